From an optimization exercise on the open Yosys and OpenROAD flow, aimed at small area and a short achievable clock period; shortcuts taken in it are not production practice.
At most, simulation tests tie the RTL to the original design; equivalence was not proved.
The runs stand in the order in which they began. Some may have run side by side, so a run need not build on the results above it, and the first need not be the original design.
Not every run is shown, and edits may drop behaviour that the tests do not exercise.
Only the layout flow was run in runs 2 to 6, 12 and 23; the RTL was not checked for function there.
Power and IR drop assume default switching activity.

`flow/config.mk`:
```
export PLATFORM = sky130hd
export DESIGN_NAME = alu
export DESIGN_NICKNAME = alu
export VERILOG_FILES = /design/flow/design.v
export SDC_FILE = /design/flow/constraint.sdc
export NUM_CORES = 4
export LEC_CHECK = 0
export CAP_MARGIN = 20
export CORE_MARGIN = 2
export CORE_UTILIZATION = 40
export SLEW_MARGIN = 20
```
`flow/design.v`:
```
module alu #(parameter DATA_WIDTH = 8, CMD_WIDTH = 4)(
        input clk, rst, MODE, CE,
        input [1:0]INP_VALID,
        input [CMD_WIDTH-1:0]CMD,
        input [DATA_WIDTH-1:0]OPA,OPB,
        input CIN,
        output reg [2*DATA_WIDTH:0]res,
        output reg cout, oflow, g, l, e, err
);
        localparam ADD = 4'b0000,  
                        SUB = 4'b0001,
                        ADD_CIN = 4'b0010,
                        SUB_CIN = 4'b0011,
                        INC_A = 4'b0100,
                        DEC_A = 4'b0101,
                        INC_B = 4'b0110,
                        DEC_B = 4'b0111,
                        CMP = 4'b1000,
                        MUL_1 = 4'b1001,
                        MUL_2 = 4'b1010,
                        ADD_S = 4'b1011,
                        SUB_S = 4'b1100,
                        AND = 4'b0000,  
                        NAND = 4'b0001,
                        OR = 4'b0010,
                        NOR = 4'b0011,
                        XOR = 4'b0100,
                        XNOR = 4'b0101,
                        NOT_A = 4'b0110,
                        NOT_B = 4'b0111,
                        SHR1_A = 4'b1000,
                        SHL1_A = 4'b1001,
                        SHR1_B = 4'b1010,
                        SHL1_B = 4'b1011,
                        ROL_A_B = 4'b1100,
                        ROR_A_B = 4'b1101;
        localparam N = $clog2(DATA_WIDTH);
        localparam signed [DATA_WIDTH:0] MAX_POS = (1 << (DATA_WIDTH - 1)) - 1;
        localparam signed [DATA_WIDTH:0] MIN_NEG = -(1 << (DATA_WIDTH - 1));
        reg [DATA_WIDTH-1:0]opa_reg, opb_reg;
        reg [CMD_WIDTH-1:0] cmd_reg;
        reg mode_reg, ce_reg;
        reg [1:0] inp_valid_reg;
        reg cin_reg;
        reg [DATA_WIDTH-1:0] mul_opa, mul_opb;
        reg mul_reg1;
        reg [2*DATA_WIDTH:0] mul_res;
        reg mul_reg2;
        reg [N-1:0]shift_amount;
        reg [2*DATA_WIDTH:0] RES;
        reg COUT, OFLOW, G, L, E, ERR;
        wire signed [DATA_WIDTH-1:0] opa_s = opa_reg;
        wire signed [DATA_WIDTH-1:0] opb_s = opb_reg;
        reg signed [2*DATA_WIDTH:0] res_s;
    	always@(posedge clk or posedge rst) begin
		if(rst) begin
			opa_reg <= 0;
			opb_reg <= 0;
			ce_reg <= 0;
			mode_reg <= 0;
			cmd_reg <= 0;
			inp_valid_reg <= 0;
			cin_reg <= 0;
		end
		else begin
			opa_reg <= OPA;
			opb_reg <= OPB;
			cmd_reg <= CMD;
			mode_reg <= MODE;
			ce_reg <= CE;
			inp_valid_reg <= INP_VALID;
			cin_reg <= CIN;
		end
	end
	always @(*) begin
        RES = 0;
        COUT = 0;
        OFLOW = 0;
        G = 0;
        L = 0;
        E = 0;
        ERR = 0;
        res_s = 0;
        shift_amount = 0;
        if(ce_reg) begin
            if(mode_reg) begin
                if(inp_valid_reg == 2'b11)begin
                    case(cmd_reg)
                        ADD : begin
                            RES = opa_reg + opb_reg;
                            COUT = RES[DATA_WIDTH]?1:0;
                        end
                        SUB : begin
                            OFLOW = (opa_reg < opb_reg)?1:0;
                            RES = opa_reg - opb_reg;
                        end
                        ADD_CIN : begin
                            RES = opa_reg + opb_reg + cin_reg;
                            COUT = RES[DATA_WIDTH]?1:0;
                        end
                        SUB_CIN : begin
                            OFLOW = (opa_reg < opb_reg)?1:0;
                            RES = opa_reg - opb_reg - cin_reg;
                        end
                        CMP : begin
                            if(opa_reg == opb_reg)
                            begin
                                E = 1'b1;
                            end
                            else if(opa_reg > opb_reg)
                            begin
                                G = 1'b1;
                            end
                            else if(opa_reg < opb_reg)
                            begin
                                L = 1'b1;
                            end
                            else
                            begin
                                E = 0;
                                G = 0;
                                L = 0;
                            end
                        end
                        MUL_1 : begin
                                if(mul_reg2) begin
                                    RES = mul_res;
                                end else begin
                                    RES = 0;
                                end
                        end
                        MUL_2 : begin
                                if(mul_reg2) begin
                                   RES = mul_res;
                                end else begin
                                    RES = 0;
                                end
                        end
                        ADD_S : begin
                                res_s = opa_s + opb_s;
                                RES = res_s;
                                COUT = res_s[DATA_WIDTH];
                                OFLOW = (res_s > MAX_POS) || (res_s < MIN_NEG);
                                E = (opa_s == opb_s)?1:0;
                                G = (opa_s > opb_s)?1:0;
                                L = (opa_s < opb_s)?1:0;
                        end
					    SUB_S : begin
                                res_s = opa_s - opb_s;
                                RES = res_s;
                                COUT = res_s[DATA_WIDTH];
                                OFLOW = (res_s > MAX_POS) || (res_s < MIN_NEG);
                                E = (opa_s == opb_s)?1:0;
                                G = (opa_s > opb_s)?1:0;
                                L = (opa_s < opb_s)?1:0;
                        end
                        default : begin
                                    RES = 0;
                                    COUT = 0;
                                    OFLOW = 0;
                                    G = 0;
                                    L = 0;
                                    E = 0;
                                    ERR = 1;
                               end
                    endcase
                end
                else if(inp_valid_reg == 2'b10) begin
                    case(cmd_reg)
                        INC_A : begin
                            RES = opa_reg + 1;
                            OFLOW = RES[DATA_WIDTH]?1:0;
                        end
                        DEC_A : begin
                            RES = opa_reg - 1;
                            OFLOW = (opa_reg < 1)?1:0;
                        end
                        default : begin
                            RES = 0;
                            COUT = 0;
                            OFLOW = 0;
                            G = 0;
                            L = 0;
                            E = 0;
                            ERR = 1;
                        end
                    endcase
                end
                else if(inp_valid_reg == 2'b01) begin
                    case(cmd_reg)
                        INC_B : begin
                            RES = opb_reg + 1;
                            OFLOW = RES[DATA_WIDTH]?1:0;
                        end
                        DEC_B : begin
                            RES = opb_reg - 1;
                            OFLOW = (opb_reg < 1)?1:0;
                        end
                        default : begin
                            RES = 0;
                            COUT = 0;
                            OFLOW = 0;
                            E = 0;
                            G = 0;
                            L = 0;
                            ERR = 1;
                        end
                    endcase
                end
				else begin
                        RES = 0;
                        COUT = 0;
                        OFLOW = 0;
                        G = 0;
                        L = 0;
                        E = 0;
                        ERR = 1;
                end
            end
            else begin
                if(inp_valid_reg == 2'b11) begin
                    case(cmd_reg)
                        AND : RES = {1'b0, opa_reg & opb_reg};
                        NAND : RES = {1'b0, ~(opa_reg & opb_reg)};
                        OR : RES = {1'b0, opa_reg | opb_reg};
                        NOR : RES = {1'b0, ~(opa_reg | opb_reg)};
                        XOR : RES = {1'b0, opa_reg ^ opb_reg};
                        XNOR : RES = {1'b0, ~(opa_reg ^ opb_reg)};
                        SHR1_A : RES = {1'b0, opa_reg >> 1};
                        SHL1_A : RES = {1'b0, opa_reg << 1};
                        SHR1_B : RES = {1'b0, opb_reg >> 1};
                        SHL1_B : RES = {1'b0, opb_reg << 1};
                        ROL_A_B : begin
                            ERR = (opb_reg[7] | opb_reg[6] | opb_reg[5] | opb_reg[4]);
                            shift_amount = opb_reg[N-1:0];
                            if(shift_amount == 0) begin
                                RES = opa_reg;
                            end
                            else begin
                                RES = (opa_reg << shift_amount) | (opa_reg >> (DATA_WIDTH - shift_amount));
                            end
                        end
			            ROR_A_B : begin
                            ERR = (opb_reg[7] | opb_reg[6] | opb_reg[5] | opb_reg[4]);
                            shift_amount = opb_reg[N-1:0];
                            if(shift_amount == 0)begin
                                RES = opa_reg;
                            end
                            else begin
                                RES = (opa_reg >> shift_amount) | (opa_reg << (DATA_WIDTH - shift_amount));
                            end
                        end
                        default : begin
                            RES = 0;
                            COUT = 0;
                            OFLOW = 0;
                            E = 0;
                            G = 0;
                            L = 0;
                            ERR = 1;
                        end
                    endcase
                end
                else if(inp_valid_reg == 2'b10) begin
                    case(cmd_reg)
                        NOT_A : RES = {1'b0, ~opa_reg};
                        default : ERR = 1;
                    endcase
                end
                else if(inp_valid_reg == 2'b01) begin
                    case(cmd_reg)
                        NOT_B : RES = {1'b0, ~opb_reg};
                        default : ERR = 1;
                    endcase
                end
                else begin
                    RES = 0;
                    COUT = 0;
                    OFLOW = 0;
                    E = 0;
                    G = 0;
                    L = 0;
                    ERR = 1;
                end
            end
        end
    end
    always@(posedge clk  or posedge rst) begin
        if(rst) begin
            mul_opa <= 0;
            mul_opb <= 0;
            mul_reg1 <= 0;
        end
        else begin
            if(ce_reg && mode_reg && inp_valid_reg == 2'b11) begin
                case(cmd_reg)
                    MUL_1 : begin
                        mul_opa <= opa_reg + 1;
                        mul_opb <= opb_reg + 1;
                    end
                    MUL_2 : begin
                        mul_opa <= opa_reg >> 1;
                        mul_opb <= opb_reg;
                    end
                    default : begin
                        mul_opa <= opa_reg;
                        mul_opb <= opb_reg;
                    end
                endcase
                mul_reg1 <= 1;
            end else begin
                mul_reg1 <= 0;
            end
        end
    end  
    always @(posedge clk or posedge rst) begin
        if(rst) begin
            mul_res <= 0;
            mul_reg2 <= 0;
        end else begin
            if(mul_reg1) begin
                mul_res <= mul_opa * mul_opb;
                mul_reg2 <= 1;
            end else begin
                mul_reg2 <= 0;
            end
        end
    end
    always@(posedge clk or posedge rst) begin
        if(rst) begin
            res <= 0;
            cout <= 0;
            oflow <= 0;
            g <= 0;
            l <= 0;
            e <= 0;
            err <= 0;
        end 
        else begin
            res <= RES;
            cout <= COUT;
            oflow <= OFLOW;
            g <= G;
            l <= L;
            e <= E;
            err <= ERR;
        end
    end
endmodule
```
`flow/constraint.sdc`:
```
create_clock -name core_clock -period 5.0 [get_ports {clk}]
set_input_delay 1.0000 -clock core_clock [delete_from_list [all_inputs] [get_ports {clk}]]
set_output_delay 1.0000 -clock core_clock [all_outputs]
set_load 0.01 [all_outputs]
```
`flow/run.sh`:
```
#!/bin/bash
# synth_recipe.tcl (not shown) runs the flow's synth.tcl, then flattens the netlist and writes it again
# the make line also repeats each setting of config.mk as NAME=value (left out here)
make -C /OpenROAD-flow-scripts/flow DESIGN_CONFIG=/design/flow/config.mk WORK_HOME=/design/flow/orfs CLKGATE_MAP_FILE= SYNTH_SCRIPT=/design/flow/synth_recipe.tcl finish
```
==> impl_results.md, run 1 <==
- Pwr/cell area: 331 nW/µm²
- Overflow left after global routing: 0
- Topmost layer with routed signal wires: met4
- Most used flip-flop cell after synthesis: sky130_fd_sc_hd__dfrtp_1
- Gp weighted congestion: ~1
- Sum Neg Setup Slack: 0 ns
- Setup repair after global routing missed its margin: no
- Post-CTS clock slew at the launch and capture registers of the worst setup and hold paths: 0.08 ns
- Total of flip-flops plus latches after synthesis: about 80
- Synthesized netlist net count: between 1000 and 1500
- Placement Cell Area: ~11000 µm²
- Placeable Area: around 25000 µm²
- Source of the worst hold timing path: mul_res[10]
- Antenna Cells: 0
- Min-delay worst type: register to register
- Number of rows in the core area: 58
- Routed wl met2: around 16 mm
- Chip height: 162 µm
- Synthesized netlist cell count: roughly 1200
- Post-DP HPWL: around 27 mm
- Die boundary width: roughly 160 µm
- Routed length on met1: around 15 mm
- Launching element type of the critical path: register
- Gates resized, CTS repair: 0
- Number of nets in the finished design: approximately 1400
- Leakage power figure: 4.61 nW
- Routed length per placed instance: ~23 µm
- Type of the worst setup path: register to register
- H-tree lvl count: 3
- Timing startpoint of the critical path: mul_opa[2]
- Share of synthesized flip-flops with an asynchronous set or reset: 1.00
- Final worst path period share: 0.915
- Maximum number of pins on one net before global-route repair: 48
- Number of top-level pins: 50
- Final routed wirelength across all metal layers: around 35 mm
- Max rail drop VDD: between 0.0004 and 0.0005 V
- Count of different cell masters after synthesis: 91
- Final setup violation count: 0
- Flip-flop count of the largest register, all copies and words added: 17
- Max_cap viols: 0
- Headroom to the max-slew limit: 0.295
- Max FO, Critical Path: 9
- Min Hold Slack: about 0.52 ns
- Critical path capture point type: register
- Initial DRC count: about 1400
- Fraction of final layout cells sized beyond drive strength 1: 0.0958
- Transition time of the tightest slew-check pin: between 1 and 1.5 ns
- Sequential cell area fraction in the yosys report: 0.204
- Highest attainable clock frequency: ~220 MHz
- Global-route wire length before repair: ~55 mm
- Max Transition Viols Final: 0
- Count of endpoints failing hold in the final timing report: 0
- Vias: between 9000 and 10000
- Worst-skew pair later-pin latency: approximately 0.37 ns
- Detailed-routed wire length on met3: 3.16 mm
- Largest reg by FF count: res
- Mean number of vias per cell: roughly 6.2
- Buffer levels on the longest clock path: 2
- Synth-to-layout area growth: 11.1%
- Post-synth EDFFs: 0
- Average cell area after synthesis: between 8 and 9 µm²
- Fillers: ~2500
- Fin area: about 11000 µm²
- Total CTS buffers: 9
- Largest regs: res (17), mul_res (16)
- Antenna-violating nets left: 0
- Clock sink count: 82
- Worst reg2reg startpoint: mul_opa[2]
- Clock tree skew after final layout: 0.0151 ns
- DRC errors left: 0
- CTS Hold Buffers Added: 0
- TritonCTS clock tree: built
- Global-route usage over all layers: 0.272
- Number of global-route vias before repair: 9273
- Warning count from the yosys run: 1
- Number of search-and-repair iterations in the first detailed-routing pass: 6
- Antenna violations before repair: 0
- Status: complete, no violations
- Die outline area: roughly 26000 µm²
- Time the worst path needs with I/O delays and setup: 4.58 ns
- Required time of the worst setup path: about 5.3 ns
- Cell area after synthesis: ~10000 µm²
- WP data arrival: between 4 and 5 ns
- Post-CTS Repair Setup Buffers: 0
- Clock root buffer: sky130_fd_sc_hd__clkbuf_16
- Starting density of the core: 0.404
- Port bufs: 49
-- placed cells by master, fill, tap and decap left out, types with 32 or more instances in the layout --
cell / n
sky130_fd_sc_hd__buf_4: 39
sky130_fd_sc_hd__nand2_1: 130
sky130_fd_sc_hd__dfrtp_1: 81
sky130_fd_sc_hd__nand3_1: 32
sky130_fd_sc_hd__ha_1: 74
sky130_fd_sc_hd__nor3_1: 32
sky130_fd_sc_hd__fa_1: 38
sky130_fd_sc_hd__clkdlybuf4s50_1: 49
sky130_fd_sc_hd__inv_1: 90
sky130_fd_sc_hd__xnor2_1: 35
sky130_fd_sc_hd__and2_1: 38
sky130_fd_sc_hd__a21oi_1: 54
sky130_fd_sc_hd__o21ai_0: 58
sky130_fd_sc_hd__nor2_1: 97
-- cells by family (layout without fill, tap and decap cells) --
kind of cell | Yosys count | after routing | share of synthesized area
compound gates | 319 | 319 | 0.228
buf+inv | 188 | 197 | 0.0740
flops | 82 | 82 | 0.204
fa+ha+maj | 112 | 112 | 0.168
simple gates | 428 | 428 | 0.212
xor+xnor | 49 | 49 | 0.0441
mux | 55 | 55 | 0.0701
-- routing by layer --
| layer | track usage | vias to the layer above |
|---|---|---|
| met4 | 0.116 | 0 |
| met2 | 0.428 | 540 |
| met3 | 0.0369 | 90 |
| met5 | 0 | - |
| met1 | 0.377 | 4675 |
| li1 | - | 4472 |
-- synth_stat cells, drive strengths merged (23+ instances only) --
cell type / instances / area, µm²
o21ai: 58 / 290
dfrtp: 82 / 2050
a21oi: 54 / 270
fa: 38 / 761
nand2: 130 / 488
nor3: 35 / 190
nor2: 98 / 370
ha: 74 / 926
and2: 40 / 250
nand3: 32 / 160
xnor2: 35 / 307
clkbuf: 73 / 274
mux2: 23 / 259
inv: 92 / 345
-- report_power, final --
part / switching [mW] / internal [mW]
Sequential: 0.152 / 0.765
Clock: 0.325 / 0.344
Combinational: 1.22 / 0.898
-- worst max-delay path, stage by stage, from the launching register on --
cell	delay, ns
sky130_fd_sc_hd__dfrtp_1	0.51
sky130_fd_sc_hd__nand2_1	0.11
sky130_fd_sc_hd__fa_1	0.48
sky130_fd_sc_hd__fa_1	0.54
sky130_fd_sc_hd__inv_1	0.05
sky130_fd_sc_hd__fa_1	0.52
sky130_fd_sc_hd__inv_1	0.05
sky130_fd_sc_hd__fa_1	0.52
sky130_fd_sc_hd__inv_1	0.04
sky130_fd_sc_hd__ha_1	0.32
sky130_fd_sc_hd__o21a_1	0.14
sky130_fd_sc_hd__o31a_1	0.19
sky130_fd_sc_hd__o211ai_1	0.14
sky130_fd_sc_hd__a21oi_1	0.23
sky130_fd_sc_hd__nor3_1	0.10
sky130_fd_sc_hd__or3_1	0.36
sky130_fd_sc_hd__a31oi_1	0.16
-- through the flow --
step | setup slack (ns) | util | power [mW] | instances
5_1_grt | 0.0943 | 0.449 | 4.07 | 1572
3_3_place_gp | 0.347 | 0.437 | 2.99 | 1556
4_1_cts | 0.188 | 0.448 | 3.72 | 1572
2_1_floorplan | 0.594 | - | 2.45 | 1233
3_5_place_dp | 0.233 | 0.437 | 3.03 | 1556
6_report | 0.423 | 0.449 | 3.70 | 1572
-- path summary, 6_finish.rpt --
kind	cells past startpoint	slack, ns	end
setup / recovery	16	0.42	mul_res[15]
hold / removal	1	0.52	mul_res[10]
setup reg to reg	16	0.42	mul_res[15]
hold reg to reg	1	0.52	mul_res[10]
max in group asynchronous	3	2.95	res[9]
min in group asynchronous	2	1.09	cout
-- cell type report --
cell class / count / area (µm²) / area share
multi-input combinational: 963 / 7290 / 0.653
sequential: 82 / 2050 / 0.184
timing repair buffer: 88 / 783 / 0.0702
tap: 330 / 413 / 0.0370
inverter: 93 / 350 / 0.0314
clock buffer: 10 / 229 / 0.0205
clock inverter: 6 / 48.8 / 0.00437
==> run 2, diff against run 1 <==
==> flow/design.v (replaced) <==
module alu #(parameter DATA_WIDTH = 8, CMD_WIDTH = 4)(
        input clk, rst, MODE, CE,
        input [1:0]INP_VALID,
        input [CMD_WIDTH-1:0]CMD,
        input [DATA_WIDTH-1:0]OPA,OPB,
        input CIN,
        output reg [2*DATA_WIDTH:0]res,
        output reg cout, oflow, g, l, e, err
);
        reg ce_r;
        reg mode_r, cin_r;
        reg [1:0] iv_r;
        reg [3:0] cmd_r;
        reg [7:0] a_r, b_r;
        reg [15:0] p1, p2;
        reg s1, s2;
        wire mul1_in = MODE & (CMD == 4'd9);
        wire mul2_in = MODE & (CMD == 4'd10);
        always @(posedge clk or posedge rst)
                if (rst) ce_r <= 1'b0;
                else ce_r <= CE;
        always @(posedge clk) begin
                mode_r <= MODE;
                cin_r  <= CIN;
                iv_r   <= INP_VALID;
                cmd_r  <= CMD;
                a_r    <= mul1_in ? OPA + 8'd1 : mul2_in ? {1'b0, OPA[7:1]} : OPA;
                b_r    <= mul1_in ? OPB + 8'd1 : OPB;
                p1     <= a_r * b_r;
                p2     <= p1;
        end
        wire start = ce_r & mode_r & (iv_r == 2'b11);
        always @(posedge clk or posedge rst)
                if (rst) begin
                        s1 <= 1'b0;
                        s2 <= 1'b0;
                end else begin
                        s1 <= start;
                        s2 <= s1;
                end
        wire v11 = iv_r == 2'b11, v10 = iv_r == 2'b10, v01 = iv_r == 2'b01;
        wire am = ce_r & mode_r, lm = ce_r & ~mode_r;
        wire [15:0] c = 16'd1 << cmd_r;
        wire op_add  = am & v11 & c[0];
        wire op_sub  = am & v11 & c[1];
        wire op_addc = am & v11 & c[2];
        wire op_subc = am & v11 & c[3];
        wire op_cmp  = am & v11 & c[8];
        wire op_mul  = am & v11 & (c[9] | c[10]);
        wire op_adds = am & v11 & c[11];
        wire op_subs = am & v11 & c[12];
        wire op_inca = am & v10 & c[4];
        wire op_deca = am & v10 & c[5];
        wire op_incb = am & v01 & c[6];
        wire op_decb = am & v01 & c[7];
        wire op_rol  = lm & v11 & c[12];
        wire op_ror  = lm & v11 & c[13];
        wire err_a = am & (v11 ? (c[4] | c[5] | c[6] | c[7] | c[13] | c[14] | c[15]) :
                           v10 ? ~(c[4] | c[5]) : v01 ? ~(c[6] | c[7]) : 1'b1);
        wire err_l = lm & (v11 ? (c[6] | c[7] | c[14] | c[15]) :
                           v10 ? ~c[6] : v01 ? ~c[7] : 1'b1);
        wire err_r = (op_rol | op_ror) & (|b_r[7:4]);
        wire sgn   = op_adds | op_subs;
        wire use_a = op_add | op_sub | op_addc | op_subc | op_adds | op_subs | op_inca | op_deca;
        wire use_b = op_add | op_sub | op_addc | op_subc | op_adds | op_subs | op_incb | op_decb;
        wire inv_b = op_sub | op_subc | op_subs;
        wire [8:0] x9 = ({9{use_a}} & {sgn & a_r[7], a_r}) | {9{op_decb}};
        wire [8:0] y9 = (({9{use_b}} & {sgn & b_r[7], b_r}) ^ {9{inv_b}}) | {9{op_deca}};
        wire ci = op_sub | op_subs | op_inca | op_incb | (op_addc & cin_r) | (op_subc & ~cin_r);
        wire [8:0] s9 = x9 + y9 + ci;
        wire sext = op_sub | op_subc | op_deca | op_decb | op_adds | op_subs;
        wire [7:0] ca = {a_r[7] ^ sgn, a_r[6:0]};
        wire [7:0] cb = {b_r[7] ^ sgn, b_r[6:0]};
        wire eq = a_r == b_r;
        wire lt = ca < cb;
        wire cmpop = op_cmp | op_adds | op_subs;
        wire [2:0] sh = op_ror ? (3'd0 - b_r[2:0]) : b_r[2:0];
        wire [15:0] rx = {8'd0, a_r} << sh;
        wire rot = op_rol | op_ror;
        wire l11 = lm & v11;
        wire [7:0] lres =
                ({8{l11 & c[0]}} & (a_r & b_r)) |
                ({8{l11 & c[1]}} & ~(a_r & b_r)) |
                ({8{l11 & c[2]}} & (a_r | b_r)) |
                ({8{l11 & c[3]}} & ~(a_r | b_r)) |
                ({8{l11 & c[4]}} & (a_r ^ b_r)) |
                ({8{l11 & c[5]}} & ~(a_r ^ b_r)) |
                ({8{lm & v10 & c[6]}} & ~a_r) |
                ({8{lm & v01 & c[7]}} & ~b_r) |
                ({8{l11 & c[8]}} & {1'b0, a_r[7:1]}) |
                ({8{l11 & c[9]}} & {a_r[6:0], 1'b0}) |
                ({8{l11 & c[10]}} & {1'b0, b_r[7:1]}) |
                ({8{l11 & c[11]}} & {b_r[6:0], 1'b0}) |
                ({8{rot}} & (rx[7:0] | rx[15:8]));
        wire [15:0] mres = {16{op_mul & s2}} & p2;
        wire [16:0] RES = {{8{sext & s9[8]}}, {9{use_a | use_b}} & s9} |
                          {1'b0, {8{rot}} & rx[15:8], lres} |
                          {1'b0, mres};
        wire COUT  = (op_add | op_addc | op_adds | op_subs) & s9[8];
        wire OFLOW = ((op_sub | op_subc) & lt) |
                     ((op_inca | op_incb | op_deca | op_decb) & s9[8]) |
                     ((op_adds | op_subs) & (s9[8] ^ s9[7]));
        wire E = cmpop & eq;
        wire L = cmpop & lt;
        wire G = cmpop & ~eq & ~lt;
        wire ERR = err_a | err_l | err_r;
        always @(posedge clk or posedge rst)
                if (rst) begin
                        res <= 0;
                        cout <= 0;
                        oflow <= 0;
                        g <= 0;
                        l <= 0;
                        e <= 0;
                        err <= 0;
                end else begin
                        res <= RES;
                        cout <= COUT;
                        oflow <= OFLOW;
                        g <= G;
                        l <= L;
                        e <= E;
                        err <= ERR;
                end
endmodule
==> impl_results.md, run 2 <==
- Status: complete, no violations
- Peak per-stage delay on the critical path: roughly 0.57 ns
- Slowest cell on the critical path: sky130_fd_sc_hd__dfxtp_1
- Synthesized netlist cell count: 800
- Warning count from the yosys run: 1
- Post-DP HPWL: ~15 mm
- Chip height: roughly 140 µm
- Max FO, Critical Path: 10
- Worst reg2reg startpoint: b_r[6]
- Global-route wire length before repair: 31.0 mm
- Initial DRC count: roughly 600
- Total CTS buffers: 9
- Number of cells on the worst reg-to-reg path: 15
- Max Transition Viols Final: 0
- Die outline area: 18500 µm²
- Routed length per placed instance: between 15 and 20 µm
- Setup repair after global routing missed its margin: no
- Number of search-and-repair iterations in the first detailed-routing pass: 5
- CP Cell Sequence: inv_1, nor2_1, fa_1, inv_1, fa_1, fa_1, fa_1, inv_1, ha_1, or3_1, o221a_2, o21a_1, o21a_1, o41a_1, xor2_1
- Count leader, synth: sky130_fd_sc_hd__nor2_1
- Number of top-level pins: 50
- Largest regs: res (17), p1 (16), p2 (16)
- Synthesized netlist net count: 937
- Gates resized, CTS repair: 0
- Fillers: approximately 1700
- Worst-skew pair later-pin latency: 0.36 ns
- Type of the worst setup path: register to register
- Final routed wirelength across all metal layers: 19.0 mm
- Flip-flop count of the largest register, all copies and words added: 17
- Max rail drop VDD: around 0.00016 V
- Total of flip-flops plus latches after synthesis: 82
- Sum Neg Setup Slack: 0 ns
- CTS Hold Buffers Added: 0
- Die boundary width: 136 µm
- Most common library cell in the layout ignoring fill and taps: sky130_fd_sc_hd__nor2_1
- Headroom to the max-slew limit: 0.378
- Starting density of the core: 0.406
- Clock root buffer: sky130_fd_sc_hd__clkbuf_16
- Post-CTS clock slew at the launch and capture registers of the worst setup and hold paths: ~0.06 ns
- Pwr/cell area: between 300 and 400 nW/µm²
- Largest reg by FF count: res
- Synth top area cells: sky130_fd_sc_hd__dfxtp_1 16%, sky130_fd_sc_hd__ha_1 13%, sky130_fd_sc_hd__fa_1 11%
- Placeable Area: ~17000 µm²
- Required time of the worst setup path: around 5.2 ns
- Final worst path period share: 0.943
- Number of rows in the core area: 48
- Global-route usage over all layers: 0.220
- Average cell area after synthesis: roughly 8.7 µm²
- Placement Cell Area: between 7000 and 8000 µm²
- Launching element type of the critical path: register
- Vias: just under 6000
- Combined flip-flop and latch cell area: about 1800 µm²
- Count of endpoints failing hold in the final timing report: 0
- Cell area after synthesis: roughly 7000 µm²
- Post-CTS Repair Setup Buffers: 0
- Maximum number of pins on one net before global-route repair: 30
- Antenna-violating nets left: 0
- Overflow left after global routing: 0
- Terminating pin of the worst hold path: p2[0]
- Commonest cells in the synthesized netlist: 96 x sky130_fd_sc_hd__nor2_1, 77 x sky130_fd_sc_hd__inv_1, 72 x sky130_fd_sc_hd__ha_1
- Most used flip-flop cell after synthesis: sky130_fd_sc_hd__dfxtp_1
- Area of combinational cells with multiple inputs: between 4000 and 5000 µm²
- H-tree lvl count: 3
- Count of different cell masters after synthesis: 78
- Max_cap viols: 0
- Leakage power figure: 3.79 nW
- Fin area: 8140 µm²
- Highest attainable clock frequency: between 200 and 250 MHz
- Clock sink count: between 80 and 90
- Number of cells on the worst hold path: 0
- Min-delay worst type: register to register
- Source of the worst hold timing path: p1[0]
- Clock tree skew after final layout: a little over 0.008 ns
- Critical path capture point type: register
- Number of nets in the finished design: about 990
- Mean number of vias per cell: 5.49
- TritonCTS clock tree: built
- Post-synth EDFFs: 0
- DRC errors left: 0
- Buffer levels on the longest clock path: 2
- Register-to-Register Setup Slack: 0.29 ns
- Share of synthesized flip-flops with an asynchronous set or reset: 0.317
- Top cell type by total area after synthesis: sky130_fd_sc_hd__dfxtp_1
- Final setup violation count: 0
- WP data arrival: approximately 5.0 ns
- Most frequent cell on the critical path: sky130_fd_sc_hd__fa_1
- Antenna Cells: 0
- Most frequent cells in the layout: 96 x sky130_fd_sc_hd__nor2_1, 77 x sky130_fd_sc_hd__inv_1, 72 x sky130_fd_sc_hd__ha_1
- Share of Yosys cell area claimed by the top area cell type: 0.161
- Worst reg2reg path endpoint: p1[14]
- Transition time of the tightest slew-check pin: ~0.93 ns
- Sequential cell area fraction in the yosys report: 0.254
- Time the worst path needs with I/O delays and setup: roughly 4.7 ns
- Antenna violations before repair: 0
- Number of global-route vias before repair: approximately 5800
- Fraction of final layout cells sized beyond drive strength 1: 0.0863
- Gp weighted congestion: 0.954
- Synth-to-layout area growth: 16.8%
- Port bufs: between 40 and 50
[run 2: stage by stage]
stage | utilization | cells | hold WS, ns | power (mW) | worst slack (ns)
6_report | 0.474 | 1082 | 0.320 | 2.53 | 0.286
3_3_place_gp | 0.454 | 1065 | 0.310 | 1.83 | 0.388
4_1_cts | 0.473 | 1081 | 0.321 | 2.56 | 0.300
5_1_grt | 0.474 | 1082 | 0.331 | 2.74 | 0.0428
3_5_place_dp | 0.454 | 1065 | 0.312 | 1.84 | 0.321
2_1_floorplan | - | 800 | 0.310 | 1.56 | 0.354
[run 2: worst max-delay path, delay by kind of cell (launching register included)]
family | cells | cell delay (ns)
adder cells (fa/ha/maj) | 5 | 2.05
AO/OA/AOI/OAI | 4 | 0.97
flip-flops | 1 | 0.57
AND/OR/NAND/NOR | 2 | 0.55
buffers and inverters | 3 | 0.34
XOR/XNOR | 1 | 0.15
[run 2: area by class of cell]
cell class / instances / share of cell area
multi-input combinational: 597 / 0.580
inverter: 83 / 0.0383
timing repair buffer: 79 / 0.0903
sequential: 82 / 0.218
clock buffer: 10 / 0.0281
clock inverter: 6 / 0.0111
tap: 225 / 0.0346
[run 2: worst max-delay path by stage]
stage / start / endpoint / slack (ns) / depth (start not counted)
after floorplan: a_r[5] / p1[14] / 0.35 / 16
after global placement: b_r[4] / p1[14] / 0.39 / 14
after detailed placement: b_r[4] / p1[14] / 0.32 / 14
after CTS: b_r[4] / p1[14] / 0.30 / 14
after global routing: b_r[4] / p1[15] / 0.04 / 17
final: b_r[6] / p1[14] / 0.29 / 15
[run 2: logic make-up (layout without fill, tap and decap cells)]
family / after synthesis / after routing / synth area share
compound gates: 162 / 162 / 0.160
xor+xnor: 38 / 38 / 0.0488
fa+ha+maj: 110 / 110 / 0.238
buf+inv: 121 / 178 / 0.0687
flops: 82 / 82 / 0.254
mux: 22 / 22 / 0.0500
simple gates: 265 / 265 / 0.180
[run 2: routing by layer]
metal  GRT usage  wire [µm]  vias up
met3      0.0444       1090       45
met2       0.345       8780      212
li1            -          -     2868
met4      0.0995        709        0
met5           0          0        -
met1       0.291       8430     2811
[run 2: power breakdown]
part | total, mW | internal (mW) | switching (mW) | leakage, nW
logic | 0.939 | 0.432 | 0.507 | 2.81
clock network | 0.713 | 0.439 | 0.274 | 0.155
registers | 0.882 | 0.793 | 0.0883 | 0.830
total | 2.53 | 1.66 | 0.869 | 3.79
==> run 3, diff against run 2 <==
--- a/flow/config.mk
+++ b/flow/config.mk
@@ -5,7 +5,9 @@
 export SDC_FILE = /design/flow/constraint.sdc
 export NUM_CORES = 4
 export LEC_CHECK = 0
+export ABC_CLOCK_PERIOD_IN_PS = 2500
 export CAP_MARGIN = 20
 export CORE_MARGIN = 2
-export CORE_UTILIZATION = 40
+export CORE_UTILIZATION = 60
+export SETUP_SLACK_MARGIN = 2.5
 export SLEW_MARGIN = 20
==> impl_results.md, run 3 <==
- Worst reg2reg path endpoint: p1[14]
- Leakage power figure: about 4.4 nW
- Clock root buffer: sky130_fd_sc_hd__clkbuf_16
- Maximum number of pins on one net before global-route repair: 28
- TritonCTS clock tree: built
- Flip-flop count of the largest register, all copies and words added: 17
- Post-CTS clock slew at the launch and capture registers of the worst setup and hold paths: 0.06 ns
- Transition time of the tightest slew-check pin: around 1.0 ns
- Die outline area: roughly 13000 µm²
- Post-DP HPWL: about 16 mm
- Port bufs: 49
- Antenna violations before repair: 1
- Fraction of power consumed by sequential logic: 0.290
- Sw Share: 0.375
- Sequential cell area fraction in the yosys report: 0.254
- Clock power share: 0.225
- Max FO, Critical Path: 5
- Fraction of final layout cells sized beyond drive strength 1: 0.343
- Warning count from the yosys run: 1
- Max_cap viols: 0
- Psw: between 1 and 1.5 mW
- Max rail drop VDD: roughly 0.00044 V
- Final worst path period share: 0.901
- Total of flip-flops plus latches after synthesis: 82
- Initial DRC count: 969
- Post-synth EDFFs: 0
- Count of endpoints failing hold in the final timing report: 0
- Overflow left after global routing: 0
- Synthesized netlist net count: 937
- Type of the worst setup path: register to register
- Status: complete, no violations
- Worst reg2reg startpoint: a_r[1]
- Timing startpoint of the critical path: a_r[1]
- Most frequent cells in the layout: 87 x sky130_fd_sc_hd__buf_4, 76 x sky130_fd_sc_hd__nor2_1, 58 x sky130_fd_sc_hd__inv_1, 58 x sky130_fd_sc_hd__nand2_1, 56 x sky130_fd_sc_hd__ha_1
- Share of power burned in combinational logic: 0.484
- Headroom to the max-slew limit: 0.297
- Min-delay worst type: register to register
- Count of different cell masters after synthesis: between 70 and 80
- Time the worst path needs with I/O delays and setup: between 4 and 5 ns
- Antenna-violating nets left: 0
- Clock tree skew after final layout: between 0.008 and 0.009 ns
- Endpoint of the worst setup timing path: p1[14]
- Pwr/cell area: between 300 and 400 nW/µm²
- Sum Neg Setup Slack: 0 ns
- Count leader, synth: sky130_fd_sc_hd__nor2_1
- Setup repair after global routing missed its margin: yes
- Total CTS buffers: 9
- Share of Yosys cell area claimed by the top area cell type: 0.161
- Share of synthesized flip-flops with an asynchronous set or reset: 0.317
- Clock sink count: a little over 80
- Largest regs: res (17), p1 (16), p2 (16)
- Final setup violation count: 0
- Launching element type of the critical path: register
- Starting density of the core: 0.614
- H-tree lvl count: 3
- Buffer levels on the longest clock path: 2
- Routed length per placed instance: 23.7 µm
- Number of cells on the worst reg-to-reg path: 18
- Cell-internal power: approximately 1.9 mW
- Global-route usage over all layers: 0.389
- Number of global-route vias before repair: approximately 7000
- Number of rows in the core area: 39
- Global-route wire length before repair: 37.4 mm
- Final routed wirelength across all metal layers: between 20 and 30 mm
- Top cell type by total area after synthesis: sky130_fd_sc_hd__dfxtp_1
- Number of search-and-repair iterations in the first detailed-routing pass: 6
- Most used flip-flop cell after synthesis: sky130_fd_sc_hd__dfxtp_1
- Max Transition Viols Final: 0
- Commonest cells in the synthesized netlist: 96 x sky130_fd_sc_hd__nor2_1, 77 x sky130_fd_sc_hd__inv_1, 72 x sky130_fd_sc_hd__ha_1
- Average cell area after synthesis: approximately 8.7 µm²
- Required time of the worst setup path: about 5.2 ns
- Number of top-level pins: 50
- Synthesized netlist cell count: 800
- Register-to-Register Setup Slack: around 0.50 ns
- Vias: 7161
- Number of nets in the finished design: 1082
- Critical path capture point type: register
- Antenna Cells: 0
- CTS Hold Buffers Added: 0
- Chip height: approximately 110 µm
- Synth-to-layout area growth: 38.6%
- Cell area after synthesis: 6980 µm²
- Placeable Area: 11400 µm²
- WP data arrival: around 4.8 ns
- Fin area: about 9700 µm²
- Highest attainable clock frequency: between 200 and 250 MHz
- Synth top area cells: sky130_fd_sc_hd__dfxtp_1 16%, sky130_fd_sc_hd__ha_1 13%, sky130_fd_sc_hd__fa_1 11%
- Mean number of vias per cell: between 6 and 7
- Largest reg by FF count: res
- Most common library cell in the layout ignoring fill and taps: sky130_fd_sc_hd__buf_4
- Gp weighted congestion: about 1.0
- Worst-skew pair later-pin latency: 0.36 ns
- Die boundary width: roughly 110 µm
- Placement Cell Area: about 7800 µm²
- DRC errors left: 0
- Min Hold Slack: roughly 0.32 ns
run 3: critical path: stages (launching register included):
cell and delay, ns:
sky130_fd_sc_hd__dfxtp_4 0.39, sky130_fd_sc_hd__inv_6 0.04, sky130_fd_sc_hd__buf_6 0.13, sky130_fd_sc_hd__nor2_1 0.17, sky130_fd_sc_hd__ha_1 0.21, sky130_fd_sc_hd__inv_1 0.07
sky130_fd_sc_hd__fa_1 0.55, sky130_fd_sc_hd__inv_1 0.07, sky130_fd_sc_hd__fa_1 0.50, sky130_fd_sc_hd__inv_1 0.07, sky130_fd_sc_hd__fa_1 0.48, sky130_fd_sc_hd__inv_1 0.06
sky130_fd_sc_hd__ha_4 0.16, sky130_fd_sc_hd__or3_4 0.38, sky130_fd_sc_hd__o221a_4 0.27, sky130_fd_sc_hd__o21a_1 0.18, sky130_fd_sc_hd__o21a_1 0.18, sky130_fd_sc_hd__o41a_1 0.33
sky130_fd_sc_hd__xor2_1 0.15
run 3: stage by stage:
step / std cells / worst slack (ns) / util / power, mW
floorplan: 800 / 0.666 / - / 1.64
global placement: 971 / 0.412 / 0.685 / 1.87
detailed placement: 971 / 0.285 / 0.685 / 1.92
CTS: 1065 / 0.580 / 0.805 / 2.73
global route: 1093 / 0.442 / 0.850 / 3.13
finish: 1093 / 0.495 / 0.850 / 2.99
run 3: power groups by stage:
stage	logic (mW)	registers (mW)	clock network, mW
after detailed placement	1.02	0.893	0
after global routing	1.56	0.871	0.697
after CTS	1.20	0.860	0.674
after global placement	0.984	0.889	0
final	1.45	0.870	0.674
after floorplan	0.801	0.837	0
run 3: area by class of cell:
class | count | area, µm²
multi-input combinational | 598 | 5440
sequential | 82 | 1840
fill | 603 | 1700
timing repair buffer | 171 | 1560
inverter | 83 | 360
clock buffer | 9 | 225
tap | 143 | 179
clock inverter | 7 | 68.8
run 3: how the worst min path moves through the flow:
stage	slack (ns)	cells after the start	from	endpoint
final	0.32	0	p1[9]	p2[9]
after global routing	0.33	0	p1[6]	p2[6]
after CTS	0.32	0	p1[9]	p2[9]
after detailed placement	0.31	0	p1[9]	p2[9]
after global placement	0.31	0	p1[7]	p2[7]
after floorplan	0.31	0	p1[0]	p2[0]
run 3: logic make-up after synthesis:
family / share of synthesized area
flops: 0.254
xor+xnor: 0.0488
buf+inv: 0.0687
simple gates: 0.180
fa+ha+maj: 0.238
compound gates: 0.160
mux: 0.0500
run 3: layer usage:
metal	vias to the layer above	GRT usage	wire [µm]
met4	2	0.206	1720
met5	-	0	11
met3	161	0.0974	2660
met2	517	0.638	12100
met1	3410	0.472	9470
li1	3071	-	-
run 3: what timing repair did:
item	CTS	global route
gates cloned	1	0
pin swaps	36	52
endpoints found under the setup margin	34	36
resized for setup	124	80
setup buffers	77	28
hold endpoints to repair	0	0
==> run 4, diff against run 3 <==
==> flow/design.v (replaced) <==
module alu #(parameter DATA_WIDTH = 8, CMD_WIDTH = 4)(
        input clk, rst, MODE, CE,
        input [1:0]INP_VALID,
        input [CMD_WIDTH-1:0]CMD,
        input [DATA_WIDTH-1:0]OPA,OPB,
        input CIN,
        output reg [2*DATA_WIDTH:0]res,
        output reg cout, oflow, g, l, e, err
);
        wire iv11 = INP_VALID == 2'b11, iv10 = INP_VALID == 2'b10, iv01 = INP_VALID == 2'b01;
        wire i_sub  = MODE & iv11 & (CMD == 4'd1 || CMD == 4'd3 || CMD == 4'd8 || CMD == 4'd12);
        wire i_adds = MODE & iv11 & (CMD == 4'd11 || CMD == 4'd12);
        wire i_inca = MODE & iv10 & (CMD == 4'd4);
        wire i_deca = MODE & iv10 & (CMD == 4'd5);
        wire i_incb = MODE & iv01 & (CMD == 4'd6);
        wire i_decb = MODE & iv01 & (CMD == 4'd7);
        wire i_ror  = ~MODE & (CMD == 4'd13);
        wire m1 = MODE & (CMD == 4'd9);
        wire m2 = MODE & (CMD == 4'd10);
        wire [7:0] a_in = m1 ? OPA + 8'd1 : m2 ? {1'b0, OPA[7:1]} :
                          ({8{~(i_incb | i_decb)}} & OPA) | {8{i_decb}};
        wire [7:0] b_in = m1 ? OPB + 8'd1 :
                          i_ror ? {OPB[7:3], 3'd0 - OPB[2:0]} :
                          ({8{~(i_inca | i_deca)}} & OPB) | {8{i_deca}};
        reg ce_r;
        reg mode_r, cin_r;
        reg [1:0] iv_r;
        reg [3:0] cmd_r;
        reg [7:0] a_r, b_r;
        reg xe_r, ye_r, inv_r, ci_r;
        reg st1, st2;
        always @(posedge clk or posedge rst)
                if (rst) ce_r <= 1'b0;
                else ce_r <= CE;
        always @(posedge clk) begin
                mode_r <= MODE;
                cin_r  <= CIN;
                iv_r   <= INP_VALID;
                cmd_r  <= CMD;
                a_r    <= a_in;
                b_r    <= b_in;
                xe_r   <= i_adds & OPA[7] | i_decb;
                ye_r   <= i_adds & OPB[7] | i_deca;
                inv_r  <= i_sub;
                ci_r   <= (i_sub & ~(CMD == 4'd3)) | i_inca | i_incb | (MODE & (CMD == 4'd2) & CIN) | (MODE & (CMD == 4'd3) & ~CIN);
        end
        wire [15:0] c = 16'd1 << cmd_r;
        wire v11 = iv_r == 2'b11, v10 = iv_r == 2'b10, v01 = iv_r == 2'b01;
        wire am = ce_r & mode_r, lm = ce_r & ~mode_r;
        wire a11 = am & v11, l11 = lm & v11;
        wire op_add  = a11 & c[0];
        wire op_sub  = a11 & c[1];
        wire op_addc = a11 & c[2];
        wire op_subc = a11 & c[3];
        wire op_cmp  = a11 & c[8];
        wire op_mul  = a11 & (c[9] | c[10]);
        wire op_adds = a11 & c[11];
        wire op_subs = a11 & c[12];
        wire op_inca = am & v10 & c[4];
        wire op_deca = am & v10 & c[5];
        wire op_incb = am & v01 & c[6];
        wire op_decb = am & v01 & c[7];
        wire op_rot  = l11 & (c[12] | c[13]);
        wire sel_add  = op_add | op_sub | op_addc | op_subc | op_adds | op_subs |
                        op_inca | op_deca | op_incb | op_decb;
        wire sel_sext = op_sub | op_subc | op_deca | op_decb | op_adds | op_subs;
        wire sel_cout = op_add | op_addc | op_adds | op_subs;
        wire sel_ovc  = op_sub | (op_subc & ~cin_r) | op_inca | op_deca | op_incb | op_decb;
        wire sel_ovl  = op_subc & cin_r;
        wire sel_ovs  = op_adds | op_subs;
        wire sel_cmpu = op_cmp | op_subs;
        wire sel_mul  = op_mul & st2;
        wire ERR = (am & (v11 ? (c[4] | c[5] | c[6] | c[7] | c[13] | c[14] | c[15]) :
                          v10 ? ~(c[4] | c[5]) : v01 ? ~(c[6] | c[7]) : 1'b1)) |
                   (lm & (v11 ? (c[6] | c[7] | c[14] | c[15]) :
                          v10 ? ~c[6] : v01 ? ~c[7] : 1'b1)) |
                   (op_rot & (|b_r[7:4]));
        always @(posedge clk or posedge rst)
                if (rst) begin
                        st1 <= 1'b0;
                        st2 <= 1'b0;
                end else begin
                        st1 <= a11;
                        st2 <= st1;
                end
        reg [9:0] u0, u1, u2, u3;
        reg [11:0] w0, w1;
        always @(posedge clk) begin
                u0 <= a_r * b_r[1:0];
                u1 <= a_r * b_r[3:2];
                u2 <= a_r * b_r[5:4];
                u3 <= a_r * b_r[7:6];
                w0 <= u0 + {u1, 2'b0};
                w1 <= u2 + {u3, 2'b0};
        end
        wire [15:0] prod = {4'd0, w0} + {w1, 4'd0};
        wire [8:0] y9 = {ye_r, b_r} ^ {9{inv_r}};
        wire [8:0] s9 = {xe_r, a_r} + y9 + ci_r;
        wire eq = a_r == b_r;
        wire lt_s = {~a_r[7], a_r[6:0]} < {~b_r[7], b_r[6:0]};
        wire [15:0] rx = {8'd0, a_r} << b_r[2:0];
        wire [7:0] lres =
                ({8{l11 & c[0]}} & (a_r & b_r)) |
                ({8{l11 & c[1]}} & ~(a_r & b_r)) |
                ({8{l11 & c[2]}} & (a_r | b_r)) |
                ({8{l11 & c[3]}} & ~(a_r | b_r)) |
                ({8{l11 & c[4]}} & (a_r ^ b_r)) |
                ({8{l11 & c[5]}} & ~(a_r ^ b_r)) |
                ({8{lm & v10 & c[6]}} & ~a_r) |
                ({8{lm & v01 & c[7]}} & ~b_r) |
                ({8{l11 & c[8]}} & {1'b0, a_r[7:1]}) |
                ({8{l11 & c[9]}} & {a_r[6:0], 1'b0}) |
                ({8{l11 & c[10]}} & {1'b0, b_r[7:1]}) |
                ({8{l11 & c[11]}} & {b_r[6:0], 1'b0}) |
                ({8{op_rot}} & (rx[7:0] | rx[15:8]));
        wire [16:0] RES = {{8{sel_sext & s9[8]}}, {9{sel_add}} & s9} |
                          {1'b0, {8{op_rot}} & rx[15:8], lres} |
                          {1'b0, {16{sel_mul}} & prod};
        wire COUT  = sel_cout & s9[8];
        wire OFLOW = (sel_ovc & s9[8]) | (sel_ovl & s9[8] & ~eq) | (sel_ovs & (s9[8] ^ s9[7]));
        wire E = (sel_cmpu | op_adds) & eq;
        wire L = (sel_cmpu & s9[8]) | (op_adds & lt_s);
        wire G = (sel_cmpu & ~eq & ~s9[8]) | (op_adds & ~eq & ~lt_s);
        always @(posedge clk or posedge rst)
                if (rst) begin
                        res <= 0;
                        cout <= 0;
                        oflow <= 0;
                        g <= 0;
                        l <= 0;
                        e <= 0;
                        err <= 0;
                end else begin
                        res <= RES;
                        cout <= COUT;
                        oflow <= OFLOW;
                        g <= G;
                        l <= L;
                        e <= E;
                        err <= ERR;
                end
endmodule
--- a/flow/config.mk
+++ b/flow/config.mk
@@ -5,7 +5,6 @@
 export SDC_FILE = /design/flow/constraint.sdc
 export NUM_CORES = 4
 export LEC_CHECK = 0
-export ABC_CLOCK_PERIOD_IN_PS = 2500
 export CAP_MARGIN = 20
 export CORE_MARGIN = 2
 export CORE_UTILIZATION = 60
==> impl_results.md, run 4 <==
- Sum Neg Setup Slack: 0 ns
- Die boundary width: 121 µm
- Post-synth EDFFs: 0
- Global-route usage over all layers: 0.344
- Most common library cell in the layout ignoring fill and taps: sky130_fd_sc_hd__nor2_1
- Transition time of the tightest slew-check pin: around 0.85 ns
- DRC errors left: 0
- Critical path capture point type: register
- Required time of the worst setup path: between 5 and 6 ns
- Initial DRC count: about 800
- Time the worst path needs with I/O delays and setup: ~2.6 ns
- Launching element type of the critical path: register
- Overall power after layout: approximately 3.6 mW
- Port bufs: 49
- Number of nets in the finished design: between 1000 and 1500
- Antenna-violating nets left: 0
- Buffer levels on the longest clock path: 2
- Adder-cell area share of the yosys netlist: 0.154
- Final setup violation count: 0
- Leakage power figure: ~4.5 nW
- WP data arrival: 2.92 ns
- Combined flip-flop and latch cell area: roughly 2500 µm²
- Area of combinational cells with multiple inputs: approximately 5400 µm²
- Main combinational cell family by area after synthesis: compound AO/OA/AOI/OAI gates
- Max_cap viols: 0
- Fraction of the mapped netlist area in simple logic gates: 0.188
- Min-delay worst type: register to register
- Share of synthesized flip-flops with an asynchronous set or reset: 0.220
- Highest attainable clock frequency: about 380 MHz
- Fillers: between 1000 and 1500
- Gp weighted congestion: roughly 1
- Vias: between 7000 and 8000
- Number of rows in the core area: 42
- Final routed wirelength across all metal layers: roughly 25 mm
- Final worst path period share: 0.521
- Number of search-and-repair iterations in the first detailed-routing pass: 6
- Number of top-level pins: 50
- Synth top area cells: sky130_fd_sc_hd__dfxtp_1 22%, sky130_fd_sc_hd__ha_1 13%, sky130_fd_sc_hd__dfrtp_1 7.9%
- Headroom to the max-slew limit: 0.434
- Commonest cells in the synthesized netlist: 109 x sky130_fd_sc_hd__nor2_1, 92 x sky130_fd_sc_hd__dfxtp_1, 87 x sky130_fd_sc_hd__ha_1
- Starting density of the core: 0.617
- Warning count from the yosys run: 1
- Sequential cell area fraction in the yosys report: 0.302
- Fraction of final layout cells sized beyond drive strength 1: 0.141
- TritonCTS clock tree: built
- Most used flip-flop cell after synthesis: sky130_fd_sc_hd__dfxtp_1
- Most frequent cells in the layout: 106 x sky130_fd_sc_hd__nor2_1, 87 x sky130_fd_sc_hd__ha_1, 73 x sky130_fd_sc_hd__nand2_1, 73 x sky130_fd_sc_hd__dfxtp_1, 52 x sky130_fd_sc_hd__a21oi_1
- Status: complete, no violations
- Synth Area in XOR/XNOR: 0.0852
- Total CTS buffers: 17
- Placeable Area: 13300 µm²
- Clock sink count: ~120
- Overflow left after global routing: 0
- Multiplexer fraction of the synthesized cell area: 0.0285
- Mean number of vias per cell: approximately 6.3
- Number of global-route vias before repair: 7548
- Chip height: 121 µm
- Clock root buffer: sky130_fd_sc_hd__clkbuf_16
- Post-synthesis compound-gate area fraction: 0.190
- Number of cells on the worst hold path: 0
- Number of cells on the worst reg-to-reg path: 12
- Total of flip-flops plus latches after synthesis: about 120
- Post-CTS clock slew at the launch and capture registers of the worst setup and hold paths: 0.05 ns
- Maximum number of pins on one net before global-route repair: 31
- Synthesized netlist net count: ~1100
- Synth-to-layout area growth: 18.8%
- Cell area after synthesis: a little over 8000 µm²
- Synthesized netlist cell count: 963
- Die outline area: ~15000 µm²
- Share of Yosys cell area claimed by the top area cell type: 0.224
- Largest regs: res (17), w0 (12), w1 (12)
- H-tree lvl count: 4
- Antenna Cells: 0
- Largest reg by FF count: res
- Global-route wire length before repair: 38.9 mm
- Clock tree skew after final layout: between 0.01 and 0.015 ns
- Average cell area after synthesis: 8.56 µm²
- Type of the worst setup path: register to register
- Max rail drop VDD: ~0.00023 V
- Top cell type by total area after synthesis: sky130_fd_sc_hd__dfxtp_1
- Worst-skew pair later-pin latency: 0.43 ns
- Max Transition Viols Final: 0
- Max FO, Critical Path: 8
- Count leader, synth: sky130_fd_sc_hd__nor2_1
- Setup repair after global routing missed its margin: yes
- Routed length per placed instance: roughly 20 µm
- Count of endpoints failing hold in the final timing report: 0
- Post-DP HPWL: around 17 mm
- Count of different cell masters after synthesis: between 80 and 90
- Antenna violations before repair: 0
- Flip-flop count of the largest register, all copies and words added: 17
- Pwr/cell area: ~360 nW/µm²
==> run 4: cell count changes after synthesis, moves of 15 or more <==
cell	before	now
sky130_fd_sc_hd__dfxtp_1	56	92
sky130_fd_sc_hd__o21ai_0	33	51
sky130_fd_sc_hd__xnor2_1	27	42
sky130_fd_sc_hd__clkbuf_1	27	6
sky130_fd_sc_hd__xor2_1	10	35
sky130_fd_sc_hd__a21oi_1	27	52
sky130_fd_sc_hd__ha_1	72	87
sky130_fd_sc_hd__fa_1	38	9
sky130_fd_sc_hd__inv_1	77	58
==> run 4: report_power, final <==
group          switching, mW  total (mW)  internal (mW)
combinational          0.646        1.13          0.484
clock                  0.461        1.24          0.780
sequential             0.113        1.20           1.09
total                   1.22        3.57           2.35
==> run 4: repair_timing <==
item / in CTS / in global routing
pin swaps: 10 / 5
setup endpoints to repair: 48 / 30
hold buffers: 0 / 0
setup buffers: 12 / 15
gates resized for setup: 49 / 28
==> run 4: worst max-delay path: stages (launching register included) <==
cell and delay, ns:
sky130_fd_sc_hd__dfxtp_4 0.36, sky130_fd_sc_hd__xnor2_2 0.17, sky130_fd_sc_hd__fa_2 0.26, sky130_fd_sc_hd__inv_2 0.05, sky130_fd_sc_hd__fa_2 0.37, sky130_fd_sc_hd__a211oi_4 0.25
sky130_fd_sc_hd__nor2_2 0.08, sky130_fd_sc_hd__o211a_4 0.26, sky130_fd_sc_hd__nor2_8 0.14, sky130_fd_sc_hd__xor2_4 0.21, sky130_fd_sc_hd__a21o_4 0.21, sky130_fd_sc_hd__buf_4 0.13
sky130_fd_sc_hd__inv_2 0.02
==> run 4: worst paths after layout <==
path / start / slack, ns / endpoint
max in group asynchronous: rst / 3.61 / res[13]
min in group asynchronous: rst / 0.97 / ce_r
worst max register to register: inv_r / 2.40 / res[16]
worst min-delay path: u0[0] / 0.33 / w0[0]
worst min register to register: u0[0] / 0.33 / w0[0]
worst max-delay path: inv_r / 2.40 / res[16]
==> run 4: cell type report <==
| type | instances | share of cell area |
|---|---|---|
| Inverter | 65 | 0.0275 |
| Multi-Input combinational cell | 748 | 0.555 |
| Timing Repair Buffer | 79 | 0.0736 |
| Clock inverter | 13 | 0.0148 |
| Tap cell | 176 | 0.0225 |
| Clock buffer | 19 | 0.0474 |
| Sequential cell | 118 | 0.259 |
==> run 4: stage by stage <==
step	setup slack [ns]	utilization	hold WS [ns]	instance area, µm²	cells
6_report	2.40	0.734	0.330	9790	1218
5_1_grt	2.32	0.734	0.342	9790	1218
4_1_cts	2.34	0.720	0.334	9610	1203
3_5_place_dp	1.31	0.659	0.317	8800	1159
3_3_place_gp	1.44	0.659	0.312	8800	1159
2_1_floorplan	2.53	-	0.310	8250	963
==> run 4: per-layer routing <==
metal | GRT usage | part of all wire
met1 | 0.398 | 0.39
met2 | 0.601 | 0.48
met4 | 0.185 | 0.056
met3 | 0.0653 | 0.069
met5 | 0 | 0
==> run 4: kinds of logic after synthesis <==
group / count (synthesis)
adders and majority gates: 96
DFF: 118
buffers and inverters: 97
and+or+nand+nor: 320
AOI/OAI and AO/OA: 235
muxes: 19
xor gates and xnor gates: 78
==> run 5, diff against run 4 <==
--- a/flow/config.mk
+++ b/flow/config.mk
@@ -7,6 +7,9 @@
 export LEC_CHECK = 0
 export CAP_MARGIN = 20
 export CORE_MARGIN = 2
-export CORE_UTILIZATION = 60
+export CORE_UTILIZATION = 50
+export CTS_BUF_LIST = sky130_fd_sc_hd__clkbuf_4 sky130_fd_sc_hd__clkbuf_8
+export CTS_CLUSTER_DIAMETER = 80
+export CTS_CLUSTER_SIZE = 40
 export SETUP_SLACK_MARGIN = 2.5
 export SLEW_MARGIN = 20
==> impl_results.md, run 5 <==
- Share of synthesized flip-flops with an asynchronous set or reset: 0.220
- Number of rows in the core area: between 40 and 50
- Sw Share: 0.342
- Placeable Area: 16000 µm²
- Max rail drop VDD: about 0.00018 V
- Number of nets in the finished design: roughly 1100
- Warning count from the yosys run: 1
- Antenna violations before repair: 0
- Number of global-route vias before repair: 6952
- Largest regs: res (17), w0 (12), w1 (12)
- Initial DRC count: ~620
- Post-synth EDFFs: 0
- Finished Core Util: 0.602
- Clock tree skew after final layout: ~0.012 ns
- Source of the worst hold timing path: u0[0]
- Final worst path period share: 0.501
- Mean number of vias per cell: just under 6
- Gp weighted congestion: ~0.97
- Synthesized netlist net count: between 1000 and 1500
- Count leader, synth: sky130_fd_sc_hd__nor2_1
- Antenna-violating nets left: 0
- Transition time of the tightest slew-check pin: between 0.9 and 1 ns
- Synthesized netlist cell count: 963
- Maximum number of pins on one net before global-route repair: 31
- Max_cap viols: 0
- Port bufs: approximately 50
- Final Non-Filler Cells: 1252
- Top cell type by total area after synthesis: sky130_fd_sc_hd__dfxtp_1
- Worst reg2reg startpoint: b_r[0]
- Type of the worst setup path: register to register
- Most frequent cells in the layout: 105 x sky130_fd_sc_hd__nor2_1, 86 x sky130_fd_sc_hd__ha_1, 75 x sky130_fd_sc_hd__dfxtp_1
- Commonest cells in the synthesized netlist: 109 x sky130_fd_sc_hd__nor2_1, 92 x sky130_fd_sc_hd__dfxtp_1, 87 x sky130_fd_sc_hd__ha_1
- Post-CTS clock slew at the launch and capture registers of the worst setup and hold paths: 0.06 ns
- Critical path capture point type: register
- Required time of the worst setup path: between 5 and 6 ns
- Number of top-level pins: 50
- Global-route wire length before repair: 37.4 mm
- Timing startpoint of the critical path: b_r[0]
- Max FO, Critical Path: 8
- Buffer levels on the longest clock path: 2
- Most frequent cell on the critical path: sky130_fd_sc_hd__fa_2
- Post-DP HPWL: approximately 18 mm
- H-tree lvl count: 4
- Worst-skew pair later-pin latency: 0.45 ns
- Share of power burned in combinational logic: 0.334
- Number of search-and-repair iterations in the first detailed-routing pass: 5
- Synth top area cells: sky130_fd_sc_hd__dfxtp_1 22%, sky130_fd_sc_hd__ha_1 13%, sky130_fd_sc_hd__dfrtp_1 7.9%
- Count of different cell masters after synthesis: between 80 and 90
- Cell-internal power: roughly 2.2 mW
- Placement Cell Area: between 8000 and 9000 µm²
- Setup repair after global routing missed its margin: yes
- Cell area after synthesis: ~8000 µm²
- WP data arrival: around 2.8 ns
- Topmost layer with routed signal wires: met4
- Time the worst path needs with I/O delays and setup: between 2 and 3 ns
- Global-route usage over all layers: 0.274
- Cell count after placement: approximately 1200
- Status: complete, no violations
- Die outline area: roughly 18000 µm²
- Overflow left after global routing: 0
- Slowest cell on the critical path: sky130_fd_sc_hd__fa_2
- Clock sink count: about 120
- Largest reg by FF count: res
- Clock power share: 0.296
- Leakage power figure: 4.37 nW
- Fin area: between 9000 and 10000 µm²
- Starting density of the core: 0.515
- Flip-flop count of the largest register, all copies and words added: 17
- CP Cell Sequence: xnor2_2, fa_2, inv_2, fa_2, a211oi_2, nor2_2, o211a_4, nor2_8, xor2_4, a21o_4, o221ai_2
- Routed length per placed instance: approximately 19 µm
- Final routed wirelength across all metal layers: 23.6 mm
- Sequential cell area fraction in the yosys report: 0.302
- Highest attainable clock frequency: approximately 400 MHz
- Psw: 1.12 mW
- Routed length on met1: 10.8 mm
- Total CTS buffers: 17
- Fraction of power consumed by sequential logic: 0.370
- CTS Hold Buffers Added: 0
- Fraction of final layout cells sized beyond drive strength 1: 0.128
- Min-delay worst type: register to register
- Detailed-routed wire length on met3: around 1.5 mm
- Total of flip-flops plus latches after synthesis: around 120
- Routed wl met2: between 10 and 15 mm
- Count of endpoints failing hold in the final timing report: 0
- Launching element type of the critical path: register
- Antenna Cells: 0
- Sum Neg Setup Slack: 0 ns
- Chip height: roughly 130 µm
- Most common library cell in the layout ignoring fill and taps: sky130_fd_sc_hd__nor2_1
- Final setup violation count: 0
- Vias: between 7000 and 8000
- Clock root buffer: sky130_fd_sc_hd__clkbuf_8
- TritonCTS clock tree: built
- Peak per-stage delay on the critical path: around 0.37 ns
- Die boundary width: 132 µm
- Most used flip-flop cell after synthesis: sky130_fd_sc_hd__dfxtp_1
- Max Transition Viols Final: 0
- Share of Yosys cell area claimed by the top area cell type: 0.224
- DRC errors left: 0
- Pwr/cell area: ~340 nW/µm²
- Average cell area after synthesis: between 8 and 9 µm²
- Synth-to-layout area growth: 16.9%
- Headroom to the max-slew limit: 0.374
- Overall power after layout: between 3 and 4 mW
-- run 5: worst max-delay path: cells and delay by family (launching register included) --
kind | cells | cell delay (ns)
simple gates | 2 | 0.19
buf+inv | 1 | 0.04
fa+ha+maj | 2 | 0.61
flops | 1 | 0.36
compound gates | 4 | 0.77
xor+xnor | 2 | 0.40
-- run 5: final timing paths --
| kind | end | slack, ns | cells past startpoint |
|---|---|---|---|
| worst min register to register | w0[0] | 0.33 | 0 |
| worst max-delay path | res[11] | 2.49 | 11 |
| worst min-delay path | w0[0] | 0.33 | 0 |
| max in group asynchronous | res[0] | 3.34 | 2 |
| worst max register to register | res[11] | 2.49 | 11 |
| min in group asynchronous | g | 1.08 | 2 |
-- run 5: kinds of logic after synthesis --
family | share of synthesized area
AND/OR/NAND/NOR | 0.188
AO/OA/AOI/OAI | 0.190
flip-flops | 0.302
buffers and inverters | 0.0518
adder cells (fa/ha/maj) | 0.154
XOR/XNOR | 0.0852
multiplexers | 0.0285
-- run 5: layer usage --
metal,vias to the layer above,GRT usage
met1,3471,0.372
met4,0,0.0741
met5,-,0
met3,30,0.0623
li1,3516,-
met2,196,0.440
-- run 5: power groups by stage --
stage,Clock (mW),Sequential [mW],Combinational [mW]
final,0.970,1.21,1.10
after global routing,1.03,1.22,1.21
after CTS,0.989,1.21,1.07
after detailed placement,0,1.23,1.05
after global placement,0,1.23,1.02
after floorplan,0,1.16,0.785
-- run 5: repair_timing --
item | CTS | global route
pin swaps | 2 | 5
setup buffers | 8 | 12
endpoints found under the hold margin | 0 | 0
gates resized for setup | 41 | 26
endpoints found under the setup margin | 41 | 34
-- run 5: area by class of cell --
cell class	instances	area, µm²
fill	1443	6370
timing repair buffer	75	709
clock inverter	8	146
tap	216	270
inverter	65	274
multi-input combinational	748	5400
clock buffer	22	297
sequential	118	2530
-- run 5: per-stage QoR --
stage	hold WS, ns	worst slack [ns]
after floorplan	0.310	2.53
final	0.329	2.49
after global placement	0.312	1.47
after CTS	0.329	2.49
after global routing	0.332	2.40
after detailed placement	0.313	1.40
==> run 6, diff against run 5 <==
--- a/flow/design.v
+++ b/flow/design.v
@@ -7,6 +7,31 @@
         output reg [2*DATA_WIDTH:0]res,
         output reg cout, oflow, g, l, e, err
 );
+        function [16:0] ks_add(input [15:0] x, input [15:0] y, input c);
+                reg [16:0] kg, kp, kg2, kp2;
+                integer i, d;
+                begin
+                        kg[0] = c;
+                        kp[0] = 1'b0;
+                        for (i = 0; i < 16; i = i + 1) begin
+                                kg[i+1] = x[i] & y[i];
+                                kp[i+1] = x[i] ^ y[i];
+                        end
+                        for (d = 1; d < 17; d = d * 2) begin
+                                kg2 = kg;
+                                kp2 = kp;
+                                for (i = d; i < 17; i = i + 1) begin
+                                        kg2[i] = kg[i] | (kp[i] & kg[i-d]);
+                                        kp2[i] = kp[i] & kp[i-d];
+                                end
+                                kg = kg2;
+                                kp = kp2;
+                        end
+                        for (i = 0; i < 16; i = i + 1)
+                                ks_add[i] = x[i] ^ y[i] ^ kg[i];
+                        ks_add[16] = kg[16];
+                end
+        endfunction
         wire iv11 = INP_VALID == 2'b11, iv10 = INP_VALID == 2'b10, iv01 = INP_VALID == 2'b01;
         wire i_sub  = MODE & iv11 & (CMD == 4'd1 || CMD == 4'd3 || CMD == 4'd8 || CMD == 4'd12);
         wire i_adds = MODE & iv11 & (CMD == 4'd11 || CMD == 4'd12);
@@ -20,14 +45,18 @@
         wire [7:0] a_in = m1 ? OPA + 8'd1 : m2 ? {1'b0, OPA[7:1]} :
                           ({8{~(i_incb | i_decb)}} & OPA) | {8{i_decb}};
         wire [7:0] b_in = m1 ? OPB + 8'd1 :
-                          i_ror ? {OPB[7:3], 3'd0 - OPB[2:0]} :
-                          ({8{~(i_inca | i_deca)}} & OPB) | {8{i_deca}};
+                          i_ror ? {OPB[7:3], 3'd0 - OPB[2:0]} : OPB;
+        wire use_b = MODE & ((iv11 & (CMD == 4'd0 || CMD == 4'd1 || CMD == 4'd2 || CMD == 4'd3 ||
+                                      CMD == 4'd8 || CMD == 4'd11 || CMD == 4'd12)) |
+                             (iv01 & (CMD == 4'd6 || CMD == 4'd7)));
+        wire [8:0] yb_in = ({9{use_b}} & ({i_adds & OPB[7], OPB} ^ {9{i_sub}})) | {9{i_deca}};
         reg ce_r;
         reg mode_r, cin_r;
         reg [1:0] iv_r;
         reg [3:0] cmd_r;
         reg [7:0] a_r, b_r;
-        reg xe_r, ye_r, inv_r, ci_r;
+        reg xe_r, ci_r;
+        reg [8:0] yb_r;
         reg st1, st2;
         always @(posedge clk or posedge rst)
                 if (rst) ce_r <= 1'b0;
@@ -40,8 +69,7 @@
                 a_r    <= a_in;
                 b_r    <= b_in;
                 xe_r   <= i_adds & OPA[7] | i_decb;
-                ye_r   <= i_adds & OPB[7] | i_deca;
-                inv_r  <= i_sub;
+                yb_r   <= yb_in;
                 ci_r   <= (i_sub & ~(CMD == 4'd3)) | i_inca | i_incb | (MODE & (CMD == 4'd2) & CIN) | (MODE & (CMD == 4'd3) & ~CIN);
         end
         wire [15:0] c = 16'd1 << cmd_r;
@@ -85,17 +113,24 @@
                 end
         reg [9:0] u0, u1, u2, u3;
         reg [11:0] w0, w1;
+        wire [16:0] u0w = ks_add({8'd0, a_r & {8{b_r[0]}}}, {7'd0, a_r & {8{b_r[1]}}, 1'b0}, 1'b0);
+        wire [16:0] u1w = ks_add({8'd0, a_r & {8{b_r[2]}}}, {7'd0, a_r & {8{b_r[3]}}, 1'b0}, 1'b0);
+        wire [16:0] u2w = ks_add({8'd0, a_r & {8{b_r[4]}}}, {7'd0, a_r & {8{b_r[5]}}, 1'b0}, 1'b0);
+        wire [16:0] u3w = ks_add({8'd0, a_r & {8{b_r[6]}}}, {7'd0, a_r & {8{b_r[7]}}, 1'b0}, 1'b0);
+        wire [16:0] w0w = ks_add({6'd0, u0}, {4'd0, u1, 2'd0}, 1'b0);
+        wire [16:0] w1w = ks_add({6'd0, u2}, {4'd0, u3, 2'd0}, 1'b0);
         always @(posedge clk) begin
-                u0 <= a_r * b_r[1:0];
-                u1 <= a_r * b_r[3:2];
-                u2 <= a_r * b_r[5:4];
-                u3 <= a_r * b_r[7:6];
-                w0 <= u0 + {u1, 2'b0};
-                w1 <= u2 + {u3, 2'b0};
+                u0 <= u0w[9:0];
+                u1 <= u1w[9:0];
+                u2 <= u2w[9:0];
+                u3 <= u3w[9:0];
+                w0 <= w0w[11:0];
+                w1 <= w1w[11:0];
         end
-        wire [15:0] prod = {4'd0, w0} + {w1, 4'd0};
-        wire [8:0] y9 = {ye_r, b_r} ^ {9{inv_r}};
-        wire [8:0] s9 = {xe_r, a_r} + y9 + ci_r;
+        wire [16:0] prodw = ks_add({4'd0, w0}, {w1, 4'd0}, 1'b0);
+        wire [15:0] prod = prodw[15:0];
+        wire [16:0] s9w = ks_add({7'd0, xe_r, a_r}, {7'd0, yb_r}, ci_r);
+        wire [8:0] s9 = s9w[8:0];
         wire eq = a_r == b_r;
         wire lt_s = {~a_r[7], a_r[6:0]} < {~b_r[7], b_r[6:0]};
         wire [15:0] rx = {8'd0, a_r} << b_r[2:0];
--- a/flow/config.mk
+++ b/flow/config.mk
@@ -11,5 +11,5 @@
 export CTS_BUF_LIST = sky130_fd_sc_hd__clkbuf_4 sky130_fd_sc_hd__clkbuf_8
 export CTS_CLUSTER_DIAMETER = 80
 export CTS_CLUSTER_SIZE = 40
-export SETUP_SLACK_MARGIN = 2.5
+export SETUP_SLACK_MARGIN = 2.7
 export SLEW_MARGIN = 20
==> impl_results.md, run 6 <==
- Die outline area: 18000 µm²
- Peak per-stage delay on the critical path: 0.47 ns
- WP data arrival: approximately 2.5 ns
- Starting density of the core: 0.511
- Slowest cell on the critical path: sky130_fd_sc_hd__dfxtp_4
- Warning count from the yosys run: 1
- Number of rows in the core area: 47
- Count of endpoints failing hold in the final timing report: 0
- Pre-CTS setup slack: about 1.7 ns
- Initial DRC count: 650
- Flip-flop count of the largest register, all copies and words added: 17
- Worst-skew pair later-pin latency: around 0.45 ns
- Max rail drop VDD: 0.000214 V
- Headroom to the max-slew limit: 0.542
- Pwr/cell area: 323 nW/µm²
- Final routed wirelength across all metal layers: approximately 25 mm
- Largest reg by FF count: res
- Critical path capture point type: register
- TritonCTS clock tree: built
- Die boundary width: ~130 µm
- Max Transition Viols Final: 0
- Setup repair after global routing missed its margin: yes
- Overflow left after global routing: 0
- Max_cap viols: 0
- Top cell type by total area after synthesis: sky130_fd_sc_hd__dfxtp_1
- Share of synthesized flip-flops with an asynchronous set or reset: 0.208
- Most common library cell in the layout ignoring fill and taps: sky130_fd_sc_hd__nor2_1
- Synthesized netlist cell count: around 1000
- Sequential cell area fraction in the yosys report: 0.312
- Global-route wire length before repair: 38.1 mm
- Antenna Cells: 0
- Commonest cells in the synthesized netlist: 127 x sky130_fd_sc_hd__nor2_1, 99 x sky130_fd_sc_hd__dfxtp_1, 88 x sky130_fd_sc_hd__ha_1
- Number of global-route vias before repair: roughly 7000
- Cell area after synthesis: about 8500 µm²
- Post-CTS clock slew at the launch and capture registers of the worst setup and hold paths: 0.07 ns
- DRC errors left: 0
- Most frequent cells in the layout: 122 x sky130_fd_sc_hd__nor2_1, 84 x sky130_fd_sc_hd__ha_1, 80 x sky130_fd_sc_hd__dfxtp_1
- Routed length per placed instance: about 19 µm
- H-tree lvl count: 4
- Placeable Area: roughly 17000 µm²
- Final setup violation count: 0
- Antenna-violating nets left: 0
- Max FO, Critical Path: 10
- Clock sink count: 125
- Type of the worst setup path: register to register
- Post-synth EDFFs: 0
- Launching element type of the critical path: register
- Share of Yosys cell area claimed by the top area cell type: 0.235
- Post-DP HPWL: approximately 18 mm
- Most used flip-flop cell after synthesis: sky130_fd_sc_hd__dfxtp_1
- Total CTS buffers: 17
- Vias: between 7000 and 8000
- Number of top-level pins: 50
- Status: complete, no violations
- Fillers: between 1500 and 2000
- Gp weighted congestion: around 0.93
- Global-route usage over all layers: 0.275
- Largest regs: res (17), w0 (12), w1 (12)
- Count of different cell masters after synthesis: between 80 and 90
- CTS Hold Buffers Added: 0
- Min-delay worst type: register to register
- Total of flip-flops plus latches after synthesis: 125
- Highest attainable clock frequency: approximately 440 MHz
- Clock root buffer: sky130_fd_sc_hd__clkbuf_8
- Count leader, synth: sky130_fd_sc_hd__nor2_1
- Transition time of the tightest slew-check pin: approximately 0.7 ns
- Time the worst path needs with I/O delays and setup: between 2 and 2.5 ns
- Antenna violations before repair: 0
- Final worst path period share: 0.451
- Required time of the worst setup path: between 5 and 6 ns
- Buffer levels on the longest clock path: 2
- Chip height: ~130 µm
- Sum Neg Setup Slack: 0 ns
- Mean number of vias per cell: 5.77
- Fraction of final layout cells sized beyond drive strength 1: 0.163
- Maximum number of pins on one net before global-route repair: 29
- CP Cell Sequence: clkinvlp_4, buf_4, ha_1, xor2_1, a222oi_1, nor3b_2, o311ai_0
- Number of search-and-repair iterations in the first detailed-routing pass: 6
- Port bufs: 49
- Synth top area cells: sky130_fd_sc_hd__dfxtp_1 23%, sky130_fd_sc_hd__ha_1 13%, sky130_fd_sc_hd__dfrtp_1 7.7%
- Clock tree skew after final layout: between 0.009 and 0.01 ns
- Average cell area after synthesis: ~8.5 µm²
- Number of nets in the finished design: 1197
- Least setup slack across all paths after layout: ~2.7 ns
- Synthesized netlist net count: 1115
- Leakage power figure: roughly 4.5 nW
- Synth-to-layout area growth: 19.7%
run 6: cell count changes in the layout (fill, tap and decap cells not counted), moves of 8 or more:
cell / delta
sky130_fd_sc_hd__dfxtp_4: +9
sky130_fd_sc_hd__o21ai_0: +8
sky130_fd_sc_hd__dlygate4sd2_1: +22
sky130_fd_sc_hd__buf_4: +23
sky130_fd_sc_hd__nor2_1: +17
sky130_fd_sc_hd__clkdlybuf4s50_1: -23
sky130_fd_sc_hd__xnor2_1: +13
sky130_fd_sc_hd__a22oi_1: -12
sky130_fd_sc_hd__nand2b_1: -12
run 6: power by group:
group	leakage (nW)	total, mW	switching (mW)	internal (mW)
clock	0.199	0.876	0.421	0.455
combinational	3.08	1.12	0.617	0.505
sequential	1.19	1.27	0.121	1.15
total	4.46	3.27	1.16	2.11
run 6: cells by family after synthesis:
family	synth area share
and+or+nand+nor	0.189
AOI/OAI and AO/OA	0.188
DFF	0.312
buffers and inverters	0.0514
adders and majority gates	0.149
xor gates and xnor gates	0.0850
muxes	0.0262
run 6: worst paths after layout:
check / cells after the start / end / slack, ns / from
max in group asynchronous: 3 / res[4] / 3.74 / rst
min in group asynchronous: 3 / ce_r / 0.94 / rst
min: 0 / w1[1] / 0.33 / u2[1]
max reg2reg: 7 / res[2] / 2.74 / a_r[2]
min reg2reg: 0 / w1[1] / 0.33 / u2[1]
max: 7 / res[2] / 2.74 / a_r[2]
run 6: area by class of cell:
| class | instances | area [µm²] | share of cell area |
|---|---|---|---|
| Timing Repair Buffer | 98 | 867 | 0.0857 |
| Clock inverter | 14 | 144 | 0.0142 |
| Clock buffer | 18 | 248 | 0.0245 |
| Tap cell | 220 | 275 | 0.0272 |
| Inverter | 70 | 307 | 0.0303 |
| Sequential cell | 125 | 2690 | 0.266 |
| Multi-Input combinational cell | 762 | 5580 | 0.552 |
run 6: per-layer routing:
metal | share of wire | vias to the layer above | wire (µm) | track usage
li1 | - | 3682 | - | -
met1 | 0.42 | 3478 | 10400 | 0.341
met2 | 0.47 | 302 | 11600 | 0.460
met3 | 0.062 | 83 | 1530 | 0.0616
met4 | 0.044 | 0 | 1080 | 0.120
met5 | 0 | - | 0 | 0
run 6: critical path, delay by kind of cell, from the launching register on:
kind,cells,cell delay [ns]
adder cells (fa/ha/maj),1,0.31
AND/OR/NAND/NOR,1,0.31
flip-flops,1,0.47
buffers and inverters,2,0.43
XOR/XNOR,1,0.16
AO/OA/AOI/OAI,2,0.41
run 6: through the flow:
| stage | cell area [µm²] | total power, mW | hold slack, ns | instances | util |
|---|---|---|---|---|---|
| 2_1_floorplan | 8460 | 2.02 | 0.310 | 992 | - |
| 3_3_place_gp | 9090 | 2.32 | 0.310 | 1231 | 0.550 |
| 3_5_place_dp | 9090 | 2.32 | 0.316 | 1231 | 0.550 |
| 4_1_cts | 9730 | 3.23 | 0.333 | 1281 | 0.589 |
| 5_1_grt | 10100 | 3.48 | 0.337 | 1307 | 0.612 |
| 6_report | 10100 | 3.27 | 0.328 | 1307 | 0.612 |
run 6: timing repair:
item	CTS	global route
endpoints found under the hold margin	0	0
resized for setup	88	65
setup buffers	18	26
pin swaps	3	16
endpoints found under the setup margin	88	46
==> run 7, diff against run 6 <==
--- a/flow/design.v
+++ b/flow/design.v
@@ -111,19 +111,28 @@
                         st1 <= a11;
                         st2 <= st1;
                 end
-        reg [9:0] u0, u1, u2, u3;
+        reg [7:0] mx;
+        reg [3:0] d1, d2, d3;
+        reg [9:0] m3;
         reg [11:0] w0, w1;
-        wire [16:0] u0w = ks_add({8'd0, a_r & {8{b_r[0]}}}, {7'd0, a_r & {8{b_r[1]}}, 1'b0}, 1'b0);
-        wire [16:0] u1w = ks_add({8'd0, a_r & {8{b_r[2]}}}, {7'd0, a_r & {8{b_r[3]}}, 1'b0}, 1'b0);
-        wire [16:0] u2w = ks_add({8'd0, a_r & {8{b_r[4]}}}, {7'd0, a_r & {8{b_r[5]}}, 1'b0}, 1'b0);
-        wire [16:0] u3w = ks_add({8'd0, a_r & {8{b_r[6]}}}, {7'd0, a_r & {8{b_r[7]}}, 1'b0}, 1'b0);
+        wire [16:0] m3w = ks_add({8'd0, a_r}, {7'd0, a_r, 1'b0}, 1'b0);
+        always @(posedge clk) begin
+                mx <= a_r;
+                d1 <= {b_r[7:6] == 2'd1, b_r[5:4] == 2'd1, b_r[3:2] == 2'd1, b_r[1:0] == 2'd1};
+                d2 <= {b_r[7:6] == 2'd2, b_r[5:4] == 2'd2, b_r[3:2] == 2'd2, b_r[1:0] == 2'd2};
+                d3 <= {b_r[7:6] == 2'd3, b_r[5:4] == 2'd3, b_r[3:2] == 2'd3, b_r[1:0] == 2'd3};
+                m3 <= m3w[9:0];
+        end
+        function [9:0] digit(input e1, input e2, input e3, input [7:0] x, input [9:0] x3);
+                digit = ({10{e1}} & {2'd0, x}) | ({10{e2}} & {1'b0, x, 1'b0}) | ({10{e3}} & x3);
+        endfunction
+        wire [9:0] u0 = digit(d1[0], d2[0], d3[0], mx, m3);
+        wire [9:0] u1 = digit(d1[1], d2[1], d3[1], mx, m3);
+        wire [9:0] u2 = digit(d1[2], d2[2], d3[2], mx, m3);
+        wire [9:0] u3 = digit(d1[3], d2[3], d3[3], mx, m3);
         wire [16:0] w0w = ks_add({6'd0, u0}, {4'd0, u1, 2'd0}, 1'b0);
         wire [16:0] w1w = ks_add({6'd0, u2}, {4'd0, u3, 2'd0}, 1'b0);
         always @(posedge clk) begin
-                u0 <= u0w[9:0];
-                u1 <= u1w[9:0];
-                u2 <= u2w[9:0];
-                u3 <= u3w[9:0];
                 w0 <= w0w[11:0];
                 w1 <= w1w[11:0];
         end
--- a/flow/config.mk
+++ b/flow/config.mk
@@ -9,7 +9,7 @@
 export CORE_MARGIN = 2
 export CORE_UTILIZATION = 50
 export CTS_BUF_LIST = sky130_fd_sc_hd__clkbuf_4 sky130_fd_sc_hd__clkbuf_8
-export CTS_CLUSTER_DIAMETER = 80
-export CTS_CLUSTER_SIZE = 40
-export SETUP_SLACK_MARGIN = 2.7
+export CTS_CLUSTER_DIAMETER = 150
+export CTS_CLUSTER_SIZE = 60
+export SETUP_SLACK_MARGIN = 2.8
 export SLEW_MARGIN = 20
==> impl_results.md, run 7 <==
- Status: complete, no violations
- Max Transition Viols Final: 0
- Most frequent cells in the layout: 70 x sky130_fd_sc_hd__inv_1, 68 x sky130_fd_sc_hd__nand2_1, 60 x sky130_fd_sc_hd__dfxtp_1
- Worst-skew pair later-pin latency: between 0.4 and 0.5 ns
- Most common library cell in the layout ignoring fill and taps: sky130_fd_sc_hd__inv_1
- TritonCTS clock tree: built
- Port bufs: about 50
- Required time of the worst setup path: around 5.3 ns
- Final worst path period share: 0.494
- Clock root buffer: sky130_fd_sc_hd__clkbuf_8
- Fraction of final layout cells sized beyond drive strength 1: 0.221
- Layer with the highest usage: met2
- Die boundary width: between 100 and 150 µm
- Global-route wire length before repair: about 36 mm
- Average cell area after synthesis: between 8 and 9 µm²
- Finished Core Util: 0.631
- Total CTS buffers: 17
- Type of the worst setup path: register to register
- Register-to-Register Setup Slack: roughly 2.5 ns
- Post-DP HPWL: approximately 17 mm
- Cell area after synthesis: approximately 7600 µm²
- Global-route usage over all layers: 0.290
- Top cell type by total area after synthesis: sky130_fd_sc_hd__dfxtp_1
- Commonest cells in the synthesized netlist: 88 x sky130_fd_sc_hd__dfxtp_1, 76 x sky130_fd_sc_hd__inv_1, 71 x sky130_fd_sc_hd__nand2_1
- Launching element type of the critical path: register
- Synthesized netlist cell count: roughly 900
- Sequential cell area fraction in the yosys report: 0.318
- Antenna Cells: 0
- Clock sink count: ~110
- Number of global-route vias before repair: roughly 6800
- Endpoint of the worst setup timing path: w0[10]
- Total of flip-flops plus latches after synthesis: ~110
- Worst reg2reg startpoint: d2[0]
- Synth-to-layout area growth: 25.0%
- Placeable Area: ~15000 µm²
- Final routed wirelength across all metal layers: around 24 mm
- Overflow left after global routing: 0
- Synth top area cells: sky130_fd_sc_hd__dfxtp_1 23%, sky130_fd_sc_hd__ha_1 11%, sky130_fd_sc_hd__dfrtp_1 8.6%
- Initial DRC count: just over 800
- Die outline area: ~16000 µm²
- Global routing met3 resource utilization: 0.0666
- H-tree lvl count: 4
- Clock tree skew after final layout: between 0.015 and 0.02 ns
- Warning count from the yosys run: 1
- Number of nets in the finished design: about 1100
- DRC errors left: 0
- Worst reg2reg path endpoint: w0[10]
- Most used flip-flop cell after synthesis: sky130_fd_sc_hd__dfxtp_1
- Number of cells on the worst reg-to-reg path: 12
- Vias: 7030
- Sum Neg Setup Slack: 0 ns
- Share of synthesized flip-flops with an asynchronous set or reset: 0.228
- Chip height: 127 µm
- Count leader, synth: sky130_fd_sc_hd__dfxtp_1
- Time the worst path needs with I/O delays and setup: roughly 2.5 ns
- Synthesized netlist net count: around 980
- Met2 track demand over resource in global routing: 0.453
- Number of rows in the core area: 45
- Largest reg by FF count: res
- Highest attainable clock frequency: a little over 400 MHz
- Buffer levels on the longest clock path: 2
- Maximum number of pins on one net before global-route repair: 36
- Post-synth EDFFs: 0
- Antenna violations before repair: 0
- Mean number of vias per cell: about 6
- Fillers: 1302
- WP data arrival: ~2.8 ns
- Count of endpoints failing hold in the final timing report: 0
- Gp weighted congestion: 0.924
- Count of different cell masters after synthesis: 76
- Flip-flop count of the largest register, all copies and words added: 17
- Routed length per placed instance: 20.3 µm
- Headroom to the max-slew limit: 0.561
- Max FO, Critical Path: 4
- Transition time of the tightest slew-check pin: between 0.6 and 0.7 ns
- Post-CTS clock slew at the launch and capture registers of the worst setup and hold paths: 0.07 ns
- Largest regs: res (17), w0 (12), w1 (12)
- Antenna-violating nets left: 0
- Final setup violation count: 0
- Least setup slack across all paths after layout: between 2 and 3 ns
- Number of top-level pins: 50
- Critical path capture point type: register
- Max_cap viols: 0
- Pre-CTS setup slack: ~1.9 ns
- Leakage power figure: roughly 4.4 nW
- Max rail drop VDD: ~0.00037 V
- Timing startpoint of the critical path: d2[0]
- Number of search-and-repair iterations in the first detailed-routing pass: 9
- Pwr/cell area: 331 nW/µm²
- Share of Yosys cell area claimed by the top area cell type: 0.232
- Min-delay worst type: register to register
- Starting density of the core: 0.505
- Met1 layer usage reported by global route: 0.392
- Setup repair after global routing missed its margin: yes
run 7: changes by cell type in the layout (fill, tap and decap cells not counted), sizes merged, moves of 7 or more:
cell	before	now
a21boi	9	1
a222oi	3	29
buf	49	61
clkinv	12	5
dfxtp	99	88
ha	88	69
inv	63	82
nor2	129	55
nor3	23	11
o21ai	67	50
o21bai	2	12
run 7: cell type report:
class / count / area (µm²) / share of cell area
Multi-Input combinational cell: 640 / 5080 / 0.536
Timing Repair Buffer: 110 / 971 / 0.102
Inverter: 77 / 294 / 0.0310
Clock buffer: 17 / 234 / 0.0247
Sequential cell: 114 / 2490 / 0.263
Clock inverter: 15 / 173 / 0.0182
Tap cell: 188 / 235 / 0.0248
run 7: logic make-up after synthesis:
kind of cell,count (synthesis),share of synthesized area
AOI/OAI and AO/OA,258,0.238
xor gates and xnor gates,72,0.0831
adders and majority gates,74,0.127
buffers and inverters,128,0.0675
DFF,114,0.318
muxes,17,0.0262
and+or+nand+nor,217,0.140
run 7: worst min path at each step:
| stage | from | end | slack (ns) | cells after the start |
|---|---|---|---|---|
| floorplan | st1 | st2 | 0.33 | 0 |
| global placement | st1 | st2 | 0.34 | 0 |
| detailed placement | st1 | st2 | 0.34 | 0 |
| CTS | st1 | st2 | 0.36 | 0 |
| global route | st1 | st2 | 0.38 | 0 |
| finish | st1 | st2 | 0.36 | 0 |
run 7: critical path, cell delays in order, from the launching register on:
cell	delay (ns)
sky130_fd_sc_hd__dfxtp_4	0.37
sky130_fd_sc_hd__a222oi_1	0.36
sky130_fd_sc_hd__inv_1	0.09
sky130_fd_sc_hd__ha_2	0.19
sky130_fd_sc_hd__inv_2	0.06
sky130_fd_sc_hd__fa_2	0.21
sky130_fd_sc_hd__inv_2	0.03
sky130_fd_sc_hd__a21o_1	0.16
sky130_fd_sc_hd__a21oi_2	0.16
sky130_fd_sc_hd__o21bai_1	0.09
sky130_fd_sc_hd__a21o_1	0.18
sky130_fd_sc_hd__a31oi_1	0.18
sky130_fd_sc_hd__xor2_1	0.28
run 7: report_power, final:
| part | total, mW | switching (mW) | internal [mW] |
|---|---|---|---|
| Clock | 0.883 | 0.427 | 0.455 |
| Sequential | 1.17 | 0.144 | 1.03 |
| Combinational | 1.08 | 0.580 | 0.498 |
| Total | 3.13 | 1.15 | 1.98 |
run 7: stage by stage:
step / hold slack [ns] / area [µm²] / power, mW / instances
floorplan: 0.331 / 7670 / 1.81 / 880
global placement: 0.342 / 8170 / 2.08 / 1071
detailed placement: 0.343 / 8170 / 2.10 / 1071
CTS: 0.365 / 9030 / 3.07 / 1132
global route: 0.377 / 9480 / 3.30 / 1161
finish: 0.359 / 9480 / 3.13 / 1161
run 7: routing by layer:
| metal | routed length (µm) | part of all wire |
|---|---|---|
| met1 | 10500 | 0.44 |
| met2 | 10900 | 0.46 |
| met3 | 1590 | 0.068 |
| met4 | 571 | 0.024 |
| met5 | 0 | 0 |
run 7: timing repair:
action | CTS | global route
hold buffers | 0 | 0
gates cloned | 1 | 1
buffers inserted | 28 | 27
pin swaps | 40 | 36
gates resized for setup | 110 | 64
endpoints found under the setup margin | 83 | 53
==> run 8, diff against run 7 <==
==> flow/flow/run.sh (new file) <==
#!/bin/bash
# The standard layout, with plain buffers (buf_2) as the port buffers
# instead of the delay buffers buffer_ports picks by default.
set -euo pipefail
export BUFFER_PORTS_ARGS="-buffer_cell sky130_fd_sc_hd__buf_2"
bash standard.sh > standard.log 2>&1
==> flow/standard.sh (new file) <==
#!/bin/bash
# synth_recipe.tcl (not shown) runs the flow's synth.tcl, then flattens the netlist and writes it again
# the make line also repeats each setting of config.mk as NAME=value (left out here)
make -C /OpenROAD-flow-scripts/flow DESIGN_CONFIG=/design/flow/config.mk WORK_HOME=/design/flow/orfs CLKGATE_MAP_FILE= SYNTH_SCRIPT=/design/flow/synth_recipe.tcl "${@:-finish}"
removed: flow/run.sh
==> impl_results.md, run 8 <==
- Count of endpoints failing hold in the final timing report: 0
- Synth top area cells: sky130_fd_sc_hd__dfxtp_1 23%, sky130_fd_sc_hd__ha_1 11%, sky130_fd_sc_hd__dfrtp_1 8.6%
- Warning count from the yosys run: 1
- Antenna violations before repair: 0
- Flip-flop count of the largest register, all copies and words added: 17
- Placeable Area: 15000 µm²
- Total of flip-flops plus latches after synthesis: about 110
- Clock sink count: 114
- Count of different cell masters after synthesis: between 70 and 80
- Max rail drop VDD: ~0.00021 V
- Fraction of final layout cells sized beyond drive strength 1: 0.254
- Number of cells on the worst hold path: 0
- Min Hold Slack: roughly 0.35 ns
- Global-route usage over all layers: 0.290
- Routed length per placed instance: 20.1 µm
- Final worst path period share: 0.484
- Max FO, Critical Path: 8
- Number of global-route vias before repair: about 6600
- Time the worst path needs with I/O delays and setup: 2.42 ns
- Clock root buffer: sky130_fd_sc_hd__clkbuf_8
- Highest attainable clock frequency: a little over 400 MHz
- Cell area after synthesis: between 7000 and 8000 µm²
- Final setup violation count: 0
- Gp weighted congestion: approximately 0.94
- Type of the worst setup path: register to register
- Pwr/cell area: about 350 nW/µm²
- Clock power share: 0.301
- CP Cell Sequence: a222oi_1, inv_1, ha_2, inv_2, fa_2, inv_2, a21o_1, a21oi_2, o21bai_1, a21o_1, a31oi_1, xor2_1
- Global-route wire length before repair: ~36 mm
- Share of Yosys cell area claimed by the top area cell type: 0.232
- Vias: about 7000
- Synthesized netlist cell count: 880
- Synthesized netlist net count: roughly 980
- Clock tree skew after final layout: around 0.010 ns
- Number of nets in the finished design: 1047
- Synth-to-layout area growth: 20.3%
- Final routed wirelength across all metal layers: about 23 mm
- Sequential cell area fraction in the yosys report: 0.318
- Share of synthesized flip-flops with an asynchronous set or reset: 0.228
- TritonCTS clock tree: built
- Headroom to the max-slew limit: 0.394
- Count leader, synth: sky130_fd_sc_hd__dfxtp_1
- Maximum number of pins on one net before global-route repair: 27
- Initial DRC count: a little under 900
- Die outline area: about 16000 µm²
- Antenna-violating nets left: 0
- Peak per-stage delay on the critical path: slightly above 0.4 ns
- Setup repair after global routing missed its margin: yes
- Number of search-and-repair iterations in the first detailed-routing pass: 7
- Critical path capture point type: register
- Number of top-level pins: 50
- Overflow left after global routing: 0
- CTS Hold Buffers Added: 0
- Placement Cell Area: 7920 µm²
- Die boundary width: roughly 130 µm
- Cell-internal power: 2.08 mW
- Sw Share: 0.347
- Most common library cell in the layout ignoring fill and taps: sky130_fd_sc_hd__nand2_1
- Number of rows in the core area: 45
- Top cell type by total area after synthesis: sky130_fd_sc_hd__dfxtp_1
- Slowest cell on the critical path: sky130_fd_sc_hd__dfxtp_1
- Total CTS buffers: 17
- DRC errors left: 0
- Commonest cells in the synthesized netlist: 88 x sky130_fd_sc_hd__dfxtp_1, 76 x sky130_fd_sc_hd__inv_1, 71 x sky130_fd_sc_hd__nand2_1
- Required time of the worst setup path: 5.34 ns
- Port bufs: a little under 50
- Chip height: 127 µm
- Most frequent cells in the layout: 69 x sky130_fd_sc_hd__nand2_1, 68 x sky130_fd_sc_hd__inv_1, 59 x sky130_fd_sc_hd__ha_1
- Sum Neg Setup Slack: 0 ns
- Buffer levels on the longest clock path: 2
- Largest regs: res (17), w0 (12), w1 (12)
- Min-delay worst type: register to register
- Worst-skew pair later-pin latency: roughly 0.45 ns
- Mean number of vias per cell: just over 6
- Post-CTS clock slew at the launch and capture registers of the worst setup and hold paths: approximately 0.080 ns
- Status: complete, no violations
- Largest reg by FF count: res
- Leakage power figure: 4.17 nW
- H-tree lvl count: 4
- Max Transition Viols Final: 0
- Launching element type of the critical path: register
- Number of cells on the worst reg-to-reg path: 12
- Most used flip-flop cell after synthesis: sky130_fd_sc_hd__dfxtp_1
- Psw: approximately 1.1 mW
- Fin area: between 9000 and 10000 µm²
- Post-synth EDFFs: 0
- Max_cap viols: 0
- Average cell area after synthesis: 8.62 µm²
- Share of power burned in combinational logic: 0.328
- Post-DP HPWL: between 15 and 20 mm
- WP data arrival: ~2.8 ns
- Starting density of the core: 0.505
- Antenna Cells: 0
- Transition time of the tightest slew-check pin: 0.909 ns
- Fraction of power consumed by sequential logic: 0.371
## run 8: stage by stage
| step | instances | worst slack, ns | util | power [mW] |
|---|---|---|---|---|
| CTS | 1127 | 2.63 | 0.580 | 3.11 |
| finish | 1147 | 2.58 | 0.607 | 3.19 |
| detailed placement | 1071 | 1.98 | 0.527 | 2.07 |
| global placement | 1071 | 2.00 | 0.527 | 2.05 |
| floorplan | 880 | 2.77 | - | 1.81 |
| global route | 1147 | 2.43 | 0.607 | 3.36 |
## run 8: what timing repair did
item	4_1_cts	5_1_grt
setup endpoints to repair	34	50
cloned	0	0
buffers inserted	24	20
pin swaps	40	25
resized for setup	58	63
## run 8: final timing paths
check / from / endpoint / slack [ns]
max in group asynchronous: rst / res[14] / 3.70
worst max-delay path: d1[0] / w0[10] / 2.58
worst max register to register: d1[0] / w0[10] / 2.58
worst min-delay path: st1 / st2 / 0.35
min in group asynchronous: rst / st1 / 0.74
worst min register to register: st1 / st2 / 0.35
## run 8: per-layer routing
layer  routed length [µm]  part of all wire  global-route usage
met5                    0                 0                   0
met2                10500              0.45               0.457
met1                10100              0.44               0.393
met3                 1720             0.074              0.0653
met4                  696             0.030               0.105
## run 8: cells by family (layout without fill, tap and decap cells)
group / Yosys count / after routing / synth area share
AOI/OAI and AO/OA: 258 / 258 / 0.238
and+or+nand+nor: 217 / 217 / 0.140
buffers and inverters: 128 / 207 / 0.0675
DFF: 114 / 114 / 0.318
adders and majority gates: 74 / 74 / 0.127
xor gates and xnor gates: 72 / 72 / 0.0831
muxes: 17 / 17 / 0.0262
## run 8: layout make-up
type / instances / area (µm²)
clock buffers: 19 / 262
clock inverters: 13 / 183
fillers: 1310 / 5910
inverters: 77 / 295
multi-input cells: 638 / 5000
flip-flops and latches: 114 / 2490
well taps: 188 / 235
repair buffers: 98 / 652
## run 8: power by group through the flow
stage | clock network (mW) | registers, mW | logic (mW)
final | 0.958 | 1.18 | 1.05
after global routing | 1.02 | 1.20 | 1.14
after global placement | 0 | 1.19 | 0.862
after detailed placement | 0 | 1.19 | 0.874
after floorplan | 0 | 1.11 | 0.703
after CTS | 0.979 | 1.18 | 0.957
## run 8: worst max-delay path, delay by kind of cell (launching register included)
| kind | cells | cell delay (ns) |
|---|---|---|
| flip-flops | 1 | 0.41 |
| buffers and inverters | 3 | 0.17 |
| adder cells (fa/ha/maj) | 2 | 0.41 |
| AO/OA/AOI/OAI | 6 | 1.04 |
| XOR/XNOR | 1 | 0.29 |
==> run 9, diff against run 8 <==
--- a/flow/design.v
+++ b/flow/design.v
@@ -40,12 +40,15 @@
         wire i_incb = MODE & iv01 & (CMD == 4'd6);
         wire i_decb = MODE & iv01 & (CMD == 4'd7);
         wire i_ror  = ~MODE & (CMD == 4'd13);
+        wire i_shra = ~MODE & (CMD == 4'd8);
+        wire i_shla = ~MODE & (CMD == 4'd9);
         wire m1 = MODE & (CMD == 4'd9);
         wire m2 = MODE & (CMD == 4'd10);
         wire [7:0] a_in = m1 ? OPA + 8'd1 : m2 ? {1'b0, OPA[7:1]} :
                           ({8{~(i_incb | i_decb)}} & OPA) | {8{i_decb}};
         wire [7:0] b_in = m1 ? OPB + 8'd1 :
-                          i_ror ? {OPB[7:3], 3'd0 - OPB[2:0]} : OPB;
+                          i_ror ? {OPB[7:3], 3'd0 - OPB[2:0]} :
+                          i_shla ? {OPB[7:3], 3'd1} : i_shra ? {OPB[7:3], 3'd7} : OPB;
         wire use_b = MODE & ((iv11 & (CMD == 4'd0 || CMD == 4'd1 || CMD == 4'd2 || CMD == 4'd3 ||
                                       CMD == 4'd8 || CMD == 4'd11 || CMD == 4'd12)) |
                              (iv01 & (CMD == 4'd6 || CMD == 4'd7)));
@@ -114,7 +117,7 @@
         reg [7:0] mx;
         reg [3:0] d1, d2, d3;
         reg [9:0] m3;
-        reg [11:0] w0, w1;
+        reg [15:0] w0, w1;
         wire [16:0] m3w = ks_add({8'd0, a_r}, {7'd0, a_r, 1'b0}, 1'b0);
         always @(posedge clk) begin
                 mx <= a_r;
@@ -130,33 +133,39 @@
         wire [9:0] u1 = digit(d1[1], d2[1], d3[1], mx, m3);
         wire [9:0] u2 = digit(d1[2], d2[2], d3[2], mx, m3);
         wire [9:0] u3 = digit(d1[3], d2[3], d3[3], mx, m3);
-        wire [16:0] w0w = ks_add({6'd0, u0}, {4'd0, u1, 2'd0}, 1'b0);
-        wire [16:0] w1w = ks_add({6'd0, u2}, {4'd0, u3, 2'd0}, 1'b0);
+        wire [15:0] r0 = {6'd0, u0};
+        wire [15:0] r1 = {4'd0, u1, 2'd0};
+        wire [15:0] r2 = {2'd0, u2, 4'd0};
+        wire [15:0] r3 = {u3, 6'd0};
+        wire [15:0] cs1 = r0 ^ r1 ^ r2;
+        wire [15:0] cc1 = {(r0[14:0] & r1[14:0]) | (r0[14:0] & r2[14:0]) | (r1[14:0] & r2[14:0]), 1'b0};
+        wire [15:0] cs2 = cs1 ^ cc1 ^ r3;
+        wire [15:0] cc2 = {(cs1[14:0] & cc1[14:0]) | (cs1[14:0] & r3[14:0]) | (cc1[14:0] & r3[14:0]), 1'b0};
         always @(posedge clk) begin
-                w0 <= w0w[11:0];
-                w1 <= w1w[11:0];
+                w0 <= cs2;
+                w1 <= cc2;
         end
-        wire [16:0] prodw = ks_add({4'd0, w0}, {w1, 4'd0}, 1'b0);
+        wire [16:0] prodw = ks_add(w0, w1, 1'b0);
         wire [15:0] prod = prodw[15:0];
         wire [16:0] s9w = ks_add({7'd0, xe_r, a_r}, {7'd0, yb_r}, ci_r);
         wire [8:0] s9 = s9w[8:0];
         wire eq = a_r == b_r;
         wire lt_s = {~a_r[7], a_r[6:0]} < {~b_r[7], b_r[6:0]};
         wire [15:0] rx = {8'd0, a_r} << b_r[2:0];
-        wire [7:0] lres =
-                ({8{l11 & c[0]}} & (a_r & b_r)) |
-                ({8{l11 & c[1]}} & ~(a_r & b_r)) |
-                ({8{l11 & c[2]}} & (a_r | b_r)) |
-                ({8{l11 & c[3]}} & ~(a_r | b_r)) |
-                ({8{l11 & c[4]}} & (a_r ^ b_r)) |
-                ({8{l11 & c[5]}} & ~(a_r ^ b_r)) |
-                ({8{lm & v10 & c[6]}} & ~a_r) |
-                ({8{lm & v01 & c[7]}} & ~b_r) |
-                ({8{l11 & c[8]}} & {1'b0, a_r[7:1]}) |
-                ({8{l11 & c[9]}} & {a_r[6:0], 1'b0}) |
-                ({8{l11 & c[10]}} & {1'b0, b_r[7:1]}) |
-                ({8{l11 & c[11]}} & {b_r[6:0], 1'b0}) |
-                ({8{op_rot}} & (rx[7:0] | rx[15:8]));
+        wire [3:0] tt = ({4{l11 & c[0]}} & 4'b1000) |
+                        ({4{l11 & c[1]}} & 4'b0111) |
+                        ({4{l11 & c[2]}} & 4'b1110) |
+                        ({4{l11 & c[3]}} & 4'b0001) |
+                        ({4{l11 & c[4]}} & 4'b0110) |
+                        ({4{l11 & c[5]}} & 4'b1001) |
+                        ({4{lm & v10 & c[6]}} & 4'b0011) |
+                        ({4{lm & v01 & c[7]}} & 4'b0101);
+        wire sel_lo = op_rot | (l11 & c[9]);
+        wire sel_hi = op_rot | (l11 & c[8]);
+        wire [7:0] lres = (a_r & b_r & {8{tt[3]}}) | (a_r & ~b_r & {8{tt[2]}}) |
+                          (~a_r & b_r & {8{tt[1]}}) | (~a_r & ~b_r & {8{tt[0]}}) |
+                          ({8{l11 & c[10]}} & {1'b0, b_r[7:1]}) | ({8{l11 & c[11]}} & {b_r[6:0], 1'b0}) |
+                          ({8{sel_lo}} & rx[7:0]) | ({8{sel_hi}} & rx[15:8]);
         wire [16:0] RES = {{8{sel_sext & s9[8]}}, {9{sel_add}} & s9} |
                           {1'b0, {8{op_rot}} & rx[15:8], lres} |
                           {1'b0, {16{sel_mul}} & prod};
--- a/flow/config.mk
+++ b/flow/config.mk
@@ -11,5 +11,5 @@
 export CTS_BUF_LIST = sky130_fd_sc_hd__clkbuf_4 sky130_fd_sc_hd__clkbuf_8
 export CTS_CLUSTER_DIAMETER = 150
 export CTS_CLUSTER_SIZE = 60
-export SETUP_SLACK_MARGIN = 2.8
+export SETUP_SLACK_MARGIN = 3.0
 export SLEW_MARGIN = 20
==> impl_results.md, run 9 <==
- Status: complete, no violations
- Share of power burned in combinational logic: 0.322
- Peak per-stage delay on the critical path: about 0.37 ns
- Largest reg by FF count: res
- Post-synth EDFFs: 0
- Dominant delay contributor by cell family on the critical path: compound AO/OA/AOI/OAI gates
- Commonest cells in the synthesized netlist: 91 x sky130_fd_sc_hd__dfxtp_1, 72 x sky130_fd_sc_hd__ha_1, 64 x sky130_fd_sc_hd__inv_1
- Maximum number of pins on one net before global-route repair: 27
- Clock power share: 0.269
- Pwr/cell area: slightly above 300 nW/µm²
- Placeable Area: ~15000 µm²
- Sequential cell area fraction in the yosys report: 0.330
- Max FO, Critical Path: 4
- Total of flip-flops plus latches after synthesis: between 100 and 150
- Vias: 6822
- Die boundary width: between 100 and 150 µm
- Sw Share: 0.365
- CP Cell Sequence: buf_6, ha_4, a211o_4, a211oi_2, o21ai_0, a21oi_1, xnor2_1, a211o_1
- Count leader, synth: sky130_fd_sc_hd__dfxtp_1
- Mean number of vias per cell: roughly 6.2
- Slowest cell on the critical path: sky130_fd_sc_hd__dfxtp_4
- Antenna Cells: 0
- Flip-flop count of the largest register, all copies and words added: 17
- Share of synthesized flip-flops with an asynchronous set or reset: 0.222
- Final worst path period share: 0.423
- Global-route usage over all layers: 0.284
- Warning count from the yosys run: 1
- Psw: 1.05 mW
- Overall power after layout: around 2.9 mW
- Synthesized netlist cell count: between 800 and 900
- Chip height: 126 µm
- Share of Yosys cell area claimed by the top area cell type: 0.244
- Gp weighted congestion: 0.922
- Worst-skew pair later-pin latency: between 0.4 and 0.5 ns
- Buffer levels on the longest clock path: 2
- Top cell type by total area after synthesis: sky130_fd_sc_hd__dfxtp_1
- Highest attainable clock frequency: ~470 MHz
- Sum Neg Setup Slack: 0 ns
- Transition time of the tightest slew-check pin: between 0.6 and 0.7 ns
- Cell area after synthesis: between 7000 and 8000 µm²
- CP Buf/Inv Count: 1
- Final Non-Filler Cells: between 1000 and 1500
- Launching element type of the critical path: register
- Fillers: 1224
- Routed length per placed instance: approximately 21 µm
- Number of global-route vias before repair: ~6400
- Final routed wirelength across all metal layers: about 23 mm
- Number of nets in the finished design: ~1000
- Initial DRC count: between 900 and 1000
- Synth top area cells: sky130_fd_sc_hd__dfxtp_1 24%, sky130_fd_sc_hd__ha_1 12%, sky130_fd_sc_hd__dfrtp_1 8.7%
- DRC errors left: 0
- Required time of the worst setup path: around 5.3 ns
- WP data arrival: approximately 2.4 ns
- Antenna violations before repair: 0
- TritonCTS clock tree: built
- Max rail drop VDD: ~0.00021 V
- Largest regs: res (17), w0 (16), w1 (11)
- Fraction of final layout cells sized beyond drive strength 1: 0.310
- Number of search-and-repair iterations in the first detailed-routing pass: 11
- Placement Cell Area: roughly 7800 µm²
- Synthesized netlist net count: 926
- Post-DP HPWL: about 16 mm
- Min Hold Slack: around 0.36 ns
- Time the worst path needs with I/O delays and setup: between 2 and 2.5 ns
- Synth-to-layout area growth: 24.4%
- Post-CTS clock slew at the launch and capture registers of the worst setup and hold paths: around 0.07 ns
- Max Transition Viols Final: 0
- Count of endpoints failing hold in the final timing report: 0
- Type of the worst setup path: register to register
- Number of top-level pins: 50
- Setup repair after global routing missed its margin: yes
- Headroom to the max-slew limit: 0.592
- Fin area: between 9000 and 10000 µm²
- Starting density of the core: 0.513
- Most used flip-flop cell after synthesis: sky130_fd_sc_hd__dfxtp_1
- Clock tree skew after final layout: 0.00984 ns
- Most frequent cells in the layout: 60 x sky130_fd_sc_hd__inv_1, 60 x sky130_fd_sc_hd__ha_1, 56 x sky130_fd_sc_hd__buf_4
- Critical path capture point type: register
- Max_cap viols: 0
- Register-to-Register Setup Slack: 2.89 ns
- Fraction of power consumed by sequential logic: 0.410
- Leakage power figure: between 4 and 5 nW
- Port bufs: 49
- Global-route wire length before repair: ~35 mm
- Min-delay worst type: register to register
- Die outline area: 16000 µm²
- Total CTS buffers: 17
- Clock sink count: 117
- H-tree lvl count: 4
- Number of rows in the core area: 44
- Final setup violation count: 0
- Overflow left after global routing: 0
- Count of different cell masters after synthesis: 75
- Cell-internal power: 1.83 mW
- Cell count after placement: 1000
- Average cell area after synthesis: 9.22 µm²
- CTS Hold Buffers Added: 0
- Antenna-violating nets left: 0
- Clock root buffer: sky130_fd_sc_hd__clkbuf_8
-- run 9: cell types whose count changed after synthesis, sizes merged, moves of 7 or more --
cell and change:
o211ai -7, fa +11, xnor2 -30, o21bai -8
a211oi +7, nand2 -15, a31oi -8, inv -11
o21ai -9, o22ai -11, buf -11
-- run 9: final timing paths --
| path | from | to | cells past startpoint |
|---|---|---|---|
| setup / recovery | a_r[0] | res[6] | 8 |
| hold / removal | st1 | st2 | 0 |
| setup reg to reg | a_r[0] | res[6] | 8 |
| hold reg to reg | st1 | st2 | 0 |
| max in group asynchronous | rst | g | 3 |
| min in group asynchronous | rst | res[8] | 2 |
-- run 9: timing repair --
action                     in CTS  in global routing
setup endpoints to repair      37                 44
setup buffers                  33                 31
pin swaps                      14                 45
gates resized for setup        73                 80
-- run 9: through the flow --
| step | worst slack [ns] | utilization |
|---|---|---|
| 6_report | 2.89 | 0.638 |
| 5_1_grt | 2.80 | 0.638 |
| 4_1_cts | 2.90 | 0.599 |
| 3_5_place_dp | 2.15 | 0.537 |
| 3_3_place_gp | 2.13 | 0.537 |
| 2_1_floorplan | 2.72 | - |
-- run 9: metal layers --
metal	global-route usage	share of wire	routed length (µm)
met5	0	0	0
met2	0.429	0.44	10300
met1	0.397	0.45	10400
met4	0.118	0.027	618
met3	0.0590	0.082	1900
-- run 9: cell type report --
class / instances / area [µm²] / share of cell area
sequential: 117 / 2580 / 0.277
clock buffer: 19 / 255 / 0.0274
tap: 184 / 230 / 0.0247
timing repair buffer: 116 / 843 / 0.0906
clock inverter: 13 / 100 / 0.0108
inverter: 66 / 262 / 0.0281
multi-input combinational: 582 / 5040 / 0.541
-- run 9: cells by family (layout without fill, tap and decap cells) --
logic type	after synthesis	after routing	synth area share
AOI/OAI and AO/OA	224	224	0.223
buffers and inverters	112	214	0.0599
adders and majority gates	88	88	0.163
and+or+nand+nor	210	210	0.141
DFF	117	117	0.330
xor gates and xnor gates	42	42	0.0492
muxes	18	18	0.0328
-- run 9: worst reg2reg max path: stages (launching register included) --
cell	delay, ns
sky130_fd_sc_hd__dfxtp_4	0.37
sky130_fd_sc_hd__buf_6	0.12
sky130_fd_sc_hd__ha_4	0.23
sky130_fd_sc_hd__a211o_4	0.36
sky130_fd_sc_hd__a211oi_2	0.22
sky130_fd_sc_hd__o21ai_0	0.12
sky130_fd_sc_hd__a21oi_1	0.16
sky130_fd_sc_hd__xnor2_1	0.09
sky130_fd_sc_hd__a211o_1	0.31
-- run 9: power groups by stage --
| stage | logic (mW) | clock network, mW | registers, mW |
|---|---|---|---|
| 3_5_place_dp | 0.756 | 0 | 1.21 |
| 2_1_floorplan | 0.598 | 0 | 1.13 |
| 5_1_grt | 1.02 | 0.832 | 1.19 |
| 6_report | 0.926 | 0.773 | 1.18 |
| 4_1_cts | 0.842 | 0.786 | 1.18 |
| 3_3_place_gp | 0.754 | 0 | 1.21 |
==> run 10, diff against run 9 <==
--- a/flow/config.mk
+++ b/flow/config.mk
@@ -11,5 +11,5 @@
 export CTS_BUF_LIST = sky130_fd_sc_hd__clkbuf_4 sky130_fd_sc_hd__clkbuf_8
 export CTS_CLUSTER_DIAMETER = 150
 export CTS_CLUSTER_SIZE = 60
-export SETUP_SLACK_MARGIN = 3.0
+export SETUP_SLACK_MARGIN = 2.8
 export SLEW_MARGIN = 20
==> impl_results.md, run 10 <==
- Port bufs: 49
- Largest regs: res (17), w0 (16), w1 (11)
- Cell area after synthesis: approximately 7500 µm²
- Max rail drop VDD: 0.000197 V
- H-tree lvl count: 4
- Transition time of the tightest slew-check pin: about 0.68 ns
- TritonCTS clock tree: built
- Sequential cell area fraction in the yosys report: 0.330
- Fillers: between 1000 and 1500
- Number of cells on the worst hold path: 0
- Synth top area cells: sky130_fd_sc_hd__dfxtp_1 24%, sky130_fd_sc_hd__ha_1 12%, sky130_fd_sc_hd__dfrtp_1 8.7%
- Status: complete, no violations
- Count of different cell masters after synthesis: between 70 and 80
- Maximum number of pins on one net before global-route repair: 27
- Worst-skew pair later-pin latency: around 0.46 ns
- Buffer levels on the longest clock path: 2
- Number of rows in the core area: 44
- Count leader, synth: sky130_fd_sc_hd__dfxtp_1
- DRC errors left: 0
- Antenna violations before repair: 0
- Share of Yosys cell area claimed by the top area cell type: 0.244
- Global-route wire length before repair: 34.4 mm
- Setup repair after global routing missed its margin: yes
- WP data arrival: 2.48 ns
- Clock power share: 0.321
- Most used flip-flop cell after synthesis: sky130_fd_sc_hd__dfxtp_1
- Top cell type by total area after synthesis: sky130_fd_sc_hd__dfxtp_1
- Starting density of the core: 0.513
- Warning count from the yosys run: 1
- Flip-flop count of the largest register, all copies and words added: 17
- Headroom to the max-slew limit: 0.547
- Fraction of final layout cells sized beyond drive strength 1: 0.196
- Highest attainable clock frequency: around 470 MHz
- Synthesized netlist cell count: 811
- Clock root buffer: sky130_fd_sc_hd__clkbuf_8
- Most frequent cells in the layout: 71 x sky130_fd_sc_hd__ha_1, 71 x sky130_fd_sc_hd__dfxtp_1, 63 x sky130_fd_sc_hd__inv_1
- Cell-internal power: between 1.5 and 2 mW
- Worst reg2reg path endpoint: res[6]
- Leakage power figure: 3.92 nW
- Routed length per placed instance: between 20 and 25 µm
- Final worst path period share: 0.429
- Overall power after layout: ~3 mW
- Mean number of vias per cell: approximately 6.2
- Max Transition Viols Final: 0
- Required time of the worst setup path: between 5 and 6 ns
- Placeable Area: 14600 µm²
- Pwr/cell area: ~350 nW/µm²
- Psw: between 1 and 1.5 mW
- Gp weighted congestion: just under 1
- Time the worst path needs with I/O delays and setup: between 2 and 2.5 ns
- Share of synthesized flip-flops with an asynchronous set or reset: 0.222
- Average cell area after synthesis: approximately 9.2 µm²
- Sw Share: 0.352
- Max FO, Critical Path: 4
- Vias: approximately 6500
- Commonest cells in the synthesized netlist: 91 x sky130_fd_sc_hd__dfxtp_1, 72 x sky130_fd_sc_hd__ha_1, 64 x sky130_fd_sc_hd__inv_1
- Terminating pin of the worst hold path: st2
- Share of power burned in combinational logic: 0.282
- Synthesized netlist net count: 926
- Clock sink count: ~120
- Register-to-Register Setup Slack: approximately 2.9 ns
- Sum Neg Setup Slack: 0 ns
- Antenna-violating nets left: 0
- Final routed wirelength across all metal layers: between 20 and 25 mm
- Overflow left after global routing: 0
- Source of the worst hold timing path: st1
- Number of nets in the finished design: between 900 and 1000
- Critical path capture point type: register
- Initial DRC count: 843
- Launching element type of the critical path: register
- Number of global-route vias before repair: between 6000 and 7000
- Number of search-and-repair iterations in the first detailed-routing pass: 11
- Antenna Cells: 0
- Synth-to-layout area growth: 13.9%
- Post-DP HPWL: roughly 16 mm
- Global-route usage over all layers: 0.278
- Total CTS buffers: 17
- Die outline area: around 16000 µm²
- Chip height: around 130 µm
- Post-synth EDFFs: 0
- Largest reg by FF count: res
- Die boundary width: roughly 130 µm
- Post-CTS clock slew at the launch and capture registers of the worst setup and hold paths: 0.08 ns
- Min-delay worst type: register to register
- Clock tree skew after final layout: around 0.014 ns
- Max_cap viols: 0
- Type of the worst setup path: register to register
- Final setup violation count: 0
- Number of cells on the worst reg-to-reg path: 7
- Worst reg2reg startpoint: a_r[0]
- CTS Hold Buffers Added: 0
- Number of top-level pins: 50
- Count of endpoints failing hold in the final timing report: 0
- Fraction of power consumed by sequential logic: 0.397
- Total of flip-flops plus latches after synthesis: about 120
run 10: worst max path at each step:
stage          startpoint     end  slack, ns  cells past startpoint
6_report           a_r[0]  res[6]       2.85                      7
2_1_floorplan      CMD[2]  b_r[7]       2.72                      8
4_1_cts            a_r[4]   oflow       2.80                      8
5_1_grt            a_r[0]  res[6]       2.78                      7
3_5_place_dp       b_r[2]       g       2.09                      8
3_3_place_gp       b_r[2]   oflow       2.12                      8
run 10: worst max-delay path: stages, from the launching register on:
cell                       delay, ns
sky130_fd_sc_hd__dfxtp_4        0.37
sky130_fd_sc_hd__ha_1           0.31
sky130_fd_sc_hd__a211o_1        0.37
sky130_fd_sc_hd__a211oi_2       0.28
sky130_fd_sc_hd__o21ai_1        0.10
sky130_fd_sc_hd__a21oi_1        0.17
sky130_fd_sc_hd__xnor2_1        0.11
sky130_fd_sc_hd__a211o_1        0.30
run 10: metal layers:
metal / GRT usage / vias to the layer above / routed length, µm
met2: 0.419 / 312 / 9530
met1: 0.390 / 3097 / 10100
met3: 0.0755 / 34 / 1780
met4: 0.0853 / 0 / 397
li1: - / 3039 / -
met5: 0 / - / 0
run 10: logic make-up after synthesis:
family,after synthesis,synth area share
xor gates and xnor gates,42,0.0492
muxes,18,0.0328
adders and majority gates,88,0.163
buffers and inverters,112,0.0599
and+or+nand+nor,210,0.141
DFF,117,0.330
AOI/OAI and AO/OA,224,0.223
run 10: repair_timing:
action	4_1_cts	5_1_grt
setup endpoints to repair	25	27
pin swaps	4	12
resized for setup	35	26
buffers inserted	3	13
run 10: stage by stage:
stage	setup WS (ns)	area [µm²]	utilization	instances	hold WS [ns]
5_1_grt	2.78	8520	0.584	1047	0.372
4_1_cts	2.80	8330	0.571	1034	0.368
3_5_place_dp	2.09	7770	0.533	999	0.354
2_1_floorplan	2.72	7510	-	811	0.331
6_report	2.85	8520	0.584	1047	0.370
3_3_place_gp	2.12	7770	0.533	999	0.347
run 10: cell type report:
class / instances / area, µm² / share of cell area
clock buffers: 18 / 248 / 0.0291
multi-input cells: 582 / 4700 / 0.551
well taps: 184 / 230 / 0.0270
inverters: 66 / 251 / 0.0295
repair buffers: 66 / 375 / 0.0441
clock inverters: 14 / 189 / 0.0222
flip-flops and latches: 117 / 2530 / 0.297
run 10: power by group through the flow:
stage               combinational, mW  sequential, mW  clock, mW
floorplan                       0.585            1.13          0
global placement                0.759            1.21          0
detailed placement              0.764            1.21          0
CTS                             0.786            1.19      0.976
global route                    0.930            1.20       1.03
finish                          0.842            1.19      0.959
==> run 11, diff against run 10 <==
==> flow/flow/run.sh (replaced) <==
#!/bin/bash
# The standard layout with two changes: plain buffers (buf_2) as the port
# buffers instead of the delay buffers buffer_ports picks by default, and a
# clock tree without the dummy loads CTS adds for balancing.
set -euo pipefail
export BUFFER_PORTS_ARGS="-buffer_cell sky130_fd_sc_hd__buf_2"
export CTS_ARGS="-sink_clustering_enable -repair_clock_nets -dont_use_dummy_load -sink_clustering_size 60 -sink_clustering_max_diameter 150 -buf_list sky130_fd_sc_hd__clkbuf_8"
bash standard.sh > standard.log 2>&1
==> flow/config.mk (replaced) <==
export PLATFORM = sky130hd
export DESIGN_NAME = alu
export DESIGN_NICKNAME = alu
export VERILOG_FILES = /design/flow/design.v
export SDC_FILE = /design/flow/constraint.sdc
export NUM_CORES = 4
export LEC_CHECK = 0
export ABC_AREA = 1
export CAP_MARGIN = 20
export CORE_MARGIN = 2
export CORE_UTILIZATION = 50
export SETUP_SLACK_MARGIN = 3.0
export SLEW_MARGIN = 20
==> impl_results.md, run 11 <==
- Status: complete, no violations
- Post-CTS clock slew at the launch and capture registers of the worst setup and hold paths: around 0.07 ns
- Largest reg by FF count: res
- Commonest cells in the synthesized netlist: 327 x sky130_fd_sc_hd__nand2_1, 123 x sky130_fd_sc_hd__inv_1, 107 x sky130_fd_sc_hd__nand3_1
- Maximum number of pins on one net before global-route repair: 27
- Max_cap viols: 0
- Flip-flop count of the largest register, all copies and words added: 17
- Clock tree skew after final layout: 0.0217 ns
- Type of the worst setup path: register to register
- Placeable Area: between 15000 and 20000 µm²
- Number of search-and-repair iterations in the first detailed-routing pass: 5
- DRC errors left: 0
- Initial DRC count: about 610
- Area of combinational cells with multiple inputs: around 4800 µm²
- Required time of the worst setup path: about 5.3 ns
- Time the worst path needs with I/O delays and setup: approximately 1.9 ns
- Number of top-level pins: 50
- Pre-CTS setup slack: 2.55 ns
- Number of cells on the worst reg-to-reg path: 8
- Count of endpoints failing hold in the final timing report: 0
- Number of global-route vias before repair: approximately 6400
- Fraction of final layout cells sized beyond drive strength 1: 0.144
- Clock sink count: about 120
- Register-to-Register Setup Slack: 3.05 ns
- Setup repair after global routing missed its margin: yes
- Clock root buffer: sky130_fd_sc_hd__clkbuf_8
- Routed length on met1: 10.4 mm
- Synth top area cells: sky130_fd_sc_hd__dfxtp_1 23%, sky130_fd_sc_hd__nand2_1 16%, sky130_fd_sc_hd__ha_1 12%
- Gp weighted congestion: a little over 0.9
- Launching element type of the critical path: register
- Synthesized netlist net count: 1213
- Share of power burned in combinational logic: 0.296
- Final routed wirelength across all metal layers: between 20 and 25 mm
- Worst-skew pair later-pin latency: between 0.4 and 0.5 ns
- Max Transition Viols Final: 0
- Port bufs: 49
- Cell-internal power: ~1.6 mW
- TritonCTS clock tree: built
- Transition time of the tightest slew-check pin: between 0.8 and 0.9 ns
- Routed length per placed instance: 15.8 µm
- Share of Yosys cell area claimed by the top area cell type: 0.233
- Total of flip-flops plus latches after synthesis: roughly 120
- Final worst path period share: 0.390
- Fillers: between 1500 and 2000
- Critical path capture point type: register
- Most common library cell in the layout ignoring fill and taps: sky130_fd_sc_hd__nand2_1
- Overall power after layout: approximately 2.5 mW
- Max FO, Critical Path: 7
- Average cell area after synthesis: 7.13 µm²
- Post-synth EDFFs: 0
- Antenna violations before repair: 0
- Antenna-violating nets left: 0
- Die boundary width: about 130 µm
- Least setup slack across all paths after layout: 3.05 ns
- Antenna Cells: 0
- Overflow left after global routing: 0
- Most used flip-flop cell after synthesis: sky130_fd_sc_hd__dfxtp_1
- Clock power share: 0.240
- CTS Hold Buffers Added: 0
- Finished Core Util: 0.567
- Combined flip-flop and latch cell area: 2530 µm²
- Min-delay worst type: register to register
- Sw Share: 0.356
- Global-route usage over all layers: 0.266
- Global-route wire length before repair: 33.9 mm
- Most frequent cells in the layout: 325 x sky130_fd_sc_hd__nand2_1, 121 x sky130_fd_sc_hd__inv_1, 107 x sky130_fd_sc_hd__nand3_1
- Max rail drop VDD: 0.000160 V
- Count leader, synth: sky130_fd_sc_hd__nand2_1
- Detailed-routed wire length on met3: 1.45 mm
- Psw: 0.905 mW
- Chip height: around 130 µm
- Vias: slightly above 7000
- Starting density of the core: 0.513
- Sequential cell area fraction in the yosys report: 0.316
- Fraction of power consumed by sequential logic: 0.465
- Final setup violation count: 0
- Synth-to-layout area growth: 10.4%
- Number of nets in the finished design: roughly 1300
- Headroom to the max-slew limit: 0.402
- Topmost layer with routed signal wires: met4
- Total CTS buffers: 17
- Synthesized netlist cell count: around 1100
- Warning count from the yosys run: 1
- H-tree lvl count: 4
- Number of cells on the worst hold path: 0
- Largest regs: res (17), w0 (16), w1 (11)
- Leakage power figure: about 4.5 nW
- Die outline area: about 17000 µm²
- Mean number of vias per cell: approximately 5.3
- Post-DP HPWL: about 17 mm
- Number of rows in the core area: 45
- Count of different cell masters after synthesis: 47
- Cell area after synthesis: 7830 µm²
- Routed wl met2: ~9.1 mm
- WP data arrival: 2.26 ns
- Pwr/cell area: roughly 300 nW/µm²
- Highest attainable clock frequency: 513 MHz
- Top cell type by total area after synthesis: sky130_fd_sc_hd__dfxtp_1
- Buffer levels on the longest clock path: 2
- Share of synthesized flip-flops with an asynchronous set or reset: 0.222
- Sum Neg Setup Slack: 0 ns
run 11: cell types whose count changed in the layout (fill, tap and decap cells not counted), sizes merged, moves of 9 or more:
cell	before	now
a211oi	13	1
nand2	56	340
a222oi	31	0
xnor2	18	6
nor2	51	102
nand4	8	22
nand3	22	112
mux2i	11	1
a21o	10	1
inv	73	132
nor2b	12	0
run 11: critical path, cell delays in order, from the launching register on:
cell and delay (ns):
sky130_fd_sc_hd__dfxtp_2 0.49, sky130_fd_sc_hd__inv_1 0.19, sky130_fd_sc_hd__ha_1 0.33, sky130_fd_sc_hd__nor2_1 0.15, sky130_fd_sc_hd__nand2_1 0.08, sky130_fd_sc_hd__nor2_2 0.20
sky130_fd_sc_hd__a21oi_1 0.09, sky130_fd_sc_hd__o31ai_1 0.19, sky130_fd_sc_hd__nand2_1 0.07
run 11: repair_timing:
| action | 4_1_cts | 5_1_grt |
|---|---|---|
| cloned | 0 | 1 |
| endpoints found under the setup margin | 24 | 44 |
| setup buffers | 1 | 7 |
| resized for setup | 26 | 25 |
| pin swaps | 0 | 4 |
run 11: kinds of logic after synthesis:
family | Yosys count | synth area share
fa+ha+maj | 88 | 0.156
simple gates | 590 | 0.331
flops | 117 | 0.316
mux | 1 | 0.00128
xor+xnor | 22 | 0.0246
compound gates | 122 | 0.0945
buf+inv | 158 | 0.0770
run 11: worst paths after layout:
kind	from	endpoint
setup / recovery	b_r[5]	oflow
hold / removal	st1	st2
setup reg to reg	b_r[5]	oflow
hold reg to reg	st1	st2
max in group asynchronous	rst	l
min in group asynchronous	rst	ce_r
run 11: power groups by stage:
stage	Sequential, mW	Clock [mW]	Combinational (mW)
after global placement	1.20	0	0.728
after floorplan	1.13	0	0.567
final	1.18	0.609	0.752
after global routing	1.19	0.665	0.856
after detailed placement	1.19	0	0.732
after CTS	1.18	0.627	0.739
run 11: cell type report:
class	instances	area share
timing repair buffer	57	0.0353
tap	211	0.0305
clock buffer	17	0.0271
timing repair inverter	1	0.000868
multi-input combinational	823	0.554
sequential	117	0.292
inverter	135	0.0595
run 11: through the flow:
step           std cells  hold slack, ns  cell area [µm²]
2_1_floorplan       1098           0.331             7830
3_3_place_gp        1335           0.341             8240
3_5_place_dp        1335           0.336             8240
4_1_cts             1353           0.374             8530
5_1_grt             1361           0.377             8640
6_report            1361           0.367             8640
run 11: metal layers:
metal  vias to the layer above  track usage
li1                       3631            -
met1                      3226        0.383
met3                        37       0.0495
met2                       274        0.393
met5                         -            0
met4                         0        0.107
==> run 12, diff against run 11 <==
--- a/flow/design.v
+++ b/flow/design.v
@@ -32,34 +32,48 @@
                         ks_add[16] = kg[16];
                 end
         endfunction
-        wire iv11 = INP_VALID == 2'b11, iv10 = INP_VALID == 2'b10, iv01 = INP_VALID == 2'b01;
-        wire i_sub  = MODE & iv11 & (CMD == 4'd1 || CMD == 4'd3 || CMD == 4'd8 || CMD == 4'd12);
-        wire i_adds = MODE & iv11 & (CMD == 4'd11 || CMD == 4'd12);
-        wire i_inca = MODE & iv10 & (CMD == 4'd4);
-        wire i_deca = MODE & iv10 & (CMD == 4'd5);
-        wire i_incb = MODE & iv01 & (CMD == 4'd6);
-        wire i_decb = MODE & iv01 & (CMD == 4'd7);
+        function [8:0] ks_pg(input [8:0] p, input [8:0] g, input c);
+                reg [9:0] kg, kp, kg2, kp2;
+                integer i, d;
+                begin
+                        kg = {g, c};
+                        kp = {p, 1'b0};
+                        for (d = 1; d < 10; d = d * 2) begin
+                                kg2 = kg;
+                                kp2 = kp;
+                                for (i = d; i < 10; i = i + 1) begin
+                                        kg2[i] = kg[i] | (kp[i] & kg[i-d]);
+                                        kp2[i] = kp[i] & kp[i-d];
+                                end
+                                kg = kg2;
+                                kp = kp2;
+                        end
+                        ks_pg = p ^ kg[8:0];
+                end
+        endfunction
+        wire sub_f = (~CMD[3] & ~CMD[2] & CMD[0]) | (CMD[3] & ~CMD[1] & ~CMD[0]);  
+        wire sgn_f = CMD[3] & (CMD[2] | CMD[0]);                                    
+        wire c_inca = CMD == 4'd4, c_deca = CMD == 4'd5;
+        wire c_incb = CMD == 4'd6, c_decb = CMD == 4'd7;
+        wire ci_in = (~CMD[3] & ~CMD[2]) ? (CMD[1] ? (CIN ^ CMD[0]) : CMD[0]) : ~CMD[0];
         wire i_ror  = ~MODE & (CMD == 4'd13);
         wire i_shra = ~MODE & (CMD == 4'd8);
         wire i_shla = ~MODE & (CMD == 4'd9);
         wire m1 = MODE & (CMD == 4'd9);
         wire m2 = MODE & (CMD == 4'd10);
-        wire [7:0] a_in = m1 ? OPA + 8'd1 : m2 ? {1'b0, OPA[7:1]} :
-                          ({8{~(i_incb | i_decb)}} & OPA) | {8{i_decb}};
+        wire [7:0] a_in = m1 ? OPA + 8'd1 : m2 ? {1'b0, OPA[7:1]} : OPA;
         wire [7:0] b_in = m1 ? OPB + 8'd1 :
                           i_ror ? {OPB[7:3], 3'd0 - OPB[2:0]} :
                           i_shla ? {OPB[7:3], 3'd1} : i_shra ? {OPB[7:3], 3'd7} : OPB;
-        wire use_b = MODE & ((iv11 & (CMD == 4'd0 || CMD == 4'd1 || CMD == 4'd2 || CMD == 4'd3 ||
-                                      CMD == 4'd8 || CMD == 4'd11 || CMD == 4'd12)) |
-                             (iv01 & (CMD == 4'd6 || CMD == 4'd7)));
-        wire [8:0] yb_in = ({9{use_b}} & ({i_adds & OPB[7], OPB} ^ {9{i_sub}})) | {9{i_deca}};
+        wire [8:0] xa_in = c_incb ? 9'd0 : c_decb ? 9'h1ff : {sgn_f & OPA[7], OPA};
+        wire [8:0] yb_in = c_inca ? 9'd0 : c_deca ? 9'h1ff : {sgn_f & OPB[7], OPB} ^ {9{sub_f}};
         reg ce_r;
         reg mode_r, cin_r;
         reg [1:0] iv_r;
         reg [3:0] cmd_r;
         reg [7:0] a_r, b_r;
-        reg xe_r, ci_r;
-        reg [8:0] yb_r;
+        reg ci_r;
+        reg [8:0] p_r, g_r;
         reg st1, st2;
         always @(posedge clk or posedge rst)
                 if (rst) ce_r <= 1'b0;
@@ -71,9 +85,9 @@
                 cmd_r  <= CMD;
                 a_r    <= a_in;
                 b_r    <= b_in;
-                xe_r   <= i_adds & OPA[7] | i_decb;
-                yb_r   <= yb_in;
-                ci_r   <= (i_sub & ~(CMD == 4'd3)) | i_inca | i_incb | (MODE & (CMD == 4'd2) & CIN) | (MODE & (CMD == 4'd3) & ~CIN);
+                p_r    <= xa_in ^ yb_in;
+                g_r    <= xa_in & yb_in;
+                ci_r   <= ci_in;
         end
         wire [15:0] c = 16'd1 << cmd_r;
         wire v11 = iv_r == 2'b11, v10 = iv_r == 2'b10, v01 = iv_r == 2'b01;
@@ -147,8 +161,7 @@
         end
         wire [16:0] prodw = ks_add(w0, w1, 1'b0);
         wire [15:0] prod = prodw[15:0];
-        wire [16:0] s9w = ks_add({7'd0, xe_r, a_r}, {7'd0, yb_r}, ci_r);
-        wire [8:0] s9 = s9w[8:0];
+        wire [8:0] s9 = ks_pg(p_r, g_r, ci_r);
         wire eq = a_r == b_r;
         wire lt_s = {~a_r[7], a_r[6:0]} < {~b_r[7], b_r[6:0]};
         wire [15:0] rx = {8'd0, a_r} << b_r[2:0];
--- a/flow/config.mk
+++ b/flow/config.mk
@@ -9,5 +9,5 @@
 export CAP_MARGIN = 20
 export CORE_MARGIN = 2
 export CORE_UTILIZATION = 50
-export SETUP_SLACK_MARGIN = 3.0
+export SETUP_SLACK_MARGIN = 3.05
 export SLEW_MARGIN = 20
==> impl_results.md, run 12 <==
- Final Non-Filler Cells: 1337
- Sequential cell area fraction in the yosys report: 0.336
- Cell area after synthesis: roughly 7800 µm²
- Register-to-Register Setup Slack: between 3 and 4 ns
- Placeable Area: roughly 15000 µm²
- Post-DP HPWL: ~17 mm
- Commonest cells in the synthesized netlist: 280 x sky130_fd_sc_hd__nand2_1, 144 x sky130_fd_sc_hd__inv_1, 110 x sky130_fd_sc_hd__nor2_1
- Routed length per placed instance: approximately 16 µm
- CTS Hold Buffers Added: 0
- Global-route usage over all layers: 0.270
- Max FO, Critical Path: 1
- Antenna Cells: 0
- Transition time of the tightest slew-check pin: 0.937 ns
- Post-CTS clock slew at the launch and capture registers of the worst setup and hold paths: about 0.070 ns
- Initial DRC count: 498
- Min-delay worst type: register to register
- Final setup violation count: 0
- Count of endpoints failing hold in the final timing report: 0
- Flip-flop count of the largest register, all copies and words added: 17
- Worst reg2reg startpoint: d3[2]
- Cell count after placement: approximately 1300
- CP Cell Sequence: buf_6
- Slowest cell on the critical path: sky130_fd_sc_hd__dfrtp_1
- Required time of the worst setup path: 4.00 ns
- Number of search-and-repair iterations in the first detailed-routing pass: 6
- Most common library cell in the layout ignoring fill and taps: sky130_fd_sc_hd__nand2_1
- Worst-skew pair later-pin latency: ~0.43 ns
- Area of combinational cells with multiple inputs: roughly 4600 µm²
- Clock tree skew after final layout: between 0.02 and 0.03 ns
- Die outline area: approximately 17000 µm²
- Sum Neg Setup Slack: 0 ns
- Share of Yosys cell area claimed by the top area cell type: 0.252
- Clock root buffer: sky130_fd_sc_hd__clkbuf_8
- Chip height: about 130 µm
- Antenna violations before repair: 0
- Most frequent cells in the layout: 279 x sky130_fd_sc_hd__nand2_1, 136 x sky130_fd_sc_hd__inv_1, 101 x sky130_fd_sc_hd__nor2_1
- Warning count from the yosys run: 1
- Max rail drop VDD: 0.000165 V
- Combined flip-flop and latch cell area: about 2700 µm²
- Worst reg2reg path endpoint: w0[9]
- Peak per-stage delay on the critical path: ~0.38 ns
- Most used flip-flop cell after synthesis: sky130_fd_sc_hd__dfxtp_1
- Timing startpoint of the critical path: res[8]
- Gp weighted congestion: ~0.99
- Starting density of the core: 0.511
- Pwr/cell area: between 300 and 400 nW/µm²
- Number of cells on the worst reg-to-reg path: 5
- Synth top area cells: sky130_fd_sc_hd__dfxtp_1 25%, sky130_fd_sc_hd__nand2_1 14%, sky130_fd_sc_hd__ha_1 12%
- Number of cells on the worst hold path: 0
- Final routed wirelength across all metal layers: roughly 22 mm
- Largest regs: res (17), w0 (16), w1 (11)
- CP Buf/Inv Count: 1
- Total of flip-flops plus latches after synthesis: 124
- Leakage power figure: approximately 4.6 nW
- Fraction of final layout cells sized beyond drive strength 1: 0.142
- Largest reg by FF count: res
- Number of top-level pins: 50
- Maximum number of pins on one net before global-route repair: 27
- Average cell area after synthesis: 7.13 µm²
- Count leader, synth: sky130_fd_sc_hd__nand2_1
- Vias: 7098
- Buffer levels on the longest clock path: 2
- Final worst path period share: 0.388
- Dominant delay contributor by cell family on the critical path: flip-flops
- Die boundary width: 129 µm
- Global-route wire length before repair: 34.4 mm
- Headroom to the max-slew limit: 0.375
- Synthesized netlist net count: between 1000 and 1500
- Time the worst path needs with I/O delays and setup: 1.94 ns
- Total CTS buffers: 17
- Setup repair after global routing missed its margin: yes
- Number of nets in the finished design: roughly 1300
- Critical path capture point type: output port
- WP data arrival: between 0.9 and 1 ns
- Antenna-violating nets left: 0
- DRC errors left: 0
- Max Transition Viols Final: 0
- Overflow left after global routing: 0
- Synthesized netlist cell count: approximately 1100
- Count of different cell masters after synthesis: 38
- Type of the worst setup path: register to output port
- Number of global-route vias before repair: around 6400
- Status: complete, no violations
- H-tree lvl count: 4
- Clock sink count: roughly 120
- Fillers: 1490
- Max_cap viols: 0
- Mean number of vias per cell: between 5 and 6
- Share of synthesized flip-flops with an asynchronous set or reset: 0.210
- TritonCTS clock tree: built
- Synth-to-layout area growth: 12.7%
- Launching element type of the critical path: register
- Top cell type by total area after synthesis: sky130_fd_sc_hd__dfxtp_1
- Number of logic stages on the critical path including buffering: 1
- Post-synth EDFFs: 0
- Highest attainable clock frequency: between 500 and 600 MHz
- Endpoint of the worst setup timing path: res[8]
- Port bufs: 49
- Number of rows in the core area: 45
## run 12: changes by cell type in the layout (fill, tap and decap cells not counted), sizes merged, moves of 3 or more
cell	delta
nand4	-12
nand2	-55
nor2	+11
a31oi	-3
a21oi	+21
buf	+8
o21ai	+21
inv	+13
nand3	-10
nor3	+3
dfxtp	+7
## run 12: how the worst min path moves through the flow
stage,to,start
after floorplan,st2,st1
after global placement,st2,st1
after detailed placement,st2,st1
after CTS,st2,st1
after global routing,st2,st1
final,st2,st1
## run 12: repair_timing
action,CTS,global route
setup buffers,3,15
hold endpoints to repair,0,0
resized for setup,25,54
pin swaps,1,5
endpoints found under the setup margin,36,60
## run 12: where the power goes
part / switching [mW] / internal (mW) / total, mW
combinational: 0.491 / 0.304 / 0.794
sequential: 0.143 / 1.13 / 1.27
clock: 0.323 / 0.298 / 0.621
total: 0.957 / 1.73 / 2.69
## run 12: area by class of cell
| type | instances | area share |
|---|---|---|
| clock buffers | 17 | 0.0267 |
| inverters | 147 | 0.0638 |
| multi-input cells | 794 | 0.529 |
| flip-flops and latches | 124 | 0.305 |
| well taps | 188 | 0.0268 |
| repair buffers | 67 | 0.0483 |
## run 12: per-stage QoR
stage | util | instance area [µm²] | setup WS (ns) | hold WS, ns | total power [mW]
5_1_grt | 0.576 | 8760 | 3.01 | 0.368 | 2.88
3_5_place_dp | 0.538 | 8180 | 2.33 | 0.340 | 2.04
4_1_cts | 0.559 | 8500 | 3.01 | 0.354 | 2.68
2_1_floorplan | - | 7830 | 2.94 | 0.331 | 1.80
6_report | 0.576 | 8760 | 3.06 | 0.351 | 2.69
3_3_place_gp | 0.538 | 8180 | 2.38 | 0.337 | 2.04
## run 12: kinds of logic after synthesis
logic type	Yosys count	share of synthesized area
AND/OR/NAND/NOR	529	0.285
AO/OA/AOI/OAI	156	0.113
multiplexers	2	0.00258
XOR/XNOR	19	0.0214
flip-flops	124	0.336
adder cells (fa/ha/maj)	88	0.156
buffers and inverters	173	0.0855
## run 12: metal layers
layer,vias to the layer above,GRT usage,wire (µm),share of wire
met5,-,0,0,0
met4,0,0.0729,312,0.014
met3,25,0.0511,1580,0.073
met2,236,0.400,9260,0.43
met1,3224,0.402,10400,0.48
li1,3613,-,-,-
==> run 13, diff against run 12 <==
--- a/flow/design.v
+++ b/flow/design.v
@@ -32,48 +32,30 @@
                         ks_add[16] = kg[16];
                 end
         endfunction
-        function [8:0] ks_pg(input [8:0] p, input [8:0] g, input c);
-                reg [9:0] kg, kp, kg2, kp2;
-                integer i, d;
-                begin
-                        kg = {g, c};
-                        kp = {p, 1'b0};
-                        for (d = 1; d < 10; d = d * 2) begin
-                                kg2 = kg;
-                                kp2 = kp;
-                                for (i = d; i < 10; i = i + 1) begin
-                                        kg2[i] = kg[i] | (kp[i] & kg[i-d]);
-                                        kp2[i] = kp[i] & kp[i-d];
-                                end
-                                kg = kg2;
-                                kp = kp2;
-                        end
-                        ks_pg = p ^ kg[8:0];
-                end
-        endfunction
         wire sub_f = (~CMD[3] & ~CMD[2] & CMD[0]) | (CMD[3] & ~CMD[1] & ~CMD[0]);  
         wire sgn_f = CMD[3] & (CMD[2] | CMD[0]);                                    
         wire c_inca = CMD == 4'd4, c_deca = CMD == 4'd5;
-        wire c_incb = CMD == 4'd6, c_decb = CMD == 4'd7;
         wire ci_in = (~CMD[3] & ~CMD[2]) ? (CMD[1] ? (CIN ^ CMD[0]) : CMD[0]) : ~CMD[0];
+        wire i_incb = (INP_VALID == 2'b01) & (CMD == 4'd6);
+        wire i_decb = (INP_VALID == 2'b01) & (CMD == 4'd7);
         wire i_ror  = ~MODE & (CMD == 4'd13);
         wire i_shra = ~MODE & (CMD == 4'd8);
         wire i_shla = ~MODE & (CMD == 4'd9);
         wire m1 = MODE & (CMD == 4'd9);
         wire m2 = MODE & (CMD == 4'd10);
-        wire [7:0] a_in = m1 ? OPA + 8'd1 : m2 ? {1'b0, OPA[7:1]} : OPA;
+        wire [7:0] a_in = m1 ? OPA + 8'd1 : m2 ? {1'b0, OPA[7:1]} :
+                          ({8{~(i_incb | i_decb)}} & OPA) | {8{i_decb}};
         wire [7:0] b_in = m1 ? OPB + 8'd1 :
                           i_ror ? {OPB[7:3], 3'd0 - OPB[2:0]} :
                           i_shla ? {OPB[7:3], 3'd1} : i_shra ? {OPB[7:3], 3'd7} : OPB;
-        wire [8:0] xa_in = c_incb ? 9'd0 : c_decb ? 9'h1ff : {sgn_f & OPA[7], OPA};
         wire [8:0] yb_in = c_inca ? 9'd0 : c_deca ? 9'h1ff : {sgn_f & OPB[7], OPB} ^ {9{sub_f}};
         reg ce_r;
         reg mode_r, cin_r;
         reg [1:0] iv_r;
         reg [3:0] cmd_r;
         reg [7:0] a_r, b_r;
-        reg ci_r;
-        reg [8:0] p_r, g_r;
+        reg xe_r, ci_r;
+        reg [8:0] yb_r;
         reg st1, st2;
         always @(posedge clk or posedge rst)
                 if (rst) ce_r <= 1'b0;
@@ -85,8 +67,8 @@
                 cmd_r  <= CMD;
                 a_r    <= a_in;
                 b_r    <= b_in;
-                p_r    <= xa_in ^ yb_in;
-                g_r    <= xa_in & yb_in;
+                xe_r   <= sgn_f & OPA[7] | i_decb;
+                yb_r   <= yb_in;
                 ci_r   <= ci_in;
         end
         wire [15:0] c = 16'd1 << cmd_r;
@@ -161,7 +143,8 @@
         end
         wire [16:0] prodw = ks_add(w0, w1, 1'b0);
         wire [15:0] prod = prodw[15:0];
-        wire [8:0] s9 = ks_pg(p_r, g_r, ci_r);
+        wire [16:0] s9w = ks_add({7'd0, xe_r, a_r}, {7'd0, yb_r}, ci_r);
+        wire [8:0] s9 = s9w[8:0];
         wire eq = a_r == b_r;
         wire lt_s = {~a_r[7], a_r[6:0]} < {~b_r[7], b_r[6:0]};
         wire [15:0] rx = {8'd0, a_r} << b_r[2:0];
--- a/flow/config.mk
+++ b/flow/config.mk
@@ -9,5 +9,5 @@
 export CAP_MARGIN = 20
 export CORE_MARGIN = 2
 export CORE_UTILIZATION = 50
-export SETUP_SLACK_MARGIN = 3.05
+export SETUP_SLACK_MARGIN = 3.1
 export SLEW_MARGIN = 20
==> impl_results.md, run 13 <==
- Status: complete, no violations
- Cell area after synthesis: about 7700 µm²
- Synthesized netlist net count: between 1000 and 1500
- Chip height: 128 µm
- Clock sink count: 117
- Post-synth EDFFs: 0
- Port bufs: a little under 50
- Final setup violation count: 0
- Headroom to the max-slew limit: 0.407
- Number of rows in the core area: 45
- Least setup slack across all paths after layout: 3.07 ns
- Average cell area after synthesis: 7.11 µm²
- Synth-to-layout area growth: 15.0%
- Count leader, synth: sky130_fd_sc_hd__nand2_1
- Share of synthesized flip-flops with an asynchronous set or reset: 0.222
- Min Hold Slack: approximately 0.36 ns
- Clock tree skew after final layout: about 0.017 ns
- Flip-flop count of the largest register, all copies and words added: 17
- Overflow left after global routing: 0
- Post-DP HPWL: roughly 17 mm
- Peak per-stage delay on the critical path: between 0.3 and 0.4 ns
- Antenna violations before repair: 0
- Starting density of the core: 0.510
- Maximum number of pins on one net before global-route repair: 27
- Routed length per placed instance: 16.9 µm
- Die outline area: roughly 16000 µm²
- Fillers: 1475
- Global-route wire length before repair: roughly 35 mm
- Count of endpoints failing hold in the final timing report: 0
- Most used flip-flop cell after synthesis: sky130_fd_sc_hd__dfxtp_1
- Overall power after layout: between 2 and 3 mW
- Most common library cell in the layout ignoring fill and taps: sky130_fd_sc_hd__nand2_1
- Placement Cell Area: roughly 8100 µm²
- Commonest cells in the synthesized netlist: 292 x sky130_fd_sc_hd__nand2_1, 141 x sky130_fd_sc_hd__inv_1, 105 x sky130_fd_sc_hd__nor2_1
- Total CTS buffers: 17
- Count of different cell masters after synthesis: 47
- TritonCTS clock tree: built
- DRC errors left: 0
- Number of global-route vias before repair: ~6700
- Type of the worst setup path: register to output port
- Global-route usage over all layers: 0.280
- Number of top-level pins: 50
- H-tree lvl count: 4
- Antenna-violating nets left: 0
- Sequential cell area fraction in the yosys report: 0.322
- Final Non-Filler Cells: about 1300
- Required time of the worst setup path: ~4 ns
- Sum Neg Setup Slack: 0 ns
- Buffer levels on the longest clock path: 2
- Number of search-and-repair iterations in the first detailed-routing pass: 6
- Launching element type of the critical path: register
- Critical path capture point type: output port
- Top cell type by total area after synthesis: sky130_fd_sc_hd__dfxtp_1
- Pre-CTS setup slack: 2.51 ns
- Mean number of vias per cell: around 5.4
- Synthesized netlist cell count: about 1100
- Transition time of the tightest slew-check pin: between 0.8 and 0.9 ns
- Cell count after placement: approximately 1300
- CP Cell Sequence: buf_6
- Largest reg by FF count: res
- WP data arrival: approximately 0.93 ns
- Highest attainable clock frequency: a little over 500 MHz
- Warning count from the yosys run: 1
- Initial DRC count: approximately 760
- Total of flip-flops plus latches after synthesis: 117
- Dominant delay contributor by cell family on the critical path: flip-flops
- Max Transition Viols Final: 0
- Pwr/cell area: around 310 nW/µm²
- Placeable Area: about 15000 µm²
- Vias: between 7000 and 8000
- Share of Yosys cell area claimed by the top area cell type: 0.237
- Final routed wirelength across all metal layers: 22.6 mm
- Slowest cell on the critical path: sky130_fd_sc_hd__dfrtp_1
- Setup repair after global routing missed its margin: yes
- CTS Hold Buffers Added: 0
- Min-delay worst type: register to register
- Fin area: around 8800 µm²
- Antenna Cells: 0
- Synth top area cells: sky130_fd_sc_hd__dfxtp_1 24%, sky130_fd_sc_hd__nand2_1 14%, sky130_fd_sc_hd__ha_1 12%
- Max rail drop VDD: a little over 0.0002 V
- Number of nets in the finished design: 1264
- Fraction of final layout cells sized beyond drive strength 1: 0.167
- Post-CTS clock slew at the launch and capture registers of the worst setup and hold paths: 0.06 ns
- Gp weighted congestion: ~0.93
- Source of the worst hold timing path: st1
- Largest regs: res (17), w0 (16), w1 (11)
- Worst reg2reg startpoint: d2[2]
- Finished Core Util: 0.586
- Die boundary width: ~130 µm
- Leakage power figure: roughly 4.6 nW
- Max FO, Critical Path: 1
- Time the worst path needs with I/O delays and setup: between 1.5 and 2 ns
- CP Buf/Inv Count: 1
- Timing startpoint of the critical path: res[2]
- Final worst path period share: 0.386
- Max_cap viols: 0
- Clock root buffer: sky130_fd_sc_hd__clkbuf_8
- Worst-skew pair later-pin latency: ~0.44 ns
- Most frequent cells in the layout: 287 x sky130_fd_sc_hd__nand2_1, 132 x sky130_fd_sc_hd__inv_1, 98 x sky130_fd_sc_hd__nand3_1
## run 13: layer usage
metal / global-route usage / routed length, µm
met5: 0 / 0
met3: 0.0467 / 1270
met1: 0.400 / 10900
met2: 0.424 / 9830
met4: 0.111 / 535
## run 13: what timing repair did
| action | in CTS | in global routing |
|---|---|---|
| hold endpoints to repair | 0 | 0 |
| resized for setup | 49 | 72 |
| endpoints found under the setup margin | 59 | 72 |
| pin swaps | 1 | 12 |
| cloned | 0 | 0 |
| buffers inserted | 6 | 17 |
## run 13: cell families (layout without fill, tap and decap cells)
group | after synthesis | after routing | synth area share
xor+xnor | 20 | 20 | 0.0228
simple gates | 540 | 540 | 0.297
flops | 117 | 117 | 0.322
buf+inv | 168 | 233 | 0.0866
compound gates | 148 | 148 | 0.112
mux | 1 | 1 | 0.00130
fa+ha+maj | 88 | 88 | 0.159
## run 13: area by class of cell
class / count / area [µm²] / share of cell area
multi-input cells: 797 / 4830 / 0.546
repair buffers: 72 / 424 / 0.0480
flip-flops and latches: 117 / 2560 / 0.290
inverters: 144 / 557 / 0.0630
well taps: 188 / 235 / 0.0266
clock buffers: 17 / 234 / 0.0265
## run 13: path summary, 6_finish.rpt
check	endpoint	slack [ns]	depth (start not counted)
max	res[2]	3.07	1
min	st2	0.36	0
max reg2reg	w0[7]	3.08	5
min reg2reg	st2	0.36	0
max in group asynchronous	res[15]	3.69	2
min in group asynchronous	res[7]	0.75	2
## run 13: report_power, final
part / switching [mW] / internal (mW) / leakage, nW
sequential: 0.135 / 1.07 / 1.13
combinational: 0.568 / 0.353 / 3.31
clock: 0.323 / 0.297 / 0.122
==> run 14, diff against run 13 <==
--- a/flow/config.mk
+++ b/flow/config.mk
@@ -8,6 +8,6 @@
 export ABC_AREA = 1
 export CAP_MARGIN = 20
 export CORE_MARGIN = 2
-export CORE_UTILIZATION = 50
-export SETUP_SLACK_MARGIN = 3.1
+export CORE_UTILIZATION = 65
+export SETUP_SLACK_MARGIN = 3.05
 export SLEW_MARGIN = 20
==> impl_results.md, run 14 <==
- Multiplexer fraction of the synthesized cell area: 0.00130
- Synthesized netlist cell count: between 1000 and 1500
- Status: complete, no violations
- Largest reg by FF count: res
- Max_cap viols: 0
- Launching element type of the critical path: register
- Gp weighted congestion: 1.02
- Warning count from the yosys run: 1
- Routed length per placed instance: approximately 17 µm
- Global-route usage over all layers: 0.336
- Vias: approximately 7400
- Sum Neg Setup Slack: 0 ns
- Number of search-and-repair iterations in the first detailed-routing pass: 5
- Chip height: 113 µm
- Cell area after synthesis: approximately 7700 µm²
- WP data arrival: approximately 2.4 ns
- Die outline area: 12700 µm²
- Average cell area after synthesis: roughly 7.1 µm²
- Headroom to the max-slew limit: 0.406
- Leakage power figure: about 4.5 nW
- Dominant delay contributor by cell family on the critical path: simple AND/OR/NAND/NOR gates
- Overall power after layout: approximately 2.7 mW
- Clock sink count: 117
- Total CTS buffers: 17
- Port bufs: 49
- Max Transition Viols Final: 0
- Critical path capture point type: register
- Sequential cell area fraction in the yosys report: 0.322
- Flip-flop count of the largest register, all copies and words added: 17
- Required time of the worst setup path: approximately 5.3 ns
- Peak per-stage delay on the critical path: 0.43 ns
- Post-synth EDFFs: 0
- Pwr/cell area: 313 nW/µm²
- Final worst path period share: 0.403
- Adder-cell area share of the yosys netlist: 0.159
- Number of top-level pins: 50
- Most used flip-flop cell after synthesis: sky130_fd_sc_hd__dfxtp_1
- Synth top area cells: sky130_fd_sc_hd__dfxtp_1 24%, sky130_fd_sc_hd__nand2_1 14%, sky130_fd_sc_hd__ha_1 12%
- Number of rows in the core area: 39
- Max FO, Critical Path: 12
- Count leader, synth: sky130_fd_sc_hd__nand2_1
- Fraction of the mapped netlist area in simple logic gates: 0.297
- Worst-skew pair later-pin latency: 0.45 ns
- Total of flip-flops plus latches after synthesis: roughly 120
- Buffer levels on the longest clock path: 2
- Number of global-route vias before repair: roughly 6600
- Global-route wire length before repair: approximately 34 mm
- Number of nets in the finished design: around 1300
- Fillers: 907
- Time the worst path needs with I/O delays and setup: 2.01 ns
- Starting density of the core: 0.671
- Slowest cell on the critical path: sky130_fd_sc_hd__dfxtp_4
- Die boundary width: roughly 110 µm
- DRC errors left: 0
- Placeable Area: approximately 11000 µm²
- Min-delay worst type: register to register
- Synth Area in XOR/XNOR: 0.0228
- Synth-to-layout area growth: 10.9%
- Most frequent cell on the critical path: sky130_fd_sc_hd__nand2_1
- Post-DP HPWL: approximately 16 mm
- Max rail drop VDD: around 0.00033 V
- Final routed wirelength across all metal layers: 21.1 mm
- Initial DRC count: 684
- Clock root buffer: sky130_fd_sc_hd__clkbuf_8
- H-tree lvl count: 4
- Share of synthesized flip-flops with an asynchronous set or reset: 0.222
- Antenna-violating nets left: 0
- Clock tree skew after final layout: roughly 0.025 ns
- Antenna violations before repair: 0
- Largest regs: res (17), w0 (16), w1 (11)
- Synthesized netlist net count: 1197
- Mean number of vias per cell: 5.78
- Share of Yosys cell area claimed by the top area cell type: 0.237
- Final setup violation count: 0
- Count of different cell masters after synthesis: 47
- CP Buf/Inv Count: 1
- Main combinational cell family by area after synthesis: simple AND/OR/NAND/NOR gates
- Fraction of final layout cells sized beyond drive strength 1: 0.132
- Setup repair after global routing missed its margin: yes
- Maximum number of pins on one net before global-route repair: 27
- Overflow left after global routing: 0
- Type of the worst setup path: register to register
- CP Cell Sequence: inv_1, ha_1, or2_2, nor3_2, nand3_1, o21ai_0, nand2_1, nand2_1, nand2_1
- Post-CTS clock slew at the launch and capture registers of the worst setup and hold paths: ~0.060 ns
- Post-synthesis compound-gate area fraction: 0.112
- Antenna Cells: 0
- Highest attainable clock frequency: between 400 and 500 MHz
- TritonCTS clock tree: built
- Most frequent cells in the layout: 290 x sky130_fd_sc_hd__nand2_1, 137 x sky130_fd_sc_hd__inv_1, 101 x sky130_fd_sc_hd__nand3_1
- Top cell type by total area after synthesis: sky130_fd_sc_hd__dfxtp_1
- Most common library cell in the layout ignoring fill and taps: sky130_fd_sc_hd__nand2_1
- Transition time of the tightest slew-check pin: about 0.89 ns
- Commonest cells in the synthesized netlist: 292 x sky130_fd_sc_hd__nand2_1, 141 x sky130_fd_sc_hd__inv_1, 105 x sky130_fd_sc_hd__nor2_1
- Count of endpoints failing hold in the final timing report: 0
run 14: cell count changes in the layout (fill, tap and decap cells not counted), moves of 4 or more:
cell                      change
sky130_fd_sc_hd__buf_4       -12
sky130_fd_sc_hd__dfxtp_1      +7
sky130_fd_sc_hd__dfxtp_4      -7
sky130_fd_sc_hd__inv_1        +5
sky130_fd_sc_hd__o21ai_0      +5
sky130_fd_sc_hd__a21oi_1      +4
sky130_fd_sc_hd__inv_2        -4
sky130_fd_sc_hd__nor2_1       +4
sky130_fd_sc_hd__o21ai_1      -4
run 14: where the power goes:
part	internal, mW	switching [mW]	total (mW)
sequential	1.07	0.145	1.21
combinational	0.317	0.526	0.843
clock	0.296	0.315	0.612
total	1.68	0.987	2.67
run 14: cell type report:
class / count / area [µm²] / share of cell area
Clock buffer: 17 / 234 / 0.0274
Inverter: 144 / 551 / 0.0645
Multi-Input combinational cell: 797 / 4690 / 0.550
Sequential cell: 117 / 2540 / 0.297
Tap cell: 143 / 179 / 0.0210
Timing Repair Buffer: 60 / 340 / 0.0399
run 14: kinds of logic (layout without fill, tap and decap cells):
family	Yosys count	in the layout
simple gates	540	540
fa+ha+maj	88	88
buf+inv	168	221
xor+xnor	20	20
mux	1	1
compound gates	148	148
flops	117	117
run 14: worst paths after layout:
path,slack [ns],from,endpoint,depth (start not counted)
max,2.99,a_r[7],oflow,9
min,0.34,st1,st2,0
max reg2reg,2.99,a_r[7],oflow,9
min reg2reg,0.34,st1,st2,0
max in group asynchronous,3.69,rst,res[3],2
min in group asynchronous,0.74,rst,oflow,2
run 14: worst register-to-register path, cell delays in order, from the launching register on:
cell                      delay [ns]
sky130_fd_sc_hd__dfxtp_4        0.43
sky130_fd_sc_hd__inv_1          0.09
sky130_fd_sc_hd__ha_1           0.32
sky130_fd_sc_hd__or2_2          0.34
sky130_fd_sc_hd__nor3_2         0.16
sky130_fd_sc_hd__nand3_1        0.20
sky130_fd_sc_hd__o21ai_0        0.19
sky130_fd_sc_hd__nand2_1        0.07
sky130_fd_sc_hd__nand2_1        0.06
sky130_fd_sc_hd__nand2_1        0.05
run 14: routing by layer:
layer	global-route usage	wire, µm	vias up
met1	0.481	9250	3323
li1	-	-	3594
met2	0.510	9320	411
met3	0.0643	1890	63
met5	0	0	-
met4	0.122	617	0
run 14: metrics by stage:
stage	util	hold WS (ns)	area, µm²	setup slack (ns)	cells
2_1_floorplan	-	0.331	7700	3.02	1082
3_3_place_gp	0.698	0.335	8000	2.66	1250
3_5_place_dp	0.698	0.338	8000	2.57	1250
4_1_cts	0.723	0.342	8290	3.00	1267
5_1_grt	0.744	0.345	8530	2.89	1278
6_report	0.744	0.341	8530	2.99	1278
run 14: what timing repair did:
action                     CTS  global route
setup endpoints to repair   31            54
gates resized for setup     30            46
hold buffers                 0             0
cloned                       0             0
pin swaps                    1             5
setup buffers                0            11
==> run 15, diff against run 14 <==
--- a/flow/config.mk
+++ b/flow/config.mk
@@ -8,6 +8,6 @@
 export ABC_AREA = 1
 export CAP_MARGIN = 20
 export CORE_MARGIN = 2
-export CORE_UTILIZATION = 65
+export CORE_UTILIZATION = 50
 export SETUP_SLACK_MARGIN = 3.05
 export SLEW_MARGIN = 20
==> impl_results.md, run 15 <==
- Most common library cell in the layout ignoring fill and taps: sky130_fd_sc_hd__nand2_1
- Finished Core Util: 0.574
- Pre-CTS setup slack: ~2.5 ns
- Number of rows in the core area: 45
- Initial DRC count: 870
- Total of flip-flops plus latches after synthesis: about 120
- CP Buf/Inv Count: 1
- Synthesized netlist net count: ~1200
- Maximum number of pins on one net before global-route repair: 27
- Share of synthesized flip-flops with an asynchronous set or reset: 0.222
- Overflow left after global routing: 0
- Average cell area after synthesis: 7.11 µm²
- H-tree lvl count: 4
- Antenna violations before repair: 0
- Number of search-and-repair iterations in the first detailed-routing pass: 6
- Starting density of the core: 0.510
- WP data arrival: 0.92 ns
- Dominant delay contributor by cell family on the critical path: flip-flops
- Post-DP HPWL: around 17 mm
- Placeable Area: 15100 µm²
- Final routed wirelength across all metal layers: about 22 mm
- Buffer levels on the longest clock path: 2
- Sequential cell area fraction in the yosys report: 0.322
- Largest regs: res (17), w0 (16), w1 (11)
- DRC errors left: 0
- Gp weighted congestion: about 0.94
- Global-route wire length before repair: 34.1 mm
- Most frequent cells in the layout: 287 x sky130_fd_sc_hd__nand2_1, 138 x sky130_fd_sc_hd__inv_1, 100 x sky130_fd_sc_hd__nand3_1
- Highest attainable clock frequency: 521 MHz
- Warning count from the yosys run: 1
- Slowest cell on the critical path: sky130_fd_sc_hd__dfrtp_1
- Count of endpoints failing hold in the final timing report: 0
- Max Transition Viols Final: 0
- Clock tree skew after final layout: about 0.024 ns
- Clock root buffer: sky130_fd_sc_hd__clkbuf_8
- Count of different cell masters after synthesis: 47
- Top cell type by total area after synthesis: sky130_fd_sc_hd__dfxtp_1
- Die boundary width: about 130 µm
- Max FO, Critical Path: 1
- Overall power after layout: about 2.7 mW
- Number of global-route vias before repair: ~6400
- Setup repair after global routing missed its margin: yes
- Flip-flop count of the largest register, all copies and words added: 17
- Required time of the worst setup path: about 4.0 ns
- Clock sink count: approximately 120
- Commonest cells in the synthesized netlist: 292 x sky130_fd_sc_hd__nand2_1, 141 x sky130_fd_sc_hd__inv_1, 105 x sky130_fd_sc_hd__nor2_1
- Synth top area cells: sky130_fd_sc_hd__dfxtp_1 24%, sky130_fd_sc_hd__nand2_1 14%, sky130_fd_sc_hd__ha_1 12%
- Worst-skew pair later-pin latency: ~0.43 ns
- Synthesized netlist cell count: between 1000 and 1500
- Pwr/cell area: 310 nW/µm²
- Status: complete, no violations
- Transition time of the tightest slew-check pin: 0.905 ns
- Peak per-stage delay on the critical path: between 0.3 and 0.4 ns
- Global-route usage over all layers: 0.273
- Critical path capture point type: output port
- Post-CTS clock slew at the launch and capture registers of the worst setup and hold paths: approximately 0.050 ns
- TritonCTS clock tree: built
- Antenna Cells: 0
- Port bufs: 49
- Vias: around 7000
- Antenna-violating nets left: 0
- Headroom to the max-slew limit: 0.396
- Largest reg by FF count: res
- Final setup violation count: 0
- Number of nets in the finished design: approximately 1300
- Least setup slack across all paths after layout: slightly above 3 ns
- Number of top-level pins: 50
- Sum Neg Setup Slack: 0 ns
- Min-delay worst type: register to register
- Total CTS buffers: 17
- Synth-to-layout area growth: 12.7%
- Fraction of final layout cells sized beyond drive strength 1: 0.143
- Launching element type of the critical path: register
- Time the worst path needs with I/O delays and setup: 1.92 ns
- Most used flip-flop cell after synthesis: sky130_fd_sc_hd__dfxtp_1
- CP Cell Sequence: buf_2
- Routed length per placed instance: around 16 µm
- Share of Yosys cell area claimed by the top area cell type: 0.237
- Die outline area: around 16000 µm²
- CTS Hold Buffers Added: 0
- Type of the worst setup path: register to output port
- Cell area after synthesis: about 7700 µm²
- Leakage power figure: about 4.5 nW
- Chip height: between 100 and 150 µm
- Post-synth EDFFs: 0
- Final worst path period share: 0.384
- Max_cap viols: 0
- Mean number of vias per cell: roughly 5.4
- Max rail drop VDD: about 0.00018 V
- Min Hold Slack: approximately 0.35 ns
- Count leader, synth: sky130_fd_sc_hd__nand2_1
-- run 15: cell type report --
cell class                 count  area (µm²)
timing repair buffer          68         394
tap                          188         235
clock buffer                  17         234
fill                        1466        6420
inverter                     144         551
multi-input combinational    797        4700
sequential                   117        2550
-- run 15: routing by layer --
layer	GRT usage	routed length, µm	vias up
li1	-	-	3605
met1	0.401	10700	3244
met2	0.408	9230	277
met3	0.0526	1410	37
met4	0.0782	447	0
met5	0	0	-
-- run 15: what timing repair did --
item                                    4_1_cts  5_1_grt
setup buffers                                 1       18
gates resized for setup                      38       56
pin swaps                                     0        6
endpoints found under the setup margin       32       61
-- run 15: cell families after synthesis --
group / Yosys count / synth area share
AO/OA/AOI/OAI: 148 / 0.112
XOR/XNOR: 20 / 0.0228
adder cells (fa/ha/maj): 88 / 0.159
buffers and inverters: 168 / 0.0866
flip-flops: 117 / 0.322
multiplexers: 1 / 0.00130
AND/OR/NAND/NOR: 540 / 0.297
-- run 15: path summary, 6_finish.rpt --
kind / from / cells after the start / end / slack (ns)
setup / recovery: oflow / 1 / oflow / 3.08
hold / removal: st1 / 0 / st2 / 0.35
setup reg to reg: b_r[7] / 9 / oflow / 3.09
hold reg to reg: st1 / 0 / st2 / 0.35
max in group asynchronous: rst / 2 / g / 3.66
min in group asynchronous: rst / 2 / res[11] / 0.76
-- run 15: through the flow --
step / cells / cell area, µm²
global placement: 1295 / 8060
detailed placement: 1295 / 8060
floorplan: 1082 / 7700
CTS: 1313 / 8380
global route: 1331 / 8670
finish: 1331 / 8670
-- run 15: power breakdown --
part / internal (mW) / switching (mW)
clock: 0.297 / 0.307
combinational: 0.331 / 0.548
sequential: 1.07 / 0.134
total: 1.70 / 0.989
==> run 16, diff against run 15 <==
==> flow/flow/run.sh (replaced) <==
#!/bin/bash
# The standard layout with two changes: plain buffers (buf_2) as the port
# buffers instead of the delay buffers buffer_ports picks by default, and a
# smaller clock tree: a clkbuf_16 root, clkbuf_4 leaves and none of the
# dummy loads CTS adds for balancing.
set -euo pipefail
export BUFFER_PORTS_ARGS="-buffer_cell sky130_fd_sc_hd__buf_2"
export CTS_ARGS="-sink_clustering_enable -repair_clock_nets -dont_use_dummy_load -sink_clustering_size 60 -sink_clustering_max_diameter 150 -root_buf sky130_fd_sc_hd__clkbuf_16 -buf_list sky130_fd_sc_hd__clkbuf_4"
bash standard.sh > standard.log 2>&1
==> impl_results.md, run 16 <==
- CP Cell Sequence: a21oi_1, fa_1, inv_1, fa_1
- Leakage power figure: 4.50 nW
- Worst-skew pair later-pin latency: roughly 0.37 ns
- Number of search-and-repair iterations in the first detailed-routing pass: 5
- Number of rows in the core area: 45
- Final setup violation count: 0
- Max Transition Viols Final: 0
- Required time of the worst setup path: between 5 and 6 ns
- Most frequent cells in the layout: 286 x sky130_fd_sc_hd__nand2_1, 136 x sky130_fd_sc_hd__inv_1, 99 x sky130_fd_sc_hd__nand3_1
- Fin area: 8680 µm²
- Count of different cell masters after synthesis: 47
- Cell-internal power: between 1.5 and 2 mW
- Warning count from the yosys run: 1
- Vias: roughly 7200
- Launching element type of the critical path: register
- Pwr/cell area: between 200 and 300 nW/µm²
- Flip-flop count of the largest register, all copies and words added: 17
- Fillers: between 1000 and 1500
- Synth-to-layout area growth: 12.9%
- Global-route usage over all layers: 0.274
- Most frequent cell on the critical path: sky130_fd_sc_hd__fa_1
- Fraction of final layout cells sized beyond drive strength 1: 0.153
- Sw Share: 0.382
- Max FO, Critical Path: 8
- Setup repair after global routing missed its margin: yes
- Placement Cell Area: 8060 µm²
- Cell area after synthesis: slightly below 8000 µm²
- Share of synthesized flip-flops with an asynchronous set or reset: 0.222
- Clock power share: 0.185
- H-tree lvl count: 4
- Synthesized netlist cell count: approximately 1100
- Overflow left after global routing: 0
- Initial DRC count: 888
- Pre-CTS setup slack: 2.54 ns
- Average cell area after synthesis: around 7.1 µm²
- Maximum number of pins on one net before global-route repair: 27
- Sum Neg Setup Slack: 0 ns
- Overall power after layout: 2.58 mW
- Min-delay worst type: register to register
- Starting density of the core: 0.510
- Top cell type by total area after synthesis: sky130_fd_sc_hd__dfxtp_1
- Highest attainable clock frequency: roughly 530 MHz
- Synthesized netlist net count: about 1200
- Peak per-stage delay on the critical path: 0.54 ns
- Number of nets in the finished design: 1259
- Largest regs: res (17), w0 (16), w1 (11)
- Port bufs: 49
- Synth top area cells: sky130_fd_sc_hd__dfxtp_1 24%, sky130_fd_sc_hd__nand2_1 14%, sky130_fd_sc_hd__ha_1 12%
- TritonCTS clock tree: built
- Max rail drop VDD: 0.000168 V
- Count of endpoints failing hold in the final timing report: 0
- Die outline area: 16400 µm²
- Mean number of vias per cell: 5.39
- Most used flip-flop cell after synthesis: sky130_fd_sc_hd__dfxtp_1
- Status: complete, no violations
- Least setup slack across all paths after layout: between 3 and 4 ns
- Psw: 0.983 mW
- Share of Yosys cell area claimed by the top area cell type: 0.237
- Clock root buffer: sky130_fd_sc_hd__clkbuf_16
- Post-synth EDFFs: 0
- Number of top-level pins: 50
- Global-route wire length before repair: 34.3 mm
- Largest reg by FF count: res
- Post-DP HPWL: about 17 mm
- Headroom to the max-slew limit: 0.392
- Die boundary width: approximately 130 µm
- Final worst path period share: 0.380
- Total CTS buffers: 17
- Sequential cell area fraction in the yosys report: 0.322
- DRC errors left: 0
- Antenna violations before repair: 0
- Antenna-violating nets left: 0
- Chip height: 128 µm
- Type of the worst setup path: register to register
- Most common library cell in the layout ignoring fill and taps: sky130_fd_sc_hd__nand2_1
- WP data arrival: roughly 2.1 ns
- Max_cap viols: 0
- Time the worst path needs with I/O delays and setup: 1.90 ns
- Finished Core Util: 0.575
- Commonest cells in the synthesized netlist: 292 x sky130_fd_sc_hd__nand2_1, 141 x sky130_fd_sc_hd__inv_1, 105 x sky130_fd_sc_hd__nor2_1
- Total of flip-flops plus latches after synthesis: approximately 120
- Count leader, synth: sky130_fd_sc_hd__nand2_1
- Fraction of power consumed by sequential logic: 0.466
- Number of global-route vias before repair: approximately 6400
- Antenna Cells: 0
- Routed length per placed instance: roughly 16 µm
- Gp weighted congestion: about 0.94
- Placeable Area: roughly 15000 µm²
- Buffer levels on the longest clock path: 2
- Clock sink count: 117
- Clock tree skew after final layout: a little over 0.04 ns
- Critical path capture point type: register
- Share of power burned in combinational logic: 0.349
- Post-CTS clock slew at the launch and capture registers of the worst setup and hold paths: about 0.1 ns
- Slowest cell on the critical path: sky130_fd_sc_hd__fa_1
- Transition time of the tightest slew-check pin: roughly 0.91 ns
- Final routed wirelength across all metal layers: 21.9 mm
[run 16: cell types whose count changed in the layout (fill, tap and decap cells not counted), moves of 3 or more]
cell	change
sky130_fd_sc_hd__clkbuf_4	+17
sky130_fd_sc_hd__clkbuf_8	-17
sky130_fd_sc_hd__dfxtp_4	+3
sky130_fd_sc_hd__ha_2	-4
sky130_fd_sc_hd__ha_4	+5
[run 16: per-stage QoR]
step           hold WS [ns]  instances
2_1_floorplan         0.331       1082
3_3_place_gp          0.333       1295
3_5_place_dp          0.337       1295
4_1_cts               0.353       1315
5_1_grt               0.371       1330
6_report              0.352       1330
[run 16: final timing paths]
check | startpoint | end | slack [ns] | depth (start not counted)
worst min register to register | st1 | st2 | 0.35 | 0
worst min-delay path | st1 | st2 | 0.35 | 0
worst max-delay path | d1[2] | w0[9] | 3.10 | 4
worst max register to register | d1[2] | w0[9] | 3.10 | 4
max in group asynchronous | rst | g | 3.58 | 2
min in group asynchronous | rst | res[11] | 0.83 | 2
[run 16: power by group through the flow]
stage          Combinational (mW)  Clock, mW  Sequential (mW)
3_5_place_dp                0.821          0             1.22
4_1_cts                     0.837      0.494             1.20
5_1_grt                      1.01      0.534             1.21
2_1_floorplan               0.623          0             1.15
6_report                    0.900      0.477             1.20
3_3_place_gp                0.827          0             1.22
[run 16: routing by layer]
| metal | wire (µm) | global-route usage |
|---|---|---|
| met1 | 11000 | 0.405 |
| met2 | 9300 | 0.409 |
| met4 | 432 | 0.0769 |
| met3 | 1240 | 0.0526 |
| met5 | 0 | 0 |
[run 16: area by class of cell]
type,instances,area [µm²],area share
Clock buffer,17,145,0.0167
Inverter,144,551,0.0634
Multi-Input combinational cell,797,4790,0.552
Sequential cell,117,2560,0.295
Tap cell,188,235,0.0271
Timing Repair Buffer,67,395,0.0455
[run 16: cells by family after synthesis]
family	synth area share
buffers and inverters	0.0866
xor gates and xnor gates	0.0228
muxes	0.00130
AOI/OAI and AO/OA	0.112
adders and majority gates	0.159
DFF	0.322
and+or+nand+nor	0.297
[run 16: repair_timing]
item	4_1_cts	5_1_grt
gates resized for setup	40	74
hold buffers	0	0
setup endpoints to repair	32	51
pin swaps	0	6
cloned	0	0
buffers inserted	3	15
[run 16: critical path: cells and delay by family (launching register included)]
family / cells / cell delay (ns)
AO/OA/AOI/OAI: 1 / 0.15
adder cells (fa/ha/maj): 2 / 1.06
buffers and inverters: 1 / 0.05
flip-flops: 1 / 0.52
==> run 17, diff against run 16 <==
--- a/flow/config.mk
+++ b/flow/config.mk
@@ -9,5 +9,5 @@
 export CAP_MARGIN = 20
 export CORE_MARGIN = 2
 export CORE_UTILIZATION = 50
-export SETUP_SLACK_MARGIN = 3.05
+export SETUP_SLACK_MARGIN = 3.1
 export SLEW_MARGIN = 20
==> impl_results.md, run 17 <==
- Port bufs: 49
- Post-CTS clock slew at the launch and capture registers of the worst setup and hold paths: approximately 0.07 ns
- Final worst path period share: 0.380
- CP Cell Sequence: clkbuf_4, inv_2, nor2_2, nand3_4, clkinv_4, nand4_4, nor3_2, xor2_1
- Post-DP HPWL: 17.3 mm
- Share of Yosys cell area claimed by the top area cell type: 0.237
- Routed wl met2: 9.73 mm
- Max Transition Viols Final: 0
- Highest attainable clock frequency: between 500 and 600 MHz
- Type of the worst setup path: input port to register
- Top cell type by total area after synthesis: sky130_fd_sc_hd__dfxtp_1
- Min-delay worst type: register to register
- Clock power share: 0.186
- Number of top-level pins: 50
- Die boundary width: roughly 130 µm
- Max rail drop VDD: between 0.00015 and 0.0002 V
- Required time of the worst setup path: 5.27 ns
- Sequential cell area fraction in the yosys report: 0.322
- Headroom to the max-slew limit: 0.404
- Synthesized netlist cell count: approximately 1100
- Max_cap viols: 0
- Worst-skew pair later-pin latency: roughly 0.37 ns
- Peak per-stage delay on the critical path: 0.21 ns
- Share of synthesized flip-flops with an asynchronous set or reset: 0.222
- Warning count from the yosys run: 1
- Topmost layer with routed signal wires: met4
- Sum Neg Setup Slack: 0 ns
- Gp weighted congestion: between 0.9 and 1
- Clock root buffer: sky130_fd_sc_hd__clkbuf_16
- Global-route wire length before repair: between 30 and 40 mm
- Status: complete, no violations
- Routed length on met1: 10.7 mm
- Slowest cell on the critical path: sky130_fd_sc_hd__nor3_2
- Most common library cell in the layout ignoring fill and taps: sky130_fd_sc_hd__nand2_1
- Chip height: around 130 µm
- Clock sink count: about 120
- Average cell area after synthesis: 7.11 µm²
- Synthesized netlist net count: about 1200
- Mean number of vias per cell: 5.39
- Overflow left after global routing: 0
- DRC errors left: 0
- Final Non-Filler Cells: approximately 1300
- Final setup violation count: 0
- Number of search-and-repair iterations in the first detailed-routing pass: 6
- Number of rows in the core area: 45
- Synth-to-layout area growth: 14.5%
- TritonCTS clock tree: built
- Vias: 7222
- Count leader, synth: sky130_fd_sc_hd__nand2_1
- Max FO, Critical Path: 13
- Psw: 1.00 mW
- Cell count after placement: approximately 1300
- Commonest cells in the synthesized netlist: 292 x sky130_fd_sc_hd__nand2_1, 141 x sky130_fd_sc_hd__inv_1, 105 x sky130_fd_sc_hd__nor2_1
- Critical path capture point type: register
- Clock tree skew after final layout: approximately 0.034 ns
- Initial DRC count: slightly below 800
- Most used flip-flop cell after synthesis: sky130_fd_sc_hd__dfxtp_1
- Die outline area: approximately 16000 µm²
- Cell area after synthesis: approximately 7700 µm²
- Count of endpoints failing hold in the final timing report: 0
- Overall power after layout: ~2.6 mW
- Flip-flop count of the largest register, all copies and words added: 17
- Antenna Cells: 0
- Transition time of the tightest slew-check pin: approximately 0.89 ns
- Antenna-violating nets left: 0
- Largest regs: res (17), w0 (16), w1 (11)
- Leakage power figure: 4.55 nW
- Total of flip-flops plus latches after synthesis: ~120
- Buffer levels on the longest clock path: 2
- CP Buf/Inv Count: 3
- Routed length per placed instance: between 15 and 20 µm
- Detailed-routed wire length on met3: roughly 1.4 mm
- Launching element type of the critical path: input port
- Antenna violations before repair: 0
- Pwr/cell area: a little under 300 nW/µm²
- Global-route usage over all layers: 0.282
- Dominant delay contributor by cell family on the critical path: simple AND/OR/NAND/NOR gates
- Most frequent cells in the layout: 288 x sky130_fd_sc_hd__nand2_1, 131 x sky130_fd_sc_hd__inv_1, 98 x sky130_fd_sc_hd__nand3_1
- Number of nets in the finished design: approximately 1300
- Largest reg by FF count: res
- Final routed wirelength across all metal layers: between 20 and 25 mm
- Cell-internal power: 1.61 mW
- Time the worst path needs with I/O delays and setup: roughly 1.9 ns
- H-tree lvl count: 4
- Fraction of final layout cells sized beyond drive strength 1: 0.175
- Number of global-route vias before repair: 6703
- Placeable Area: roughly 15000 µm²
- Starting density of the core: 0.510
- Maximum number of pins on one net before global-route repair: 27
- Finished Core Util: 0.584
- Count of different cell masters after synthesis: 47
- Synth top area cells: sky130_fd_sc_hd__dfxtp_1 24%, sky130_fd_sc_hd__nand2_1 14%, sky130_fd_sc_hd__ha_1 12%
- Setup repair after global routing missed its margin: yes
- Sw Share: 0.384
- Fraction of power consumed by sequential logic: 0.458
- Total CTS buffers: 17
- Share of power burned in combinational logic: 0.356
- WP data arrival: around 2.2 ns
- Post-synth EDFFs: 0
==> run 17: cell types whose count changed in the layout (fill, tap and decap cells not counted), sizes merged <==
cell	change
inv	+1
buf	+8
clkbuf	+1
clkinv	-1
==> run 17: final timing paths <==
| check | from | to | slack, ns | depth (start not counted) |
|---|---|---|---|---|
| max | CMD[0] | b_r[6] | 3.10 | 8 |
| min | st1 | st2 | 0.36 | 0 |
| max reg2reg | mx[5] | w0[7] | 3.12 | 5 |
| min reg2reg | st1 | st2 | 0.36 | 0 |
| max in group asynchronous | rst | res[15] | 3.61 | 2 |
| min in group asynchronous | rst | res[7] | 0.83 | 2 |
==> run 17: kinds of logic (layout without fill, tap and decap cells) <==
| logic type | count (synthesis) | in the layout | share of synthesized area |
|---|---|---|---|
| xor+xnor | 20 | 20 | 0.0228 |
| mux | 1 | 1 | 0.00130 |
| compound gates | 148 | 148 | 0.112 |
| buf+inv | 168 | 237 | 0.0866 |
| flops | 117 | 117 | 0.322 |
| fa+ha+maj | 88 | 88 | 0.159 |
| simple gates | 540 | 540 | 0.297 |
==> run 17: power groups by stage <==
stage | logic (mW) | registers (mW) | clock network (mW)
finish | 0.929 | 1.20 | 0.484
global route | 1.05 | 1.21 | 0.543
CTS | 0.863 | 1.19 | 0.502
detailed placement | 0.833 | 1.22 | 0
global placement | 0.833 | 1.22 | 0
floorplan | 0.624 | 1.15 | 0
==> run 17: timing repair <==
action,in CTS,in global routing
cloned,0,0
hold buffers,0,0
resized for setup,64,68
pin swaps,4,12
setup buffers,11,16
setup endpoints to repair,38,46
==> run 17: routing by layer <==
layer | vias to the layer above | global-route usage
met5 | - | 0
met3 | 38 | 0.0534
met1 | 3254 | 0.400
met4 | 0 | 0.101
met2 | 294 | 0.429
li1 | 3636 | -
==> run 17: cell type report <==
cell class              count  area [µm²]
multi-input cells         797        4850
well taps                 188         235
repair buffers             76         453
fillers                  1479        6280
inverters                 144         557
flip-flops and latches    117        2570
clock buffers              17         145
==> run 17: through the flow <==
| stage | hold WS (ns) | setup WS (ns) | instance area (µm²) |
|---|---|---|---|
| after floorplan | 0.331 | 3.08 | 7720 |
| final | 0.362 | 3.10 | 8810 |
| after CTS | 0.368 | 3.03 | 8440 |
| after global placement | 0.346 | 2.44 | 8080 |
| after detailed placement | 0.342 | 2.51 | 8080 |
| after global routing | 0.373 | 3.03 | 8810 |
==> run 18, diff against run 17 <==
--- a/flow/design.v
+++ b/flow/design.v
@@ -48,26 +48,24 @@
         wire [7:0] b_in = m1 ? OPB + 8'd1 :
                           i_ror ? {OPB[7:3], 3'd0 - OPB[2:0]} :
                           i_shla ? {OPB[7:3], 3'd1} : i_shra ? {OPB[7:3], 3'd7} : OPB;
-        wire [8:0] yb_in = c_inca ? 9'd0 : c_deca ? 9'h1ff : {sgn_f & OPB[7], OPB} ^ {9{sub_f}};
+        wire [7:0] yb_in = c_inca ? 8'd0 : c_deca ? 8'hff : OPB ^ {8{sub_f}};
         reg ce_r;
-        reg mode_r, cin_r;
+        reg mode_r;
         reg [1:0] iv_r;
         reg [3:0] cmd_r;
         reg [7:0] a_r, b_r;
-        reg xe_r, ci_r;
-        reg [8:0] yb_r;
+        reg ci_r;
+        reg [7:0] yb_r;
         reg st1, st2;
         always @(posedge clk or posedge rst)
                 if (rst) ce_r <= 1'b0;
                 else ce_r <= CE;
         always @(posedge clk) begin
                 mode_r <= MODE;
-                cin_r  <= CIN;
                 iv_r   <= INP_VALID;
                 cmd_r  <= CMD;
                 a_r    <= a_in;
                 b_r    <= b_in;
-                xe_r   <= sgn_f & OPA[7] | i_decb;
                 yb_r   <= yb_in;
                 ci_r   <= ci_in;
         end
@@ -92,8 +90,8 @@
                         op_inca | op_deca | op_incb | op_decb;
         wire sel_sext = op_sub | op_subc | op_deca | op_decb | op_adds | op_subs;
         wire sel_cout = op_add | op_addc | op_adds | op_subs;
-        wire sel_ovc  = op_sub | (op_subc & ~cin_r) | op_inca | op_deca | op_incb | op_decb;
-        wire sel_ovl  = op_subc & cin_r;
+        wire sel_ovc  = op_sub | (op_subc & ci_r) | op_inca | op_deca | op_incb | op_decb;
+        wire sel_ovl  = op_subc & ~ci_r;
         wire sel_ovs  = op_adds | op_subs;
         wire sel_cmpu = op_cmp | op_subs;
         wire sel_mul  = op_mul & st2;
@@ -143,7 +141,11 @@
         end
         wire [16:0] prodw = ks_add(w0, w1, 1'b0);
         wire [15:0] prod = prodw[15:0];
-        wire [16:0] s9w = ks_add({7'd0, xe_r, a_r}, {7'd0, yb_r}, ci_r);
+        wire sgn_k = cmd_r[3] & (cmd_r[2] | cmd_r[0]);                                     
+        wire sub_k = (~cmd_r[3] & ~cmd_r[2] & cmd_r[0]) | (cmd_r[3] & ~cmd_r[1] & ~cmd_r[0]);  
+        wire xe = (sgn_k & a_r[7]) | (cmd_r == 4'd7);
+        wire ye = (cmd_r == 4'd5) | ((cmd_r != 4'd4) & ((sgn_k & b_r[7]) ^ sub_k));
+        wire [16:0] s9w = ks_add({7'd0, xe, a_r}, {7'd0, ye, yb_r}, ci_r);
         wire [8:0] s9 = s9w[8:0];
         wire eq = a_r == b_r;
         wire lt_s = {~a_r[7], a_r[6:0]} < {~b_r[7], b_r[6:0]};
--- a/flow/config.mk
+++ b/flow/config.mk
@@ -9,5 +9,5 @@
 export CAP_MARGIN = 20
 export CORE_MARGIN = 2
 export CORE_UTILIZATION = 50
-export SETUP_SLACK_MARGIN = 3.1
+export SETUP_SLACK_MARGIN = 3.05
 export SLEW_MARGIN = 20
==> impl_results.md, run 18 <==
- Routed length per placed instance: ~16 µm
- Die outline area: ~16000 µm²
- Count leader, synth: sky130_fd_sc_hd__nand2_1
- Commonest cells in the synthesized netlist: 258 x sky130_fd_sc_hd__nand2_1, 127 x sky130_fd_sc_hd__inv_1, 89 x sky130_fd_sc_hd__nor2_1
- Cell area after synthesis: around 7500 µm²
- Post-DP HPWL: between 15 and 20 mm
- Global-route usage over all layers: 0.262
- Overflow left after global routing: 0
- Top cell type by total area after synthesis: sky130_fd_sc_hd__dfxtp_1
- Antenna-violating nets left: 0
- Clock root buffer: sky130_fd_sc_hd__clkbuf_16
- Fillers: about 1400
- Number of top-level pins: 50
- Area of combinational cells with multiple inputs: approximately 4700 µm²
- Average cell area after synthesis: just over 7 µm²
- Finished Core Util: 0.594
- Max_cap viols: 0
- Die boundary width: between 100 and 150 µm
- Least setup slack across all paths after layout: slightly above 3 ns
- Max FO, Critical Path: 7
- Port bufs: 49
- Max rail drop VDD: about 0.00013 V
- Combined flip-flop and latch cell area: 2500 µm²
- Number of nets in the finished design: between 1000 and 1500
- Count of endpoints failing hold in the final timing report: 0
- Required time of the worst setup path: 5.28 ns
- H-tree lvl count: 4
- Min-delay worst type: register to register
- Gp weighted congestion: ~0.93
- Share of synthesized flip-flops with an asynchronous set or reset: 0.228
- Flip-flop count of the largest register, all copies and words added: 17
- Synthesized netlist cell count: between 1000 and 1500
- Time the worst path needs with I/O delays and setup: approximately 1.9 ns
- Sum Neg Setup Slack: 0 ns
- Chip height: between 100 and 150 µm
- Placeable Area: approximately 15000 µm²
- Setup repair after global routing missed its margin: yes
- Global-route wire length before repair: between 30 and 40 mm
- Number of rows in the core area: between 40 and 50
- Total CTS buffers: 17
- Fin area: approximately 8600 µm²
- Number of global-route vias before repair: 6193
- Mean number of vias per cell: 5.33
- Largest reg by FF count: res
- WP data arrival: around 2.2 ns
- Most used flip-flop cell after synthesis: sky130_fd_sc_hd__dfxtp_1
- Warning count from the yosys run: 1
- TritonCTS clock tree: built
- Final setup violation count: 0
- Initial DRC count: approximately 580
- Pre-CTS setup slack: 2.50 ns
- Maximum number of pins on one net before global-route repair: 27
- Antenna Cells: 0
- Timing startpoint of the critical path: CMD[1]
- Critical path capture point type: register
- Sequential cell area fraction in the yosys report: 0.324
- Clock sink count: approximately 110
- Final worst path period share: 0.377
- Final routed wirelength across all metal layers: just over 20 mm
- Pwr/cell area: 287 nW/µm²
- Status: complete, no violations
- Post-synth EDFFs: 0
- Starting density of the core: 0.513
- Count of different cell masters after synthesis: 44
- Vias: 6918
- Transition time of the tightest slew-check pin: between 0.5 and 0.6 ns
- Type of the worst setup path: input port to register
- CTS Hold Buffers Added: 0
- Largest regs: res (17), w0 (16), w1 (11)
- Post-CTS clock slew at the launch and capture registers of the worst setup and hold paths: 0.09 ns
- Worst reg2reg startpoint: d1[1]
- Source of the worst hold timing path: st1
- Clock tree skew after final layout: around 0.03 ns
- Launching element type of the critical path: input port
- Total of flip-flops plus latches after synthesis: around 110
- Number of search-and-repair iterations in the first detailed-routing pass: 5
- Share of Yosys cell area claimed by the top area cell type: 0.236
- Placement Cell Area: ~7800 µm²
- Most frequent cells in the layout: 254 x sky130_fd_sc_hd__nand2_1, 118 x sky130_fd_sc_hd__inv_1, 83 x sky130_fd_sc_hd__nor2_1
- Synthesized netlist net count: between 1000 and 1500
- Highest attainable clock frequency: ~530 MHz
- Fraction of final layout cells sized beyond drive strength 1: 0.195
- Worst-skew pair later-pin latency: 0.35 ns
- Most common library cell in the layout ignoring fill and taps: sky130_fd_sc_hd__nand2_1
- Max Transition Viols Final: 0
- Antenna violations before repair: 0
- Synth-to-layout area growth: 15.8%
- Synth top area cells: sky130_fd_sc_hd__dfxtp_1 24%, sky130_fd_sc_hd__nand2_1 13%, sky130_fd_sc_hd__ha_1 12%
- Overall power after layout: roughly 2.5 mW
- DRC errors left: 0
- Buffer levels on the longest clock path: 2
- Headroom to the max-slew limit: 0.627
- Leakage power figure: between 4 and 5 nW
-- run 18: cell count changes after synthesis, moves of 4 or more --
cell,change
sky130_fd_sc_hd__o22ai_1,+11
sky130_fd_sc_hd__inv_1,-14
sky130_fd_sc_hd__nand3_1,-17
sky130_fd_sc_hd__xnor2_1,-4
sky130_fd_sc_hd__nor2_1,-16
sky130_fd_sc_hd__a21boi_0,-4
sky130_fd_sc_hd__clkbuf_1,+4
sky130_fd_sc_hd__or2_2,+9
sky130_fd_sc_hd__nand4_1,-5
sky130_fd_sc_hd__a21oi_1,+8
sky130_fd_sc_hd__nor2_2,+4
sky130_fd_sc_hd__nand2_1,-34
-- run 18: worst paths after layout --
check | slack, ns | cells after the start | endpoint
hold reg to reg | 0.36 | 0 | st2
setup / recovery | 3.12 | 9 | b_r[6]
min in group asynchronous | 0.69 | 2 | res[10]
hold / removal | 0.36 | 0 | st2
max in group asynchronous | 3.92 | 2 | res[0]
setup reg to reg | 3.12 | 5 | w0[9]
-- run 18: cell type report --
| cell class | count | share of cell area |
|---|---|---|
| repair buffers | 91 | 0.0670 |
| clock buffers | 17 | 0.0168 |
| multi-input cells | 759 | 0.539 |
| inverters | 132 | 0.0593 |
| flip-flops and latches | 114 | 0.290 |
| well taps | 184 | 0.0267 |
| repair inverters | 1 | 0.000870 |
-- run 18: power by group --
part / switching (mW) / internal [mW] / total (mW)
clock: 0.282 / 0.185 / 0.468
combinational: 0.515 / 0.334 / 0.848
sequential: 0.122 / 1.04 / 1.16
-- run 18: logic make-up (layout without fill, tap and decap cells) --
logic type	Yosys count	count (layout)	synth area share
simple gates	481	481	0.276
compound gates	172	172	0.134
buf+inv	157	241	0.0806
flops	114	114	0.324
fa+ha+maj	88	88	0.164
xor+xnor	16	16	0.0188
mux	2	2	0.00269
-- run 18: per-layer routing --
metal | vias to the layer above | GRT usage | routed length, µm
li1 | 3523 | - | -
met1 | 3119 | 0.371 | 9700
met2 | 253 | 0.402 | 9370
met3 | 23 | 0.0548 | 1380
met4 | 0 | 0.0802 | 317
met5 | - | 0 | 0
-- run 18: critical path: stages --
cell	delay, ns
sky130_fd_sc_hd__buf_2	0.16
sky130_fd_sc_hd__nor2_4	0.10
sky130_fd_sc_hd__inv_2	0.04
sky130_fd_sc_hd__nor3_2	0.17
sky130_fd_sc_hd__buf_6	0.13
sky130_fd_sc_hd__buf_4	0.11
sky130_fd_sc_hd__nand4_1	0.11
sky130_fd_sc_hd__nor3_2	0.19
sky130_fd_sc_hd__xor2_1	0.15
-- run 18: per-stage QoR --
stage,hold WS [ns],instances
4_1_cts,0.361,1268
3_5_place_dp,0.336,1240
5_1_grt,0.367,1298
6_report,0.359,1298
2_1_floorplan,0.331,1030
3_3_place_gp,0.336,1240
-- run 18: repair_timing --
action,in CTS,in global routing
gates cloned,0,1
pin swaps,4,14
resized for setup,40,82
endpoints found under the hold margin,0,0
setup buffers,11,29
endpoints found under the setup margin,43,48
==> run 19, diff against run 18 <==
--- a/flow/design.v
+++ b/flow/design.v
@@ -160,8 +160,8 @@
                         ({4{lm & v01 & c[7]}} & 4'b0101);
         wire sel_lo = op_rot | (l11 & c[9]);
         wire sel_hi = op_rot | (l11 & c[8]);
-        wire [7:0] lres = (a_r & b_r & {8{tt[3]}}) | (a_r & ~b_r & {8{tt[2]}}) |
-                          (~a_r & b_r & {8{tt[1]}}) | (~a_r & ~b_r & {8{tt[0]}}) |
+        wire [7:0] lres = (b_r & ((a_r & {8{tt[3]}}) | (~a_r & {8{tt[1]}}))) |
+                          (~b_r & ((a_r & {8{tt[2]}}) | (~a_r & {8{tt[0]}}))) |
                           ({8{l11 & c[10]}} & {1'b0, b_r[7:1]}) | ({8{l11 & c[11]}} & {b_r[6:0], 1'b0}) |
                           ({8{sel_lo}} & rx[7:0]) | ({8{sel_hi}} & rx[15:8]);
         wire [16:0] RES = {{8{sel_sext & s9[8]}}, {9{sel_add}} & s9} |
--- a/flow/config.mk
+++ b/flow/config.mk
@@ -9,5 +9,5 @@
 export CAP_MARGIN = 20
 export CORE_MARGIN = 2
 export CORE_UTILIZATION = 50
-export SETUP_SLACK_MARGIN = 3.05
+export SETUP_SLACK_MARGIN = 2.95
 export SLEW_MARGIN = 20
==> impl_results.md, run 19 <==
- Status: complete, no violations
- Max rail drop VDD: about 0.00016 V
- Warning count from the yosys run: 1
- Number of top-level pins: 50
- Global-route wire length before repair: ~32 mm
- Transition time of the tightest slew-check pin: ~0.56 ns
- Source of the worst hold timing path: st1
- Antenna-violating nets left: 0
- Total of flip-flops plus latches after synthesis: 114
- Average cell area after synthesis: 7.18 µm²
- Flip-flop count of the largest register, all copies and words added: 17
- Clock sink count: around 110
- Routed length per placed instance: 16.1 µm
- Worst reg2reg startpoint: mx[5]
- Die boundary width: around 120 µm
- Fraction of final layout cells sized beyond drive strength 1: 0.151
- Largest reg by FF count: res
- Port bufs: between 40 and 50
- Final setup violation count: 0
- Clock tree skew after final layout: approximately 0.041 ns
- Starting density of the core: 0.516
- Synthesized netlist cell count: about 1000
- Final worst path period share: 0.399
- Post-DP HPWL: 15.5 mm
- Vias: 6777
- Number of cells on the worst reg-to-reg path: 5
- Setup repair after global routing missed its margin: yes
- Number of global-route vias before repair: between 6000 and 7000
- Antenna Cells: 0
- WP data arrival: 2.22 ns
- CTS Hold Buffers Added: 0
- Pwr/cell area: approximately 310 nW/µm²
- Slowest cell on the critical path: sky130_fd_sc_hd__fa_1
- Buffer levels on the longest clock path: 2
- Share of synthesized flip-flops with an asynchronous set or reset: 0.228
- H-tree lvl count: 4
- Global-route usage over all layers: 0.272
- Cell count after placement: roughly 1200
- Initial DRC count: between 500 and 600
- Count leader, synth: sky130_fd_sc_hd__nand2_1
- Sequential cell area fraction in the yosys report: 0.334
- Max_cap viols: 0
- Commonest cells in the synthesized netlist: 249 x sky130_fd_sc_hd__nand2_1, 125 x sky130_fd_sc_hd__inv_1, 88 x sky130_fd_sc_hd__dfxtp_1
- Min-delay worst type: register to register
- Highest attainable clock frequency: approximately 500 MHz
- Top cell type by total area after synthesis: sky130_fd_sc_hd__dfxtp_1
- Count of different cell masters after synthesis: 47
- Overflow left after global routing: 0
- Placeable Area: between 10000 and 15000 µm²
- Peak per-stage delay on the critical path: roughly 0.58 ns
- Type of the worst setup path: register to register
- Final routed wirelength across all metal layers: about 20 mm
- Most used flip-flop cell after synthesis: sky130_fd_sc_hd__dfxtp_1
- Time the worst path needs with I/O delays and setup: 2.00 ns
- Max FO, Critical Path: 8
- Post-CTS clock slew at the launch and capture registers of the worst setup and hold paths: roughly 0.11 ns
- Most frequent cells in the layout: 246 x sky130_fd_sc_hd__nand2_1, 121 x sky130_fd_sc_hd__inv_1, 85 x sky130_fd_sc_hd__nand3_1
- Mean number of vias per cell: approximately 5.5
- Chip height: between 100 and 150 µm
- Number of search-and-repair iterations in the first detailed-routing pass: 7
- Post-synth EDFFs: 0
- Synthesized netlist net count: 1096
- Worst-skew pair later-pin latency: 0.37 ns
- Antenna violations before repair: 0
- Synth top area cells: sky130_fd_sc_hd__dfxtp_1 24%, sky130_fd_sc_hd__nand2_1 13%, sky130_fd_sc_hd__dfrtp_1 9.0%
- Critical path capture point type: register
- Launching element type of the critical path: register
- Most frequent cell on the critical path: sky130_fd_sc_hd__fa_1
- Min Hold Slack: roughly 0.34 ns
- Cell area after synthesis: between 7000 and 8000 µm²
- Gp weighted congestion: between 0.9 and 1
- Maximum number of pins on one net before global-route repair: 27
- Largest regs: res (17), w0 (16), w1 (11)
- Sum Neg Setup Slack: 0 ns
- Number of cells on the worst hold path: 0
- Register-to-Register Setup Slack: approximately 3 ns
- CP Cell Sequence: a22o_1, a21oi_1, fa_1, inv_1, fa_1
- Final Non-Filler Cells: about 1200
- Share of Yosys cell area claimed by the top area cell type: 0.244
- Synth-to-layout area growth: 11.0%
- Total CTS buffers: 17
- Clock root buffer: sky130_fd_sc_hd__clkbuf_16
- Worst reg2reg path endpoint: w0[6]
- Required time of the worst setup path: between 5 and 6 ns
- Number of rows in the core area: 43
- Terminating pin of the worst hold path: st2
- Number of nets in the finished design: 1153
- Die outline area: approximately 15000 µm²
- DRC errors left: 0
- Most common library cell in the layout ignoring fill and taps: sky130_fd_sc_hd__nand2_1
- Headroom to the max-slew limit: 0.625
- Max Transition Viols Final: 0
- Count of endpoints failing hold in the final timing report: 0
- TritonCTS clock tree: built
- Leakage power figure: slightly above 4 nW
## run 19: cell types whose count changed after synthesis, moves of 4 or more
cell / change
sky130_fd_sc_hd__buf_1: +4
sky130_fd_sc_hd__a21oi_1: +7
sky130_fd_sc_hd__nor2_1: -10
sky130_fd_sc_hd__ha_1: -24
sky130_fd_sc_hd__clkbuf_1: -6
sky130_fd_sc_hd__o211ai_1: +4
sky130_fd_sc_hd__nand4_1: +8
sky130_fd_sc_hd__nand2_1: -9
## run 19: worst max-delay path by stage
stage | depth (start not counted) | end | start | slack [ns]
floorplan | 9 | a_r[0] | CMD[3] | 2.96
global placement | 9 | b_r[7] | CMD[0] | 2.50
detailed placement | 9 | b_r[7] | CMD[0] | 2.45
CTS | 9 | oflow | b_r[2] | 2.87
global route | 9 | oflow | b_r[6] | 2.93
finish | 5 | w0[6] | mx[5] | 3.00
## run 19: cell families (layout without fill, tap and decap cells)
logic type | Yosys count | after routing | share of synthesized area
compound gates | 183 | 183 | 0.146
mux | 1 | 1 | 0.00139
buf+inv | 158 | 213 | 0.0865
fa+ha+maj | 64 | 64 | 0.128
flops | 114 | 114 | 0.334
simple gates | 466 | 466 | 0.282
xor+xnor | 19 | 19 | 0.0231
## run 19: through the flow
stage          cell area, µm²  total power [mW]  utilization  worst slack, ns
6_report                 8010              2.51        0.573             3.00
2_1_floorplan            7220              1.76            -             2.96
3_3_place_gp             7560              2.02        0.540             2.50
3_5_place_dp             7560              2.02        0.540             2.45
4_1_cts                  7770              2.50        0.556             2.87
5_1_grt                  8010              2.69        0.573             2.93
## run 19: area by class of cell
class / instances / area [µm²]
multi-input combinational: 733 / 4310
inverter: 130 / 495
timing repair inverter: 1 / 7.51
fill: 1393 / 5980
tap: 180 / 225
timing repair buffer: 65 / 365
sequential: 114 / 2460
clock buffer: 17 / 145
## run 19: report_power, final
| part | switching (mW) | leakage [nW] | internal, mW | total (mW) |
|---|---|---|---|---|
| sequential | 0.133 | 1.09 | 1.05 | 1.18 |
| clock | 0.284 | 0.0859 | 0.185 | 0.469 |
| combinational | 0.523 | 2.87 | 0.338 | 0.861 |
| total | 0.940 | 4.05 | 1.57 | 2.51 |
## run 19: worst max-delay path, delay by kind of cell, from the launching register on
kind	cells	cell delay, ns
fa+ha+maj	2	1.05
compound gates	2	0.22
buf+inv	1	0.07
flops	1	0.51
## run 19: repair_timing
| action | in CTS | in global routing |
|---|---|---|
| gates cloned | 0 | 1 |
| buffers inserted | 5 | 11 |
| resized for setup | 16 | 45 |
| pin swaps | 2 | 6 |
| endpoints found under the setup margin | 34 | 40 |
## run 19: layer usage
metal,vias up,routed length (µm),global-route usage,share of wire
li1,3417,-,-,-
met1,3090,9580,0.384,0.48
met2,248,8680,0.412,0.43
met3,22,1470,0.0623,0.073
met4,0,291,0.0899,0.015
met5,-,0,0,0
==> run 20, diff against run 19 <==
--- a/flow/config.mk
+++ b/flow/config.mk
@@ -9,5 +9,5 @@
 export CAP_MARGIN = 20
 export CORE_MARGIN = 2
 export CORE_UTILIZATION = 50
-export SETUP_SLACK_MARGIN = 2.95
+export SETUP_SLACK_MARGIN = 3.05
 export SLEW_MARGIN = 20
==> impl_results.md, run 20 <==
- Status: complete, no violations
- Antenna Cells: 0
- Final routed wirelength across all metal layers: slightly above 20 mm
- Total CTS buffers: 17
- Post-synth EDFFs: 0
- Synthesized netlist net count: 1096
- Count of endpoints failing hold in the final timing report: 0
- Min-delay worst type: register to register
- Global-route wire length before repair: 31.9 mm
- Required time of the worst setup path: around 5.2 ns
- Routed length per placed instance: between 15 and 20 µm
- Sum Neg Setup Slack: 0 ns
- Clock root buffer: sky130_fd_sc_hd__clkbuf_16
- Most common library cell in the layout ignoring fill and taps: sky130_fd_sc_hd__nand2_1
- Die boundary width: between 100 and 150 µm
- Antenna violations before repair: 0
- Overflow left after global routing: 0
- Top cell type by total area after synthesis: sky130_fd_sc_hd__dfxtp_1
- Leakage power figure: roughly 4.1 nW
- Buffer levels on the longest clock path: 2
- Clock sink count: between 100 and 150
- Vias: 6854
- Most used flip-flop cell after synthesis: sky130_fd_sc_hd__dfxtp_1
- CTS Hold Buffers Added: 0
- Clock tree skew after final layout: around 0.035 ns
- Number of search-and-repair iterations in the first detailed-routing pass: 5
- Mean number of vias per cell: ~5.5
- DRC errors left: 0
- Post-CTS clock slew at the launch and capture registers of the worst setup and hold paths: 0.11 ns
- Type of the worst setup path: register to register
- Final setup violation count: 0
- Cell area after synthesis: slightly above 7000 µm²
- Worst-skew pair later-pin latency: roughly 0.37 ns
- Maximum number of pins on one net before global-route repair: 27
- Max rail drop VDD: 0.000180 V
- Number of global-route vias before repair: slightly above 6000
- Average cell area after synthesis: slightly above 7 µm²
- Max Transition Viols Final: 0
- Max FO, Critical Path: 8
- Cell count after placement: ~1200
- Finished Core Util: 0.589
- Flip-flop count of the largest register, all copies and words added: 17
- Global-route usage over all layers: 0.276
- Chip height: between 100 and 150 µm
- Share of Yosys cell area claimed by the top area cell type: 0.244
- H-tree lvl count: 4
- Port bufs: around 50
- Post-DP HPWL: around 16 mm
- Number of top-level pins: 50
- Largest regs: res (17), w0 (16), w1 (11)
- Headroom to the max-slew limit: 0.565
- Synth-to-layout area growth: 14.2%
- Critical path capture point type: register
- Pwr/cell area: ~310 nW/µm²
- Warning count from the yosys run: 1
- Placeable Area: approximately 14000 µm²
- Launching element type of the critical path: register
- Synthesized netlist cell count: roughly 1000
- Total of flip-flops plus latches after synthesis: around 110
- Starting density of the core: 0.516
- Sequential cell area fraction in the yosys report: 0.334
- Share of synthesized flip-flops with an asynchronous set or reset: 0.228
- Time the worst path needs with I/O delays and setup: 1.91 ns
- Final worst path period share: 0.382
- Die outline area: between 15000 and 20000 µm²
- Antenna-violating nets left: 0
- Count of different cell masters after synthesis: 47
- Number of nets in the finished design: between 1000 and 1500
- Gp weighted congestion: 0.916
- TritonCTS clock tree: built
- Max_cap viols: 0
- Commonest cells in the synthesized netlist: 249 x sky130_fd_sc_hd__nand2_1, 125 x sky130_fd_sc_hd__inv_1, 88 x sky130_fd_sc_hd__dfxtp_1
- Setup repair after global routing missed its margin: yes
- Transition time of the tightest slew-check pin: ~0.65 ns
- Final Non-Filler Cells: around 1200
- WP data arrival: around 2.1 ns
- Number of rows in the core area: 43
- Highest attainable clock frequency: approximately 520 MHz
- Fraction of final layout cells sized beyond drive strength 1: 0.185
- Synth top area cells: sky130_fd_sc_hd__dfxtp_1 24%, sky130_fd_sc_hd__nand2_1 13%, sky130_fd_sc_hd__dfrtp_1 9.0%
- Initial DRC count: 578
- Largest reg by FF count: res
- Most frequent cells in the layout: 241 x sky130_fd_sc_hd__nand2_1, 115 x sky130_fd_sc_hd__inv_1, 84 x sky130_fd_sc_hd__nand3_1
- Count leader, synth: sky130_fd_sc_hd__nand2_1
==> run 20: changes by cell type in the layout (fill, tap and decap cells not counted), moves of 3 or more <==
cell,change
sky130_fd_sc_hd__buf_4,+7
sky130_fd_sc_hd__buf_2,-3
sky130_fd_sc_hd__o21ai_2,+3
sky130_fd_sc_hd__inv_2,+3
sky130_fd_sc_hd__dfxtp_4,+7
sky130_fd_sc_hd__nand2_4,+3
sky130_fd_sc_hd__nand2_1,-5
sky130_fd_sc_hd__dfxtp_1,-7
sky130_fd_sc_hd__nor2_1,-3
sky130_fd_sc_hd__inv_1,-6
==> run 20: path summary, 6_finish.rpt <==
| kind | start | endpoint | slack, ns | cells past startpoint |
|---|---|---|---|---|
| worst max-delay path | mx[6] | w0[6] | 3.09 | 5 |
| worst min-delay path | st1 | st2 | 0.35 | 0 |
| worst max register to register | mx[6] | w0[6] | 3.09 | 5 |
| worst min register to register | st1 | st2 | 0.35 | 0 |
| max in group asynchronous | rst | res[0] | 4.06 | 3 |
| min in group asynchronous | rst | res[9] | 0.56 | 2 |
==> run 20: worst max-delay path: stages (launching register included) <==
cell,delay (ns)
sky130_fd_sc_hd__dfxtp_2,0.43
sky130_fd_sc_hd__a22o_1,0.18
sky130_fd_sc_hd__a21oi_2,0.05
sky130_fd_sc_hd__fa_1,0.57
sky130_fd_sc_hd__inv_1,0.07
sky130_fd_sc_hd__fa_1,0.47
==> run 20: per-layer routing <==
layer / track usage / up-vias / wire length (µm) / part of all wire
li1: - / 3448 / - / -
met1: 0.390 / 3128 / 9740 / 0.47
met2: 0.424 / 243 / 9080 / 0.44
met3: 0.0517 / 35 / 1310 / 0.064
met4: 0.0892 / 0 / 483 / 0.023
met5: 0 / - / 0 / 0
==> run 20: through the flow <==
step                hold WS, ns  instance area, µm²  total power [mW]  setup WS (ns)
floorplan                 0.331                7230              1.76           2.97
global route              0.362                8240              2.73           3.02
detailed placement        0.347                7570              2.02           2.44
CTS                       0.346                7860              2.51           2.99
global placement          0.335                7570              2.02           2.48
finish                    0.349                8240              2.56           3.09
==> run 20: cell type report <==
cell class / instances / area, µm²
inverters: 130 / 503
multi-input cells: 733 / 4440
well taps: 180 / 225
flip-flops and latches: 114 / 2490
repair buffers: 71 / 445
fillers: 1369 / 5750
clock buffers: 17 / 145
==> run 20: cell families after synthesis <==
logic type	Yosys count	synth area share
and+or+nand+nor	466	0.282
AOI/OAI and AO/OA	183	0.146
buffers and inverters	158	0.0865
DFF	114	0.334
adders and majority gates	64	0.128
xor gates and xnor gates	19	0.0231
muxes	1	0.00139
==> run 20: what timing repair did <==
| action | CTS | global route |
|---|---|---|
| endpoints found under the setup margin | 45 | 47 |
| gates resized for setup | 39 | 77 |
| pin swaps | 3 | 11 |
| setup buffers | 8 | 13 |
==> run 20: power by group <==
group | leakage (nW) | switching (mW) | internal, mW | total (mW)
clock network | 0.0859 | 0.292 | 0.186 | 0.478
logic | 2.92 | 0.539 | 0.356 | 0.896
registers | 1.10 | 0.137 | 1.05 | 1.18
total | 4.11 | 0.969 | 1.59 | 2.56
==> run 21, diff against run 20 <==
--- a/flow/config.mk
+++ b/flow/config.mk
@@ -9,5 +9,6 @@
 export CAP_MARGIN = 20
 export CORE_MARGIN = 2
 export CORE_UTILIZATION = 50
+export PLACE_DENSITY = 0.7
 export SETUP_SLACK_MARGIN = 3.05
 export SLEW_MARGIN = 20
==> impl_results.md, run 21 <==
- Antenna violations before repair: 0
- Critical path capture point type: register
- Headroom to the max-slew limit: 0.635
- Finished Core Util: 0.593
- Transition time of the tightest slew-check pin: ~0.54 ns
- Total CTS buffers: 17
- Warning count from the yosys run: 1
- Number of cells on the worst hold path: 0
- Sw Share: 0.377
- Final routed wirelength across all metal layers: about 20 mm
- Fraction of power consumed by sequential logic: 0.459
- Pwr/cell area: around 310 nW/µm²
- Share of synthesized flip-flops with an asynchronous set or reset: 0.228
- Routed length per placed instance: 15.7 µm
- Average cell area after synthesis: 7.18 µm²
- Status: complete, no violations
- Fillers: 1351
- Count of endpoints failing hold in the final timing report: 0
- Starting density of the core: 0.516
- Max FO, Critical Path: 7
- Maximum number of pins on one net before global-route repair: 27
- Most common library cell in the layout ignoring fill and taps: sky130_fd_sc_hd__nand2_1
- Type of the worst setup path: register to register
- Flip-flop count of the largest register, all copies and words added: 17
- Chip height: between 100 and 150 µm
- Clock tree skew after final layout: roughly 0.036 ns
- Fraction of final layout cells sized beyond drive strength 1: 0.193
- Final setup violation count: 0
- Vias: between 6000 and 7000
- Port bufs: 49
- Post-synth EDFFs: 0
- Post-CTS clock slew at the launch and capture registers of the worst setup and hold paths: around 0.11 ns
- Max rail drop VDD: approximately 0.00015 V
- Time the worst path needs with I/O delays and setup: around 1.9 ns
- Number of cells on the worst reg-to-reg path: 5
- Synthesized netlist net count: around 1100
- Placeable Area: about 14000 µm²
- Fin area: 8300 µm²
- Global-route wire length before repair: 31.5 mm
- Antenna Cells: 0
- Clock power share: 0.185
- Die outline area: roughly 15000 µm²
- Initial DRC count: slightly above 600
- Synth-to-layout area growth: 14.9%
- Number of top-level pins: 50
- DRC errors left: 0
- Count leader, synth: sky130_fd_sc_hd__nand2_1
- Buffer levels on the longest clock path: 2
- Sequential cell area fraction in the yosys report: 0.334
- Share of Yosys cell area claimed by the top area cell type: 0.244
- Min-delay worst type: register to register
- Required time of the worst setup path: 5.23 ns
- Leakage power figure: roughly 4.1 nW
- Placement Cell Area: approximately 7600 µm²
- Antenna-violating nets left: 0
- Most frequent cells in the layout: 240 x sky130_fd_sc_hd__nand2_1, 115 x sky130_fd_sc_hd__inv_1, 82 x sky130_fd_sc_hd__nand3_1
- Synth top area cells: sky130_fd_sc_hd__dfxtp_1 24%, sky130_fd_sc_hd__nand2_1 13%, sky130_fd_sc_hd__dfrtp_1 9.0%
- WP data arrival: 2.14 ns
- Cell-internal power: around 1.6 mW
- Max_cap viols: 0
- Largest reg by FF count: res
- Number of nets in the finished design: ~1200
- Global-route usage over all layers: 0.267
- Mean number of vias per cell: 5.51
- Setup repair after global routing missed its margin: yes
- Commonest cells in the synthesized netlist: 249 x sky130_fd_sc_hd__nand2_1, 125 x sky130_fd_sc_hd__inv_1, 88 x sky130_fd_sc_hd__dfxtp_1
- Overflow left after global routing: 0
- Die boundary width: between 100 and 150 µm
- H-tree lvl count: 4
- Synthesized netlist cell count: approximately 1000
- Gp weighted congestion: 0.966
- Number of rows in the core area: 43
- Psw: just under 1 mW
- Number of search-and-repair iterations in the first detailed-routing pass: 5
- Count of different cell masters after synthesis: between 40 and 50
- Number of global-route vias before repair: ~6300
- Final worst path period share: 0.382
- Top cell type by total area after synthesis: sky130_fd_sc_hd__dfxtp_1
- Highest attainable clock frequency: between 500 and 600 MHz
- Clock sink count: ~110
- Launching element type of the critical path: register
- Post-DP HPWL: roughly 15 mm
- Total of flip-flops plus latches after synthesis: 114
- Largest regs: res (17), w0 (16), w1 (11)
- Share of power burned in combinational logic: 0.355
- Sum Neg Setup Slack: 0 ns
- Max Transition Viols Final: 0
- Cell area after synthesis: between 7000 and 8000 µm²
- Clock root buffer: sky130_fd_sc_hd__clkbuf_16
- Most used flip-flop cell after synthesis: sky130_fd_sc_hd__dfxtp_1
- TritonCTS clock tree: built
- Worst-skew pair later-pin latency: between 0.3 and 0.4 ns
[run 21: cell counts after synthesis]
Identical to the previous run, type by type.
[run 21: routing by layer]
layer | part of all wire | track usage | vias to the layer above
met1 | 0.44 | 0.364 | 3122
met5 | 0 | 0 | -
li1 | - | - | 3453
met3 | 0.080 | 0.0458 | 38
met4 | 0.025 | 0.0913 | 0
met2 | 0.46 | 0.428 | 296
[run 21: repair_timing]
action | CTS | global route
buffers inserted | 6 | 24
hold buffers | 0 | 0
setup endpoints to repair | 44 | 49
cloned | 0 | 1
pin swaps | 3 | 10
gates resized for setup | 43 | 72
[run 21: power groups by stage]
stage / clock network (mW) / registers [mW] / logic [mW]
6_report: 0.472 / 1.17 / 0.905
5_1_grt: 0.516 / 1.18 / 1.03
4_1_cts: 0.481 / 1.17 / 0.842
3_5_place_dp: 0 / 1.19 / 0.822
3_3_place_gp: 0 / 1.19 / 0.816
2_1_floorplan: 0 / 1.13 / 0.634
[run 21: metrics by stage]
stage	std cells	total power, mW	setup WS [ns]	hold slack (ns)
global route	1255	2.73	2.95	0.364
detailed placement	1206	2.01	2.50	0.343
floorplan	1005	1.76	2.97	0.331
finish	1255	2.55	3.09	0.350
global placement	1206	2.00	2.53	0.334
CTS	1229	2.49	2.94	0.353
[run 21: area by class of cell]
class                           instances  area (µm²)  share of cell area
Multi-Input combinational cell        733        4410               0.532
Sequential cell                       114        2490               0.300
Timing Repair Buffer                   80         517              0.0623
Inverter                              130         504              0.0608
Tap cell                              180         225              0.0271
Clock buffer                           17         145              0.0175
Timing Repair inverter                  1        7.51            0.000905
[run 21: worst max-delay path, stage by stage, from the launching register on]
cell,delay [ns]
sky130_fd_sc_hd__dfxtp_2,0.38
sky130_fd_sc_hd__a22o_1,0.23
sky130_fd_sc_hd__a21oi_1,0.18
sky130_fd_sc_hd__fa_1,0.48
sky130_fd_sc_hd__inv_1,0.10
sky130_fd_sc_hd__fa_1,0.38
[run 21: final timing paths]
check	startpoint	end	slack [ns]
hold reg to reg	st1	st2	0.35
hold / removal	st1	st2	0.35
setup reg to reg	d2[2]	w0[6]	3.09
setup / recovery	d2[2]	w0[6]	3.09
min in group asynchronous	rst	res[9]	0.66
max in group asynchronous	rst	res[2]	3.90
[run 21: cells by family after synthesis]
kind of cell    share of synthesized area
mux                               0.00139
buf+inv                            0.0865
compound gates                      0.146
xor+xnor                           0.0231
flops                               0.334
fa+ha+maj                           0.128
simple gates                        0.282
==> run 22, diff against run 21 <==
--- a/flow/config.mk
+++ b/flow/config.mk
@@ -8,7 +8,6 @@
 export ABC_AREA = 1
 export CAP_MARGIN = 20
 export CORE_MARGIN = 2
-export CORE_UTILIZATION = 50
-export PLACE_DENSITY = 0.7
+export CORE_UTILIZATION = 45
 export SETUP_SLACK_MARGIN = 3.05
 export SLEW_MARGIN = 20
==> impl_results.md, run 22 <==
- Type of the worst setup path: input port to register
- Clock sink count: roughly 110
- Least setup slack across all paths after layout: roughly 3 ns
- Share of Yosys cell area claimed by the top area cell type: 0.244
- TritonCTS clock tree: built
- Mean number of vias per cell: 5.31
- Headroom to the max-slew limit: 0.636
- Total of flip-flops plus latches after synthesis: 114
- Largest regs: res (17), w0 (16), w1 (11)
- Buffer levels on the longest clock path: 2
- Average cell area after synthesis: 7.18 µm²
- Die outline area: approximately 17000 µm²
- Final routed wirelength across all metal layers: around 20 mm
- Number of global-route vias before repair: roughly 6200
- Overflow left after global routing: 0
- Initial DRC count: approximately 620
- Chip height: around 130 µm
- Placeable Area: ~16000 µm²
- Area of combinational cells with multiple inputs: between 4000 and 5000 µm²
- Synthesized netlist cell count: 1005
- Routed length per placed instance: ~16 µm
- Count leader, synth: sky130_fd_sc_hd__nand2_1
- Count of different cell masters after synthesis: between 40 and 50
- Launching element type of the critical path: input port
- DRC errors left: 0
- Post-DP HPWL: 15.4 mm
- Die boundary width: 131 µm
- Number of search-and-repair iterations in the first detailed-routing pass: 5
- Sequential cell area fraction in the yosys report: 0.334
- Most used flip-flop cell after synthesis: sky130_fd_sc_hd__dfxtp_1
- Transition time of the tightest slew-check pin: between 0.5 and 0.6 ns
- Post-synth EDFFs: 0
- WP data arrival: ~2.1 ns
- Synth top area cells: sky130_fd_sc_hd__dfxtp_1 24%, sky130_fd_sc_hd__nand2_1 13%, sky130_fd_sc_hd__dfrtp_1 9.0%
- Number of nets in the finished design: ~1200
- Combined flip-flop and latch cell area: between 2000 and 2500 µm²
- Highest attainable clock frequency: roughly 520 MHz
- Clock root buffer: sky130_fd_sc_hd__clkbuf_16
- Commonest cells in the synthesized netlist: 249 x sky130_fd_sc_hd__nand2_1, 125 x sky130_fd_sc_hd__inv_1, 88 x sky130_fd_sc_hd__dfxtp_1
- Global-route usage over all layers: 0.245
- Final setup violation count: 0
- Global-route wire length before repair: ~32 mm
- Cell area after synthesis: 7220 µm²
- Fin area: between 8000 and 9000 µm²
- Top cell type by total area after synthesis: sky130_fd_sc_hd__dfxtp_1
- Fillers: around 1600
- Setup repair after global routing missed its margin: yes
- Number of top-level pins: 50
- Leakage power figure: around 4.1 nW
- Post-CTS clock slew at the launch and capture registers of the worst setup and hold paths: about 0.070 ns
- Max rail drop VDD: 0.000172 V
- Starting density of the core: 0.458
- Count of endpoints failing hold in the final timing report: 0
- Most frequent cells in the layout: 242 x sky130_fd_sc_hd__nand2_1, 116 x sky130_fd_sc_hd__inv_1, 83 x sky130_fd_sc_hd__nand3_1
- Min-delay worst type: register to register
- Required time of the worst setup path: roughly 5.2 ns
- Synthesized netlist net count: about 1100
- Port bufs: 49
- Fraction of final layout cells sized beyond drive strength 1: 0.190
- Maximum number of pins on one net before global-route repair: 27
- Number of rows in the core area: 46
- Synth-to-layout area growth: 15.9%
- H-tree lvl count: 4
- Max Transition Viols Final: 0
- Sum Neg Setup Slack: 0 ns
- Placement Cell Area: 7610 µm²
- Antenna-violating nets left: 0
- Critical path capture point type: register
- Largest reg by FF count: res
- Gp weighted congestion: approximately 0.92
- Warning count from the yosys run: 1
- Antenna violations before repair: 0
- Share of synthesized flip-flops with an asynchronous set or reset: 0.228
- Worst-skew pair later-pin latency: ~0.36 ns
- Time the worst path needs with I/O delays and setup: 1.91 ns
- Min Hold Slack: ~0.36 ns
- Vias: slightly below 7000
- Antenna Cells: 0
- Final worst path period share: 0.382
- Clock tree skew after final layout: around 0.03 ns
- Finished Core Util: 0.530
- Max FO, Critical Path: 6
- CTS Hold Buffers Added: 0
- Flip-flop count of the largest register, all copies and words added: 17
- Total CTS buffers: 17
- Status: complete, no violations
- Pwr/cell area: 305 nW/µm²
- Pre-CTS setup slack: between 2 and 2.5 ns
- Max_cap viols: 0
- Most common library cell in the layout ignoring fill and taps: sky130_fd_sc_hd__nand2_1
## run 22: repair_timing
action                                  4_1_cts  5_1_grt
cloned                                        0        1
resized for setup                            40       77
pin swaps                                     3       16
endpoints found under the setup margin       42       45
buffers inserted                              4       24
## run 22: kinds of logic after synthesis
family                     after synthesis  synth area share
xor gates and xnor gates                19            0.0231
and+or+nand+nor                        466             0.282
DFF                                    114             0.334
adders and majority gates               64             0.128
AOI/OAI and AO/OA                      183             0.146
muxes                                    1           0.00139
buffers and inverters                  158            0.0865
## run 22: cell type report
cell class                 instances  area share
clock buffer                      17      0.0174
multi-input combinational        733       0.532
tap                              216      0.0323
timing repair buffer              78      0.0595
sequential                       114       0.298
inverter                         130      0.0603
timing repair inverter             1    0.000598
## run 22: per-layer routing
layer,track usage,up-vias,share of wire
met3,0.0366,44,0.064
met1,0.340,3121,0.46
met4,0.109,0,0.030
met5,0,-,0
li1,-,3448,-
met2,0.380,226,0.45
## run 22: critical path, stage by stage
cell                       delay (ns)
sky130_fd_sc_hd__buf_6           0.10
sky130_fd_sc_hd__inv_2           0.06
sky130_fd_sc_hd__nor2_4          0.15
sky130_fd_sc_hd__clkinv_4        0.08
sky130_fd_sc_hd__nor2_4          0.13
sky130_fd_sc_hd__nand4_1         0.12
sky130_fd_sc_hd__nor3_2          0.23
sky130_fd_sc_hd__nand3_1         0.12
sky130_fd_sc_hd__xor2_1          0.15
## run 22: stage by stage
| stage | power [mW] | instances |
|---|---|---|
| finish | 2.55 | 1289 |
| global placement | 2.02 | 1242 |
| global route | 2.76 | 1289 |
| floorplan | 1.76 | 1005 |
| detailed placement | 2.02 | 1242 |
| CTS | 2.51 | 1263 |
## run 22: power breakdown
part	total, mW	internal (mW)	switching [mW]	leakage [nW]
Sequential	1.17	1.04	0.129	1.10
Clock	0.470	0.185	0.285	0.0859
Combinational	0.910	0.360	0.550	2.96
## run 22: final timing paths
kind | startpoint | endpoint | slack, ns | cells past startpoint
worst max-delay path | CMD[0] | b_r[7] | 3.09 | 9
worst min-delay path | st1 | st2 | 0.36 | 0
worst max register to register | d2[0] | w0[8] | 3.09 | 6
worst min register to register | st1 | st2 | 0.36 | 0
max in group asynchronous | rst | e | 3.89 | 3
min in group asynchronous | rst | res[9] | 0.66 | 2
==> run 23, diff against run 22 <==
--- a/flow/design.v
+++ b/flow/design.v
@@ -45,8 +45,7 @@
         wire m2 = MODE & (CMD == 4'd10);
         wire [7:0] a_in = m1 ? OPA + 8'd1 : m2 ? {1'b0, OPA[7:1]} :
                           ({8{~(i_incb | i_decb)}} & OPA) | {8{i_decb}};
-        wire [7:0] b_in = m1 ? OPB + 8'd1 :
-                          i_ror ? {OPB[7:3], 3'd0 - OPB[2:0]} :
+        wire [7:0] b_in = i_ror ? {OPB[7:3], 3'd0 - OPB[2:0]} :
                           i_shla ? {OPB[7:3], 3'd1} : i_shra ? {OPB[7:3], 3'd7} : OPB;
         wire [7:0] yb_in = c_inca ? 8'd0 : c_deca ? 8'hff : OPB ^ {8{sub_f}};
         reg ce_r;
@@ -113,11 +112,12 @@
         reg [9:0] m3;
         reg [15:0] w0, w1;
         wire [16:0] m3w = ks_add({8'd0, a_r}, {7'd0, a_r, 1'b0}, 1'b0);
+        wire [7:0] my = (mode_r & (cmd_r == 4'd9)) ? b_r + 8'd1 : b_r;
         always @(posedge clk) begin
                 mx <= a_r;
-                d1 <= {b_r[7:6] == 2'd1, b_r[5:4] == 2'd1, b_r[3:2] == 2'd1, b_r[1:0] == 2'd1};
-                d2 <= {b_r[7:6] == 2'd2, b_r[5:4] == 2'd2, b_r[3:2] == 2'd2, b_r[1:0] == 2'd2};
-                d3 <= {b_r[7:6] == 2'd3, b_r[5:4] == 2'd3, b_r[3:2] == 2'd3, b_r[1:0] == 2'd3};
+                d1 <= {my[7:6] == 2'd1, my[5:4] == 2'd1, my[3:2] == 2'd1, my[1:0] == 2'd1};
+                d2 <= {my[7:6] == 2'd2, my[5:4] == 2'd2, my[3:2] == 2'd2, my[1:0] == 2'd2};
+                d3 <= {my[7:6] == 2'd3, my[5:4] == 2'd3, my[3:2] == 2'd3, my[1:0] == 2'd3};
                 m3 <= m3w[9:0];
         end
         function [9:0] digit(input e1, input e2, input e3, input [7:0] x, input [9:0] x3);
--- a/flow/config.mk
+++ b/flow/config.mk
@@ -8,6 +8,6 @@
 export ABC_AREA = 1
 export CAP_MARGIN = 20
 export CORE_MARGIN = 2
-export CORE_UTILIZATION = 45
+export CORE_UTILIZATION = 50
 export SETUP_SLACK_MARGIN = 3.05
 export SLEW_MARGIN = 20
==> impl_results.md, run 23 <==
- Antenna Cells: 0
- Synthesized netlist net count: between 1000 and 1500
- Most used flip-flop cell after synthesis: sky130_fd_sc_hd__dfxtp_1
- Share of synthesized flip-flops with an asynchronous set or reset: 0.228
- Count leader, synth: sky130_fd_sc_hd__nand2_1
- Total CTS buffers: 17
- Worst-skew pair later-pin latency: roughly 0.36 ns
- Synth-to-layout area growth: 16.4%
- TritonCTS clock tree: built
- Overflow left after global routing: 0
- Total of flip-flops plus latches after synthesis: 114
- Setup repair after global routing missed its margin: yes
- Fraction of power consumed by sequential logic: 0.466
- Sw Share: 0.372
- Initial DRC count: between 400 and 500
- Chip height: approximately 130 µm
- Topmost layer with routed signal wires: met4
- Most frequent cells in the layout: 265 x sky130_fd_sc_hd__nand2_1, 123 x sky130_fd_sc_hd__inv_1, 89 x sky130_fd_sc_hd__nand3_1
- Headroom to the max-slew limit: 0.623
- Number of rows in the core area: between 40 and 50
- Number of search-and-repair iterations in the first detailed-routing pass: 7
- Launching element type of the critical path: register
- Commonest cells in the synthesized netlist: 267 x sky130_fd_sc_hd__nand2_1, 131 x sky130_fd_sc_hd__inv_1, 95 x sky130_fd_sc_hd__nand3_1
- Number of cells on the worst reg-to-reg path: 9
- Synthesized netlist cell count: 1028
- Final routed wirelength across all metal layers: 20.1 mm
- Die outline area: ~16000 µm²
- Final setup violation count: 0
- Worst reg2reg startpoint: b_r[4]
- Share of power burned in combinational logic: 0.349
- Antenna violations before repair: 0
- Global-route wire length before repair: 32.6 mm
- Final worst path period share: 0.388
- Most frequent cell on the critical path: sky130_fd_sc_hd__nand2_1
- Time the worst path needs with I/O delays and setup: 1.94 ns
- Max Transition Viols Final: 0
- Register-to-Register Setup Slack: about 3 ns
- Routed wl met2: ~8.8 mm
- Source of the worst hold timing path: st1
- Transition time of the tightest slew-check pin: 0.565 ns
- Clock root buffer: sky130_fd_sc_hd__clkbuf_16
- Post-synth EDFFs: 0
- Max_cap viols: 0
- Most common library cell in the layout ignoring fill and taps: sky130_fd_sc_hd__nand2_1
- Largest regs: res (17), w0 (16), w1 (11)
- Fraction of final layout cells sized beyond drive strength 1: 0.189
- Max rail drop VDD: approximately 0.00016 V
- Synth top area cells: sky130_fd_sc_hd__dfxtp_1 24%, sky130_fd_sc_hd__nand2_1 14%, sky130_fd_sc_hd__dfrtp_1 8.9%
- Largest reg by FF count: res
- Peak per-stage delay on the critical path: approximately 0.46 ns
- Antenna-violating nets left: 0
- Timing startpoint of the critical path: b_r[4]
- Final Non-Filler Cells: ~1300
- Placeable Area: ~14000 µm²
- Count of different cell masters after synthesis: 50
- Sequential cell area fraction in the yosys report: 0.329
- Type of the worst setup path: register to register
- Detailed-routed wire length on met3: about 1.2 mm
- Number of nets in the finished design: 1204
- Buffer levels on the longest clock path: 2
- Average cell area after synthesis: 7.14 µm²
- Routed length per placed instance: roughly 16 µm
- Clock sink count: about 110
- Finished Core Util: 0.593
- Vias: slightly below 7000
- Routed length on met1: ~9.8 mm
- Cell-internal power: around 1.6 mW
- Flip-flop count of the largest register, all copies and words added: 17
- Leakage power figure: between 4 and 5 nW
- Slowest cell on the critical path: sky130_fd_sc_hd__dfxtp_2
- Worst reg2reg path endpoint: oflow
- Max FO, Critical Path: 6
- CP Cell Sequence: inv_1, ha_1, nand2_1, nor2_1, nand3b_1, nor3_2, o21ai_0, nand3_1, nand2_1
- Clock tree skew after final layout: 0.0336 ns
- H-tree lvl count: 4
- Post-DP HPWL: 15.5 mm
- Sum Neg Setup Slack: 0 ns
- Cell count after placement: ~1200
- DRC errors left: 0
- Psw: between 0.9 and 1 mW
- Top cell type by total area after synthesis: sky130_fd_sc_hd__dfxtp_1
- Critical path capture point type: register
- Highest attainable clock frequency: roughly 510 MHz
- Global-route usage over all layers: 0.263
- Port bufs: between 40 and 50
- WP data arrival: 2.17 ns
- Fillers: ~1400
- Clock power share: 0.186
- Post-CTS clock slew at the launch and capture registers of the worst setup and hold paths: ~0.090 ns
- Gp weighted congestion: a little over 0.9
- Pwr/cell area: a little under 300 nW/µm²
- Cell area after synthesis: around 7300 µm²
- Number of cells on the worst hold path: 0
- Number of global-route vias before repair: 6253
- Starting density of the core: 0.509
- Required time of the worst setup path: ~5.2 ns
- Count of endpoints failing hold in the final timing report: 0
- Number of top-level pins: 50
- Placement Cell Area: 7720 µm²
- Share of Yosys cell area claimed by the top area cell type: 0.240
- Mean number of vias per cell: between 5 and 6
- Die boundary width: 125 µm
- Min-delay worst type: register to register
- Fin area: around 8500 µm²
- Maximum number of pins on one net before global-route repair: 27
- Status: complete, no violations
- Terminating pin of the worst hold path: st2
- Min Hold Slack: roughly 0.35 ns
- Warning count from the yosys run: 1
-- run 23: metrics by stage --
step,power [mW],setup WS (ns)
6_report,2.52,3.06
5_1_grt,2.73,2.97
4_1_cts,2.49,2.94
3_5_place_dp,1.99,2.44
3_3_place_gp,1.99,2.40
2_1_floorplan,1.74,3.00
-- run 23: power by group through the flow --
stage	registers, mW	logic [mW]	clock network, mW
final	1.17	0.880	0.468
after global routing	1.19	1.01	0.532
after CTS	1.18	0.812	0.493
after detailed placement	1.20	0.793	0
after global placement	1.20	0.793	0
after floorplan	1.13	0.619	0
-- run 23: timing repair --
action	4_1_cts	5_1_grt
setup endpoints to repair	45	45
pin swaps	3	11
setup buffers	4	39
cloned	0	2
hold buffers	0	0
gates resized for setup	39	62
-- run 23: worst max path at each step --
| stage | endpoint | cells past startpoint |
|---|---|---|
| after floorplan | a_r[0] | 7 |
| after global placement | oflow | 8 |
| after detailed placement | oflow | 8 |
| after CTS | oflow | 8 |
| after global routing | oflow | 8 |
| final | oflow | 9 |
-- run 23: cell families (layout without fill, tap and decap cells) --
group / after synthesis / count (layout) / synth area share
simple gates: 496 / 496 / 0.299
flops: 114 / 114 / 0.329
buf+inv: 164 / 247 / 0.0854
fa+ha+maj: 64 / 64 / 0.125
compound gates: 170 / 170 / 0.137
xor+xnor: 18 / 18 / 0.0215
mux: 2 / 2 / 0.00273
-- run 23: final cells by class --
| cell class | instances | area, µm² | area share |
|---|---|---|---|
| Sequential cell | 114 | 2490 | 0.292 |
| Clock buffer | 17 | 145 | 0.0170 |
| Multi-Input combinational cell | 750 | 4530 | 0.530 |
| Inverter | 136 | 529 | 0.0619 |
| Timing Repair Buffer | 92 | 607 | 0.0710 |
| Tap cell | 184 | 230 | 0.0269 |
| Timing Repair inverter | 2 | 12.5 | 0.00146 |
-- run 23: layer usage --
metal | track usage | up-vias
li1 | - | 3547
met1 | 0.378 | 3097
met2 | 0.398 | 204
met3 | 0.0462 | 25
met4 | 0.0922 | 0
met5 | 0 | -
-- run 23: worst max-delay path, delay by kind of cell, from the launching register on --
family	cells	cell delay (ns)
simple gates	6	0.79
flops	1	0.46
fa+ha+maj	1	0.30
buf+inv	1	0.16
compound gates	1	0.12
==> run 24, diff against run 23 <==
--- a/flow/design.v
+++ b/flow/design.v
@@ -45,7 +45,8 @@
         wire m2 = MODE & (CMD == 4'd10);
         wire [7:0] a_in = m1 ? OPA + 8'd1 : m2 ? {1'b0, OPA[7:1]} :
                           ({8{~(i_incb | i_decb)}} & OPA) | {8{i_decb}};
-        wire [7:0] b_in = i_ror ? {OPB[7:3], 3'd0 - OPB[2:0]} :
+        wire [7:0] b_in = m1 ? OPB + 8'd1 :
+                          i_ror ? {OPB[7:3], 3'd0 - OPB[2:0]} :
                           i_shla ? {OPB[7:3], 3'd1} : i_shra ? {OPB[7:3], 3'd7} : OPB;
         wire [7:0] yb_in = c_inca ? 8'd0 : c_deca ? 8'hff : OPB ^ {8{sub_f}};
         reg ce_r;
@@ -112,12 +113,11 @@
         reg [9:0] m3;
         reg [15:0] w0, w1;
         wire [16:0] m3w = ks_add({8'd0, a_r}, {7'd0, a_r, 1'b0}, 1'b0);
-        wire [7:0] my = (mode_r & (cmd_r == 4'd9)) ? b_r + 8'd1 : b_r;
         always @(posedge clk) begin
                 mx <= a_r;
-                d1 <= {my[7:6] == 2'd1, my[5:4] == 2'd1, my[3:2] == 2'd1, my[1:0] == 2'd1};
-                d2 <= {my[7:6] == 2'd2, my[5:4] == 2'd2, my[3:2] == 2'd2, my[1:0] == 2'd2};
-                d3 <= {my[7:6] == 2'd3, my[5:4] == 2'd3, my[3:2] == 2'd3, my[1:0] == 2'd3};
+                d1 <= {b_r[7:6] == 2'd1, b_r[5:4] == 2'd1, b_r[3:2] == 2'd1, b_r[1:0] == 2'd1};
+                d2 <= {b_r[7:6] == 2'd2, b_r[5:4] == 2'd2, b_r[3:2] == 2'd2, b_r[1:0] == 2'd2};
+                d3 <= {b_r[7:6] == 2'd3, b_r[5:4] == 2'd3, b_r[3:2] == 2'd3, b_r[1:0] == 2'd3};
                 m3 <= m3w[9:0];
         end
         function [9:0] digit(input e1, input e2, input e3, input [7:0] x, input [9:0] x3);
--- a/flow/config.mk
+++ b/flow/config.mk
@@ -9,5 +9,5 @@
 export CAP_MARGIN = 20
 export CORE_MARGIN = 2
 export CORE_UTILIZATION = 50
-export SETUP_SLACK_MARGIN = 3.05
+export SETUP_SLACK_MARGIN = 3.0
 export SLEW_MARGIN = 20
==> impl_results.md, run 24 <==
- Status: complete, no violations
- Cell area after synthesis: around 7200 µm²
- Most frequent cell on the critical path: sky130_fd_sc_hd__fa_1
- Mean number of vias per cell: approximately 5.5
- Clock root buffer: sky130_fd_sc_hd__clkbuf_16
- Least setup slack across all paths after layout: roughly 3.1 ns
- Final Non-Filler Cells: ~1200
- TritonCTS clock tree: built
- Post-synth EDFFs: 0
- Synthesized netlist net count: between 1000 and 1500
- Count of endpoints failing hold in the final timing report: 0
- Number of cells on the worst hold path: 0
- Buffer levels on the longest clock path: 2
- Most frequent cells in the layout: 244 x sky130_fd_sc_hd__nand2_1, 118 x sky130_fd_sc_hd__inv_1, 84 x sky130_fd_sc_hd__nand3_1
- Die boundary width: 124 µm
- Overflow left after global routing: 0
- Cell count after placement: roughly 1200
- Clock tree skew after final layout: 0.0389 ns
- Worst reg2reg startpoint: d2[2]
- Largest reg by FF count: res
- Antenna violations before repair: 0
- Headroom to the max-slew limit: 0.604
- Number of rows in the core area: 43
- Setup repair after global routing missed its margin: yes
- Main combinational cell family by area after synthesis: simple AND/OR/NAND/NOR gates
- Multiplexer fraction of the synthesized cell area: 0.00139
- Max FO, Critical Path: 7
- Highest attainable clock frequency: between 500 and 600 MHz
- Overall power after layout: between 2 and 3 mW
- Starting density of the core: 0.516
- Transition time of the tightest slew-check pin: just under 0.6 ns
- H-tree lvl count: 4
- Max_cap viols: 0
- WP data arrival: approximately 2.2 ns
- Top cell type by total area after synthesis: sky130_fd_sc_hd__dfxtp_1
- Count leader, synth: sky130_fd_sc_hd__nand2_1
- CTS Hold Buffers Added: 0
- Register-to-Register Setup Slack: 3.05 ns
- Share of power burned in combinational logic: 0.350
- Sw Share: 0.377
- Launching element type of the critical path: register
- Final routed wirelength across all metal layers: 20.4 mm
- Global-route wire length before repair: 31.7 mm
- Worst-skew pair later-pin latency: between 0.3 and 0.4 ns
- Gp weighted congestion: roughly 0.92
- Global-route usage over all layers: 0.275
- Number of top-level pins: 50
- Number of cells on the worst reg-to-reg path: 5
- Pwr/cell area: roughly 310 nW/µm²
- Synth top area cells: sky130_fd_sc_hd__dfxtp_1 24%, sky130_fd_sc_hd__nand2_1 13%, sky130_fd_sc_hd__dfrtp_1 9.0%
- Routed length per placed instance: about 16 µm
- Number of global-route vias before repair: around 6200
- Total of flip-flops plus latches after synthesis: between 100 and 150
- Placeable Area: roughly 14000 µm²
- Critical path capture point type: register
- Most used flip-flop cell after synthesis: sky130_fd_sc_hd__dfxtp_1
- Flip-flop count of the largest register, all copies and words added: 17
- Share of synthesized flip-flops with an asynchronous set or reset: 0.228
- Maximum number of pins on one net before global-route repair: 27
- Clock sink count: roughly 110
- Fraction of the mapped netlist area in simple logic gates: 0.282
- Chip height: around 120 µm
- CP Cell Sequence: a22o_1, a21oi_1, fa_1, inv_1, fa_1
- Most common library cell in the layout ignoring fill and taps: sky130_fd_sc_hd__nand2_1
- Leakage power figure: roughly 4.1 nW
- Pre-CTS setup slack: approximately 2.4 ns
- Antenna Cells: 0
- Terminating pin of the worst hold path: st2
- Share of Yosys cell area claimed by the top area cell type: 0.244
- Largest regs: res (17), w0 (16), w1 (11)
- Final setup violation count: 0
- Synth Area in XOR/XNOR: 0.0231
- Max rail drop VDD: 0.000190 V
- Post-CTS clock slew at the launch and capture registers of the worst setup and hold paths: about 0.090 ns
- Average cell area after synthesis: 7.18 µm²
- Fillers: 1375
- Commonest cells in the synthesized netlist: 249 x sky130_fd_sc_hd__nand2_1, 125 x sky130_fd_sc_hd__inv_1, 88 x sky130_fd_sc_hd__dfxtp_1
- Adder-cell area share of the yosys netlist: 0.128
- Clock power share: 0.186
- Total CTS buffers: 17
- Time the worst path needs with I/O delays and setup: about 2 ns
- Antenna-violating nets left: 0
- DRC errors left: 0
- Post-DP HPWL: roughly 16 mm
- Warning count from the yosys run: 1
- Sequential cell area fraction in the yosys report: 0.334
- Sum Neg Setup Slack: 0 ns
- Final worst path period share: 0.390
- Max Transition Viols Final: 0
- Synthesized netlist cell count: between 1000 and 1500
- Number of search-and-repair iterations in the first detailed-routing pass: 8
- Number of nets in the finished design: about 1200
- Area of combinational cells with multiple inputs: around 4400 µm²
- Cell-internal power: between 1.5 and 2 mW
- Source of the worst hold timing path: st1
- Worst reg2reg path endpoint: w0[9]
- Count of different cell masters after synthesis: 47
- Fraction of final layout cells sized beyond drive strength 1: 0.168
- Combined flip-flop and latch cell area: 2470 µm²
- Min-delay worst type: register to register
- Fraction of power consumed by sequential logic: 0.464
- Type of the worst setup path: register to register
- Vias: 6841
- Peak per-stage delay on the critical path: approximately 0.53 ns
- Die outline area: between 15000 and 20000 µm²
- Synth-to-layout area growth: 12.5%
- Port bufs: 49
- Psw: roughly 0.96 mW
- Slowest cell on the critical path: sky130_fd_sc_hd__fa_1
- Required time of the worst setup path: between 5 and 6 ns
- Initial DRC count: between 700 and 800
- Post-synthesis compound-gate area fraction: 0.146
==> run 24: cell types whose count changed in the layout (fill, tap and decap cells not counted), moves of 5 or more <==
cell | previous run | this run
sky130_fd_sc_hd__dfxtp_4 | 17 | 10
sky130_fd_sc_hd__inv_1 | 123 | 118
sky130_fd_sc_hd__o2bb2ai_1 | 6 | 0
sky130_fd_sc_hd__dfxtp_1 | 56 | 62
sky130_fd_sc_hd__o22ai_1 | 3 | 15
sky130_fd_sc_hd__nand3_1 | 89 | 84
sky130_fd_sc_hd__nand2_1 | 265 | 244
sky130_fd_sc_hd__buf_4 | 39 | 23
sky130_fd_sc_hd__nand2_2 | 2 | 7
sky130_fd_sc_hd__a21oi_1 | 48 | 59
==> run 24: power by group through the flow <==
stage / Clock (mW) / Sequential [mW] / Combinational, mW
6_report: 0.473 / 1.18 / 0.889
3_5_place_dp: 0 / 1.20 / 0.828
4_1_cts: 0.490 / 1.18 / 0.838
5_1_grt: 0.525 / 1.19 / 0.997
2_1_floorplan: 0 / 1.13 / 0.634
3_3_place_gp: 0 / 1.20 / 0.828
==> run 24: routing by layer <==
layer  vias up  wire, µm  global-route usage
met1      3107      9570               0.385
met5         -         0                   0
li1       3439         -                   -
met4         0       541               0.104
met3        35      1370              0.0559
met2       260      8950               0.419
==> run 24: stage by stage <==
stage	utilization	hold slack (ns)	area, µm²
final	0.581	0.373	8120
after global routing	0.581	0.392	8120
after CTS	0.560	0.381	7830
after detailed placement	0.541	0.340	7570
after global placement	0.541	0.332	7570
after floorplan	-	0.331	7230
==> run 24: repair_timing <==
item / in CTS / in global routing
resized for setup: 26 / 56
cloned: 0 / 1
pin swaps: 4 / 9
endpoints found under the setup margin: 37 / 43
setup buffers: 7 / 15
==> run 24: how the worst max path moves through the flow <==
stage / start / to / slack [ns] / cells after the start
final: d2[2] / w0[9] / 3.05 / 5
after global routing: iv_r[0] / res[2] / 2.97 / 10
after global placement: CMD[0] / b_r[7] / 2.48 / 9
after detailed placement: CMD[0] / b_r[7] / 2.43 / 9
after floorplan: CMD[0] / b_r[7] / 2.97 / 8
after CTS: b_r[1] / oflow / 2.99 / 7
==> run 24: final cells by class <==
| type | instances | share of cell area |
|---|---|---|
| Timing Repair inverter | 1 | 0.000924 |
| Sequential cell | 114 | 0.304 |
| Tap cell | 180 | 0.0277 |
| Multi-Input combinational cell | 733 | 0.536 |
| Clock buffer | 17 | 0.0179 |
| Inverter | 130 | 0.0618 |
| Timing Repair Buffer | 71 | 0.0516 |
==> run 24: cells by family (layout without fill, tap and decap cells) <==
logic type                 after synthesis  count (layout)
and+or+nand+nor                        466             466
AOI/OAI and AO/OA                      183             183
buffers and inverters                  158             219
DFF                                    114             114
adders and majority gates               64              64
xor gates and xnor gates                19              19
muxes                                    1               1
==> run 24: worst max-delay path, delay by kind of cell (launching register included) <==
kind            cells  cell delay [ns]
flops               1             0.51
fa+ha+maj           2             1.00
buf+inv             1             0.08
compound gates      2             0.24
==> run 25, diff against run 24 <==
--- a/flow/config.mk
+++ b/flow/config.mk
@@ -9,5 +9,5 @@
 export CAP_MARGIN = 20
 export CORE_MARGIN = 2
 export CORE_UTILIZATION = 50
-export SETUP_SLACK_MARGIN = 3.0
+export SETUP_SLACK_MARGIN = 3.1
 export SLEW_MARGIN = 20
==> impl_results.md, run 25 <==
- Most common library cell in the layout ignoring fill and taps: sky130_fd_sc_hd__nand2_1
- Clock sink count: about 110
- Number of nets in the finished design: roughly 1200
- Antenna-violating nets left: 0
- Die boundary width: between 100 and 150 µm
- Worst-skew pair later-pin latency: between 0.3 and 0.4 ns
- Cell count after placement: around 1200
- Number of top-level pins: 50
- Count leader, synth: sky130_fd_sc_hd__nand2_1
- Terminating pin of the worst hold path: st2
- Share of synthesized flip-flops with an asynchronous set or reset: 0.228
- Die outline area: between 15000 and 20000 µm²
- Number of cells on the worst hold path: 0
- Finished Core Util: 0.603
- Gp weighted congestion: ~0.92
- Critical path capture point type: register
- Clock tree skew after final layout: 0.0248 ns
- Cell-internal power: between 1.5 and 2 mW
- Headroom to the max-slew limit: 0.622
- Worst reg2reg path endpoint: g
- Global-route wire length before repair: approximately 33 mm
- Chip height: about 120 µm
- Source of the worst hold timing path: st1
- Fraction of power consumed by sequential logic: 0.455
- Pwr/cell area: a little over 300 nW/µm²
- WP data arrival: 2.14 ns
- Status: complete, no violations
- Mean number of vias per cell: around 5.5
- H-tree lvl count: 4
- Area of combinational cells with multiple inputs: between 4000 and 5000 µm²
- Sw Share: 0.379
- Vias: just under 7000
- Routed length per placed instance: ~16 µm
- Fillers: ~1400
- Type of the worst setup path: input port to register
- Final setup violation count: 0
- Required time of the worst setup path: ~5.2 ns
- Total CTS buffers: 17
- Launching element type of the critical path: input port
- Transition time of the tightest slew-check pin: 0.566 ns
- Max Transition Viols Final: 0
- Number of rows in the core area: 43
- Count of different cell masters after synthesis: 47
- Count of endpoints failing hold in the final timing report: 0
- Register-to-Register Setup Slack: 3.13 ns
- Max rail drop VDD: between 0.00015 and 0.0002 V
- Average cell area after synthesis: 7.18 µm²
- TritonCTS clock tree: built
- Sum Neg Setup Slack: 0 ns
- Total of flip-flops plus latches after synthesis: 114
- Synthesized netlist net count: approximately 1100
- Final worst path period share: 0.381
- Starting density of the core: 0.516
- Share of Yosys cell area claimed by the top area cell type: 0.244
- Final Non-Filler Cells: 1261
- Max FO, Critical Path: 6
- Global-route usage over all layers: 0.280
- Commonest cells in the synthesized netlist: 249 x sky130_fd_sc_hd__nand2_1, 125 x sky130_fd_sc_hd__inv_1, 88 x sky130_fd_sc_hd__dfxtp_1
- Most frequent cells in the layout: 242 x sky130_fd_sc_hd__nand2_1, 115 x sky130_fd_sc_hd__inv_1, 80 x sky130_fd_sc_hd__nand3_1
- Placeable Area: between 10000 and 15000 µm²
- Synth top area cells: sky130_fd_sc_hd__dfxtp_1 24%, sky130_fd_sc_hd__nand2_1 13%, sky130_fd_sc_hd__dfrtp_1 9.0%
- DRC errors left: 0
- Post-CTS clock slew at the launch and capture registers of the worst setup and hold paths: about 0.070 ns
- Min-delay worst type: register to register
- Fraction of final layout cells sized beyond drive strength 1: 0.205
- Clock root buffer: sky130_fd_sc_hd__clkbuf_16
- Sequential cell area fraction in the yosys report: 0.334
- Number of global-route vias before repair: ~6200
- Placement Cell Area: about 7600 µm²
- Psw: 0.983 mW
- CTS Hold Buffers Added: 0
- Antenna Cells: 0
- Largest reg by FF count: res
- Number of cells on the worst reg-to-reg path: 9
- Time the worst path needs with I/O delays and setup: 1.90 ns
- Maximum number of pins on one net before global-route repair: 27
- Cell area after synthesis: 7220 µm²
- Post-DP HPWL: approximately 16 mm
- Share of power burned in combinational logic: 0.365
- Highest attainable clock frequency: 525 MHz
- Final routed wirelength across all metal layers: approximately 21 mm
- Top cell type by total area after synthesis: sky130_fd_sc_hd__dfxtp_1
- Max_cap viols: 0
- Leakage power figure: around 4.2 nW
- Number of search-and-repair iterations in the first detailed-routing pass: 5
- Synth-to-layout area growth: 16.8%
- Worst reg2reg startpoint: b_r[6]
- Largest regs: res (17), w0 (16), w1 (11)
- Overall power after layout: around 2.6 mW
- Post-synth EDFFs: 0
- Most used flip-flop cell after synthesis: sky130_fd_sc_hd__dfxtp_1
- Combined flip-flop and latch cell area: between 2000 and 2500 µm²
- Port bufs: approximately 50
- Setup repair after global routing missed its margin: yes
- Initial DRC count: 680
- Clock power share: 0.181
- Fin area: around 8400 µm²
- Warning count from the yosys run: 1
- Overflow left after global routing: 0
- Antenna violations before repair: 0
- Flip-flop count of the largest register, all copies and words added: 17
- Buffer levels on the longest clock path: 2
- Synthesized netlist cell count: roughly 1000
run 25: worst max path at each step:
stage	startpoint	endpoint	slack, ns	depth (start not counted)
floorplan	OPB[2]	b_r[7]	3.01	5
global placement	CMD[0]	b_r[7]	2.49	9
detailed placement	CMD[0]	b_r[7]	2.47	9
CTS	b_r[6]	oflow	3.04	9
global route	CMD[0]	b_r[7]	3.02	9
finish	CMD[0]	b_r[7]	3.10	9
run 25: power groups by stage:
stage	sequential (mW)	clock, mW	combinational [mW]
floorplan	1.13	0	0.636
global placement	1.20	0	0.838
detailed placement	1.19	0	0.836
CTS	1.18	0.488	0.859
global route	1.19	0.527	1.07
finish	1.18	0.468	0.945
run 25: cell type report:
type	instances	share of cell area
multi-input combinational	733	0.530
sequential	114	0.296
timing repair buffer	87	0.0691
inverter	130	0.0611
tap	180	0.0267
clock buffer	17	0.0172
run 25: metrics by stage:
stage               setup WS (ns)  hold slack (ns)
floorplan                    3.01            0.331
global placement             2.49            0.334
detailed placement           2.47            0.356
CTS                          3.04            0.364
global route                 3.02            0.380
finish                       3.10            0.358
run 25: logic make-up (layout without fill, tap and decap cells):
kind of cell	after synthesis	after routing	synth area share
AND/OR/NAND/NOR	466	466	0.282
AO/OA/AOI/OAI	183	183	0.146
buffers and inverters	158	234	0.0865
flip-flops	114	114	0.334
adder cells (fa/ha/maj)	64	64	0.128
XOR/XNOR	19	19	0.0231
multiplexers	1	1	0.00139
run 25: worst max-delay path: stages:
cell	delay, ns
sky130_fd_sc_hd__buf_12	0.11
sky130_fd_sc_hd__inv_12	0.03
sky130_fd_sc_hd__nor2_4	0.14
sky130_fd_sc_hd__clkinv_4	0.08
sky130_fd_sc_hd__nor2_4	0.15
sky130_fd_sc_hd__nand4_1	0.15
sky130_fd_sc_hd__nor3_2	0.22
sky130_fd_sc_hd__nand3_1	0.11
sky130_fd_sc_hd__xor2_1	0.15
run 25: repair_timing:
item                       in CTS  in global routing
setup endpoints to repair      48                 56
pin swaps                       6                 15
setup buffers                  11                 27
gates resized for setup        47                 78
run 25: layer usage:
metal	track usage	routed length, µm	up-vias
li1	-	-	3466
met1	0.402	9750	3171
met2	0.431	9400	241
met3	0.0467	1210	28
met4	0.0836	311	0
met5	0	0	-

==> what the ideal ports hide <==
No port has a modelled driver above. Below, the same layouts with a new extraction and two added sets of constraints. Step 1, drivers: a clkbuf_16 drives clk and a buf_2 each remaining input, both assumed. Step 2 moves the port delays by t, midway between the first and last clock arrival at a register: inputs arrive t later, outputs are due t later. That takes back most of the time a late clock gives input paths. Slacks: ideal / step 1 / step 2; pairs: ideal / step 1.
run	shift t [ns]	setup slack, ns	clock arrival spread, ns
run 1	0.408	0.423 / 0.423 / 0.423	0.015 / 0.015
run 2	0.397	0.286 / 0.286 / 0.286	0.009 / 0.009
run 3	0.402	0.495 / 0.495 / 0.495	0.009 / 0.009
run 4	0.465	2.396 / 2.396 / 2.141	0.012 / 0.012
run 5	0.481	2.493 / 2.493 / 2.192	0.012 / 0.012
run 6	0.492	2.744 / 2.744 / 2.343	0.010 / 0.010
run 7	0.479	2.531 / 2.531 / 2.428	0.016 / 0.015
run 8	0.481	2.580 / 2.580 / 2.460	0.010 / 0.010
run 9	0.483	2.886 / 2.886 / 2.624	0.010 / 0.010
run 10	0.497	2.854 / 2.854 / 2.468	0.015 / 0.015
run 11	0.472	3.052 / 3.038 / 2.641	0.022 / 0.022
run 12	0.458	3.062 / 3.025 / 2.662	0.025 / 0.026
run 13	0.470	3.072 / 3.034 / 2.729	0.017 / 0.017
run 14	0.475	2.986 / 2.986 / 2.623	0.025 / 0.025
run 15	0.462	3.081 / 3.041 / 2.670	0.024 / 0.024
run 16	0.389	3.099 / 3.099 / 2.757	0.041 / 0.041
run 17	0.396	3.098 / 3.102 / 2.723	0.034 / 0.034
run 18	0.385	3.116 / 3.106 / 2.752	0.036 / 0.036
run 19	0.388	3.003 / 3.003 / 2.659	0.042 / 0.041
run 20	0.389	3.090 / 3.071 / 2.757	0.035 / 0.035
run 21	0.397	3.089 / 3.085 / 2.737	0.039 / 0.040
run 22	0.389	3.088 / 3.086 / 2.697	0.030 / 0.030
run 23	0.386	3.058 / 3.042 / 2.708	0.033 / 0.034
run 24	0.385	3.050 / 3.050 / 2.705	0.044 / 0.044
run 25	0.393	3.096 / 3.067 / 2.688	0.026 / 0.026
After both steps setup and hold are still met in every run listed.
